This design comes from an exercise in tuning for small area on the open sky130 flow, not from production work. Where RTL was checked, it was by simulation tests only, not by an equivalence proof against the original. The runs stand in the order in which they began. Some may have run side by side, so a run need not build on the results above it, and the first need not be the original design. The series may have gaps, and a smaller design here may also do less where the tests do not look. Function not checked in run 3: the RTL went through the layout flow alone. The clock port is modelled as an ideal driver; clocking choices that lean on that would not hold on a real chip. No activity file was given, so power comes from the tool's default toggle rates.

==> design/flow/design.v <==
module w25_spi_master (
input clk,rst,
output reg  pin_mosi,pin_sclk,
input pin_miso,
input wr,
output busy,
input [7:0] din,
output reg [7:0] dout 
);
reg [1:0] d ; always @ (posedge clk) if (rst) d<=0; else d<=(d[1])?0:(d+1);
wire move = d == 0; 
reg [7:0] st ;
reg [7:0] out_r8; always@(posedge clk)  if (wr&st==10) out_r8 <= din ;
reg [7:0] in_r8 ; always@(posedge clk)  if (st==116  ) dout <= in_r8 ;
reg  pin_miso_r ; always@(posedge clk)  if (d==1) pin_miso_r<= pin_miso;
always@(posedge clk)  if (rst) st<=0; else case(st)
0  :  begin  st <= 10 ; pin_mosi<=0;pin_sclk<=0;end  
10 : begin   pin_mosi<=0;pin_sclk<=0; if (  wr  ) st<=20  ;end  
20 :   if ( move ) st<=21  ;
21 :   if ( move ) st<=100 ; 
100: begin   pin_sclk<=0;      pin_mosi<=  out_r8[7] ;  if (move) st<=st+1 ;    end 
101: begin   pin_sclk<=1;      pin_mosi<=  out_r8[7] ;  in_r8[7] <= pin_miso_r;if (move) st<=st+1 ;    end 
102: begin   pin_sclk<=0;      pin_mosi<=  out_r8[6] ;  if (move) st<=st+1 ;    end 
103: begin   pin_sclk<=1;      pin_mosi<=  out_r8[6] ;  in_r8[6] <= pin_miso_r;if (move) st<=st+1 ;    end 
104: begin   pin_sclk<=0;      pin_mosi<=  out_r8[5] ;  if (move) st<=st+1 ;    end 
105: begin   pin_sclk<=1;      pin_mosi<=  out_r8[5] ;  in_r8[5] <= pin_miso_r;if (move) st<=st+1 ;    end 
106: begin   pin_sclk<=0;      pin_mosi<=  out_r8[4] ;  if (move) st<=st+1 ;    end 
107: begin   pin_sclk<=1;      pin_mosi<=  out_r8[4] ;  in_r8[4] <= pin_miso_r;if (move) st<=st+1 ;    end 
108: begin   pin_sclk<=0;      pin_mosi<=  out_r8[3] ;  if (move) st<=st+1 ;    end 
109: begin   pin_sclk<=1;      pin_mosi<=  out_r8[3] ;  in_r8[3] <= pin_miso_r;if (move) st<=st+1 ;    end 
110: begin   pin_sclk<=0;      pin_mosi<=  out_r8[2] ;  if (move) st<=st+1 ;    end 
111: begin   pin_sclk<=1;      pin_mosi<=  out_r8[2] ;  in_r8[2] <= pin_miso_r;if (move) st<=st+1 ;    end 
112: begin   pin_sclk<=0;      pin_mosi<=  out_r8[1] ;  if (move) st<=st+1 ;    end 
113: begin   pin_sclk<=1;      pin_mosi<=  out_r8[1] ;  in_r8[1] <= pin_miso_r;if (move) st<=st+1 ;    end 
114: begin   pin_sclk<=0;      pin_mosi<=  out_r8[0] ;  if (move) st<=st+1 ;    end 
115: begin   pin_sclk<=1;      pin_mosi<=  out_r8[0] ;  in_r8[0] <= pin_miso_r;if (move) st<=st+1 ;    end 
116: begin   pin_sclk<=0; if (move)  st<=st+1;end 
117: begin                if (move)  st<=10; end
default st<=0;
endcase
assign busy = (wr==1) || (st!=10) ;
endmodule 
module async_transmitter(
	input clk,
	input rst,
	input TxD_start,
	input [7:0] TxD_data,
	output TxD,
	output TxD_busy
);
parameter ClkFrequency = 33333*1000;  
parameter Baud = 115200;
generate
endgenerate
wire BitTick;
BaudTickGen #(ClkFrequency, Baud) tickgen(.clk(clk), .rst(rst), .enable(TxD_busy), .tick(BitTick));
reg [3:0] TxD_state;
wire TxD_ready = (TxD_state==0);
assign TxD_busy =  ( ~ TxD_ready ) | TxD_start ;  
reg [7:0] TxD_shift;
always @(posedge clk)
if(rst) begin
	TxD_shift <= 0;
	TxD_state <= 0;
end else
begin
	if(TxD_ready & TxD_start)
		TxD_shift <= TxD_data;
	else
	if(TxD_state[3] & BitTick)
		TxD_shift <= (TxD_shift >> 1);
	case(TxD_state)
		4'b0000: if(TxD_start) TxD_state <= 4'b0100;
		4'b0100: if(BitTick) TxD_state <= 4'b1000;   
		4'b1000: if(BitTick) TxD_state <= 4'b1001;   
		4'b1001: if(BitTick) TxD_state <= 4'b1010;   
		4'b1010: if(BitTick) TxD_state <= 4'b1011;   
		4'b1011: if(BitTick) TxD_state <= 4'b1100;   
		4'b1100: if(BitTick) TxD_state <= 4'b1101;   
		4'b1101: if(BitTick) TxD_state <= 4'b1110;   
		4'b1110: if(BitTick) TxD_state <= 4'b1111;   
		4'b1111: if(BitTick) TxD_state <= 4'b0010;   
		4'b0010: if(BitTick) TxD_state <= 4'b0011;   
		4'b0011: if(BitTick) TxD_state <= 4'b0000;   
		default: if(BitTick) TxD_state <= 4'b0000;
	endcase
end
assign TxD = (TxD_state<4) | (TxD_state[3] & TxD_shift[0]);   
endmodule
module async_receiver(
	input clk,
	input rst,
	input RxD,
	output reg RxD_data_ready,
	output reg [7:0] RxD_data,   
	output RxD_idle,   
	output reg RxD_endofpacket   
);
parameter ClkFrequency = 33333*1000;  
parameter Baud = 115200;
parameter Oversampling = 8;   
generate 
endgenerate
reg [3:0] RxD_state;
wire OversamplingTick;
BaudTickGen #(ClkFrequency, Baud, Oversampling) tickgen(.clk(clk), .rst(rst), .enable(1'b1), .tick(OversamplingTick));
reg [1:0] RxD_sync;
always @(posedge clk) if(rst) RxD_sync <= 2'b11; else if(OversamplingTick) RxD_sync <= {RxD_sync[0], RxD};
reg [1:0] Filter_cnt;
reg RxD_bit;
always @(posedge clk)
if(rst) begin
	Filter_cnt <= 2'b11;
	RxD_bit <= 1'b1;
end else
if(OversamplingTick)
begin
	if(RxD_sync[1]==1'b1 && Filter_cnt!=2'b11) Filter_cnt <= Filter_cnt + 1'd1;
	else 
	if(RxD_sync[1]==1'b0 && Filter_cnt!=2'b00) Filter_cnt <= Filter_cnt - 1'd1;
	if(Filter_cnt==2'b11) RxD_bit <= 1'b1;
	else
	if(Filter_cnt==2'b00) RxD_bit <= 1'b0;
end
function integer log2(input integer v); begin log2=0; while(v>>log2) log2=log2+1; end endfunction
localparam l2o = log2(Oversampling);
reg [l2o-2:0] OversamplingCnt;
always @(posedge clk) if(rst) OversamplingCnt <= 0; else if(OversamplingTick) OversamplingCnt <= (RxD_state==0) ? 1'd0 : OversamplingCnt + 1'd1;
wire sampleNow = OversamplingTick && (OversamplingCnt==Oversampling/2-1);
always @(posedge clk)
if(rst) RxD_state <= 4'b0000; else
case(RxD_state)
	4'b0000: if(~RxD_bit) RxD_state <=     4'b0001 ;   
	4'b0001: if(sampleNow) RxD_state <= 4'b1000;   
	4'b1000: if(sampleNow) RxD_state <= 4'b1001;   
	4'b1001: if(sampleNow) RxD_state <= 4'b1010;   
	4'b1010: if(sampleNow) RxD_state <= 4'b1011;   
	4'b1011: if(sampleNow) RxD_state <= 4'b1100;   
	4'b1100: if(sampleNow) RxD_state <= 4'b1101;   
	4'b1101: if(sampleNow) RxD_state <= 4'b1110;   
	4'b1110: if(sampleNow) RxD_state <= 4'b1111;   
	4'b1111: if(sampleNow) RxD_state <= 4'b0010;   
	4'b0010: if(sampleNow) RxD_state <= 4'b0000;   
	default: RxD_state <= 4'b0000;
endcase
always @(posedge clk)
if(rst) RxD_data <= 0; else
if(sampleNow && RxD_state[3]) RxD_data <= {RxD_bit, RxD_data[7:1]};
always @(posedge clk)
if(rst) RxD_data_ready <= 0; else
begin
	RxD_data_ready <= (sampleNow && RxD_state==4'b0010 && RxD_bit);   
end
reg [l2o+1:0] GapCnt;
always @(posedge clk) if (rst) GapCnt<=0; else if (RxD_state!=0) GapCnt<=0; else if(OversamplingTick & ~GapCnt[log2(Oversampling)+1]) GapCnt <= GapCnt + 1'h1;
assign RxD_idle = GapCnt[l2o+1];
always @(posedge clk) if (rst) RxD_endofpacket <= 0; else RxD_endofpacket <= OversamplingTick & ~GapCnt[l2o+1] & &GapCnt[l2o:0];
endmodule
module ASSERTION_ERROR();
endmodule
module BaudTickGen(
	input clk, rst, enable,
	output tick   
);
parameter ClkFrequency = 25000000;
parameter Baud = 115200;
parameter Oversampling = 1;
function integer log2(input integer v); begin log2=0; while(v>>log2) log2=log2+1; end endfunction
localparam AccWidth = log2(ClkFrequency/Baud)+8;   
reg [AccWidth:0] Acc;
localparam ShiftLimiter = log2(Baud*Oversampling >> (31-AccWidth));   
localparam Inc = ((Baud*Oversampling << (AccWidth-ShiftLimiter))+(ClkFrequency>>(ShiftLimiter+1)))/(ClkFrequency>>ShiftLimiter);
always @(posedge clk) if(rst) Acc <= 0; else if(enable) Acc <= Acc[AccWidth-1:0] + Inc[AccWidth:0]; else Acc <= Inc[AccWidth:0];
assign tick = Acc[AccWidth];
endmodule
module uart_burn_spi_flash (
input clk,rxd,rst ,
output txd,
input spi_miso,
output spi_mosi,spi_sck,
input [31:0]in32,
output reg [31:0] out32 
);
parameter ClkFrequency = 33333*1000;  
parameter Baud = 115200*8; 
reg [7:0] st ;
reg [15:0] c,len ;
wire tx_busy, spi_master_busy ;
wire [7:0] rx_u8 ;
wire rx_ready ;
always @ (posedge clk) if (rst) st<=0; else case (st)
0 : st <=5 ;
5 : st<=10 ; 
10 : if (rx_ready) st <= ( rx_u8=='h55)?11:5; 
11 : if (rx_ready) st <= ( rx_u8=='haa)?12:5; 
12 : if (rx_ready) st <= ( rx_u8=='h5a)?13:5; 
13 : if (rx_ready) case (rx_u8)
     20: st<=20 ;    
	  30: st<=30 ;    
	  40: st<=40 ;    
	  50: st<=50 ;    
	  60: st<=60 ;    
	  default st<= 5;endcase 
	  20: if (rx_ready) st<=21;  
	  21: if (rx_ready) st<=22;  
	  22: if (rx_ready) st<=23;  
	  23: if (rx_ready) st<=24;  
	  24: st <= 25 ;
	  25: st <= 26 ;
	  26: st <= 27 ;  
	  27: st <= 5  ;
	  30: if (~tx_busy) st <= 31 ;  
	  31: if (~tx_busy) st <= 32 ;  
	  32: if (~tx_busy) st <= 33 ;  
	  33: if (~tx_busy) st <= 34 ;  
	  34: st <= 35 ;
	  35: st <= 36 ;
	  36: st <= 37 ;
	  37: st <= 5  ;
	  40 : if (rx_ready) st<=41;
	  41 : st<=42;  
	  42 : if (~spi_master_busy) st<=43;
	  43 : if (~tx_busy) st<=44;
	  44: st <= 45 ;
	  45: st <= 5  ;
	  50: if (rx_ready) st <= 51 ;  
	  51: if (rx_ready) st <= 52 ;  
	  52: st <= 53 ;
	  53:  if (rx_ready)  st<=54;     
      54:  if (~spi_master_busy) st<=55;
	  55:  st<=56; 
	  56:  if (c == len )  st<=59 ;else st<=53;
	  58:  st<= 59;
	  59:  st<= 5;
	  60: if ( rx_ready ) st <= 61 ;  
	  61: if ( rx_ready ) st <= 62 ;  
	  62: if (~spi_master_busy) st <= 63 ; 
	  63: if (~spi_master_busy) st<=65;
	  65: if (~tx_busy) st<=70 ;
	  70: if (c==len) st<=71;else st<=62 ;
	  71: st<=5;
	  default st <= 0 ; 
	  endcase 
reg spi_wr ;
reg [7:0] spi_din ;
always@(posedge clk) if (rst) out32[8*3+7:8*3+0] <= 8'hff; else if (st==20 && rx_ready==1)out32[8*3+7:8*3+0] <= rx_u8;
always@(posedge clk) if (rst) out32[8*2+7:8*2+0] <= 8'hff; else if (st==21 && rx_ready==1)out32[8*2+7:8*2+0] <= rx_u8;
always@(posedge clk) if (rst) out32[8*1+7:8*1+0] <= 8'hff; else if (st==22 && rx_ready==1)out32[8*1+7:8*1+0] <= rx_u8;
always@(posedge clk) if (rst) out32[8*0+7:8*0+0] <= 8'hff; else if (st==23 && rx_ready==1)out32[8*0+7:8*0+0] <= rx_u8;
always@(posedge clk ) case (st) 50,60 : c <= 0 ;55 : c <= c + 1 ;62 : if (~spi_master_busy) c<=1+c; endcase  
always@(posedge clk ) case (st) 50,60:if (rx_ready)  len[15:8] <= rx_u8;   endcase 
always@(posedge clk ) case (st) 51,61:if (rx_ready)  len[7:0] <= rx_u8;    endcase 
always@(posedge clk ) case (st) 
40,53:   begin spi_wr<=rx_ready;spi_din<=rx_u8 ; end  
62   :   begin spi_wr<= ~spi_master_busy ; spi_din<= 8'hff ; end  
default  begin spi_wr<=0; end
endcase 
reg [7:0]  tx_d;
reg tx_wr ;
wire [7:0] spi_q;
always@(posedge clk) case (st)
30 : begin tx_wr<=~tx_busy; tx_d<= in32[8*3+7:8*3+0] ;end   
31 : begin tx_wr<=~tx_busy; tx_d<= in32[8*2+7:8*2+0] ;end   
32 : begin tx_wr<=~tx_busy; tx_d<= in32[8*1+7:8*1+0] ;end   
33 : begin tx_wr<=~tx_busy; tx_d<= in32[8*0+7:8*0+0] ;end   
65 : begin tx_wr<=~tx_busy; tx_d<= spi_q ;end   
43  : begin tx_wr<=~tx_busy; tx_d<= spi_q ;end      
default  tx_wr <= 0; endcase 
w25_spi_master w25_spi_master (
.clk       (  clk      ) , 
.rst       (  rst      ) , 
.pin_mosi  (  spi_mosi ) , 
.pin_sclk  (  spi_sck  ) , 
.pin_miso  (  spi_miso ) , 
.wr        (  spi_wr   ) , 
.busy      (  spi_master_busy ) ,
.din       (  spi_din  ) , 
.dout      (  spi_q    )   
);
async_transmitter #(  .ClkFrequency(ClkFrequency) ,.Baud(Baud))  async_transmitter (
	.clk(clk),
	.rst(rst),
	.TxD_start(tx_wr),
	.TxD_data(tx_d),
	.TxD(txd),
	.TxD_busy(tx_busy)
);
async_receiver #(  .ClkFrequency(ClkFrequency) ,.Baud(Baud))  async_receiver(
	.clk(clk),
	.rst(rst),
	.RxD(rxd),
	.RxD_data_ready (rx_ready),
	.RxD_data(rx_u8)   
 );
endmodule
==> design/flow/run.sh <==
#!/bin/bash
# synth_recipe.tcl (not shown) runs the flow's synth.tcl, then flattens the netlist and writes it again
# the make line also repeats each setting of config.mk as NAME=value (left out here)
make -C /OpenROAD-flow-scripts/flow DESIGN_CONFIG=/design/flow/config.mk WORK_HOME=/design/flow/orfs CLKGATE_MAP_FILE= SYNTH_SCRIPT=/design/flow/synth_recipe.tcl finish
==> design/flow/config.mk <==
export PLATFORM = sky130hd
export DESIGN_NAME = uart_burn_spi_flash
export DESIGN_NICKNAME = uart_burn_spi_flash
export VERILOG_FILES = /design/flow/design.v
export SDC_FILE = /design/flow/constraint.sdc
export NUM_CORES = 4
export LEC_CHECK = 0
export CAP_MARGIN = 20
export CORE_MARGIN = 2
export CORE_UTILIZATION = 40
export PLACE_DENSITY = 0.6
export SLEW_MARGIN = 20
==> design/flow/constraint.sdc <==
create_clock -name core_clock -period 5.0 [get_ports {clk}]
set_input_delay 1.0000 -clock core_clock [delete_from_list [all_inputs] [get_ports {clk}]]
set_output_delay 1.0000 -clock core_clock [all_outputs]
set_load 0.01 [all_outputs]
==> results of run 1 <==
[where the power goes]
group          internal, W  switching (W)  total [W]
Sequential         0.00161      0.0000390    0.00165
Clock             0.000777       0.000616    0.00139
Combinational     0.000178       0.000269   0.000448
[metal layers]
layer | wire length (um) | share of wire [%] | global-route usage [%]
met1 | 10000 | 45 | 23.6
met4 | 480 | 2.2 | 6.88
met5 | 0 | 0 | 0
met3 | 935 | 4.2 | 3.75
met2 | 10600 | 48 | 30.1
[final cells by class]
type	instances	area share (%)
Multi-Input combinational cell	767	42.0
Sequential cell	186	40.9
Timing Repair Buffer	78	7.02
Clock buffer	21	4.51
Tap cell	319	3.65
Clock inverter	11	1.10
Inverter	24	0.824
[registers in the layout, summed over array words and instances, names as in the netlist, 12 cells and up]
name and count:
async_receiver.tickgen.Acc 12, c 16, out32 32, async_transmitter.tickgen.Acc 15, len 16
[logic make-up after synthesis]
logic type	share of synthesized area (%)
AOI/OAI and AO/OA	13.4
buffers and inverters	3.99
DFF	47.4
xor gates and xnor gates	5.01
muxes	1.40
other	0.0397
adders and majority gates	1.72
and+or+nand+nor	27.1
[layout by cell type, fill, tap and decap left out, types with 21 or more instances in the layout]
| cell | n |
|---|---|
| nand3b_1 | 37 |
| o21ai_0 | 31 |
| nor2_1 | 131 |
| nand3_1 | 25 |
| xor2_1 | 42 |
| clkdlybuf4s50_1 | 69 |
| nor3_1 | 21 |
| a21oi_1 | 52 |
| nand2_1 | 146 |
| edfxtp_1 | 75 |
| dfxtp_1 | 111 |
| inv_1 | 24 |
[per-stage QoR]
stage          hold WS, ps  total power [W]  cell area (um2)  utilization (%)
4_1_cts                421          0.00351            10900             46.9
5_1_grt                425          0.00363            10900             46.9
6_report               418          0.00349            10900             46.9
3_5_place_dp           405          0.00212            10300             44.3
3_3_place_gp           404          0.00212            10300             44.3
2_1_floorplan          400          0.00201             9440                -
[worst max path at each step]
stage | end | slack (ps)
global placement | st[3] | 2560
CTS | txd | 2270
finish | txd | 2340
detailed placement | tx_d[7] | 2540
global route | txd | 2190
floorplan | c[0] | 2480
[worst max-delay path: stages, from the launching register on]
cell and delay (ps):
dfxtp_1 480, nand2_1 70, o21ai_0 100, clkdlybuf4s50_1 570
==> flow_metrics.env, run 1 <==
export IMPL_status="timing/DRC/antenna clean"
export IMPL_slew_violations=0
export IMPL_p_leak_nw=4.05
export IMPL_htree_levels=4
export IMPL_yosysUniqueCellTypes=79
export IMPL_vias_per_cell=5.37
export IMPL_ys_async_sr_fraction_pct=0
export IMPL_setup_violations=0
export IMPL_clkTransAtPathRegs_ps=70
export IMPL_synth_area_leader_cell="edfxtp_1"
export IMPL_crit_required_ps=4000
export IMPL_cts_hold_buf=0
export IMPL_drive_gt1_share_pct=6.16
export IMPL_dominantRegCellSynth="dfxtp_1"
export IMPL_gp_congestion=0.937
export IMPL_relSlewSlack_pct=31.3
export IMPL_wl_per_cell_um=15.7
export IMPL_worst_setup_path_start_kind="flip-flop"
export IMPL_power_density_mw_per_mm2=319
export IMPL_cts_root_buf="clkbuf_16"
export IMPL_synthCells=1044
export IMPL_syn_area_per_cell_um2=9.05
export IMPL_min_path_type="flip-flop to flip-flop"
export IMPL_rows=56
export IMPL_rsz0062_at_grt="false"
export IMPL_synth_common_cells="146 x nand2_1, 131 x nor2_1, 111 x dfxtp_1, 75 x edfxtp_1, 52 x a21oi_1"
export IMPL_drt_iter0_drc=686
export IMPL_core_mm2=0.0233
export IMPL_ys_seq_area_share_pct=47.4
export IMPL_dp_hpwl_mm=15.0
export IMPL_cts_sinks=186
export IMPL_finClkSkew_ps=13.6
export IMPL_setup_tns_ps=0
export IMPL_synth_edf_count=75
export IMPL_grt_overflow_total=0
export IMPL_grt_max_degree=64
export IMPL_tightest_slew_ps=1020
export IMPL_synth_area_top_cells="edfxtp_1 24%, dfxtp_1 24%, nand2_1 5.8%"
export IMPL_timing_fmax_ghz=0.375
export IMPL_drtAntennaViolNets=0
export IMPL_r2r_slack_ps=2530
export IMPL_multiInputGateArea_mm2=0.00459
export IMPL_setup_ws_ps=2340
export IMPL_totalWireLength_mm=22.1
export IMPL_post_place_ws_ps=2540
export IMPL_vias=7550
export IMPL_cp_arrival_ps=1660
export IMPL_startpoint="async_transmitter.TxD_state[3]"
export IMPL_chipWidth_um=158
export IMPL_synth_fp_nets=1093
export IMPL_first_global_vias=7220
export IMPL_cts_tree="yes"
export IMPL_firstDrtPassIters=6
export IMPL_hold_end="w25_spi_master.dout[5]"
export IMPL_synth_seq_cells=186
export IMPL_antenna_found_initial=0
export IMPL_cts_max_path_buffers=2
export IMPL_min_from="w25_spi_master.in_r8[5]"
export IMPL_path_max_fanout=10
export IMPL_area_growth_pct=15.8
export IMPL_criticalPathCategory="flip-flop to output pin"
export IMPL_post_place_cells=1374
export IMPL_finalCriticalPeriod_ps=2660
export IMPL_regToRegEndpoint="tx_d[7]"
export IMPL_post_synth_top_count_cell="nand2_1"
export IMPL_peakVddDrop_mv=0.207
export IMPL_clock_latency_ps=440
export IMPL_hold_depth=0
export IMPL_cts_buffers=17
export IMPL_ctsResizeCount=0
export IMPL_yosysTopAreaCellShare_pct=23.8
export IMPL_syn_cell_area_mm2=0.00944
export IMPL_min_period_over_period_pct=53.3
export IMPL_initial_utilization_pct=40.5
export IMPL_regArea_mm2=0.00447
export IMPL_grt_pass1_wl_mm=36.3
export IMPL_ff2ff_path_depth=5
export IMPL_yosysWarnings=6
export IMPL_final_nets=1123
export IMPL_n_antenna_cell=0
export IMPL_r2r_start="st[4]"
export IMPL_portBuffers=70
export IMPL_drc_errors=0
export IMPL_nFillCells=2207
export IMPL_grtUsageTotal_pct=18.3
export IMPL_finalNonFillerCells=1406
export IMPL_io_pins=71
export IMPL_post_cts_buffers=0
export IMPL_hold_viol=0
export IMPL_die_y_um=158
export IMPL_max_cap_violations=0
export IMPL_die_area_mm2=0.0249
export IMPL_end_kind="output pin"
==> run 2, diff against run 1 <==
==> design/flow/design.v (replaced) <==
module uart_burn_spi_flash (
input clk,rxd,rst ,
output txd,
input spi_miso,
output spi_mosi,spi_sck,
input [31:0]in32,
output reg [31:0] out32
);
localparam H0   = 5'b00000, H1   = 5'b00001, H2   = 5'b00010, H3   = 5'b00011;
localparam D20  = 5'b001_00;                   
localparam D40  = 5'b01000, D50  = 5'b01001;
localparam L50H = 5'b01010, L50L = 5'b01011;
localparam L60H = 5'b01110, L60L = 5'b01111;
localparam T30  = 5'b100_00;                   
localparam T40  = 5'b10100, T60  = 5'b10101;
localparam R0   = 5'b11000, R1   = 5'b11001, R2 = 5'b11010;
localparam [5:0] CIDLE = 6'd19;                
reg s1, s2;                                    
always @(posedge clk) begin s1 <= rxd; s2 <= s1; end
reg [4:0]  st;
reg        run;                                
reg [5:0]  c;                                  
reg [3:0]  n;                                  
reg [7:0]  sr;                                 
reg        txd_r, sck_r;
reg [15:0] cnt;                                
wire rxm  = ~st[4];
wire txm  = st[4] & ~st[3];
wire fill = rst | (st[4] & st[3]);
wire wrap = (c == 6'd35);
wire ev   = run & wrap;
wire dbit = ev & (n != 4'd0) & (n <= 4'd8);
wire rxdone = ev & rxm & (n == 4'd9);
wire txdone = ev & txm & (n == 4'd10);
wire cnt0 = (cnt == 16'd0);
wire lenst = (st[4:3] == 2'b01) & st[1];       
wire spi_rx = (st == D40) | (st == D50) | (st == L60L);
wire spi_act = run & ((spi_rx & (n == 4'd9)) | ((st == T60) & (n == 4'd10) & ~cnt0));
wire spi_shift = spi_act & (c[1:0] == 2'b11) & ~c[5];
wire [15:0] cnt_dec = {cnt[7:0], cnt[15:8]} - 16'd1;
always @(posedge clk) begin
	if (!run) c <= CIDLE; else c <= wrap ? 6'd0 : c + 6'd1;
	if (!run) n <= 4'd0; else if (wrap) n <= n + 4'd1;
end
always @(posedge clk)
	if (rst) run <= 1'b0;
	else if (!run) run <= (rxm & ~s2) | txm;
	else if (rxdone | txdone) run <= 1'b0;
always @(posedge clk)
	if (dbit) sr <= {rxm ? s2 : 1'b1, sr[7:1]};
	else if (spi_shift) sr <= {sr[6:0], spi_miso};
	else if (ev & (st[4:2] == 3'b100) & (n == 4'd0))
		case (st[1:0])
		2'd0: sr <= in32[31:24];
		2'd1: sr <= in32[23:16];
		2'd2: sr <= in32[15:8];
		default: sr <= in32[7:0];
		endcase
always @(posedge clk)
	if (!run) txd_r <= 1'b1;
	else if (ev & txm) txd_r <= (n == 4'd0) ? 1'b0 : (n >= 4'd9) ? 1'b1 : sr[0];
always @(posedge clk) sck_r <= spi_act & (c[1] ^ c[0]) & ~c[5];
always @(posedge clk)
	if (dbit & rxm & lenst) cnt <= {s2, cnt[15:1]};
	else if ((rxdone & ((st == D50) | (st == L60L))) | (txdone & (st == T60) & ~cnt0))
		cnt <= {cnt_dec[7:0], cnt_dec[15:8]};
always @(posedge clk)
	if (fill | (rxdone & (st[4:2] == 3'b001))) out32 <= {out32[23:0], sr | {8{fill}}};
always @(posedge clk)
	if (rst) st <= R0;
	else case (st)
	R0: st <= R1;
	R1: st <= R2;
	R2: st <= H0;
	H0: if (rxdone) st <= (sr == 8'h55) ? H1 : H0;
	H1: if (rxdone) st <= (sr == 8'haa) ? H2 : H0;
	H2: if (rxdone) st <= (sr == 8'h5a) ? H3 : H0;
	H3: if (rxdone) case (sr)
		8'd20: st <= D20;
		8'd30: st <= T30;
		8'd40: st <= D40;
		8'd50: st <= L50H;
		8'd60: st <= L60H;
		default: st <= H0;
		endcase
	5'b00100, 5'b00101, 5'b00110: if (rxdone) st <= st + 5'd1;
	5'b00111: if (rxdone) st <= H0;
	5'b10000, 5'b10001, 5'b10010: if (txdone) st <= st + 5'd1;
	5'b10011: if (txdone) st <= H0;
	D40: if (rxdone) st <= T40;
	T40: if (txdone) st <= H0;
	L50H: if (rxdone) st <= L50L;
	L50L: if (rxdone) st <= D50;
	D50: if (cnt0) st <= H0;
	L60H: if (rxdone) st <= L60L;
	L60L: if (rxdone) st <= T60;
	T60: if (txdone & cnt0) st <= H0;
	default: st <= H0;
	endcase
assign txd = txd_r;
assign spi_sck = sck_r;
assign spi_mosi = sr[7] | (st == L60L);
endmodule
==> run 2 against run 1 <==
Net effect:
- still clean
- flip-flop and latch count down 110
- critical path depth up 1
- largest power group unchanged
- via count down 56%
==> flow_metrics.env, run 2 <==
export IMPL_status="timing/DRC/antenna clean"
export IMPL_ys_seq_area_share_pct=50.2
export IMPL_yosysTopAreaCellShare_pct=40.5
export IMPL_slew_violations=0
export IMPL_die_y_um=106
export IMPL_antenna_found_initial=0
export IMPL_min_path_type="flip-flop to flip-flop"
export IMPL_die_area_mm2=0.0112
export IMPL_crit_path_top_delay_cell="dfxtp_1"
export IMPL_r2r_slack_ps=2340
export IMPL_setup_ws_ps=1490
export IMPL_portBuffers=70
export IMPL_setup_tns_ps=0
export IMPL_p_leak_nw=1.90
export IMPL_final_cell_mix="70 x clkdlybuf4s50_1, 56 x edfxtp_1, 45 x nor2_1"
export IMPL_first_global_vias=3123
export IMPL_syn_cell_area_mm2=0.00415
export IMPL_setup_violations=0
export IMPL_n_antenna_cell=0
export IMPL_grt_max_degree=34
export IMPL_drtAntennaViolNets=0
export IMPL_timing_fmax_ghz=0.285
export IMPL_final_nets=519
export IMPL_drc_errors=0
export IMPL_yosysWarnings=1
export IMPL_post_cts_buffers=0
export IMPL_vias=3302
export IMPL_crit_chain="inv_1 -> ha_1 -> or2_2 -> clkdlybuf4s50_1"
export IMPL_finClkSkew_ps=7.23
export IMPL_min_period_over_period_pct=70.1
export IMPL_cts_hold_buf=0
export IMPL_largest_register_ffs=32
export IMPL_initial_utilization_pct=40.8
export IMPL_syn_area_per_cell_um2=10.2
export IMPL_ff2ff_path_depth=6
export IMPL_synthCells=406
export IMPL_crit_required_ps=4000
export IMPL_layout_commonest_cell="clkdlybuf4s50_1"
export IMPL_wl_per_cell_um=15.0
export IMPL_worst_setup_path_start_kind="flip-flop"
export IMPL_vias_per_cell=5.40
export IMPL_tightest_slew_ps=711
export IMPL_path_max_fanout=18
export IMPL_relSlewSlack_pct=52.5
export IMPL_rsz0062_at_grt="false"
export IMPL_gp_congestion=0.974
export IMPL_top_regs="out32 (32), cnt (16), sr (8)"
export IMPL_critPathBufInv=2
export IMPL_dp_hpwl_mm=6.68
export IMPL_peakVddDrop_mv=0.162
export IMPL_cts_sinks=76
export IMPL_firstDrtPassIters=5
export IMPL_chipWidth_um=106
export IMPL_clkTransAtPathRegs_ps=80
export IMPL_grt_overflow_total=0
export IMPL_ctsResizeCount=0
export IMPL_hold_viol=0
export IMPL_cts_buffers=9
export IMPL_post_synth_top_count_cell="edfxtp_1"
export IMPL_rows=37
export IMPL_synth_edf_count=56
export IMPL_cp_depth=4
export IMPL_area_growth_pct=23.8
export IMPL_grtUsageTotal_pct=17.0
export IMPL_hold_depth=0
export IMPL_end_kind="output pin"
export IMPL_synth_fp_nets=455
export IMPL_path_delay_family="flip-flops"
export IMPL_criticalPathCategory="flip-flop to output pin"
export IMPL_ys_async_sr_fraction_pct=0
export IMPL_r2r_start="st[0]"
export IMPL_post_place_ws_ps=1940
export IMPL_totalWireLength_mm=9.18
export IMPL_synth_common_cells="56 x edfxtp_1, 45 x nor2_1, 27 x nand2_1, 23 x a21oi_1, 20 x dfxtp_1"
export IMPL_cp_arrival_ps=2510
export IMPL_synth_area_top_cells="edfxtp_1 41%, dfxtp_1 9.6%, nor2_1 4.1%"
export IMPL_synth_area_leader_cell="edfxtp_1"
export IMPL_power_density_mw_per_mm2=390
export IMPL_max_cap_violations=0
export IMPL_htree_levels=3
export IMPL_cts_max_path_buffers=2
export IMPL_regMostFlops="out32"
export IMPL_dominantRegCellSynth="edfxtp_1"
export IMPL_min_from="s1"
export IMPL_hold_end="s2"
export IMPL_io_pins=71
export IMPL_cts_tree="yes"
export IMPL_clock_latency_ps=360
export IMPL_cts_root_buf="clkbuf_8"
export IMPL_drt_iter0_drc=234
export IMPL_regToRegEndpoint="sr[1]"
export IMPL_crit_path_max_incr_delay_ps=750
export IMPL_yosysUniqueCellTypes=61
export IMPL_core_mm2=0.0102
export IMPL_finalCriticalPeriod_ps=3510
export IMPL_synth_seq_cells=76
export IMPL_drive_gt1_share_pct=6.11
export IMPL_grt_pass1_wl_mm=15.1
-- run 2: cell count changes after synthesis, sizes merged, moves of 19 or more --
cell	before	now
nand2	146	27
dfxtp	111	20
nor2	132	46
nand3b	38	2
xor2	42	9
clkbuf	44	12
a21oi	52	23
o21ai	34	14
edfxtp	75	56
-- run 2: stage by stage --
| stage | util (%) | hold WS [ps] | power, W | std cells | instance area, um2 |
|---|---|---|---|---|---|
| 2_1_floorplan | - | 310 | 0.00134 | 406 | 4150 |
| 3_3_place_gp | 48.7 | 320 | 0.00158 | 595 | 4960 |
| 3_5_place_dp | 48.7 | 323 | 0.00158 | 595 | 4960 |
| 4_1_cts | 50.5 | 343 | 0.00202 | 611 | 5140 |
| 5_1_grt | 50.5 | 367 | 0.00213 | 611 | 5140 |
| 6_report | 50.5 | 337 | 0.00201 | 611 | 5140 |
-- run 2: per-layer routing --
| metal | GRT usage (%) | vias to the layer above | wire [um] |
|---|---|---|---|
| met5 | 0 | - | 0 |
| li1 | - | 1637 | - |
| met1 | 22.5 | 1545 | 4200 |
| met4 | 7.89 | 0 | 163 |
| met2 | 27.0 | 108 | 4270 |
| met3 | 2.84 | 12 | 547 |
-- run 2: area by class of cell --
| class | count | area (um2) |
|---|---|---|
| sequential | 76 | 2080 |
| clock buffer | 9 | 124 |
| tap | 136 | 170 |
| inverter | 12 | 45.0 |
| multi-input combinational | 298 | 1940 |
| fill | 923 | 5040 |
| clock inverter | 7 | 57.6 |
| timing repair buffer | 73 | 723 |
-- run 2: cells by family after synthesis --
| kind of cell | after synthesis | share of synthesized area, % |
|---|---|---|
| buffers and inverters | 32 | 3.22 |
| AO/OA/AOI/OAI | 83 | 13.5 |
| flip-flops | 76 | 50.2 |
| XOR/XNOR | 22 | 4.64 |
| multiplexers | 3 | 0.723 |
| adder cells (fa/ha/maj) | 13 | 3.92 |
| AND/OR/NAND/NOR | 177 | 23.9 |
-- run 2: worst max path at each step --
stage,start,to
3_5_place_dp,st[4],spi_mosi
4_1_cts,st[4],spi_mosi
3_3_place_gp,st[4],spi_mosi
5_1_grt,st[4],spi_mosi
6_report,st[4],spi_mosi
2_1_floorplan,c[0],out32[0]
-- run 2: worst reg2reg max path: cells and delay by family, from the launching register on --
family / cells / cell delay [ps]
AO/OA/AOI/OAI: 1 / 420
AND/OR/NAND/NOR: 3 / 780
adder cells (fa/ha/maj): 1 / 550
flip-flops: 1 / 460
buffers and inverters: 1 / 130
-- run 2: power breakdown --
part	total, W	switching, W	internal (W)	leakage [nW]
registers	0.000890	0.0000902	0.000799	0.700
clock network	0.000438	0.000252	0.000186	0.0829
logic	0.000680	0.000361	0.000319	1.12
==> run 3, diff against run 2 <==
--- a/design/flow/design.v
+++ b/design/flow/design.v
@@ -13,5 +13,5 @@
 localparam L60H = 5'b01110, L60L = 5'b01111;
 localparam T30  = 5'b100_00;                   
-localparam T40  = 5'b10100, T60  = 5'b10101;
+localparam T40  = 5'b10100, T60  = 5'b10101, T60L = 5'b10110;
 localparam R0   = 5'b11000, R1   = 5'b11001, R2 = 5'b11010;
 localparam [5:0] CIDLE = 6'd19;                
@@ -34,9 +34,10 @@
 wire txdone = ev & txm & (n == 4'd10);
 wire cnt0 = (cnt == 16'd0);
+reg  bw;                                       
 wire lenst = (st[4:3] == 2'b01) & st[1];       
 wire spi_rx = (st == D40) | (st == D50) | (st == L60L);
-wire spi_act = run & ((spi_rx & (n == 4'd9)) | ((st == T60) & (n == 4'd10) & ~cnt0));
+wire spi_act = run & ((spi_rx & (n == 4'd9)) | ((st == T60) & (n == 4'd10)));
 wire spi_shift = spi_act & (c[1:0] == 2'b11) & ~c[5];
-wire [15:0] cnt_dec = {cnt[7:0], cnt[15:8]} - 16'd1;
+wire dwin = c[4] ^ c[3];
 always @(posedge clk) begin
 	if (!run) c <= CIDLE; else c <= wrap ? 6'd0 : c + 6'd1;
@@ -63,6 +64,6 @@
 always @(posedge clk)
 	if (dbit & rxm & lenst) cnt <= {s2, cnt[15:1]};
-	else if ((rxdone & ((st == D50) | (st == L60L))) | (txdone & (st == T60) & ~cnt0))
-		cnt <= {cnt_dec[7:0], cnt_dec[15:8]};
+	else if (spi_act & ~c[5]) cnt <= {cnt[0] ^ (bw & dwin), cnt[15:1]};
+always @(posedge clk) bw <= ~dwin | (bw & ~cnt[0]);
 always @(posedge clk)
 	if (fill | (rxdone & (st[4:2] == 3'b001))) out32 <= {out32[23:0], sr | {8{fill}}};
@@ -92,8 +93,9 @@
 	L50H: if (rxdone) st <= L50L;
 	L50L: if (rxdone) st <= D50;
-	D50: if (cnt0) st <= H0;
+	D50: if (rxdone & cnt0) st <= H0;
 	L60H: if (rxdone) st <= L60L;
-	L60L: if (rxdone) st <= T60;
-	T60: if (txdone & cnt0) st <= H0;
+	L60L: if (rxdone) st <= cnt0 ? T60L : T60;
+	T60: if (txdone & cnt0) st <= T60L;
+	T60L: if (txdone) st <= H0;
 	default: st <= H0;
 	endcase
==> design/flow/flow/run.sh (new file) <==
#!/bin/bash
# Standard ORFS layout (standard.sh), with the port buffers made as
# sky130_fd_sc_hd__buf_1 instead of the default pick.
set -e
cp standard.sh standard_sh.txt
echo 'export BUFFER_PORTS_ARGS = -buffer_cell sky130_fd_sc_hd__buf_1' >> config.mk
bash standard.sh > standard.log 2>&1
==> design/flow/standard.sh (new file) <==
#!/bin/bash
# synth_recipe.tcl (not shown) runs the flow's synth.tcl, then flattens the netlist and writes it again
# the make line also repeats each setting of config.mk as NAME=value (left out here)
make -C /OpenROAD-flow-scripts/flow DESIGN_CONFIG=/design/flow/config.mk WORK_HOME=/design/flow/orfs CLKGATE_MAP_FILE= SYNTH_SCRIPT=/design/flow/synth_recipe.tcl "${@:-finish}"
--- a/design/flow/config.mk
+++ b/design/flow/config.mk
@@ -11,2 +11,3 @@
 export PLACE_DENSITY = 0.6
 export SLEW_MARGIN = 20
+export BUFFER_PORTS_ARGS = -buffer_cell sky130_fd_sc_hd__buf_1
removed: design/flow/run.sh
==> run 3 against run 2 <==
Net effect:
- clock skew rose by 3.0 ps
- clock-buffer cell count did not move
- synthesized area fell by 9.6%
- critical path depth did not move
- first-iteration DRC count fell by 19%
- power fell by 8.2%
- largest cell class unchanged
==> flow_metrics.env, run 3 <==
export IMPL_synthSimpleGateAreaFrac_pct=18.2
export IMPL_core_mm2=0.00915
export IMPL_synthCells=323
export IMPL_setup_tns_ps=0
export IMPL_die_y_um=101
export IMPL_layout_commonest_cell="buf_1"
export IMPL_rows=35
export IMPL_drc_errors=0
export IMPL_synth_common_cells="56 x edfxtp_1, 23 x nand2_1, 21 x dfxtp_1, 13 x nor2_1"
export IMPL_setup_violations=0
export IMPL_drtAntennaViolNets=0
export IMPL_crit_chain="inv_1 -> ha_1 -> or2_2 -> buf_1"
export IMPL_dominantRegCellSynth="edfxtp_1"
export IMPL_cts_root_buf="clkbuf_8"
export IMPL_synth_seq_cells=77
export IMPL_relSlewSlack_pct=41.2
export IMPL_final_cell_mix="70 x buf_1, 56 x edfxtp_1, 23 x nand2_1"
export IMPL_totalWireLength_mm=8.32
export IMPL_grt_pass1_wl_mm=13.4
export IMPL_cts_max_path_buffers=2
export IMPL_clkTransAtPathRegs_ps=90
export IMPL_yosysWarnings=1
export IMPL_antenna_found_initial=0
export IMPL_largest_register_ffs=32
export IMPL_finalNonFillerCells=502
export IMPL_synth_area_leader_cell="edfxtp_1"
export IMPL_syn_cell_area_mm2=0.00375
export IMPL_area_growth_pct=13.7
export IMPL_criticalPathCategory="flip-flop to output pin"
export IMPL_post_place_cells=486
export IMPL_cts_hold_buf=0
export IMPL_portBuffers=70
export IMPL_r2r_slack_ps=2070
export IMPL_gp_congestion=0.947
export IMPL_synth_compound_area_share_pct=14.0
export IMPL_crit_required_ps=4000
export IMPL_finalCriticalPeriod_ps=3080
export IMPL_io_pins=71
export IMPL_slew_violations=0
export IMPL_worst_setup_path_start_kind="flip-flop"
export IMPL_post_synth_top_count_cell="edfxtp_1"
export IMPL_chipWidth_um=101
export IMPL_syn_area_per_cell_um2=11.6
export IMPL_crit_path_max_incr_delay_ps=810
export IMPL_finClkSkew_ps=10.2
export IMPL_cp_arrival_ps=2080
export IMPL_dp_hpwl_mm=6.04
export IMPL_grt_max_degree=33
export IMPL_synth_fp_nets=371
export IMPL_timing_fmax_ghz=0.325
export IMPL_rsz0062_at_grt="false"
export IMPL_status="timing/DRC/antenna clean"
export IMPL_synth_area_top_cells="edfxtp_1 45%, dfxtp_1 11%, ha_1 4.0%"
export IMPL_regMostFlops="out32"
export IMPL_ys_async_sr_fraction_pct=0
export IMPL_min_path_type="flip-flop to flip-flop"
export IMPL_post_cts_buffers=0
export IMPL_hold_viol=0
export IMPL_grtUsageTotal_pct=17.0
export IMPL_initial_utilization_pct=41.0
export IMPL_final_nets=434
export IMPL_peakVddDrop_mv=0.263
export IMPL_yosysUniqueCellTypes=62
export IMPL_die_area_mm2=0.0102
export IMPL_top_regs="out32 (32), cnt (16), sr (8)"
export IMPL_n_antenna_cell=0
export IMPL_ctsResizeCount=0
export IMPL_min_period_over_period_pct=61.5
export IMPL_cts_buffers=9
export IMPL_ys_seq_area_share_pct=56.0
export IMPL_tightest_slew_ps=880
export IMPL_p_leak_nw=1.36
export IMPL_firstDrtPassIters=7
export IMPL_synth_edf_count=56
export IMPL_synthMuxAreaShare_pct=1.67
export IMPL_htree_levels=3
export IMPL_synthAdderAreaFrac_pct=4.00
export IMPL_drt_iter0_drc=190
export IMPL_synth_xor_area_share_pct=2.57
export IMPL_power_density_mw_per_mm2=432
export IMPL_yosysTopAreaCellShare_pct=44.8
export IMPL_vias_per_cell=5.64
export IMPL_synth_top_family_by_area="simple AND/OR/NAND/NOR gates"
export IMPL_path_max_fanout=22
export IMPL_crit_path_top_delay_cell="dfxtp_1"
export IMPL_cts_sinks=77
export IMPL_grt_overflow_total=0
export IMPL_cts_tree="yes"
export IMPL_wl_per_cell_um=16.6
export IMPL_drive_gt1_share_pct=7.16
export IMPL_vias=2831
export IMPL_end_kind="output pin"
export IMPL_nFillCells=828
export IMPL_max_cap_violations=0
export IMPL_clock_latency_ps=340
export IMPL_first_global_vias=2656
[run 3: cell count changes in the layout (fill, tap and decap cells not counted), sizes merged, moves of 5 or more]
cell           change
xnor2              -7
nor2b              -5
a31oi              -9
nor2              -33
nand4              -8
nand3             -10
a21oi             -12
o311ai             +5
clkdlybuf4s50     -70
buf               +69
[run 3: through the flow]
step                      hold slack (ps)  util [%]  instance area [um2]  power [W]  setup WS [ps]
after detailed placement              323      44.6                 4080    0.00140           2120
after global placement                320      44.6                 4080    0.00140           2220
after floorplan                       310         -                 3750    0.00126           1910
after global routing                  334      46.7                 4270    0.00196           1800
final                                 330      46.7                 4270    0.00184           1920
after CTS                             340      46.7                 4270    0.00186           1900
[run 3: worst max-delay path: cells and delay by family, from the launching register on]
| kind | cells | cell delay, ps |
|---|---|---|
| adder cells (fa/ha/maj) | 1 | 300 |
| flip-flops | 1 | 810 |
| buffers and inverters | 2 | 300 |
| AND/OR/NAND/NOR | 1 | 320 |
[run 3: cells by family (layout without fill, tap and decap cells)]
family                   count (synthesis)  after routing
AND/OR/NAND/NOR                        118            118
flip-flops                              77             77
AO/OA/AOI/OAI                           69             69
buffers and inverters                   30             98
adder cells (fa/ha/maj)                 12             12
XOR/XNOR                                11             11
multiplexers                             6              6
[run 3: power breakdown]
group / leakage [nW] / switching, W / total, W / internal, W
combinational: 0.614 / 0.000312 / 0.000518 / 0.000207
sequential: 0.656 / 0.0000828 / 0.000876 / 0.000793
clock: 0.0911 / 0.000257 / 0.000449 / 0.000192
total: 1.36 / 0.000652 / 0.00184 / 0.00119
[run 3: path summary, 6_finish.rpt]
path | end | from | cells after the start
worst max register to register | sr[1] | st[1] | 7
worst max-delay path | spi_mosi | st[4] | 4
worst min-delay path | s2 | s1 | 0
worst min register to register | s2 | s1 | 0
[run 3: layout make-up]
type / instances / area (um2) / share of cell area [%]
Inverter: 10 / 37.5 / 0.879
Sequential cell: 77 / 2100 / 49.2
Clock inverter: 7 / 68.8 / 1.61
Timing Repair Buffer: 72 / 278 / 6.50
Clock buffer: 9 / 124 / 2.90
Multi-Input combinational cell: 216 / 1520 / 35.6
Tap cell: 111 / 139 / 3.25
[run 3: per-layer routing]
layer | track usage [%] | share of wire [%] | vias up
met3 | 4.37 | 7.0 | 10
met2 | 26.1 | 45 | 107
li1 | - | - | 1378
met4 | 6.43 | 1.5 | 0
met1 | 23.2 | 46 | 1336
met5 | 0 | 0 | -
==> run 4, diff against run 3 <==
==> design/flow/design.v (replaced) <==
module uart_burn_spi_flash (
input clk,rxd,rst ,
output txd,
input spi_miso,
output spi_mosi,spi_sck,
input [31:0]in32,
output reg [31:0] out32
);
localparam HDR = 3'b000, RST = 3'b001;
localparam C20 = 3'b010, C30 = 3'b011, C40 = 3'b101, C50 = 3'b110, C60 = 3'b111;
reg s1, s2;                                    
always @(posedge clk) begin s1 <= rxd; s2 <= s1; end
reg [2:0]  mode;
reg [1:0]  k;
reg        run;                                
reg [1:0]  g;                                  
reg [3:0]  q;                                  
reg [3:0]  n;                                  
reg [7:0]  sr;                                 
reg        txd_r, sck_r;
reg [15:0] cnt;                                
reg        bw;                                 
wire m20 = (mode == C20), m30 = (mode == C30), m40 = (mode == C40);
wire m50 = (mode == C50), m60 = (mode == C60), mhdr = (mode == HDR), mrst = (mode == RST);
wire txm  = m30 | (m40 & k[0]) | (m60 & k[1]);
wire rxm  = ~txm & ~mrst;
wire g3   = g[1] & ~g[0];
wire wrap = g3 & q[3];
wire ev   = run & wrap;
wire dbit = ev & n[3];
wire done = ev & (n[3:1] == 3'd0) & (n[0] == txm);
wire cnt0 = (cnt == 16'd0);
wire spi_act = run & ((~txm & (n == 4'd0) & ((m40 & ~k[0]) | (m50 & k[1]) | (m60 & k[0])))
                    | (m60 & (k == 2'd2) & (n == 4'd1)));
wire win  = spi_act & ~q[3];                   
wire dwin = ~q[3] & (q[2] ^ q[1]);
wire hmatch = (k == 2'd0) ? (sr == 8'h55) : (k == 2'd1) ? (sr == 8'haa) : (sr == 8'h5a);
wire cmdok  = (sr == 8'd20) | (sr == 8'd30) | (sr == 8'd40) | (sr == 8'd50) | (sr == 8'd60);
always @(posedge clk)
	if (!run) begin
		g <= 2'b10; q <= 4'd4; n <= 4'd7;
	end else begin
		g <= {g[0], ~g[1]};
		if (g3) q <= q[3] ? 4'd0 : q + 4'd1;
		if (wrap) n <= n + 4'd1;
	end
always @(posedge clk)
	if (rst) run <= 1'b0;
	else if (!run) run <= (rxm & ~s2) | txm;
	else if (done) run <= 1'b0;
always @(posedge clk)
	if (dbit) sr <= {s2, sr[7:1]};
	else if (win & g3) sr <= {sr[6:0], spi_miso};
	else if (ev & m30 & (n == 4'd7))
		case (k)
		2'd0: sr <= in32[31:24];
		2'd1: sr <= in32[23:16];
		2'd2: sr <= in32[15:8];
		default: sr <= in32[7:0];
		endcase
always @(posedge clk)
	if (!run) txd_r <= 1'b1;
	else if (ev & txm) txd_r <= n[3] ? sr[0] : ~n[2];
always @(posedge clk) sck_r <= win & g[0];
always @(posedge clk)
	if (dbit & (m50 | m60) & ~k[1]) cnt <= {s2, cnt[15:1]};
	else if (win) cnt <= {cnt[0] ^ (bw & dwin), cnt[15:1]};
always @(posedge clk) bw <= ~dwin | (bw & ~cnt[0]);
wire fill = rst | mrst;
always @(posedge clk)
	if (fill | (done & m20)) out32 <= {out32[23:0], sr | {8{fill}}};
wire to_hdr = mrst ? (k == 2'd2)
            : mhdr ? ((k == 2'd3) ? ~cmdok : ~hmatch)
            : m50  ? (k[1] & cnt0)
            : m60  ? (k == 2'd3)
            : m40  ? k[0]
            : (k == 2'd3);
always @(posedge clk)
	if (rst) begin
		mode <= RST; k <= 2'd0;
	end else if (mrst | done) begin
		if (to_hdr) begin
			mode <= HDR; k <= 2'd0;
		end else if (mhdr & (k == 2'd3)) begin
			mode <= sr[5:3]; k <= 2'd0;
		end else if (m60 & (k[1] ^ k[0]))
			k <= {1'b1, cnt0};
		else if (~(m50 & k[1]))
			k <= k + 2'd1;
	end
assign txd = txd_r;
assign spi_sck = sck_r;
assign spi_mosi = sr[7] | m60;
endmodule
==> run 4 against run 3 <==
Net effect:
- combinational power decreased by about 30%
- power decreased by 12%
- largest power group unchanged
- first-iteration DRC count decreased by 10%
- sequential share of layout area increased by 1.6 points
- flip-flop and latch count unchanged
- still clean
- cell area decreased by 3.1%
==> flow_metrics.env, run 4 <==
export IMPL_area_growth_pct=14.6
export IMPL_yosysWarnings=1
export IMPL_critPathBufInv=1
export IMPL_clkTransAtPathRegs_ps=80
export IMPL_relSlewSlack_pct=31.0
export IMPL_top_regs="out32 (32), cnt (16), sr (8)"
export IMPL_timing_fmax_ghz=0.336
export IMPL_criticalPathCategory="flip-flop to flip-flop"
export IMPL_slew_violations=0
export IMPL_vias_per_cell=5.29
export IMPL_crit_path_top_delay_cell="o211ai_1"
export IMPL_synth_area_leader_cell="edfxtp_1"
export IMPL_rsz0062_at_grt="false"
export IMPL_grtUsageTotal_pct=15.5
export IMPL_cp_arrival_ps=2950
export IMPL_drtAntennaViolNets=0
export IMPL_multiInputGateArea_mm2=0.00136
export IMPL_drt_iter0_drc=171
export IMPL_crit_path_max_incr_delay_ps=810
export IMPL_portBuffers=70
export IMPL_finClkSkew_ps=8.89
export IMPL_die_y_um=99.0
export IMPL_peakVddDrop_mv=0.151
export IMPL_hold_depth=0
export IMPL_synth_xor_area_share_pct=1.21
export IMPL_post_synth_top_count_cell="edfxtp_1"
export IMPL_synthCells=305
export IMPL_chipWidth_um=99.0
export IMPL_setup_violations=0
export IMPL_grt_overflow_total=0
export IMPL_ff2ff_path_depth=5
export IMPL_vias=2555
export IMPL_layout_commonest_cell="buf_1"
export IMPL_synthSimpleGateAreaFrac_pct=16.2
export IMPL_regMostFlops="out32"
export IMPL_path_delay_family="compound AO/OA/AOI/OAI gates"
export IMPL_core_mm2=0.00872
export IMPL_design_area_mm2=0.00414
export IMPL_synth_fp_nets=351
export IMPL_status="timing/DRC/antenna clean"
export IMPL_crit_required_ps=4970
export IMPL_cts_max_path_buffers=2
export IMPL_post_cts_buffers=0
export IMPL_final_cell_mix="70 x buf_1, 56 x edfxtp_1, 22 x nor2_1, 22 x nand2_1, 21 x dfxtp_1"
export IMPL_yosysUniqueCellTypes=55
export IMPL_r2r_start="k[0]"
export IMPL_firstDrtPassIters=4
export IMPL_yosysTopAreaCellShare_pct=46.6
export IMPL_final_nets=416
export IMPL_cts_sinks=77
export IMPL_synthAdderAreaFrac_pct=3.74
export IMPL_htree_levels=3
export IMPL_ys_async_sr_fraction_pct=0
export IMPL_min_period_over_period_pct=59.6
export IMPL_synth_top_family_by_area="simple AND/OR/NAND/NOR gates"
export IMPL_totalWireLength_mm=7.29
export IMPL_regToRegEndpoint="sr[6]"
export IMPL_n_antenna_cell=0
export IMPL_power_total_w=0.00162
export IMPL_finalCriticalPeriod_ps=2980
export IMPL_die_area_mm2=0.00980
export IMPL_hold_slack_ps=335
export IMPL_setup_ws_ps=2020
export IMPL_synth_seq_cells=77
export IMPL_dp_hpwl_mm=5.14
export IMPL_dominantRegCellSynth="edfxtp_1"
export IMPL_antenna_found_initial=0
export IMPL_synthMuxAreaShare_pct=5.03
export IMPL_grt_max_degree=33
export IMPL_setup_tns_ps=0
export IMPL_end_kind="flip-flop"
export IMPL_grt_pass1_wl_mm=12.2
export IMPL_drc_errors=0
export IMPL_p_leak_nw=1.39
export IMPL_regArea_mm2=0.00210
export IMPL_crit_chain="inv_1 -> ha_1 -> and3_1 -> o211ai_1 -> o21ai_1"
export IMPL_ctsResizeCount=0
export IMPL_first_global_vias=2440
export IMPL_rows=34
export IMPL_r2r_slack_ps=2020
export IMPL_worst_setup_path_start_kind="flip-flop"
export IMPL_hold_viol=0
export IMPL_cts_buffers=9
export IMPL_min_path_type="flip-flop to flip-flop"
export IMPL_syn_area_per_cell_um2=11.8
export IMPL_hold_end="s2"
export IMPL_syn_cell_area_mm2=0.00361
export IMPL_clock_latency_ps=350
export IMPL_path_max_fanout=11
export IMPL_largest_register_ffs=32
export IMPL_initial_utilization_pct=41.4
export IMPL_gp_congestion=0.860
export IMPL_cts_root_buf="clkbuf_8"
export IMPL_max_cap_violations=0
export IMPL_synth_common_cells="56 x edfxtp_1, 22 x nand2_1, 22 x nor2_1, 21 x dfxtp_1"
export IMPL_placed_area_mm2=0.00394
export IMPL_io_pins=71
export IMPL_synth_area_top_cells="edfxtp_1 47%, dfxtp_1 12%, mux2i_1 4.7%"
export IMPL_cts_tree="yes"
export IMPL_post_place_ws_ps=1850
export IMPL_wl_per_cell_um=15.1
export IMPL_ys_seq_area_share_pct=58.2
export IMPL_synth_compound_area_share_pct=11.2
export IMPL_drive_gt1_share_pct=7.73
export IMPL_power_density_mw_per_mm2=391
export IMPL_tightest_slew_ps=1030
export IMPL_nFillCells=780
export IMPL_cts_hold_buf=0
export IMPL_min_from="s1"
export IMPL_synth_edf_count=56
[run 4: cell count changes in the layout (fill, tap and decap cells not counted), sizes merged, moves of 4 or more]
| cell | previous run | this run |
|---|---|---|
| a211oi | 5 | 0 |
| a21oi | 11 | 15 |
| inv | 13 | 19 |
| mux2i | 4 | 17 |
| nand2b | 12 | 1 |
| nand3 | 10 | 3 |
| nand4 | 9 | 3 |
| nor2 | 13 | 22 |
| o311ai | 6 | 0 |
| or3 | 2 | 9 |
| xor2 | 5 | 0 |
[run 4: report_power, final]
part | internal [W] | switching [W]
sequential | 0.000743 | 0.0000400
clock | 0.000232 | 0.000238
combinational | 0.000160 | 0.000206
[run 4: logic make-up after synthesis]
family / Yosys count
AO/OA/AOI/OAI: 52
adder cells (fa/ha/maj): 11
multiplexers: 18
flip-flops: 77
AND/OR/NAND/NOR: 106
buffers and inverters: 36
XOR/XNOR: 5
[run 4: area by class of cell]
type / instances / area share [%]
Inverter: 18 / 1.63
Timing Repair Buffer: 72 / 6.72
Multi-Input combinational cell: 192 / 32.8
Tap cell: 108 / 3.27
Sequential cell: 77 / 50.8
Clock inverter: 7 / 1.81
Clock buffer: 9 / 2.99
[run 4: through the flow]
step,utilization (%),cells
floorplan,-,305
global placement,45.2,467
detailed placement,45.2,467
CTS,47.4,483
global route,47.4,483
finish,47.4,483
[run 4: worst max path at each step]
stage	from	endpoint	slack, ps	depth (start not counted)
floorplan	k[0]	out32[0]	100	4
global placement	k[0]	sr[2]	1940	5
detailed placement	k[0]	sr[3]	1850	5
CTS	k[0]	sr[4]	1830	5
global route	k[0]	sr[6]	1810	5
finish	k[0]	sr[6]	2020	5
[run 4: routing by layer]
| metal | track usage [%] | vias to the layer above | part of all wire, % |
|---|---|---|---|
| met5 | 0 | - | 0 |
| met4 | 4.43 | 0 | 1.3 |
| met3 | 3.62 | 9 | 5.7 |
| met2 | 24.4 | 68 | 45 |
| met1 | 21.6 | 1209 | 48 |
| li1 | - | 1269 | - |
[run 4: worst reg2reg max path, stage by stage, from the launching register on]
cell and delay [ps]:
dfxtp_1 500, inv_1 130, ha_1 380, and3_1 250
o211ai_1 810, o21ai_1 540
==> run 5, diff against run 4 <==
==> design/flow/flow/run.sh (replaced) <==
#!/bin/bash
# Standard ORFS layout (standard.sh) with a few extra ORFS variables from
# flow/extra.mk: smaller port buffers and a leaner clock tree.
set -e
cat flow/extra.mk >> config.mk
bash standard.sh > standard.log 2>&1
==> design/flow/flow/extra.mk (new file) <==
export BUFFER_PORTS_ARGS = -buffer_cell sky130_fd_sc_hd__buf_1
export CTS_ARGS = -sink_clustering_enable -repair_clock_nets -dont_use_dummy_load -sink_clustering_size 40 -sink_clustering_max_diameter 300 -buf_list sky130_fd_sc_hd__clkbuf_16
--- a/design/flow/config.mk
+++ b/design/flow/config.mk
@@ -12,2 +12,3 @@
 export SLEW_MARGIN = 20
 export BUFFER_PORTS_ARGS = -buffer_cell sky130_fd_sc_hd__buf_1
+export CTS_ARGS = -sink_clustering_enable -repair_clock_nets -dont_use_dummy_load -sink_clustering_size 40 -sink_clustering_max_diameter 300 -buf_list sky130_fd_sc_hd__clkbuf_16
==> run 5 against run 4 <==
Net effect:
- setup slack better by 25 ps
- clock skew rose by 4.0 ps
- via count down 1.1%
- combinational power about the same
- clock power rose by 13%
- cell count is 1.4% lower
- synthesized cell count stayed put
- clock-buffer cell count unchanged
- first-iteration DRC count shrank 8.8%
- fmax rose by 0.86%
- critical path type unchanged
- largest power group unchanged
- highest routed layer unchanged
==> flow_metrics.env, run 5 <==
export IMPL_cp_arrival_ps=2900
export IMPL_end_kind="flip-flop"
export IMPL_final_cell_mix="70 x buf_1, 56 x edfxtp_1, 22 x nor2_1, 22 x nand2_1, 21 x dfxtp_1"
export IMPL_gp_congestion=0.860
export IMPL_criticalPathCategory="flip-flop to flip-flop"
export IMPL_vias_per_cell=5.31
export IMPL_drc_errors=0
export IMPL_cts_tree="yes"
export IMPL_cts_buffers=9
export IMPL_synth_area_leader_cell="edfxtp_1"
export IMPL_path_delay_family="compound AO/OA/AOI/OAI gates"
export IMPL_finClkSkew_ps=12.9
export IMPL_cts_max_path_buffers=2
export IMPL_portBuffers=70
export IMPL_htree_levels=3
export IMPL_n_antenna_cell=0
export IMPL_finalNonFillerCells=476
export IMPL_ctsResizeCount=0
export IMPL_grt_pass1_wl_mm=12.1
export IMPL_syn_cell_area_mm2=0.00361
export IMPL_synth_edf_count=56
export IMPL_cts_root_buf="clkbuf_16"
export IMPL_post_place_cells=467
export IMPL_dp_hpwl_mm=5.14
export IMPL_antenna_found_initial=0
export IMPL_top_regs="out32 (32), cnt (16), sr (8)"
export IMPL_cts_sinks=77
export IMPL_area_growth_pct=15.3
export IMPL_layout_commonest_cell="buf_1"
export IMPL_worst_setup_path_start_kind="flip-flop"
export IMPL_ys_seq_area_share_pct=58.2
export IMPL_syn_area_per_cell_um2=11.8
export IMPL_rsz0062_at_grt="false"
export IMPL_drive_gt1_share_pct=6.25
export IMPL_yosysUniqueCellTypes=55
export IMPL_cts_hold_buf=0
export IMPL_relSlewSlack_pct=31.7
export IMPL_clkTransAtPathRegs_ps=60
export IMPL_multiInputGateArea_mm2=0.00136
export IMPL_hold_viol=0
export IMPL_final_nets=416
export IMPL_grt_overflow_total=0
export IMPL_setup_violations=0
export IMPL_slew_violations=0
export IMPL_synth_fp_nets=351
export IMPL_initial_utilization_pct=41.4
export IMPL_synthCells=305
export IMPL_min_period_over_period_pct=59.1
export IMPL_peakVddDrop_mv=0.159
export IMPL_min_path_type="flip-flop to flip-flop"
export IMPL_chipWidth_um=99.0
export IMPL_synth_area_top_cells="edfxtp_1 47%, dfxtp_1 12%, mux2i_1 4.7%"
export IMPL_tightest_slew_ps=1020
export IMPL_power_density_mw_per_mm2=403
export IMPL_setup_tns_ps=0
export IMPL_crit_path_top_delay_cell="o211ai_1"
export IMPL_vias=2527
export IMPL_totalWireLength_mm=7.23
export IMPL_yosysWarnings=1
export IMPL_placed_area_mm2=0.00394
export IMPL_grtUsageTotal_pct=15.5
export IMPL_power_total_w=0.00168
export IMPL_critPathBufInv=1
export IMPL_clock_latency_ps=330
export IMPL_firstDrtPassIters=5
export IMPL_ys_async_sr_fraction_pct=0
export IMPL_io_pins=71
export IMPL_regArea_mm2=0.00210
export IMPL_post_synth_top_count_cell="edfxtp_1"
export IMPL_rows=34
export IMPL_crit_required_ps=4940
export IMPL_crit_path_max_incr_delay_ps=800
export IMPL_core_mm2=0.00872
export IMPL_hold_slack_ps=329
export IMPL_finalCriticalPeriod_ps=2950
export IMPL_nFillCells=775
export IMPL_max_cap_violations=0
export IMPL_status="timing/DRC/antenna clean"
export IMPL_wl_per_cell_um=15.2
export IMPL_timing_fmax_ghz=0.339
export IMPL_drt_iter0_drc=156
export IMPL_crit_chain="inv_1 -> ha_1 -> and3_1 -> o211ai_1 -> o21ai_1"
export IMPL_die_y_um=99.0
export IMPL_design_area_mm2=0.00416
export IMPL_grt_max_degree=33
export IMPL_drtAntennaViolNets=0
export IMPL_p_leak_nw=1.41
export IMPL_regMostFlops="out32"
export IMPL_post_cts_buffers=0
export IMPL_largest_register_ffs=32
export IMPL_dominantRegCellSynth="edfxtp_1"
export IMPL_synth_common_cells="56 x edfxtp_1, 22 x nand2_1, 22 x nor2_1, 21 x dfxtp_1"
export IMPL_path_max_fanout=11
export IMPL_yosysTopAreaCellShare_pct=46.6
export IMPL_first_global_vias=2428
export IMPL_die_area_mm2=0.00980
export IMPL_synth_seq_cells=77
## run 5: final timing paths
check	start	endpoint	slack, ps	cells past startpoint
max	k[0]	sr[4]	2050	5
min	s1	s2	330	0
max reg2reg	k[0]	sr[4]	2050	5
min reg2reg	s1	s2	330	0
## run 5: kinds of logic (layout without fill, tap and decap cells)
| kind of cell | count (synthesis) | after routing | share of synthesized area, % |
|---|---|---|---|
| muxes | 18 | 18 | 5.03 |
| and+or+nand+nor | 106 | 106 | 16.2 |
| buffers and inverters | 36 | 99 | 4.44 |
| DFF | 77 | 77 | 58.2 |
| xor gates and xnor gates | 5 | 5 | 1.21 |
| adders and majority gates | 11 | 11 | 3.74 |
| AOI/OAI and AO/OA | 52 | 52 | 11.2 |
## run 5: metal layers
metal / up-vias / part of all wire (%) / wire (um) / GRT usage [%]
met1: 1187 / 49 / 3520 / 21.7
met3: 9 / 5.4 / 393 / 3.40
met5: - / 0 / 0 / 0
met2: 64 / 45 / 3250 / 24.0
met4: 0 / 0.84 / 61 / 5.37
li1: 1267 / - / - / -
## run 5: through the flow
step	worst slack, ps	util, %
finish	2050	47.7
global route	1820	47.7
CTS	1840	47.7
detailed placement	1850	45.2
global placement	1940	45.2
floorplan	95.1	-
## run 5: area by class of cell
cell class,instances,area share [%]
clock buffers,9,5.41
flip-flops and latches,77,50.5
well taps,108,3.25
repair buffers,72,6.67
multi-input cells,192,32.6
inverters,18,1.62
## run 5: power by group
| part | switching, W | leakage, nW | internal, W |
|---|---|---|---|
| clock | 0.000214 | 0.111 | 0.000315 |
| sequential | 0.0000403 | 0.643 | 0.000745 |
| combinational | 0.000204 | 0.657 | 0.000159 |
| total | 0.000458 | 1.41 | 0.00122 |
==> run 6, diff against run 5 <==
==> design/flow/flow/extra.mk (replaced) <==
export BUFFER_PORTS_ARGS = -buffer_cell sky130_fd_sc_hd__buf_1
export CTS_ARGS = -sink_clustering_enable -repair_clock_nets -dont_use_dummy_load -buf_list sky130_fd_sc_hd__clkbuf_8
--- a/design/flow/config.mk
+++ b/design/flow/config.mk
@@ -12,3 +12,3 @@
 export SLEW_MARGIN = 20
 export BUFFER_PORTS_ARGS = -buffer_cell sky130_fd_sc_hd__buf_1
-export CTS_ARGS = -sink_clustering_enable -repair_clock_nets -dont_use_dummy_load -sink_clustering_size 40 -sink_clustering_max_diameter 300 -buf_list sky130_fd_sc_hd__clkbuf_16
+export CTS_ARGS = -sink_clustering_enable -repair_clock_nets -dont_use_dummy_load -buf_list sky130_fd_sc_hd__clkbuf_8
==> run 6 against run 5 <==
Net effect:
- worst hold slack improved by 5.0 ps
- sequential share of layout area grew 1.3 points
- register-to-register slack hardly changed
- die area unchanged
- wire length is essentially flat
- sequential power is essentially flat
- combinational power hardly changed
- global-route usage about the same
- flip-flop and latch count stayed put
- critical endpoint is now sr[6]
- largest power group unchanged
==> flow_metrics.env, run 6 <==
export IMPL_status="timing/DRC/antenna clean"
export IMPL_die_y_um=99.0
export IMPL_grt_pass1_wl_mm=12.1
export IMPL_grtUsageTotal_pct=15.6
export IMPL_hold_end="s2"
export IMPL_synth_area_top_cells="edfxtp_1 47%, dfxtp_1 12%, mux2i_1 4.7%"
export IMPL_timing_fmax_ghz=0.339
export IMPL_relSlewSlack_pct=31.1
export IMPL_min_path_type="flip-flop to flip-flop"
export IMPL_min_from="s1"
export IMPL_final_cell_mix="70 x buf_1, 56 x edfxtp_1, 22 x nor2_1, 22 x nand2_1, 21 x dfxtp_1"
export IMPL_final_core_util_pct=46.6
export IMPL_setup_tns_ps=0
export IMPL_regToRegEndpoint="sr[6]"
export IMPL_n_antenna_cell=0
export IMPL_crit_required_ps=4950
export IMPL_regArea_mm2=0.00210
export IMPL_ys_async_sr_fraction_pct=0
export IMPL_regMostFlops="out32"
export IMPL_setup_violations=0
export IMPL_power_density_mw_per_mm2=369
export IMPL_clock_latency_ps=350
export IMPL_max_cap_violations=0
export IMPL_vias=2535
export IMPL_synth_fp_nets=351
export IMPL_multiInputGateArea_mm2=0.00136
export IMPL_drtAntennaViolNets=0
export IMPL_first_global_vias=2431
export IMPL_cts_hold_buf=0
export IMPL_dominantRegCellSynth="edfxtp_1"
export IMPL_initial_utilization_pct=41.4
export IMPL_firstDrtPassIters=4
export IMPL_drc_errors=0
export IMPL_slew_violations=0
export IMPL_syn_cell_area_mm2=0.00361
export IMPL_nFillCells=790
export IMPL_tightest_slew_ps=1030
export IMPL_min_period_over_period_pct=59.1
export IMPL_finClkSkew_ps=18.2
export IMPL_cp_arrival_ps=2910
export IMPL_wl_per_cell_um=15.2
export IMPL_drt_iter0_drc=141
export IMPL_ys_seq_area_share_pct=58.2
export IMPL_core_mm2=0.00872
export IMPL_die_area_mm2=0.00980
export IMPL_hold_depth=0
export IMPL_post_cts_buffers=0
export IMPL_io_pins=71
export IMPL_r2r_slack_ps=2050
export IMPL_cts_buffers=9
export IMPL_cts_tree="yes"
export IMPL_gp_congestion=0.860
export IMPL_grt_max_degree=33
export IMPL_top_regs="out32 (32), cnt (16), sr (8)"
export IMPL_hold_viol=0
export IMPL_synth_edf_count=56
export IMPL_criticalPathCategory="flip-flop to flip-flop"
export IMPL_finalCriticalPeriod_ps=2950
export IMPL_power_total_w=0.00150
export IMPL_vias_per_cell=5.33
export IMPL_path_max_fanout=11
export IMPL_yosysWarnings=1
export IMPL_final_nets=416
export IMPL_worst_setup_path_start_kind="flip-flop"
export IMPL_area_growth_pct=12.5
export IMPL_ff2ff_path_depth=5
export IMPL_cts_sinks=77
export IMPL_synthCells=305
export IMPL_cts_max_path_buffers=2
export IMPL_peakVddDrop_mv=0.148
export IMPL_clkTransAtPathRegs_ps=80
export IMPL_yosysTopAreaCellShare_pct=46.6
export IMPL_rsz0062_at_grt="false"
export IMPL_rows=34
export IMPL_chipWidth_um=99.0
export IMPL_syn_area_per_cell_um2=11.8
export IMPL_cts_root_buf="clkbuf_8"
export IMPL_htree_levels=3
export IMPL_post_synth_top_count_cell="edfxtp_1"
export IMPL_antenna_found_initial=0
export IMPL_layout_commonest_cell="buf_1"
export IMPL_synth_seq_cells=77
export IMPL_ctsResizeCount=0
export IMPL_largest_register_ffs=32
export IMPL_synth_area_leader_cell="edfxtp_1"
export IMPL_synth_common_cells="56 x edfxtp_1, 22 x nand2_1, 22 x nor2_1, 21 x dfxtp_1"
export IMPL_drive_gt1_share_pct=6.25
export IMPL_portBuffers=70
export IMPL_p_leak_nw=1.37
export IMPL_grt_overflow_total=0
export IMPL_dp_hpwl_mm=5.14
export IMPL_end_kind="flip-flop"
export IMPL_yosysUniqueCellTypes=55
export IMPL_r2r_start="k[0]"
export IMPL_totalWireLength_mm=7.23
==> run 6: cell counts after synthesis <==
No cell type changed its count.
==> run 6: layer usage <==
layer / share of wire [%] / wire length (um) / track usage (%) / vias up
met5: 0 / 0 / 0 / -
met4: 1.3 / 97 / 5.06 / 0
met3: 5.7 / 410 / 4.04 / 8
met2: 45 / 3220 / 24.0 / 73
met1: 48 / 3500 / 21.5 / 1194
li1: - / - / - / 1260
==> run 6: cells by family after synthesis <==
kind of cell | count (synthesis) | synth area share, %
AOI/OAI and AO/OA | 52 | 11.2
xor gates and xnor gates | 5 | 1.21
adders and majority gates | 11 | 3.74
buffers and inverters | 36 | 4.44
DFF | 77 | 58.2
muxes | 18 | 5.03
and+or+nand+nor | 106 | 16.2
==> run 6: worst max path at each step <==
stage | slack, ps | start | cells after the start | end
after floorplan | 100 | k[0] | 4 | out32[0]
after global placement | 1940 | k[0] | 5 | sr[2]
after detailed placement | 1850 | k[0] | 5 | sr[3]
after global routing | 1820 | k[0] | 5 | sr[5]
final | 2050 | k[0] | 5 | sr[6]
after CTS | 1840 | k[0] | 5 | sr[4]
==> run 6: critical path, cell delays in order, from the launching register on <==
cell      delay, ps
dfxtp_1         490
inv_1           130
ha_1            370
and3_1          240
o211ai_1        810
o21ai_1         540
==> run 6: final cells by class <==
| cell class | instances | area share [%] |
|---|---|---|
| flip-flops and latches | 77 | 51.8 |
| multi-input cells | 192 | 33.4 |
| repair buffers | 72 | 6.84 |
| well taps | 108 | 3.33 |
| clock buffers | 9 | 3.05 |
| inverters | 18 | 1.66 |
==> run 6: per-stage QoR <==
step | std cells | setup WS [ps] | instance area (um2) | hold slack, ps
2_1_floorplan | 305 | 95.1 | 3610 | 310
3_3_place_gp | 467 | 1940 | 3940 | 316
3_5_place_dp | 467 | 1850 | 3940 | 314
4_1_cts | 476 | 1840 | 4060 | 340
5_1_grt | 476 | 1820 | 4060 | 342
6_report | 476 | 2050 | 4060 | 334
==> run 6: report_power, final <==
part / switching, W / internal (W) / total, W
Combinational: 0.000205 / 0.000159 / 0.000364
Sequential: 0.0000399 / 0.000744 / 0.000783
Clock: 0.000191 / 0.000161 / 0.000352
==> run 7, diff against run 6 <==
--- a/design/flow/design.v
+++ b/design/flow/design.v
@@ -35,5 +35,8 @@
 wire win  = spi_act & ~q[3];                   
 wire dwin = ~q[3] & (q[2] ^ q[1]);
-wire hmatch = (k == 2'd0) ? (sr == 8'h55) : (k == 2'd1) ? (sr == 8'haa) : (sr == 8'h5a);
+reg  hm;
+wire ebit = n[0] ^ (k == 2'd0) ^ (k[1] & n[2]);
+always @(posedge clk) if (!run) hm <= 1'b1; else if (dbit) hm <= hm & (s2 == ebit);
+wire hmatch = hm;
 wire cmdok  = (sr == 8'd20) | (sr == 8'd30) | (sr == 8'd40) | (sr == 8'd50) | (sr == 8'd60);
 always @(posedge clk)
@@ -52,14 +55,9 @@
 	if (dbit) sr <= {s2, sr[7:1]};
 	else if (win & g3) sr <= {sr[6:0], spi_miso};
-	else if (ev & m30 & (n == 4'd7))
-		case (k)
-		2'd0: sr <= in32[31:24];
-		2'd1: sr <= in32[23:16];
-		2'd2: sr <= in32[15:8];
-		default: sr <= in32[7:0];
-		endcase
+wire [31:0] in32r = {in32[7:0], in32[15:8], in32[23:16], in32[31:24]};
+wire tbit = m30 ? in32r[{k, n[2:0]}] : sr[0];
 always @(posedge clk)
 	if (!run) txd_r <= 1'b1;
-	else if (ev & txm) txd_r <= n[3] ? sr[0] : ~n[2];
+	else if (ev & txm) txd_r <= n[3] ? tbit : ~n[2];
 always @(posedge clk) sck_r <= win & g[0];
 always @(posedge clk)
==> run 7 against run 6 <==
Net effect:
- combinational power is 37% lower
- non-clock buffer count is 2 lower
- via count is 9.5% lower
- power is 7.8% lower
- register-to-register slack better by 220 ps
- largest cell class unchanged
- highest routed layer unchanged
==> flow_metrics.env, run 7 <==
export IMPL_cts_tree="yes"
export IMPL_synth_edf_count=56
export IMPL_dominantRegCellSynth="edfxtp_1"
export IMPL_clkTransAtPathRegs_ps=70
export IMPL_power_density_mw_per_mm2=351
export IMPL_antenna_found_initial=0
export IMPL_end_kind="flip-flop"
export IMPL_wl_per_cell_um=14.9
export IMPL_first_global_vias=2235
export IMPL_post_place_ws_ps=2120
export IMPL_criticalPathCategory="flip-flop to flip-flop"
export IMPL_regToRegEndpoint="out32[30]"
export IMPL_cts_max_path_buffers=2
export IMPL_slew_violations=0
export IMPL_drt_iter0_drc=114
export IMPL_area_growth_pct=13.2
export IMPL_largest_register_ffs=32
export IMPL_multiInputGateArea_mm2=0.00125
export IMPL_path_delay_family="flip-flops"
export IMPL_ys_seq_area_share_pct=60.9
export IMPL_synth_seq_cells=78
export IMPL_worst_setup_path_start_kind="flip-flop"
export IMPL_ff2ff_path_depth=4
export IMPL_ctsResizeCount=0
export IMPL_nFillCells=802
export IMPL_setup_violations=0
export IMPL_io_pins=71
export IMPL_crit_path_max_incr_delay_ps=830
export IMPL_cp_depth=4
export IMPL_regArea_mm2=0.00212
export IMPL_core_mm2=0.00859
export IMPL_crit_required_ps=4950
export IMPL_die_y_um=97.3
export IMPL_timing_fmax_ghz=0.366
export IMPL_synth_common_cells="56 x edfxtp_1, 22 x dfxtp_1, 19 x nand2_1, 13 x a21oi_1, 12 x inv_1"
export IMPL_cp_arrival_ps=2680
export IMPL_hold_viol=0
export IMPL_finalCriticalPeriod_ps=2730
export IMPL_tightest_slew_ps=978
export IMPL_final_cell_mix="70 x buf_1, 56 x edfxtp_1, 22 x dfxtp_1"
export IMPL_setup_tns_ps=0
export IMPL_firstDrtPassIters=4
export IMPL_cts_root_buf="clkbuf_8"
export IMPL_yosysUniqueCellTypes=52
export IMPL_final_nets=376
export IMPL_rsz0062_at_grt="false"
export IMPL_initial_utilization_pct=40.5
export IMPL_syn_cell_area_mm2=0.00348
export IMPL_die_area_mm2=0.00947
export IMPL_cts_sinks=78
export IMPL_layout_commonest_cell="buf_1"
export IMPL_cts_buffers=9
export IMPL_synth_area_leader_cell="edfxtp_1"
export IMPL_grt_pass1_wl_mm=10.8
export IMPL_drtAntennaViolNets=0
export IMPL_r2r_slack_ps=2270
export IMPL_vias=2293
export IMPL_min_period_over_period_pct=54.6
export IMPL_portBuffers=70
export IMPL_crit_chain="inv_1 -> nor4_1 -> mux2i_1 -> o21ai_4"
export IMPL_drc_errors=0
export IMPL_synth_fp_nets=306
export IMPL_cts_hold_buf=0
export IMPL_syn_area_per_cell_um2=13.3
export IMPL_n_antenna_cell=0
export IMPL_design_area_mm2=0.00394
export IMPL_yosysTopAreaCellShare_pct=48.3
export IMPL_critPathBufInv=1
export IMPL_top_regs="out32 (32), cnt (16), sr (8)"
export IMPL_synth_area_top_cells="edfxtp_1 48%, dfxtp_1 13%, mux4_2 5.8%"
export IMPL_min_path_type="flip-flop to flip-flop"
export IMPL_clock_latency_ps=350
export IMPL_grt_overflow_total=0
export IMPL_totalWireLength_mm=6.55
export IMPL_post_cts_buffers=0
export IMPL_rows=34
export IMPL_worstSetupEndpoint="out32[30]"
export IMPL_setup_ws_ps=2270
export IMPL_crit_path_top_delay_cell="dfxtp_1"
export IMPL_synthCells=262
export IMPL_drive_gt1_share_pct=10.3
export IMPL_max_cap_violations=0
export IMPL_ys_async_sr_fraction_pct=0
export IMPL_htree_levels=3
export IMPL_finClkSkew_ps=34.6
export IMPL_chipWidth_um=97.3
export IMPL_gp_congestion=0.871
export IMPL_finalNonFillerCells=438
export IMPL_relSlewSlack_pct=34.5
export IMPL_grt_max_degree=33
export IMPL_startpoint="n[0]"
export IMPL_yosysWarnings=1
export IMPL_grtUsageTotal_pct=14.3
export IMPL_dp_hpwl_mm=4.64
export IMPL_r2r_start="n[0]"
export IMPL_post_synth_top_count_cell="edfxtp_1"
export IMPL_status="timing/DRC/antenna clean"
export IMPL_hold_slack_ps=363
export IMPL_path_max_fanout=32
export IMPL_peakVddDrop_mv=0.163
export IMPL_p_leak_nw=1.25
export IMPL_post_place_cells=429
export IMPL_regMostFlops="out32"
export IMPL_vias_per_cell=5.24
export IMPL_placed_area_mm2=0.00382
[run 7: metrics by stage]
| step | utilization [%] | total power (W) |
|---|---|---|
| 5_1_grt | 45.9 | 0.00146 |
| 4_1_cts | 45.9 | 0.00140 |
| 3_3_place_gp | 44.4 | 0.00104 |
| 3_5_place_dp | 44.4 | 0.00105 |
| 6_report | 45.9 | 0.00138 |
| 2_1_floorplan | - | 0.000975 |
[run 7: kinds of logic (layout without fill, tap and decap cells)]
logic type | count (synthesis) | in the layout | share of synthesized area, %
compound gates | 38 | 38 | 7.08
xor+xnor | 6 | 6 | 1.51
fa+ha+maj | 9 | 9 | 3.16
buf+inv | 23 | 91 | 3.41
flops | 78 | 78 | 60.9
mux | 21 | 21 | 9.56
simple gates | 87 | 87 | 14.3
[run 7: layout make-up]
class	count	area share, %
Clock buffer	9	3.14
Sequential cell	78	53.8
Timing Repair Buffer	70	6.67
Tap cell	108	3.43
Multi-Input combinational cell	161	31.8
Inverter	12	1.14
[run 7: where the power goes]
group	switching (W)	total (W)	internal, W
Sequential	0.0000502	0.000799	0.000749
Clock	0.000193	0.000353	0.000161
Combinational	0.000130	0.000230	0.000100
[run 7: how the worst min path moves through the flow]
stage	start	endpoint	slack, ps	depth (start not counted)
2_1_floorplan	s1	s2	310	0
3_3_place_gp	s1	s2	360	0
3_5_place_dp	s1	s2	330	0
4_1_cts	s1	s2	360	0
5_1_grt	s1	s2	370	0
6_report	s1	s2	360	0
[run 7: routing by layer]
metal	track usage (%)	vias to the layer above	wire length, um
met5	0	-	0
met4	7.05	0	127
met3	2.45	11	280
met2	22.0	65	3020
met1	19.8	1102	3120
li1	-	1115	-
==> run 8, diff against run 7 <==
==> design/flow/flow/run.sh (replaced) <==
#!/bin/bash
# Layout flow: the standard synthesis, then the combinational logic
# between the registers is re-mapped by ABC with an area-oriented script
# (the registers, their names and cell types are kept as they are), then the
# standard ORFS layout (standard.sh) with the extra ORFS variables of
# flow/extra.mk: sky130_fd_sc_hd__buf_1 port buffers and a clock tree
# without dummy loads.
set -euo pipefail
cat flow/extra.mk >> config.mk
bash standard.sh synth > synth.log 2>&1
R=orfs/results/$FLOW_PLATFORM/uart_burn_spi_flash/base
LIB=$FLOW_HOME/platforms/$FLOW_PLATFORM/lib/sky130_fd_sc_hd__tt_025C_1v80.lib
YOSYS=$(command -v yosys || echo $FLOW_HOME/../tools/install/yosys/bin/yosys)
cp $R/1_2_yosys.v std_synth.v
python3 flow/mkmap.py $LIB > cellmap.v
DU=""
for c in probe_p_8 probec_p_8 lpflow_bleeder_1 lpflow_clkbufkapwr_1 lpflow_clkbufkapwr_16 \
  lpflow_clkbufkapwr_2 lpflow_clkbufkapwr_4 lpflow_clkbufkapwr_8 lpflow_clkinvkapwr_1 \
  lpflow_clkinvkapwr_16 lpflow_clkinvkapwr_2 lpflow_clkinvkapwr_4 lpflow_clkinvkapwr_8 \
  lpflow_decapkapwr_12 lpflow_decapkapwr_3 lpflow_decapkapwr_4 lpflow_decapkapwr_6 \
  lpflow_decapkapwr_8 lpflow_inputiso0n_1 lpflow_inputiso0p_1 lpflow_inputiso1n_1 \
  lpflow_inputiso1p_1 lpflow_inputisolatch_1 lpflow_isobufsrc_1 lpflow_isobufsrc_16 \
  lpflow_isobufsrc_2 lpflow_isobufsrc_4 lpflow_isobufsrc_8 lpflow_isobufsrckapwr_16 \
  lpflow_lsbuf_lh_hl_isowell_tap_1 lpflow_lsbuf_lh_hl_isowell_tap_2 \
  lpflow_lsbuf_lh_hl_isowell_tap_4 lpflow_lsbuf_lh_isowell_4 lpflow_lsbuf_lh_isowell_tap_1 \
  lpflow_lsbuf_lh_isowell_tap_2 lpflow_lsbuf_lh_isowell_tap_4; do
  DU="$DU -dont_use sky130_fd_sc_hd__$c"
done
cat > resyn.ys <<EOF
read_liberty -lib $LIB
read_verilog std_synth.v
hierarchy -top $FLOW_TOP
techmap -map cellmap.v
techmap
opt -purge
abc -script flow/resyn.abc -liberty $LIB $DU
opt_clean -purge
hilomap -singleton -hicell sky130_fd_sc_hd__conb_1 HI -locell sky130_fd_sc_hd__conb_1 LO
splitnets
opt_clean -purge
check -assert -mapped
stat -liberty $LIB
write_verilog -noattr -nohex -nodec resyn.v
EOF
$YOSYS -l resyn.log -s resyn.ys > /dev/null 2>&1
cp resyn.v $R/1_2_yosys.v
bash standard.sh > standard.log 2>&1
==> design/flow/flow/mkmap.py (new file) <==
# Writes a Yosys techmap file that turns every combinational cell of a
# liberty file into plain logic (its output pins' "function" attributes).
import re, sys
t = open(sys.argv[1]).read()
out = []
for m in re.finditer(r'\n\s*cell\s*\(\s*"?(\w+)"?\s*\)\s*\{', t):
    name = m.group(1); start = m.end(); d = 1; i = start
    while d > 0:
        c = t[i]
        if c == '{': d += 1
        elif c == '}': d -= 1
        i += 1
    body = t[start:i]
    if re.search(r'\b(ff|latch|statetable)\s*\(', body): continue
    pins = []
    for pm in re.finditer(r'\bpin\s*\(\s*"?(\w+)"?\s*\)\s*\{', body):
        pn = pm.group(1); s = pm.end(); d = 1; j = s
        while d > 0:
            c = body[j]
            if c == '{': d += 1
            elif c == '}': d -= 1
            j += 1
        pb = body[s:j]
        dr = re.search(r'direction\s*:\s*"?(\w+)"?', pb)
        fn = re.search(r'\bfunction\s*:\s*"([^"]*)"', pb)
        pins.append((pn, dr.group(1) if dr else None, fn.group(1) if fn else None))
    outs = [p for p in pins if p[1] == 'output']
    ins = [p for p in pins if p[1] == 'input']
    if not outs or not ins or any(p[2] is None for p in outs): continue
    s = "module %s(%s);\n" % (name, ', '.join([p[0] for p in ins] + [p[0] for p in outs]))
    for p in ins: s += "  input %s;\n" % p[0]
    for p in outs:
        f = p[2].replace('!', '~').replace('+', '|').replace('*', '&')
        f = re.sub(r'(\w)\s+(?=[\w(~])', r'\1 & ', f)
        s += "  output %s;\n  assign %s = %s;\n" % (p[0], p[0], f)
    out.append(s + "endmodule\n")
out.append("module sky130_fd_sc_hd__conb_1(HI, LO);\n  output HI; output LO;\n"
           "  assign HI = 1'b1; assign LO = 1'b0;\nendmodule\n")
sys.stdout.write(''.join(out))
==> design/flow/flow/resyn.abc (new file) <==
strash
&get -n
&deepsyn -I 20 -J 10
&put
dch -f
map -a
topo
mfs2
strash
dch -f
map -a
topo
mfs2
strash
dch -f
map -a
==> run 8 against run 7 <==
Net effect:
- die area shrank 9.9%
- largest power group unchanged
- synthesized cell count grew 10%
- synthesized area shrank 10%
- clock power grew 1%
- flip-flop and latch count is the same
- still clean
- non-clock buffer count grew 2
- critical path depth grew 5
- first-iteration DRC count shrank 12%
- register-to-register slack gained 130 ps
==> flow_metrics.env, run 8 <==
export IMPL_status="timing/DRC/antenna clean"
export IMPL_clkTransAtPathRegs_ps=60
export IMPL_rsz0062_at_grt="false"
export IMPL_totalWireLength_mm=6.39
export IMPL_top_regs="out32 (32), cnt (16), sr (8)"
export IMPL_pwr_share_clk_pct=26.5
export IMPL_hold_slack_ps=327
export IMPL_cp_arrival_ps=2880
export IMPL_dp_hpwl_mm=4.55
export IMPL_htree_levels=3
export IMPL_die_y_um=92.4
export IMPL_cts_root_buf="clkbuf_8"
export IMPL_grtUsageTotal_pct=15.5
export IMPL_hold_viol=0
export IMPL_initial_utilization_pct=40.9
export IMPL_crit_required_ps=5280
export IMPL_finClkSkew_ps=26.8
export IMPL_grt_max_degree=33
export IMPL_timing_fmax_ghz=0.384
export IMPL_firstDrtPassIters=4
export IMPL_peakVddDrop_mv=0.154
export IMPL_max_cap_violations=0
export IMPL_path_max_fanout=10
export IMPL_criticalPathCategory="flip-flop to flip-flop"
export IMPL_antenna_found_initial=0
export IMPL_synth_fp_nets=325
export IMPL_sw_frac_of_total_pct=27.6
export IMPL_layout_commonest_cell="buf_1"
export IMPL_clock_latency_ps=360
export IMPL_slew_violations=0
export IMPL_tightest_slew_ps=678
export IMPL_end_kind="flip-flop"
export IMPL_area_growth_pct=17.1
export IMPL_syn_cell_area_mm2=0.00312
export IMPL_portBuffers=70
export IMPL_path_delay_family="simple AND/OR/NAND/NOR gates"
export IMPL_rows=32
export IMPL_nFillCells=719
export IMPL_p_leak_nw=1.14
export IMPL_cts_tree="yes"
export IMPL_cts_hold_buf=0
export IMPL_syn_area_per_cell_um2=10.8
export IMPL_finalNonFillerCells=472
export IMPL_final_nets=408
export IMPL_post_place_cells=463
export IMPL_p_int_w=0.000979
export IMPL_cts_max_path_buffers=2
export IMPL_crit_path_top_delay_cell="nor2_1"
export IMPL_die_area_mm2=0.00853
export IMPL_n_antenna_cell=0
export IMPL_gp_congestion=0.933
export IMPL_setup_tns_ps=0
export IMPL_core_mm2=0.00765
export IMPL_largest_register_ffs=32
export IMPL_worst_setup_path_start_kind="flip-flop"
export IMPL_yosysWarnings=1
export IMPL_chipWidth_um=92.4
export IMPL_cts_sinks=78
export IMPL_vias=2429
export IMPL_first_global_vias=2222
export IMPL_grt_overflow_total=0
export IMPL_crit_top_cell="clkinv_1"
export IMPL_drtAntennaViolNets=0
export IMPL_drive_gt1_share_pct=3.24
export IMPL_ctsResizeCount=0
export IMPL_power_density_mw_per_mm2=369
export IMPL_crit_chain="clkinv_1 -> nor2_1 -> clkinv_1 -> nor4_1 -> a31oi_1 -> o41ai_1 -> nand2_1 -> a21oi_1 -> a32o_1"
export IMPL_power_frac_comb_pct=15.9
export IMPL_power_total_w=0.00135
export IMPL_final_cell_mix="70 x buf_1, 56 x edfxtp_1, 49 x nand2_1"
export IMPL_drt_iter0_drc=100
export IMPL_setup_violations=0
export IMPL_p_seq_share_pct=57.7
export IMPL_min_path_type="flip-flop to flip-flop"
export IMPL_io_pins=71
export IMPL_min_period_over_period_pct=52.1
export IMPL_post_cts_buffers=0
export IMPL_grt_pass1_wl_mm=10.2
export IMPL_critPathBufInv=2
export IMPL_relSlewSlack_pct=54.6
export IMPL_regMostFlops="out32"
export IMPL_vias_per_cell=5.15
export IMPL_p_switching_w=0.000372
export IMPL_drc_errors=0
export IMPL_synthCells=289
export IMPL_cts_buffers=9
export IMPL_finalCriticalPeriod_ps=2600
export IMPL_crit_path_max_incr_delay_ps=550
export IMPL_wl_per_cell_um=13.5
-- run 8: final timing paths --
check                           start    to  slack (ps)  cells after the start
worst max-delay path             k[0]  k[1]        2400                      9
worst min-delay path               s1    s2         330                      0
worst max register to register   k[0]  k[1]        2400                      9
worst min register to register     s1    s2         330                      0
-- run 8: final cells by class --
cell class,instances,area (um2),area share [%]
clock buffer,9,124,3.39
sequential,78,2120,58.0
inverter,34,128,3.49
tap,102,128,3.49
multi-input combinational,177,882,24.1
timing repair buffer,72,275,7.52
-- run 8: metrics by stage --
| stage | setup slack [ps] | area [um2] | util [%] |
|---|---|---|---|
| 3_3_place_gp | 2450 | 3530 | 46.2 |
| 6_report | 2400 | 3660 | 47.8 |
| 2_1_floorplan | 145 | 3120 | - |
| 5_1_grt | 2080 | 3660 | 47.8 |
| 4_1_cts | 2420 | 3660 | 47.8 |
| 3_5_place_dp | 2540 | 3530 | 46.2 |
-- run 8: power by group through the flow --
| stage | combinational (W) | clock [W] | sequential [W] |
|---|---|---|---|
| final | 0.000214 | 0.000358 | 0.000779 |
| after detailed placement | 0.000210 | 0 | 0.000793 |
| after CTS | 0.000212 | 0.000364 | 0.000779 |
| after global placement | 0.000212 | 0 | 0.000791 |
| after global routing | 0.000237 | 0.000390 | 0.000785 |
| after floorplan | 0.000134 | 0 | 0.000802 |
-- run 8: metal layers --
metal	wire, um	track usage (%)	vias to the layer above	share of wire (%)
met5	0	0	-	0
met4	241	10.2	0	3.8
met3	448	3.42	17	7.0
met2	2840	22.9	123	44
met1	2870	20.5	1089	45
li1	-	-	1200	-
==> run 9, diff against run 8 <==
--- a/design/flow/design.v
+++ b/design/flow/design.v
@@ -35,8 +35,5 @@
 wire win  = spi_act & ~q[3];                   
 wire dwin = ~q[3] & (q[2] ^ q[1]);
-reg  hm;
-wire ebit = n[0] ^ (k == 2'd0) ^ (k[1] & n[2]);
-always @(posedge clk) if (!run) hm <= 1'b1; else if (dbit) hm <= hm & (s2 == ebit);
-wire hmatch = hm;
+wire hmatch = (k == 2'd0) ? (sr == 8'h55) : (k == 2'd1) ? (sr == 8'haa) : (sr == 8'h5a);
 wire cmdok  = (sr == 8'd20) | (sr == 8'd30) | (sr == 8'd40) | (sr == 8'd50) | (sr == 8'd60);
 always @(posedge clk)
@@ -55,9 +52,14 @@
 	if (dbit) sr <= {s2, sr[7:1]};
 	else if (win & g3) sr <= {sr[6:0], spi_miso};
-wire [31:0] in32r = {in32[7:0], in32[15:8], in32[23:16], in32[31:24]};
-wire tbit = m30 ? in32r[{k, n[2:0]}] : sr[0];
+	else if (ev & m30 & (n == 4'd7))
+		case (k)
+		2'd0: sr <= in32[31:24];
+		2'd1: sr <= in32[23:16];
+		2'd2: sr <= in32[15:8];
+		default: sr <= in32[7:0];
+		endcase
 always @(posedge clk)
 	if (!run) txd_r <= 1'b1;
-	else if (ev & txm) txd_r <= n[3] ? tbit : ~n[2];
+	else if (ev & txm) txd_r <= n[3] ? sr[0] : ~n[2];
 always @(posedge clk) sck_r <= win & g[0];
 always @(posedge clk)
==> run 9 against run 8 <==
Net effect:
- still clean on timing, DRC and antenna
- power rose by 3.2%
- clock power fell by 4%
- utilization fell by 0.19 points
- critical path depth fell by 1
- register-to-register slack got worse by 60 ps
- synthesized area fell by 0.96%
- setup slack got worse by 55 ps
- wire length fell by 0.23%
- sequential power fell by 1%
- critical path type unchanged
- largest cell class unchanged
- highest routed layer unchanged
==> flow_metrics.env, run 9 <==
export IMPL_status="timing/DRC/antenna clean"
export IMPL_cts_tree="yes"
export IMPL_end_kind="flip-flop"
export IMPL_portBuffers=70
export IMPL_post_cts_buffers=0
export IMPL_power_total_w=0.00139
export IMPL_gp_congestion=0.946
export IMPL_cts_sinks=77
export IMPL_power_density_mw_per_mm2=385
export IMPL_layout_commonest_cell="buf_1"
export IMPL_setup_tns_ps=0
export IMPL_final_core_util_pct=47.6
export IMPL_min_path_type="flip-flop to flip-flop"
export IMPL_path_max_fanout=11
export IMPL_slew_violations=0
export IMPL_power_frac_comb_pct=20.0
export IMPL_final_cell_mix="70 x buf_1, 56 x edfxtp_1, 41 x nand2_1"
export IMPL_drc_errors=0
export IMPL_setup_ws_ps=2340
export IMPL_r2r_start="run"
export IMPL_synth_fp_nets=318
export IMPL_hold_viol=0
export IMPL_critPathBufInv=1
export IMPL_top_layer="met4"
export IMPL_crit_chain="clkinv_1 -> nor2_1 -> nand2_1 -> nor4_1 -> nand2_1 -> nor2_1 -> nor2_1 -> o31ai_2"
export IMPL_cts_root_buf="clkbuf_8"
export IMPL_setup_violations=0
export IMPL_crit_path_max_incr_delay_ps=560
export IMPL_pwr_share_clk_pct=24.8
export IMPL_cp_arrival_ps=2630
export IMPL_syn_cell_area_mm2=0.00309
export IMPL_largest_register_ffs=32
export IMPL_crit_required_ps=4970
export IMPL_tightest_slew_ps=697
export IMPL_htree_levels=3
export IMPL_top_regs="out32 (32), cnt (16), sr (8)"
export IMPL_min_from="s1"
export IMPL_drt_iter0_drc=165
export IMPL_clkTransAtPathRegs_ps=70
export IMPL_wl_met2_mm=2.78
export IMPL_timing_fmax_ghz=0.376
export IMPL_dp_hpwl_mm=4.72
export IMPL_cts_buffers=9
export IMPL_finalCriticalPeriod_ps=2660
export IMPL_met1Wirelength_mm=3.10
export IMPL_initial_utilization_pct=40.7
export IMPL_post_place_ws_ps=2270
export IMPL_io_pins=71
export IMPL_cp_depth=8
export IMPL_antenna_found_initial=0
export IMPL_drtAntennaViolNets=0
export IMPL_grt_pass1_wl_mm=10.2
export IMPL_min_period_over_period_pct=53.2
export IMPL_clock_latency_ps=340
export IMPL_cts_max_path_buffers=2
export IMPL_grt_max_degree=33
export IMPL_area_growth_pct=17.1
export IMPL_route_met3_wl_um=358
export IMPL_firstDrtPassIters=5
export IMPL_first_global_vias=2164
export IMPL_yosysWarnings=1
export IMPL_p_seq_share_pct=55.2
export IMPL_final_nets=400
export IMPL_ctsResizeCount=0
export IMPL_criticalPathCategory="flip-flop to flip-flop"
export IMPL_syn_area_per_cell_um2=11.0
export IMPL_core_mm2=0.00761
export IMPL_worst_setup_path_start_kind="flip-flop"
export IMPL_p_leak_nw=1.08
export IMPL_peakVddDrop_mv=0.132
export IMPL_die_area_mm2=0.00845
export IMPL_cts_hold_buf=0
export IMPL_regToRegEndpoint="sr[6]"
export IMPL_regMostFlops="out32"
export IMPL_grtUsageTotal_pct=15.8
export IMPL_r2r_slack_ps=2340
export IMPL_chipWidth_um=92.0
export IMPL_rows=32
export IMPL_wl_per_cell_um=13.7
export IMPL_hold_depth=0
export IMPL_drive_gt1_share_pct=3.31
export IMPL_p_int_w=0.00101
export IMPL_die_y_um=92.0
export IMPL_max_cap_violations=0
export IMPL_n_antenna_cell=0
export IMPL_finClkSkew_ps=11.6
export IMPL_crit_path_top_delay_cell="nor2_1"
export IMPL_rsz0062_at_grt="false"
export IMPL_ff2ff_path_depth=8
export IMPL_totalWireLength_mm=6.38
export IMPL_synthCells=282
export IMPL_relSlewSlack_pct=53.3
export IMPL_vias_per_cell=5.12
export IMPL_hold_end="s2"
export IMPL_grt_overflow_total=0
export IMPL_path_delay_family="simple AND/OR/NAND/NOR gates"
export IMPL_vias=2374
export IMPL_crit_top_cell="nor2_1"
export IMPL_p_switching_w=0.000387
export IMPL_sw_frac_of_total_pct=27.8
## run 9: power by group through the flow
stage | clock network, W | registers, W | logic, W
floorplan | 0 | 0.000795 | 0.000183
global placement | 0 | 0.000782 | 0.000277
detailed placement | 0 | 0.000784 | 0.000276
CTS | 0.000356 | 0.000770 | 0.000278
global route | 0.000383 | 0.000775 | 0.000312
finish | 0.000345 | 0.000770 | 0.000280
## run 9: layer usage
layer	global-route usage (%)	up-vias
met5	0	-
met4	10.7	0
met3	3.37	14
met2	22.7	91
met1	21.5	1078
li1	-	1191
## run 9: area by class of cell
cell class	count	area, um2
Multi-Input combinational cell	170	870
Clock buffer	9	124
Inverter	35	131
Timing Repair Buffer	71	270
Fill cell	751	3980
Tap cell	102	128
Sequential cell	77	2100
## run 9: worst max-delay path by stage
stage | startpoint | to | slack (ps)
2_1_floorplan | mode[2] | out32[0] | 1100
3_3_place_gp | run | sr[1] | 2340
3_5_place_dp | run | sr[2] | 2270
4_1_cts | run | sr[1] | 2220
5_1_grt | run | sr[1] | 1950
6_report | run | sr[6] | 2340
## run 9: metrics by stage
stage | hold slack [ps] | area, um2 | instances
2_1_floorplan | 310 | 3090 | 282
3_3_place_gp | 312 | 3500 | 455
3_5_place_dp | 318 | 3500 | 455
4_1_cts | 333 | 3620 | 464
5_1_grt | 347 | 3620 | 464
6_report | 328 | 3620 | 464
## run 9: worst reg2reg max path: cells and delay by family (launching register included)
kind | cells | cell delay (ps)
AO/OA/AOI/OAI | 1 | 260
buffers and inverters | 1 | 210
flip-flops | 1 | 370
AND/OR/NAND/NOR | 6 | 1440
==> run 10, diff against run 9 <==
--- a/design/flow/flow/run.sh
+++ b/design/flow/flow/run.sh
@@ -5,7 +5,8 @@
 # standard ORFS layout (standard.sh) with the extra ORFS variables of
 # flow/extra.mk: sky130_fd_sc_hd__buf_1 port buffers and a clock tree
-# without dummy loads.
+# built by flow/ctree.tcl.
 set -euo pipefail
 cat flow/extra.mk >> config.mk
+echo "export PRE_CTS_TCL = $PWD/flow/ctree.tcl" >> config.mk
 bash standard.sh synth > synth.log 2>&1
 R=orfs/results/$FLOW_PLATFORM/uart_burn_spi_flash/base
==> design/flow/flow/ctree.tcl (new file) <==
# Clock tree built by hand before CTS (run as PRE_CTS_TCL): the register
# clock pins are split into groups by k-means on their placement, each group
# gets one leaf buffer at its centroid, and one root buffer drives the leaves.
# clock_tree_synthesis then finds the clock already buffered and adds nothing.
# manual clock tree: k-means the register clock pins into NLEAF groups,
# one leaf buffer per group at its centroid, one root buffer at the centroid
# of the leaves.
proc build_clock_tree {nleaf leafcell rootcell} {
  set block [ord::get_db_block]
  set sinks {}
  foreach pin [get_pins -of_objects [get_nets clk]] {
    if {[get_property $pin direction] != "input"} continue
    set it [sta::sta_to_db_pin $pin]
    set inst [$it getInst]
    set bb [$inst getBBox]
    lappend sinks [list $pin [expr {([$bb xMin]+[$bb xMax])/2.0}] [expr {([$bb yMin]+[$bb yMax])/2.0}]]
  }
  # init centroids: spread along sorted x then y
  set n [llength $sinks]
  set srt [lsort -real -index 1 $sinks]
  set cents {}
  for {set i 0} {$i < $nleaf} {incr i} {
    set s [lindex $srt [expr {int(($i+0.5)*$n/$nleaf)}]]
    lappend cents [list [lindex $s 1] [lindex $s 2]]
  }
  for {set iter 0} {$iter < 50} {incr iter} {
    set groups {}
    for {set i 0} {$i < $nleaf} {incr i} { lappend groups {} }
    foreach s $sinks {
      set best 0; set bd 1e30
      for {set i 0} {$i < $nleaf} {incr i} {
        set c [lindex $cents $i]
        set d [expr {abs([lindex $s 1]-[lindex $c 0]) + abs([lindex $s 2]-[lindex $c 1])}]
        if {$d < $bd} { set bd $d; set best $i }
      }
      lset groups $best [concat [lindex $groups $best] [list $s]]
    }
    set cents {}
    foreach g $groups {
      set sx 0; set sy 0
      foreach s $g { set sx [expr {$sx+[lindex $s 1]}]; set sy [expr {$sy+[lindex $s 2]}] }
      set k [llength $g]; if {$k == 0} { set k 1 }
      lappend cents [list [expr {$sx/$k}] [expr {$sy/$k}]]
    }
  }
  set dbu [$block getDbUnitsPerMicron]
  set i 0
  set rx 0; set ry 0
  foreach g $groups c $cents {
    set pins {}
    foreach s $g {
      lappend pins [lindex $s 0]
    }
    insert_buffer -buffer_cell $leafcell -net clk -load_pins $pins -buffer_name clkleaf_$i -net_name clknet_leaf_$i \
      -location [list [expr {[lindex $c 0]/$dbu}] [expr {[lindex $c 1]/$dbu}]]
    puts "leaf $i: [llength $g] sinks"
    set rx [expr {$rx+[lindex $c 0]}]; set ry [expr {$ry+[lindex $c 1]}]
    incr i
  }
  insert_buffer -buffer_cell $rootcell -net clk -buffer_name clkroot -net_name clknet_root \
    -location [list [expr {$rx/$nleaf/$dbu}] [expr {$ry/$nleaf/$dbu}]]
}

build_clock_tree 5 sky130_fd_sc_hd__clkbuf_8 sky130_fd_sc_hd__clkbuf_4
==> design/flow/flow/extra.mk (replaced) <==
export BUFFER_PORTS_ARGS = -buffer_cell sky130_fd_sc_hd__buf_1
export CTS_ARGS = -clk_nets clk -dont_use_dummy_load
--- a/design/flow/config.mk
+++ b/design/flow/config.mk
@@ -12,3 +12,4 @@
 export SLEW_MARGIN = 20
 export BUFFER_PORTS_ARGS = -buffer_cell sky130_fd_sc_hd__buf_1
-export CTS_ARGS = -sink_clustering_enable -repair_clock_nets -dont_use_dummy_load -buf_list sky130_fd_sc_hd__clkbuf_8
+export CTS_ARGS = -clk_nets clk -dont_use_dummy_load
+export PRE_CTS_TCL = /design/flow/flow/ctree.tcl
==> run 10 against run 9 <==
Net effect:
- synthesized area did not move
- cell area fell by 1.3%
- synthesized cell count did not move
- register-to-register slack improved by 30 ps
- power fell by 5.8%
- still clean on timing, DRC and antenna
- combinational power barely moved
- cell count fell by 0.65%
- wire length fell by 2.0%
- clock skew rose by 14 ps
==> flow_metrics.env, run 10 <==
export IMPL_status="timing/DRC/antenna clean"
export IMPL_tightest_slew_ps=701
export IMPL_crit_required_ps=5030
export IMPL_totalWireLength_mm=6.25
export IMPL_post_cts_buffers=0
export IMPL_hold_viol=0
export IMPL_top_regs="out32 (32), cnt (16), sr (8)"
export IMPL_drt_iter0_drc=169
export IMPL_power_total_w=0.00131
export IMPL_dp_hpwl_mm=4.72
export IMPL_grt_overflow_total=0
export IMPL_regMostFlops="out32"
export IMPL_p_leak_nw=1.06
export IMPL_regToRegEndpoint="sr[6]"
export IMPL_min_path_type="flip-flop to flip-flop"
export IMPL_hold_end="s2"
export IMPL_clock_latency_ps=400
export IMPL_synth_fp_nets=318
export IMPL_min_from="s1"
export IMPL_vias_per_cell=5.05
export IMPL_clkTransAtPathRegs_ps=90
export IMPL_final_nets=397
export IMPL_die_area_mm2=0.00845
export IMPL_slew_violations=0
export IMPL_criticalPathCategory="flip-flop to flip-flop"
export IMPL_finClkSkew_ps=25.3
export IMPL_hold_depth=0
export IMPL_die_y_um=92.0
export IMPL_cts_hold_buf=0
export IMPL_yosysWarnings=1
export IMPL_ff2ff_path_depth=8
export IMPL_max_cap_violations=0
export IMPL_antenna_found_initial=0
export IMPL_layout_commonest_cell="buf_1"
export IMPL_wl_per_cell_um=13.6
export IMPL_placed_area_mm2=0.00350
export IMPL_area_growth_pct=15.6
export IMPL_grtUsageTotal_pct=14.2
export IMPL_synthCells=282
export IMPL_io_pins=71
export IMPL_initial_utilization_pct=40.7
export IMPL_portBuffers=70
export IMPL_chipWidth_um=92.0
export IMPL_syn_cell_area_mm2=0.00309
export IMPL_rsz0062_at_grt="false"
export IMPL_peakVddDrop_mv=0.124
export IMPL_largest_register_ffs=32
export IMPL_syn_area_per_cell_um2=11.0
export IMPL_finalCriticalPeriod_ps=2630
export IMPL_end_kind="flip-flop"
export IMPL_gp_congestion=0.946
export IMPL_cp_arrival_ps=2670
export IMPL_grt_max_degree=33
export IMPL_min_period_over_period_pct=52.7
export IMPL_rows=32
export IMPL_startpoint="k[1]"
export IMPL_core_mm2=0.00761
export IMPL_power_density_mw_per_mm2=367
export IMPL_r2r_slack_ps=2370
export IMPL_worst_setup_path_start_kind="flip-flop"
export IMPL_setup_tns_ps=0
export IMPL_firstDrtPassIters=5
export IMPL_drtAntennaViolNets=0
export IMPL_relSlewSlack_pct=53.0
export IMPL_design_area_mm2=0.00358
export IMPL_n_antenna_cell=0
export IMPL_final_cell_mix="70 x buf_1, 56 x edfxtp_1, 41 x nand2_1"
export IMPL_setup_violations=0
export IMPL_drive_gt1_share_pct=2.51
export IMPL_path_max_fanout=11
export IMPL_grt_pass1_wl_mm=9.98
export IMPL_r2r_start="k[1]"
export IMPL_ctsResizeCount=0
export IMPL_drc_errors=0
export IMPL_timing_fmax_ghz=0.380
export IMPL_vias=2329
export IMPL_first_global_vias=2128
-- run 10: cell types whose count changed in the layout (fill, tap and decap cells not counted), sizes merged --
| cell | before | now |
|---|---|---|
| clkbuf | 9 | 6 |
-- run 10: through the flow --
| step | cells | hold slack [ps] | worst slack [ps] | util [%] |
|---|---|---|---|---|
| 2_1_floorplan | 282 | 310 | 1100 | - |
| 3_3_place_gp | 455 | 312 | 2340 | 46.0 |
| 3_5_place_dp | 455 | 318 | 2270 | 46.0 |
| 4_1_cts | 461 | 318 | 2240 | 47.0 |
| 5_1_grt | 461 | 350 | 1980 | 47.0 |
| 6_report | 461 | 332 | 2370 | 47.0 |
-- run 10: area by class of cell, clock buffers not listed --
| type | instances | area [um2] |
|---|---|---|
| Multi-Input combinational cell | 170 | 870 |
| Timing Repair Buffer | 71 | 270 |
| Sequential cell | 77 | 2100 |
| Tap cell | 102 | 128 |
| Inverter | 35 | 131 |
| Fill cell | 742 | 4030 |
-- run 10: worst max path at each step --
stage	endpoint	slack [ps]
4_1_cts	sr[0]	2240
3_3_place_gp	sr[1]	2340
3_5_place_dp	sr[2]	2270
6_report	sr[6]	2370
2_1_floorplan	out32[0]	1100
5_1_grt	sr[1]	1980
-- run 10: worst max-delay path, cell delays in order (launching register included) --
cell and delay (ps):
dfxtp_1 380, clkinv_1 200, nor2_1 190, a31oi_1 110, nor4_1 180, nand2_1 130
nor2_1 550, nor2_1 270, o31ai_2 260
-- run 10: where the power goes --
part	switching [W]	internal [W]	total [W]
logic	0.000176	0.000101	0.000278
registers	0.0000240	0.000745	0.000769
clock network	0.000168	0.0000991	0.000267
-- run 10: metal layers --
metal,up-vias,routed length (um),global-route usage [%]
met5,-,0,0
met4,0,143,3.61
met3,13,379,1.40
met2,82,2760,22.7
met1,1054,2970,21.1
li1,1180,-,-
==> run 11, diff against run 10 <==
--- a/design/flow/config.mk
+++ b/design/flow/config.mk
@@ -8,6 +8,6 @@
 export CAP_MARGIN = 20
 export CORE_MARGIN = 2
-export CORE_UTILIZATION = 40
-export PLACE_DENSITY = 0.6
+export CORE_UTILIZATION = 70
+export PLACE_DENSITY = 0.85
 export SLEW_MARGIN = 20
 export BUFFER_PORTS_ARGS = -buffer_cell sky130_fd_sc_hd__buf_1
==> run 11 against run 10 <==
Net effect:
- utilization rose by 35 points
- combinational power increased by 3%
- fmax decreased by 3.1%
- register-to-register slack lost 80 ps
- critical path type unchanged
- largest cell class unchanged
- highest routed layer unchanged
==> flow_metrics.env, run 11 <==
export IMPL_firstDrtPassIters=5
export IMPL_totalWireLength_mm=6.66
export IMPL_setup_tns_ps=0
export IMPL_ff2ff_path_depth=8
export IMPL_die_y_um=70.5
export IMPL_crit_path_max_incr_delay_ps=530
export IMPL_nFillCells=230
export IMPL_min_period_over_period_pct=54.3
export IMPL_path_delay_family="simple AND/OR/NAND/NOR gates"
export IMPL_crit_path_top_delay_cell="nor2_1"
export IMPL_grtUsageTotal_pct=27.1
export IMPL_yosysWarnings=1
export IMPL_grt_max_degree=33
export IMPL_portBuffers=70
export IMPL_antenna_found_initial=0
export IMPL_clock_latency_ps=410
export IMPL_tightest_slew_ps=1020
export IMPL_slew_violations=0
export IMPL_crit_top_cell="nor2_1"
export IMPL_startpoint="k[1]"
export IMPL_largest_register_ffs=32
export IMPL_vias=2461
export IMPL_regToRegEndpoint="sr[0]"
export IMPL_worstSetupEndpoint="sr[0]"
export IMPL_first_global_vias=2317
export IMPL_syn_area_per_cell_um2=11.0
export IMPL_max_cap_violations=0
export IMPL_regMostFlops="out32"
export IMPL_initial_utilization_pct=72.1
export IMPL_drc_errors=0
export IMPL_p_seq_share_pct=58.4
export IMPL_vias_per_cell=5.99
export IMPL_min_path_type="flip-flop to flip-flop"
export IMPL_finalCriticalPeriod_ps=2720
export IMPL_top_regs="out32 (32), cnt (16), sr (8)"
export IMPL_post_cts_buffers=0
export IMPL_grt_pass1_wl_mm=10.8
export IMPL_r2r_start="k[1]"
export IMPL_critPathBufInv=1
export IMPL_r2r_slack_ps=2280
export IMPL_rows=24
export IMPL_final_nets=397
export IMPL_hold_slack_ps=334
export IMPL_rsz0062_at_grt="false"
export IMPL_relSlewSlack_pct=31.2
export IMPL_min_from="s1"
export IMPL_drtAntennaViolNets=0
export IMPL_cp_arrival_ps=2760
export IMPL_p_switching_w=0.000380
export IMPL_synth_fp_nets=318
export IMPL_ctsResizeCount=0
export IMPL_worst_setup_path_start_kind="flip-flop"
export IMPL_hold_viol=0
export IMPL_io_pins=71
export IMPL_grt_overflow_total=0
export IMPL_layout_commonest_cell="buf_1"
export IMPL_cp_depth=8
export IMPL_end_kind="flip-flop"
export IMPL_n_antenna_cell=0
export IMPL_dp_hpwl_mm=4.82
export IMPL_criticalPathCategory="flip-flop to flip-flop"
export IMPL_drt_iter0_drc=149
export IMPL_cts_hold_buf=0
export IMPL_syn_cell_area_mm2=0.00309
export IMPL_p_leak_nw=1.06
export IMPL_area_growth_pct=13.4
export IMPL_crit_chain="clkinv_1 -> nor2_1 -> a31oi_1 -> nor4_1 -> nand2_1 -> nor2_1 -> nor2_1 -> o31ai_1"
export IMPL_synthCells=282
export IMPL_peakVddDrop_mv=0.275
export IMPL_clkTransAtPathRegs_ps=120
export IMPL_gp_congestion=0.948
export IMPL_status="timing/DRC/antenna clean"
export IMPL_timing_fmax_ghz=0.368
export IMPL_crit_required_ps=5040
export IMPL_final_cell_mix="70 x buf_1, 56 x edfxtp_1, 41 x nand2_1"
export IMPL_sw_frac_of_total_pct=28.7
export IMPL_drive_gt1_share_pct=2.23
export IMPL_die_area_mm2=0.00497
export IMPL_setup_violations=0
export IMPL_power_frac_comb_pct=21.5
export IMPL_pwr_share_clk_pct=20.1
export IMPL_path_max_fanout=11
export IMPL_wl_per_cell_um=16.2
export IMPL_power_density_mw_per_mm2=378
export IMPL_core_mm2=0.00429
export IMPL_chipWidth_um=70.5
export IMPL_finClkSkew_ps=42.7
export IMPL_p_int_w=0.000945
==> run 11: per-layer routing <==
metal	global-route usage, %	vias to the layer above	wire length, um
met3	3.75	26	721
li1	-	1190	-
met4	8.97	0	218
met1	37.0	1084	2550
met5	0	-	0
met2	45.2	161	3170
==> run 11: final cells by class, clock buffers not listed <==
cell class / instances / area [um2] / share of cell area (%)
sequential: 77 / 2100 / 59.9
multi-input combinational: 170 / 865 / 24.6
timing repair buffer: 71 / 270 / 7.70
inverter: 35 / 131 / 3.74
tap: 52 / 65.1 / 1.85
==> run 11: worst min-delay path by stage <==
stage / to / slack (ps) / cells after the start
after floorplan: s2 / 310 / 0
after global placement: s2 / 310 / 0
after detailed placement: s2 / 320 / 0
after CTS: s2 / 320 / 0
after global routing: s2 / 360 / 0
final: s2 / 330 / 0
==> run 11: metrics by stage <==
step	instance area [um2]	worst slack (ps)	power, W	utilization [%]	std cells
after floorplan	3090	1100	0.000978	-	282
after global placement	3430	2420	0.00105	80.0	405
after detailed placement	3430	2350	0.00106	80.0	405
after CTS	3510	2330	0.00127	81.7	411
after global routing	3510	1950	0.00138	81.7	411
final	3510	2280	0.00132	81.7	411
==> run 11: power by group through the flow <==
stage	combinational, W	clock (W)	sequential, W
final	0.000285	0.000267	0.000773
after global routing	0.000320	0.000286	0.000778
after CTS	0.000278	0.000206	0.000787
after detailed placement	0.000276	0	0.000786
after global placement	0.000269	0	0.000782
after floorplan	0.000183	0	0.000795
==> run 11: worst register-to-register path, stage by stage (launching register included) <==
cell and delay [ps]:
dfxtp_1 420, clkinv_1 230, nor2_1 200, a31oi_1 100, nor4_1 180, nand2_1 140
nor2_1 530, nor2_1 240, o31ai_1 330
==> run 12, diff against run 11 <==
--- a/design/flow/design.v
+++ b/design/flow/design.v
@@ -13,5 +13,4 @@
 reg [2:0]  mode;
 reg [1:0]  k;
-reg        run;                                
 reg [1:0]  g;                                  
 reg [3:0]  q;                                  
@@ -25,4 +24,5 @@
 wire txm  = m30 | (m40 & k[0]) | (m60 & k[1]);
 wire rxm  = ~txm & ~mrst;
+wire run  = (n != 4'd6);                       
 wire g3   = g[1] & ~g[0];
 wire wrap = g3 & q[3];
@@ -39,14 +39,14 @@
 always @(posedge clk)
 	if (!run) begin
-		g <= 2'b10; q <= 4'd4; n <= 4'd7;
+		g <= 2'b10; q <= 4'd4;
 	end else begin
 		g <= {g[0], ~g[1]};
 		if (g3) q <= q[3] ? 4'd0 : q + 4'd1;
-		if (wrap) n <= n + 4'd1;
 	end
 always @(posedge clk)
-	if (rst) run <= 1'b0;
-	else if (!run) run <= (rxm & ~s2) | txm;
-	else if (done) run <= 1'b0;
+	if (rst) n <= 4'd6;
+	else if (!run) n <= {3'b011, (rxm & ~s2) | txm};
+	else if (done) n <= 4'd6;
+	else if (wrap) n <= n + 4'd1;
 always @(posedge clk)
 	if (dbit) sr <= {s2, sr[7:1]};
--- a/design/flow/config.mk
+++ b/design/flow/config.mk
@@ -8,6 +8,6 @@
 export CAP_MARGIN = 20
 export CORE_MARGIN = 2
-export CORE_UTILIZATION = 70
-export PLACE_DENSITY = 0.85
+export CORE_UTILIZATION = 40
+export PLACE_DENSITY = 0.6
 export SLEW_MARGIN = 20
 export BUFFER_PORTS_ARGS = -buffer_cell sky130_fd_sc_hd__buf_1
==> run 12 against run 11 <==
Net effect:
- critical path depth is the same
- fmax shrank 18%
- cell count grew 16%
- synthesized area grew 0.77%
- flip-flop and latch count shrank 1
- register-to-register slack lost 600 ps
- global-route usage shrank 12 points
- still clean on timing, DRC and antenna
- clock skew grew 3.0 ps
- via count shrank 2.8%
- worst hold slack lost 5.0 ps
==> flow_metrics.env, run 12 <==
export IMPL_crit_path_top_delay_cell="nor3_1"
export IMPL_tightest_slew_ps=845
export IMPL_nFillCells=741
export IMPL_syn_area_per_cell_um2=10.5
export IMPL_timing_fmax_ghz=0.302
export IMPL_top_regs="out32 (32), cnt (16), sr (8)"
export IMPL_route_met3_wl_um=395
export IMPL_setup_ws_ps=1680
export IMPL_relSlewSlack_pct=43.2
export IMPL_regMostFlops="out32"
export IMPL_power_density_mw_per_mm2=372
export IMPL_r2r_slack_ps=1680
export IMPL_finClkSkew_ps=45.7
export IMPL_max_cap_violations=0
export IMPL_syn_cell_area_mm2=0.00312
export IMPL_cts_hold_buf=0
export IMPL_criticalPathCategory="flip-flop to flip-flop"
export IMPL_clock_latency_ps=420
export IMPL_grt_overflow_total=0
export IMPL_final_nets=412
export IMPL_final_cell_mix="70 x buf_1, 56 x edfxtp_1, 45 x nor2_1"
export IMPL_grt_max_degree=33
export IMPL_grt_pass1_wl_mm=10.6
export IMPL_worstSetupEndpoint="sr[1]"
export IMPL_synth_fp_nets=333
export IMPL_yosysWarnings=1
export IMPL_met1Wirelength_mm=3.06
export IMPL_layout_commonest_cell="buf_1"
export IMPL_setup_violations=0
export IMPL_clkTransAtPathRegs_ps=70
export IMPL_placed_area_mm2=0.00352
export IMPL_core_mm2=0.00765
export IMPL_synthCells=297
export IMPL_cp_arrival_ps=3370
export IMPL_crit_required_ps=5050
export IMPL_peakVddDrop_mv=0.143
export IMPL_rows=32
export IMPL_status="timing/DRC/antenna clean"
export IMPL_vias_per_cell=5.02
export IMPL_path_max_fanout=14
export IMPL_largest_register_ffs=32
export IMPL_min_period_over_period_pct=66.3
export IMPL_r2r_start="k[0]"
export IMPL_drtAntennaViolNets=0
export IMPL_wl_met2_mm=2.97
export IMPL_regArea_mm2=0.00208
export IMPL_design_area_mm2=0.00360
export IMPL_initial_utilization_pct=40.8
export IMPL_gp_congestion=0.858
export IMPL_worst_setup_path_start_kind="flip-flop"
export IMPL_first_global_vias=2153
export IMPL_totalWireLength_mm=6.57
export IMPL_grtUsageTotal_pct=15.0
export IMPL_power_total_w=0.00134
export IMPL_hold_viol=0
export IMPL_top_layer="met4"
export IMPL_regToRegEndpoint="sr[1]"
export IMPL_p_leak_nw=1.08
export IMPL_vias=2391
export IMPL_chipWidth_um=92.3
export IMPL_finalCriticalPeriod_ps=3320
export IMPL_multiInputGateArea_um2=890
export IMPL_drt_iter0_drc=85
export IMPL_antenna_found_initial=0
export IMPL_crit_chain="clkinv_1 -> nor2_1 -> clkinv_1 -> a32oi_1 -> nand4_1 -> nor3_1 -> nor2_1 -> nand2_1"
export IMPL_io_pins=71
export IMPL_ff2ff_path_depth=8
export IMPL_drive_gt1_share_pct=2.14
export IMPL_rsz0062_at_grt="false"
export IMPL_die_area_mm2=0.00852
export IMPL_startpoint="k[0]"
export IMPL_area_growth_pct=15.3
export IMPL_min_path_type="flip-flop to flip-flop"
export IMPL_post_cts_buffers=0
export IMPL_hold_slack_ps=329
export IMPL_slew_violations=0
export IMPL_portBuffers=70
export IMPL_firstDrtPassIters=4
export IMPL_die_y_um=92.3
export IMPL_end_kind="flip-flop"
export IMPL_setup_tns_ps=0
export IMPL_drc_errors=0
export IMPL_crit_path_max_incr_delay_ps=690
export IMPL_wl_per_cell_um=13.8
export IMPL_post_place_ws_ps=1670
export IMPL_ctsResizeCount=0
export IMPL_n_antenna_cell=0
export IMPL_dp_hpwl_mm=4.99
==> run 12: how the worst min path moves through the flow <==
stage | from | end | slack (ps) | depth (start not counted)
final | s1 | s2 | 330 | 0
after floorplan | s1 | s2 | 310 | 0
after detailed placement | s1 | s2 | 320 | 0
after global routing | s1 | s2 | 340 | 0
after CTS | s1 | s2 | 320 | 0
after global placement | s1 | s2 | 310 | 0
==> run 12: critical path, delay by kind of cell (launching register included) <==
family	cells	cell delay, ps
simple gates	5	1620
compound gates	1	280
buf+inv	2	490
flops	1	590
==> run 12: cell type report, clock buffers not listed <==
class                           count  area share, %
Multi-Input combinational cell    181           24.7
Tap cell                          102           3.55
Sequential cell                    76           57.9
Inverter                           40           4.18
Timing Repair Buffer               71           7.52
==> run 12: where the power goes <==
part | switching [W] | total [W] | leakage [nW] | internal, W
sequential | 0.0000390 | 0.000781 | 0.636 | 0.000742
combinational | 0.000182 | 0.000281 | 0.400 | 0.0000995
clock | 0.000177 | 0.000277 | 0.0406 | 0.0000994
==> run 12: stage by stage <==
stage / std cells / util [%]
3_3_place_gp: 470 / 46.0
3_5_place_dp: 470 / 46.0
2_1_floorplan: 297 / -
4_1_cts: 476 / 47.0
5_1_grt: 476 / 47.0
6_report: 476 / 47.0
==> run 12: per-layer routing <==
metal | global-route usage [%] | vias up
met2 | 24.3 | 90
li1 | - | 1225
met1 | 21.5 | 1065
met5 | 0 | -
met4 | 3.98 | 0
met3 | 1.95 | 11
==> run 13, diff against run 12 <==
--- a/design/flow/design.v
+++ b/design/flow/design.v
@@ -16,5 +16,7 @@
 reg [3:0]  q;                                  
 reg [3:0]  n;                                  
-reg [7:0]  sr;                                 
+reg [7:0]  srx;                                
+localparam [7:0] SRP = 8'b11111111;            
+wire [7:0] sr = srx ^ SRP;                     
 reg        txd_r, sck_r;
 reg [15:0] cnt;                                
@@ -50,12 +52,12 @@
 	else if (wrap) n <= n + 4'd1;
 always @(posedge clk)
-	if (dbit) sr <= {s2, sr[7:1]};
-	else if (win & g3) sr <= {sr[6:0], spi_miso};
+	if (dbit) srx <= {s2, sr[7:1]} ^ SRP;
+	else if (win & g3) srx <= {sr[6:0], spi_miso} ^ SRP;
 	else if (ev & m30 & (n == 4'd7))
 		case (k)
-		2'd0: sr <= in32[31:24];
-		2'd1: sr <= in32[23:16];
-		2'd2: sr <= in32[15:8];
-		default: sr <= in32[7:0];
+		2'd0: srx <= in32[31:24] ^ SRP;
+		2'd1: srx <= in32[23:16] ^ SRP;
+		2'd2: srx <= in32[15:8] ^ SRP;
+		default: srx <= in32[7:0] ^ SRP;
 		endcase
 always @(posedge clk)
--- a/design/flow/flow/run.sh
+++ b/design/flow/flow/run.sh
@@ -1,5 +1,5 @@
 #!/bin/bash
 # Layout flow: the standard synthesis, then the combinational logic
-# between the registers is re-mapped by ABC with an area-oriented script
+# between the registers is re-mapped by ABC with area-oriented scripts
 # (the registers, their names and cell types are kept as they are), then the
 # standard ORFS layout (standard.sh) with the extra ORFS variables of
@@ -28,5 +28,8 @@
   DU="$DU -dont_use sky130_fd_sc_hd__$c"
 done
-cat > resyn.ys <<EOF
+# three ABC scripts; the smallest result is used
+best=""; besta=""
+for scr in resyn resyn2 resyn3; do
+cat > $scr.ys <<EOF
 read_liberty -lib $LIB
 read_verilog std_synth.v
@@ -35,5 +38,5 @@
 techmap
 opt -purge
-abc -script flow/resyn.abc -liberty $LIB $DU
+abc -script flow/$scr.abc -liberty $LIB $DU
 opt_clean -purge
 hilomap -singleton -hicell sky130_fd_sc_hd__conb_1 HI -locell sky130_fd_sc_hd__conb_1 LO
@@ -42,7 +45,13 @@
 check -assert -mapped
 stat -liberty $LIB
-write_verilog -noattr -nohex -nodec resyn.v
+write_verilog -noattr -nohex -nodec $scr.v
 EOF
-$YOSYS -l resyn.log -s resyn.ys > /dev/null 2>&1
-cp resyn.v $R/1_2_yosys.v
+  if $YOSYS -l $scr.log -s $scr.ys > /dev/null 2>&1; then
+    a=$(grep "Chip area" $scr.log | tail -1 | awk '{print $NF}')
+    echo "$scr: $a" >> resyn_choice.log
+    if [ -z "$besta" ] || python3 -c "import sys; sys.exit(0 if $a < $besta else 1)"; then best=$scr; besta=$a; fi
+  fi
+done
+echo "using $best" >> resyn_choice.log
+if [ -n "$best" ]; then cp $best.v $R/1_2_yosys.v; fi
 bash standard.sh > standard.log 2>&1
==> design/flow/flow/ctree.tcl (replaced) <==
# Clock tree built by hand before CTS (run as PRE_CTS_TCL): the register clock
# pins are split into NLEAF groups of at most CAP pins by a capacity-limited
# k-means on their placement; each group gets one leaf buffer at its
# centroid, sized to the smallest of LEAF_CELLS whose register clock pins see
# a slew under SLEW_LIMIT with placement parasitics; one root buffer drives
# the leaves.  clock_tree_synthesis (CTS_ARGS -clk_nets clk) then finds the
# clock already buffered and adds nothing.
set NLEAF 5
set CAP 17
set LEAF_CELLS {sky130_fd_sc_hd__clkbuf_4 sky130_fd_sc_hd__clkbuf_8 sky130_fd_sc_hd__clkbuf_16}
set ROOT_CELL sky130_fd_sc_hd__clkbuf_4
set SLEW_LIMIT 0.115

proc clock_sinks {} {
  set sinks {}
  foreach pin [get_pins -of_objects [get_nets clk]] {
    if {[get_property $pin direction] != "input"} continue
    set bb [[[sta::sta_to_db_pin $pin] getInst] getBBox]
    lappend sinks [list $pin [expr {([$bb xMin]+[$bb xMax])/2.0}] [expr {([$bb yMin]+[$bb yMax])/2.0}]]
  }
  return $sinks
}

proc cluster {sinks nleaf cap} {
  set n [llength $sinks]
  set srt [lsort -real -index 1 $sinks]
  set cents {}
  for {set i 0} {$i < $nleaf} {incr i} {
    set s [lindex $srt [expr {int(($i+0.5)*$n/$nleaf)}]]
    lappend cents [list [lindex $s 1] [lindex $s 2]]
  }
  for {set iter 0} {$iter < 40} {incr iter} {
    set pairs {}
    for {set j 0} {$j < $n} {incr j} {
      set s [lindex $sinks $j]
      for {set i 0} {$i < $nleaf} {incr i} {
        set c [lindex $cents $i]
        lappend pairs [list $j $i [expr {abs([lindex $s 1]-[lindex $c 0]) + abs([lindex $s 2]-[lindex $c 1])}]]
      }
    }
    set assign [lrepeat $n -1]
    set fill [lrepeat $nleaf 0]
    foreach p [lsort -real -index 2 $pairs] {
      lassign $p j i d
      if {[lindex $assign $j] >= 0 || [lindex $fill $i] >= $cap} continue
      lset assign $j $i
      lset fill $i [expr {[lindex $fill $i] + 1}]
    }
    set groups [lrepeat $nleaf {}]
    for {set j 0} {$j < $n} {incr j} {
      set i [lindex $assign $j]
      lset groups $i [concat [lindex $groups $i] [list [lindex $sinks $j]]]
    }
    set cents {}
    foreach g $groups {
      set sx 0; set sy 0
      foreach s $g { set sx [expr {$sx+[lindex $s 1]}]; set sy [expr {$sy+[lindex $s 2]}] }
      set k [llength $g]; if {$k == 0} { set k 1 }
      lappend cents [list [expr {$sx/$k}] [expr {$sy/$k}]]
    }
  }
  return [list $groups $cents]
}

proc worst_sink_slew {inst} {
  set worst 0
  set net [get_nets -of_objects [get_pins -of_objects $inst -filter "direction == output"]]
  foreach p [get_pins -of_objects $net] {
    if {[get_property $p direction] != "input"} continue
    set s [get_property $p slew_max]
    if {$s > $worst} { set worst $s }
  }
  return $worst
}

proc build_clock_tree {} {
  global NLEAF CAP LEAF_CELLS ROOT_CELL SLEW_LIMIT
  set dbu [[ord::get_db_block] getDbUnitsPerMicron]
  lassign [cluster [clock_sinks] $NLEAF $CAP] groups cents
  set rx 0; set ry 0; set i 0
  foreach g $groups c $cents {
    set pins {}
    foreach s $g { lappend pins [lindex $s 0] }
    insert_buffer -buffer_cell [lindex $LEAF_CELLS end] -net clk -load_pins $pins \
      -buffer_name clkleaf_$i -net_name clknet_leaf_$i \
      -location [list [expr {[lindex $c 0]/$dbu}] [expr {[lindex $c 1]/$dbu}]]
    puts "clock leaf $i: [llength $g] sinks"
    set rx [expr {$rx+[lindex $c 0]}]; set ry [expr {$ry+[lindex $c 1]}]
    incr i
  }
  insert_buffer -buffer_cell $ROOT_CELL -net clk -buffer_name clkroot -net_name clknet_root \
    -location [list [expr {$rx/$NLEAF/$dbu}] [expr {$ry/$NLEAF/$dbu}]]
  set_propagated_clock [all_clocks]
  foreach inst [get_cells clkleaf_*] {
    foreach cell $LEAF_CELLS {
      replace_cell $inst $cell
      estimate_parasitics -placement
      set w [worst_sink_slew $inst]
      if {$w <= $SLEW_LIMIT} break
    }
    puts "clock leaf [get_full_name $inst]: $cell, worst register clock slew $w"
  }
  unset_propagated_clock [all_clocks]
}

build_clock_tree
==> design/flow/flow/resyn2.abc (new file) <==
strash
&get -n
&deepsyn -I 40 -J 20
&put
dch -f
map -a
topo
mfs2
strash
dch -f
map -a
topo
mfs2
strash
dch -f
map -a
==> design/flow/flow/resyn3.abc (new file) <==
strash
dch -f
map -a
topo
mfs2
strash
dch -f
map -a
topo
mfs2
strash
dch -f
map -a
==> run 13 against run 12 <==
Net effect:
- the run now fails in 4_1_cts
- synthesized area decreased by 1.8%
- synthesized cell count fell by 6.7%
==> flow_metrics.env, run 13 <==
export IMPL_stop_stage="4_1_cts"
export IMPL_error="Error: cts.tcl, 6 can't read \"NLEAF\": no such variable"
export IMPL_synth_fp_nets=313
export IMPL_chipWidth_um=91.5
export IMPL_synthCells=277
export IMPL_portBuffers=70
export IMPL_die_y_um=91.5
export IMPL_dp_hpwl_mm=4.86
export IMPL_placed_area_mm2=0.00348
export IMPL_syn_area_per_cell_um2=11.1
export IMPL_syn_cell_area_mm2=0.00306
export IMPL_gp_congestion=0.880
export IMPL_rows=31
export IMPL_yosysWarnings=1
export IMPL_initial_utilization_pct=41.8
export IMPL_io_pins=71
export IMPL_post_place_ws_ps=1970
export IMPL_status="stopped before the end"
run 13: worst min path at each step:
stage                     from  end  slack [ps]  depth (start not counted)
after floorplan             s1   s2         310                          0
after global placement      s1   s2         310                          0
after detailed placement    s1   s2         320                          0
run 13: power by group through the flow:
stage / Clock (W) / Sequential, W / Combinational, W
global placement: 0 / 0.000783 / 0.000274
detailed placement: 0 / 0.000784 / 0.000273
floorplan: 0 / 0.000793 / 0.000176
run 13: through the flow:
| stage | instances | total power (W) |
|---|---|---|
| 3_3_place_gp | 447 | 0.00106 |
| 2_1_floorplan | 277 | 0.000969 |
| 3_5_place_dp | 447 | 0.00106 |
==> run 14, diff against run 13 <==
--- a/design/flow/flow/run.sh
+++ b/design/flow/flow/run.sh
@@ -28,7 +28,7 @@
   DU="$DU -dont_use sky130_fd_sc_hd__$c"
 done
-# three ABC scripts; the smallest result is used
+# two ABC scripts; the smallest result is used
 best=""; besta=""
-for scr in resyn resyn2 resyn3; do
+for scr in resyn resyn3; do
 cat > $scr.ys <<EOF
 read_liberty -lib $LIB
--- a/design/flow/flow/ctree.tcl
+++ b/design/flow/flow/ctree.tcl
@@ -6,9 +6,9 @@
 # the leaves.  clock_tree_synthesis (CTS_ARGS -clk_nets clk) then finds the
 # clock already buffered and adds nothing.
-set NLEAF 5
-set CAP 17
-set LEAF_CELLS {sky130_fd_sc_hd__clkbuf_4 sky130_fd_sc_hd__clkbuf_8 sky130_fd_sc_hd__clkbuf_16}
-set ROOT_CELL sky130_fd_sc_hd__clkbuf_4
-set SLEW_LIMIT 0.115
+set ::ctree_NLEAF 5
+set ::ctree_CAP 17
+set ::ctree_LEAF_CELLS {sky130_fd_sc_hd__clkbuf_4 sky130_fd_sc_hd__clkbuf_8 sky130_fd_sc_hd__clkbuf_16}
+set ::ctree_ROOT_CELL sky130_fd_sc_hd__clkbuf_4
+set ::ctree_SLEW_LIMIT 0.115
 
 proc clock_sinks {} {
@@ -75,12 +75,11 @@
 
 proc build_clock_tree {} {
-  global NLEAF CAP LEAF_CELLS ROOT_CELL SLEW_LIMIT
   set dbu [[ord::get_db_block] getDbUnitsPerMicron]
-  lassign [cluster [clock_sinks] $NLEAF $CAP] groups cents
+  lassign [cluster [clock_sinks] $::ctree_NLEAF $::ctree_CAP] groups cents
   set rx 0; set ry 0; set i 0
   foreach g $groups c $cents {
     set pins {}
     foreach s $g { lappend pins [lindex $s 0] }
-    insert_buffer -buffer_cell [lindex $LEAF_CELLS end] -net clk -load_pins $pins \
+    insert_buffer -buffer_cell [lindex $::ctree_LEAF_CELLS end] -net clk -load_pins $pins \
       -buffer_name clkleaf_$i -net_name clknet_leaf_$i \
       -location [list [expr {[lindex $c 0]/$dbu}] [expr {[lindex $c 1]/$dbu}]]
@@ -89,13 +88,13 @@
     incr i
   }
-  insert_buffer -buffer_cell $ROOT_CELL -net clk -buffer_name clkroot -net_name clknet_root \
-    -location [list [expr {$rx/$NLEAF/$dbu}] [expr {$ry/$NLEAF/$dbu}]]
+  insert_buffer -buffer_cell $::ctree_ROOT_CELL -net clk -buffer_name clkroot -net_name clknet_root \
+    -location [list [expr {$rx/$::ctree_NLEAF/$dbu}] [expr {$ry/$::ctree_NLEAF/$dbu}]]
   set_propagated_clock [all_clocks]
   foreach inst [get_cells clkleaf_*] {
-    foreach cell $LEAF_CELLS {
+    foreach cell $::ctree_LEAF_CELLS {
       replace_cell $inst $cell
       estimate_parasitics -placement
       set w [worst_sink_slew $inst]
-      if {$w <= $SLEW_LIMIT} break
+      if {$w <= $::ctree_SLEW_LIMIT} break
     }
     puts "clock leaf [get_full_name $inst]: $cell, worst register clock slew $w"
removed: design/flow/flow/resyn2.abc
==> run 14 against run 13 <==
Net effect:
- now clean on timing, DRC and antenna
- synthesized cell count did not move
- synthesized area is the same
==> flow_metrics.env, run 14 <==
export IMPL_ctsResizeCount=0
export IMPL_regMostFlops="out32"
export IMPL_path_delay_family="simple AND/OR/NAND/NOR gates"
export IMPL_p_seq_share_pct=58.2
export IMPL_chipWidth_um=91.5
export IMPL_rsz0062_at_grt="false"
export IMPL_die_area_mm2=0.00837
export IMPL_power_frac_comb_pct=20.9
export IMPL_syn_area_per_cell_um2=11.1
export IMPL_p_int_w=0.000933
export IMPL_cp_depth=10
export IMPL_min_period_over_period_pct=61.9
export IMPL_grt_overflow_total=0
export IMPL_power_density_mw_per_mm2=372
export IMPL_hold_viol=0
export IMPL_clkTransAtPathRegs_ps=100
export IMPL_grt_pass1_wl_mm=10.8
export IMPL_worst_setup_path_start_kind="flip-flop"
export IMPL_p_switching_w=0.000389
export IMPL_area_growth_pct=16.0
export IMPL_grtUsageTotal_pct=15.6
export IMPL_r2r_slack_ps=1910
export IMPL_regToRegEndpoint="srx[0]"
export IMPL_core_mm2=0.00733
export IMPL_crit_required_ps=5060
export IMPL_initial_utilization_pct=41.8
export IMPL_crit_path_top_delay_cell="nor2_1"
export IMPL_criticalPathCategory="flip-flop to flip-flop"
export IMPL_setup_violations=0
export IMPL_pwr_share_clk_pct=20.9
export IMPL_vias_per_cell=5.19
export IMPL_top_regs="out32 (32), cnt (16), srx (8)"
export IMPL_drc_errors=0
export IMPL_n_antenna_cell=0
export IMPL_drive_gt1_share_pct=2.26
export IMPL_sw_frac_of_total_pct=29.4
export IMPL_finClkSkew_ps=15.1
export IMPL_io_pins=71
export IMPL_min_path_type="flip-flop to flip-flop"
export IMPL_antenna_found_initial=0
export IMPL_grt_max_degree=33
export IMPL_startpoint="mode[1]"
export IMPL_setup_tns_ps=0
export IMPL_final_nets=392
export IMPL_gp_congestion=0.880
export IMPL_slew_violations=0
export IMPL_largest_register_ffs=32
export IMPL_crit_path_max_incr_delay_ps=490
export IMPL_drtAntennaViolNets=0
export IMPL_portBuffers=70
export IMPL_ff2ff_path_depth=10
export IMPL_p_leak_nw=1.05
export IMPL_totalWireLength_mm=6.60
export IMPL_layout_commonest_cell="buf_1"
export IMPL_firstDrtPassIters=5
export IMPL_rows=31
export IMPL_final_cell_mix="70 x buf_1, 56 x edfxtp_1, 40 x nor2_1"
export IMPL_wl_per_cell_um=14.6
export IMPL_nFillCells=705
export IMPL_first_global_vias=2243
export IMPL_drt_iter0_drc=168
export IMPL_dp_hpwl_mm=4.86
export IMPL_syn_cell_area_mm2=0.00306
export IMPL_cts_hold_buf=0
export IMPL_vias=2350
export IMPL_cp_arrival_ps=3160
export IMPL_die_y_um=91.5
export IMPL_hold_slack_ps=340
export IMPL_critPathBufInv=2
export IMPL_relSlewSlack_pct=54.6
export IMPL_finalCriticalPeriod_ps=3090
export IMPL_status="timing/DRC/antenna clean"
export IMPL_post_cts_buffers=0
export IMPL_crit_chain="clkinv_1 -> nor4_1 -> clkinv_1 -> a21oi_1 -> a31oi_1 -> nor3_1 -> nand2_1 -> nor2_1 -> nor2_1 -> nand2_1"
export IMPL_clock_latency_ps=400
export IMPL_peakVddDrop_mv=0.162
export IMPL_r2r_start="mode[1]"
export IMPL_max_cap_violations=0
export IMPL_synth_fp_nets=313
export IMPL_yosysWarnings=1
export IMPL_synthCells=277
export IMPL_path_max_fanout=9
export IMPL_end_kind="flip-flop"
export IMPL_tightest_slew_ps=679
export IMPL_worstSetupEndpoint="srx[0]"
export IMPL_timing_fmax_ghz=0.323
-- run 14: layout make-up, clock buffers not listed --
| cell class | count | area [um2] | share of cell area, % |
|---|---|---|---|
| inverter | 35 | 131 | 3.70 |
| multi-input combinational | 166 | 868 | 24.4 |
| sequential | 76 | 2080 | 58.6 |
| tap | 99 | 124 | 3.49 |
| timing repair buffer | 71 | 270 | 7.61 |
-- run 14: per-layer routing --
layer | part of all wire [%] | wire length [um] | vias up | GRT usage [%]
met5 | 0 | 0 | - | 0
met4 | 2.2 | 142 | 0 | 3.66
met3 | 6.3 | 415 | 14 | 1.66
met2 | 42 | 2800 | 81 | 24.9
met1 | 49 | 3240 | 1083 | 22.8
li1 | - | - | 1172 | -
-- run 14: how the worst min path moves through the flow --
stage | from | end | slack, ps | cells past startpoint
3_5_place_dp | s1 | s2 | 320 | 0
2_1_floorplan | s1 | s2 | 310 | 0
5_1_grt | s1 | s2 | 350 | 0
3_3_place_gp | s1 | s2 | 310 | 0
4_1_cts | s1 | s2 | 320 | 0
6_report | s1 | s2 | 340 | 0
-- run 14: metrics by stage --
stage	power, W	setup slack [ps]	utilization, %	cells	instance area (um2)
final	0.00132	1910	48.5	453	3550
after global routing	0.00140	1600	48.5	453	3550
after CTS	0.00126	1970	48.5	453	3550
after detailed placement	0.00106	1970	47.4	447	3480
after global placement	0.00106	2000	47.4	447	3480
after floorplan	0.000969	1460	-	277	3070
-- run 14: power groups by stage --
stage / combinational (W) / clock [W] / sequential, W
finish: 0.000276 / 0.000277 / 0.000770
global route: 0.000315 / 0.000310 / 0.000776
CTS: 0.000275 / 0.000205 / 0.000784
detailed placement: 0.000273 / 0 / 0.000784
global placement: 0.000274 / 0 / 0.000783
floorplan: 0.000176 / 0 / 0.000793
==> run 15, diff against run 14 <==
--- a/design/flow/design.v
+++ b/design/flow/design.v
@@ -19,5 +19,5 @@
 localparam [7:0] SRP = 8'b11111111;            
 wire [7:0] sr = srx ^ SRP;                     
-reg        txd_r, sck_r;
+reg        txd_r;
 reg [15:0] cnt;                                
 reg        bw;                                 
@@ -53,5 +53,5 @@
 always @(posedge clk)
 	if (dbit) srx <= {s2, sr[7:1]} ^ SRP;
-	else if (win & g3) srx <= {sr[6:0], spi_miso} ^ SRP;
+	else if (win & g[1] & g[0]) srx <= {sr[6:0], spi_miso} ^ SRP;
 	else if (ev & m30 & (n == 4'd7))
 		case (k)
@@ -64,5 +64,4 @@
 	if (!run) txd_r <= 1'b1;
 	else if (ev & txm) txd_r <= n[3] ? sr[0] : ~n[2];
-always @(posedge clk) sck_r <= win & g[0];
 always @(posedge clk)
 	if (dbit & (m50 | m60) & ~k[1]) cnt <= {s2, cnt[15:1]};
@@ -92,5 +91,5 @@
 	end
 assign txd = txd_r;
-assign spi_sck = sck_r;
+assign spi_sck = g[0] & win;
 assign spi_mosi = sr[7] | m60;
 endmodule
==> run 15 against run 14 <==
Net effect:
- still clean on timing, DRC and antenna
- utilization about the same
- cell area barely moved
- wire length shrank 1.9%
- first-iteration DRC count down 39%
- setup slack worse by 660 ps
- power shrank 0.62%
- via count up 1.2%
- largest cell class unchanged
- largest power group unchanged
==> flow_metrics.env, run 15 <==
export IMPL_status="timing/DRC/antenna clean"
export IMPL_min_path_type="flip-flop to flip-flop"
export IMPL_min_period_over_period_pct=75.0
export IMPL_syn_cell_area_mm2=0.00306
export IMPL_wl_per_cell_um=14.2
export IMPL_portBuffers=70
export IMPL_clock_latency_ps=400
export IMPL_finalNonFillerCells=454
export IMPL_post_cts_buffers=0
export IMPL_slew_violations=0
export IMPL_rsz0062_at_grt="false"
export IMPL_hold_viol=0
export IMPL_syn_area_per_cell_um2=11.0
export IMPL_chipWidth_um=91.4
export IMPL_setup_tns_ps=0
export IMPL_regMostFlops="out32"
export IMPL_die_y_um=91.4
export IMPL_path_max_fanout=7
export IMPL_wl_met2_mm=2.90
export IMPL_multiInputGateArea_um2=871
export IMPL_max_cap_violations=0
export IMPL_relSlewSlack_pct=45.6
export IMPL_critPathBufInv=3
export IMPL_setup_violations=0
export IMPL_synthCells=277
export IMPL_crit_chain="clkinv_1 -> nor2_1 -> clkinv_1 -> nor2_1 -> o21ai_0 -> a2111oi_0 -> and2_2 -> buf_1"
export IMPL_path_delay_family="simple AND/OR/NAND/NOR gates"
export IMPL_top_layer="met4"
export IMPL_drt_iter0_drc=103
export IMPL_drive_gt1_share_pct=3.38
export IMPL_post_place_ws_ps=1730
export IMPL_grtUsageTotal_pct=14.9
export IMPL_finClkSkew_ps=14.9
export IMPL_post_place_cells=448
export IMPL_final_cell_mix="70 x buf_1, 56 x edfxtp_1, 38 x clkinv_1, 38 x nand2_1, 35 x nor2_1"
export IMPL_cp_arrival_ps=2750
export IMPL_totalWireLength_mm=6.47
export IMPL_crit_required_ps=4000
export IMPL_core_mm2=0.00733
export IMPL_worst_setup_path_start_kind="flip-flop"
export IMPL_largest_register_ffs=32
export IMPL_setup_ws_ps=1250
export IMPL_top_regs="out32 (32), cnt (16), srx (8)"
export IMPL_area_growth_pct=16.3
export IMPL_timing_fmax_ghz=0.267
export IMPL_finalCriticalPeriod_ps=3750
export IMPL_nFillCells=690
export IMPL_cts_hold_buf=0
export IMPL_tightest_slew_ps=807
export IMPL_peakVddDrop_mv=0.147
export IMPL_first_global_vias=2163
export IMPL_regArea_mm2=0.00206
export IMPL_yosysWarnings=1
export IMPL_criticalPathCategory="flip-flop to output pin"
export IMPL_io_pins=71
export IMPL_drc_errors=0
export IMPL_vias=2379
export IMPL_end_kind="output pin"
export IMPL_route_met3_wl_um=453
export IMPL_initial_utilization_pct=41.7
export IMPL_gp_congestion=0.871
export IMPL_antenna_found_initial=0
export IMPL_n_antenna_cell=0
export IMPL_vias_per_cell=5.24
export IMPL_grt_max_degree=33
export IMPL_final_nets=393
export IMPL_p_leak_nw=1.05
export IMPL_crit_path_top_delay_cell="a2111oi_0"
export IMPL_dp_hpwl_mm=4.96
export IMPL_power_density_mw_per_mm2=370
export IMPL_firstDrtPassIters=4
export IMPL_grt_overflow_total=0
export IMPL_ctsResizeCount=0
export IMPL_die_area_mm2=0.00836
export IMPL_synth_fp_nets=313
export IMPL_layout_commonest_cell="buf_1"
export IMPL_crit_path_max_incr_delay_ps=490
export IMPL_grt_pass1_wl_mm=10.4
export IMPL_rows=31
export IMPL_clkTransAtPathRegs_ps=80
export IMPL_met1Wirelength_mm=2.94
export IMPL_drtAntennaViolNets=0
==> run 15: power by group <==
part / switching, W / total [W] / internal (W)
registers: 0.0000279 / 0.000759 / 0.000731
clock network: 0.000174 / 0.000274 / 0.0000993
logic: 0.000182 / 0.000281 / 0.0000987
total: 0.000385 / 0.00131 / 0.000929
==> run 15: area by class of cell, clock buffers not listed <==
type | count | share of cell area [%]
repair buffers | 72 | 7.82
inverters | 38 | 4.01
flip-flops and latches | 75 | 58.0
well taps | 99 | 3.49
multi-input cells | 164 | 24.5
==> run 15: worst paths after layout <==
check / from / end / slack, ps / cells after the start
worst min-delay path: s1 / s2 / 330 / 0
worst min register to register: s1 / s2 / 330 / 0
worst max-delay path: k[1] / spi_sck / 1250 / 8
worst max register to register: k[1] / srx[2] / 1630 / 12
==> run 15: through the flow <==
stage                     power (W)  cell area [um2]  util, %  hold WS (ps)
final                       0.00131             3550     48.5           332
after global routing        0.00139             3550     48.5           340
after CTS                   0.00126             3550     48.5           316
after detailed placement    0.00106             3480     47.4           316
after global placement      0.00106             3480     47.4           311
after floorplan            0.000964             3060        -           310
==> run 15: metal layers <==
metal | up-vias | track usage [%]
met1 | 1088 | 20.4
met2 | 95 | 24.3
met4 | 0 | 4.04
met3 | 15 | 2.57
met5 | - | 0
li1 | 1181 | -
==> run 16, diff against run 15 <==
--- a/design/flow/design.v
+++ b/design/flow/design.v
@@ -19,5 +19,5 @@
 localparam [7:0] SRP = 8'b11111111;            
 wire [7:0] sr = srx ^ SRP;                     
-reg        txd_r;
+reg        txd_r, sck_r;
 reg [15:0] cnt;                                
 reg        bw;                                 
@@ -53,5 +53,5 @@
 always @(posedge clk)
 	if (dbit) srx <= {s2, sr[7:1]} ^ SRP;
-	else if (win & g[1] & g[0]) srx <= {sr[6:0], spi_miso} ^ SRP;
+	else if (win & g3) srx <= {sr[6:0], spi_miso} ^ SRP;
 	else if (ev & m30 & (n == 4'd7))
 		case (k)
@@ -64,4 +64,5 @@
 	if (!run) txd_r <= 1'b1;
 	else if (ev & txm) txd_r <= n[3] ? sr[0] : ~n[2];
+always @(posedge clk) sck_r <= win & g[0];
 always @(posedge clk)
 	if (dbit & (m50 | m60) & ~k[1]) cnt <= {s2, cnt[15:1]};
@@ -91,5 +92,5 @@
 	end
 assign txd = txd_r;
-assign spi_sck = g[0] & win;
+assign spi_sck = sck_r;
 assign spi_mosi = sr[7] | m60;
 endmodule
--- a/design/flow/config.mk
+++ b/design/flow/config.mk
@@ -6,9 +6,9 @@
 export NUM_CORES = 4
 export LEC_CHECK = 0
-export CAP_MARGIN = 20
+export CAP_MARGIN = 0
 export CORE_MARGIN = 2
-export CORE_UTILIZATION = 40
-export PLACE_DENSITY = 0.6
-export SLEW_MARGIN = 20
+export CORE_UTILIZATION = 55
+export PLACE_DENSITY = 0.7
+export SLEW_MARGIN = 0
 export BUFFER_PORTS_ARGS = -buffer_cell sky130_fd_sc_hd__buf_1
 export CTS_ARGS = -clk_nets clk -dont_use_dummy_load
==> run 16 against run 15 <==
Net effect:
- synthesized area grew 0.20%
- critical path type is now flip-flop to flip-flop
- power shrank 0.18%
- first-iteration DRC count grew 16%
- highest routed layer unchanged
- via count shrank 3.3%
==> flow_metrics.env, run 16 <==
export IMPL_slew_violations=0
export IMPL_top_layer="met4"
export IMPL_cts_hold_buf=0
export IMPL_vias=2300
export IMPL_vias_per_cell=5.40
export IMPL_design_area_mm2=0.00352
export IMPL_core_mm2=0.00544
export IMPL_grt_pass1_wl_mm=9.63
export IMPL_dp_hpwl_mm=4.46
export IMPL_cp_arrival_ps=3130
export IMPL_clkTransAtPathRegs_ps=100
export IMPL_min_path_type="flip-flop to flip-flop"
export IMPL_timing_fmax_ghz=0.327
export IMPL_layout_commonest_cell="buf_1"
export IMPL_grt_max_degree=33
export IMPL_finClkSkew_ps=20.4
export IMPL_criticalPathCategory="flip-flop to flip-flop"
export IMPL_regMostFlops="out32"
export IMPL_synth_fp_nets=313
export IMPL_regToRegEndpoint="srx[4]"
export IMPL_chipWidth_um=78.6
export IMPL_met1Wirelength_mm=2.80
export IMPL_totalWireLength_mm=5.95
export IMPL_firstDrtPassIters=4
export IMPL_r2r_start="mode[2]"
export IMPL_portBuffers=70
export IMPL_drive_gt1_share_pct=2.26
export IMPL_wl_per_cell_um=14.0
export IMPL_largest_register_ffs=32
export IMPL_p_leak_nw=1.05
export IMPL_top_regs="out32 (32), cnt (16), srx (8)"
export IMPL_finalCriticalPeriod_ps=3050
export IMPL_sw_frac_of_total_pct=28.8
export IMPL_rows=27
export IMPL_clock_latency_ps=400
export IMPL_synthCells=277
export IMPL_syn_cell_area_mm2=0.00306
export IMPL_yosysWarnings=1
export IMPL_wl_met2_mm=2.66
export IMPL_pwr_share_clk_pct=20.5
export IMPL_ff2ff_path_depth=10
export IMPL_grtUsageTotal_pct=19.0
export IMPL_crit_required_ps=5080
export IMPL_hold_depth=0
export IMPL_gp_congestion=0.889
export IMPL_route_met3_wl_um=432
export IMPL_io_pins=71
export IMPL_worst_setup_path_start_kind="flip-flop"
export IMPL_tightest_slew_ps=674
export IMPL_p_int_w=0.000933
export IMPL_ctsResizeCount=0
export IMPL_n_antenna_cell=0
export IMPL_area_growth_pct=14.9
export IMPL_final_nets=392
export IMPL_status="timing/DRC/antenna clean"
export IMPL_rsz0062_at_grt="false"
export IMPL_first_global_vias=2077
export IMPL_final_cell_mix="70 x buf_1, 56 x edfxtp_1, 40 x nor2_1"
export IMPL_post_cts_buffers=0
export IMPL_setup_tns_ps=0
export IMPL_hold_end="s2"
export IMPL_hold_viol=0
export IMPL_grt_overflow_total=0
export IMPL_final_core_util_pct=64.7
export IMPL_p_seq_share_pct=58.7
export IMPL_setup_violations=0
export IMPL_antenna_found_initial=0
export IMPL_power_density_mw_per_mm2=373
export IMPL_drtAntennaViolNets=0
export IMPL_min_period_over_period_pct=61.1
export IMPL_r2r_slack_ps=1950
export IMPL_min_from="s1"
export IMPL_peakVddDrop_mv=0.268
export IMPL_power_frac_comb_pct=20.9
export IMPL_path_max_fanout=9
export IMPL_max_cap_violations=0
export IMPL_p_switching_w=0.000378
export IMPL_drc_errors=0
export IMPL_relSlewSlack_pct=54.9
export IMPL_power_total_w=0.00131
export IMPL_placed_area_mm2=0.00344
export IMPL_syn_area_per_cell_um2=11.1
export IMPL_drt_iter0_drc=119
export IMPL_initial_utilization_pct=56.3
export IMPL_end_kind="flip-flop"
export IMPL_die_area_mm2=0.00618
export IMPL_die_y_um=78.6
-- run 16: area by class of cell, clock buffers not listed --
| class | count | area, um2 |
|---|---|---|
| multi-input cells | 166 | 868 |
| repair buffers | 71 | 270 |
| flip-flops and latches | 76 | 2080 |
| fillers | 448 | 1920 |
| inverters | 35 | 131 |
| well taps | 72 | 90.1 |
-- run 16: through the flow --
stage	hold slack, ps	setup WS, ps	cells
3_3_place_gp	311	2050	420
2_1_floorplan	310	1460	277
3_5_place_dp	316	1990	420
5_1_grt	340	1400	426
4_1_cts	316	1960	426
6_report	333	1950	426
-- run 16: power groups by stage --
stage / sequential [W] / combinational, W / clock (W)
finish: 0.000770 / 0.000273 / 0.000268
detailed placement: 0.000784 / 0.000271 / 0
floorplan: 0.000793 / 0.000176 / 0
global route: 0.000777 / 0.000312 / 0.000300
CTS: 0.000784 / 0.000272 / 0.000205
global placement: 0.000782 / 0.000270 / 0
-- run 16: worst max-delay path, stage by stage, from the launching register on --
cell and delay [ps]:
dfxtp_1 490, clkinv_1 170, nor4_1 390, clkinv_1 200, a21oi_1 160, a31oi_1 50, nor3_1 140, nand2_1 110
nor2_1 460, nor2_1 230, nand2_1 320
-- run 16: worst max path at each step --
stage / startpoint / end / slack [ps] / depth (start not counted)
floorplan: mode[2] / out32[0] / 1460 / 8
global placement: k[1] / srx[3] / 2050 / 10
detailed placement: mode[2] / srx[1] / 1990 / 10
CTS: mode[2] / srx[1] / 1960 / 10
global route: k[1] / srx[5] / 1400 / 10
finish: mode[2] / srx[4] / 1950 / 10
-- run 16: routing by layer --
layer  vias to the layer above  track usage (%)
met4                         0             2.46
li1                       1170                -
met1                      1025             28.1
met2                        97             31.5
met3                         8             2.30
met5                         -                0
==> run 17, diff against run 16 <==
--- a/design/flow/config.mk
+++ b/design/flow/config.mk
@@ -8,6 +8,6 @@
 export CAP_MARGIN = 0
 export CORE_MARGIN = 2
-export CORE_UTILIZATION = 55
-export PLACE_DENSITY = 0.7
+export CORE_UTILIZATION = 40
+export PLACE_DENSITY = 0.6
 export SLEW_MARGIN = 0
 export BUFFER_PORTS_ARGS = -buffer_cell sky130_fd_sc_hd__buf_1
==> run 17 against run 16 <==
Net effect:
- die area up 35%
- sequential share of layout area down 0.56 points
- combinational power about the same
- critical path depth unchanged
- global-route usage down 3.5 points
- largest power group unchanged
==> flow_metrics.env, run 17 <==
export IMPL_largest_register_ffs=32
export IMPL_gp_congestion=0.880
export IMPL_dp_hpwl_mm=4.86
export IMPL_worst_setup_path_start_kind="flip-flop"
export IMPL_yosysWarnings=1
export IMPL_synth_fp_nets=313
export IMPL_grt_pass1_wl_mm=10.8
export IMPL_syn_area_per_cell_um2=11.1
export IMPL_syn_cell_area_mm2=0.00306
export IMPL_final_cell_mix="70 x buf_1, 56 x edfxtp_1, 40 x nor2_1"
export IMPL_status="timing/DRC/antenna clean"
export IMPL_hold_depth=0
export IMPL_p_leak_nw=1.05
export IMPL_antenna_found_initial=0
export IMPL_die_area_mm2=0.00837
export IMPL_n_antenna_cell=0
export IMPL_max_cap_violations=0
export IMPL_setup_tns_ps=0
export IMPL_tightest_slew_ps=679
export IMPL_io_pins=71
export IMPL_end_kind="flip-flop"
export IMPL_synthCells=277
export IMPL_crit_required_ps=5060
export IMPL_totalWireLength_mm=6.60
export IMPL_drtAntennaViolNets=0
export IMPL_ff2ff_path_depth=10
export IMPL_setup_violations=0
export IMPL_rsz0062_at_grt="false"
export IMPL_firstDrtPassIters=5
export IMPL_regMostFlops="out32"
export IMPL_finClkSkew_ps=15.1
export IMPL_hold_end="s2"
export IMPL_grt_overflow_total=0
export IMPL_nFillCells=705
export IMPL_slew_violations=0
export IMPL_final_nets=392
export IMPL_regToRegEndpoint="srx[0]"
export IMPL_first_global_vias=2243
export IMPL_drc_errors=0
export IMPL_criticalPathCategory="flip-flop to flip-flop"
export IMPL_r2r_start="mode[1]"
export IMPL_die_y_um=91.5
export IMPL_peakVddDrop_mv=0.162
export IMPL_grt_max_degree=33
export IMPL_wl_per_cell_um=14.6
export IMPL_portBuffers=70
export IMPL_vias_per_cell=5.19
export IMPL_initial_utilization_pct=41.8
export IMPL_regArea_mm2=0.00208
export IMPL_cp_arrival_ps=3160
export IMPL_hold_slack_ps=340
export IMPL_drive_gt1_share_pct=2.26
export IMPL_layout_commonest_cell="buf_1"
export IMPL_clkTransAtPathRegs_ps=100
export IMPL_min_path_type="flip-flop to flip-flop"
export IMPL_rows=31
export IMPL_power_density_mw_per_mm2=372
export IMPL_cts_hold_buf=0
export IMPL_chipWidth_um=91.5
export IMPL_top_regs="out32 (32), cnt (16), srx (8)"
export IMPL_clock_latency_ps=400
export IMPL_hold_viol=0
export IMPL_r2r_slack_ps=1910
export IMPL_area_growth_pct=16.0
export IMPL_multiInputGateArea_um2=868
export IMPL_path_max_fanout=9
export IMPL_drt_iter0_drc=168
export IMPL_grtUsageTotal_pct=15.6
export IMPL_post_cts_buffers=0
export IMPL_vias=2350
export IMPL_ctsResizeCount=0
export IMPL_min_period_over_period_pct=61.9
export IMPL_core_mm2=0.00733
export IMPL_timing_fmax_ghz=0.323
export IMPL_relSlewSlack_pct=54.6
export IMPL_finalCriticalPeriod_ps=3090
export IMPL_min_from="s1"
run 17: worst max-delay path by stage:
stage | from | end | cells past startpoint
floorplan | mode[2] | out32[0] | 8
global placement | k[1] | srx[2] | 10
detailed placement | k[1] | srx[0] | 10
CTS | k[1] | srx[0] | 10
global route | mode[1] | srx[5] | 10
finish | mode[1] | srx[0] | 10
run 17: layout make-up, clock buffers not listed:
type                       instances  area share, %
sequential                        76           58.6
multi-input combinational        166           24.4
timing repair buffer              71           7.61
inverter                          35           3.70
tap                               99           3.49
run 17: metrics by stage:
| stage | cell area, um2 | cells | util [%] | setup slack (ps) | total power (W) |
|---|---|---|---|---|---|
| 2_1_floorplan | 3070 | 277 | - | 1460 | 0.000969 |
| 3_3_place_gp | 3480 | 447 | 47.4 | 2000 | 0.00106 |
| 3_5_place_dp | 3480 | 447 | 47.4 | 1970 | 0.00106 |
| 4_1_cts | 3550 | 453 | 48.5 | 1970 | 0.00126 |
| 5_1_grt | 3550 | 453 | 48.5 | 1600 | 0.00140 |
| 6_report | 3550 | 453 | 48.5 | 1910 | 0.00132 |
run 17: where the power goes:
part | leakage, nW | internal (W) | switching, W
clock | 0.0406 | 0.0000994 | 0.000177
combinational | 0.377 | 0.0000950 | 0.000181
sequential | 0.636 | 0.000739 | 0.0000304
run 17: worst max-delay path, cell delays in order, from the launching register on:
cell,delay [ps]
dfxtp_1,400
clkinv_1,180
nor4_1,430
clkinv_1,190
a21oi_1,170
a31oi_1,60
nor3_1,140
nand2_1,110
nor2_1,490
nor2_1,240
nand2_1,350
run 17: per-layer routing:
| metal | GRT usage [%] | wire, um | vias to the layer above | part of all wire (%) |
|---|---|---|---|---|
| li1 | - | - | 1172 | - |
| met1 | 22.8 | 3240 | 1083 | 49 |
| met2 | 24.9 | 2800 | 81 | 42 |
| met3 | 1.66 | 415 | 14 | 6.3 |
| met4 | 3.66 | 142 | 0 | 2.2 |
| met5 | 0 | 0 | - | 0 |

[port drivers added, routing unchanged]
The results above use ideal ports. As a check the final layouts listed here were re-extracted and re-timed, cells and wires unchanged. Step 1 (the two cells are an assumption about what drives the block):
set clk [get_ports {clk}]
set_driving_cell -lib_cell sky130_fd_sc_hd__clkbuf_16 $clk
set_driving_cell -lib_cell sky130_fd_sc_hd__buf_2 [delete_from_list [all_inputs] $clk]
Step 2 moves the port delays by t, midway between the first and last clock arrival at a register: inputs arrive t later, outputs are due t later. That takes back most of the time a late clock gives input paths. Three values: ideal, step 1, step 2; two values: the first two.
run	t (ns)	setup WS [ns]	worst setup path at the end	slew at the worst register clock pin (ns)
run 1	0.479	2.337 / 2.291 / 2.529	register to register	0.08 / 0.08
run 2	0.395	1.494 / 1.460 / 1.855	register to output	0.09 / 0.09
run 3	0.370	1.923 / 1.891 / 2.074	register to register	0.09 / 0.09
run 4	0.372	2.021 / 2.021 / 2.021	register to register	0.08 / 0.08
run 5	0.357	2.046 / 2.046 / 2.046	register to register	0.06 / 0.06
run 6	0.368	2.047 / 2.047 / 2.047	register to register	0.08 / 0.08
run 7	0.363	2.270 / 2.270 / 2.230	input to register	0.09 / 0.09
run 8	0.375	2.397 / 2.371 / 2.397	register to register	0.09 / 0.09
run 9	0.370	2.342 / 2.342 / 2.342	register to register	0.07 / 0.07
run 10	0.416	2.367 / 2.367 / 2.367	register to register	0.10 / 0.10
run 11	0.411	2.284 / 2.284 / 2.284	register to register	0.12 / 0.12
run 12	0.420	1.684 / 1.684 / 1.684	register to register	0.12 / 0.12
run 14	0.428	1.907 / 1.907 / 1.907	register to register	0.10 / 0.10
run 15	0.420	1.250 / 1.220 / 1.632	register to register	0.10 / 0.10
run 16	0.409	1.946 / 1.946 / 1.946	register to register	0.10 / 0.10
run 17	0.428	1.907 / 1.907 / 1.907	register to register	0.10 / 0.10
After both steps setup and hold are still met in every run listed. For run 7, which loses most, drivers alone change the setup slack by 0.000 ns; drivers and shift together by -0.040 ns.
